What follows belongs to an exercise in optimizing a design on an open flow for small area and a short achievable clock period; a production flow would make more cautious choices. At most, simulation tests tie the RTL to the original design; equivalence was not proved. Runs are listed by start time; runs that overlapped did not see each other's results, and the first one shown may already differ from the original design. Not every run is shown, and edits may drop behaviour that the tests do not exercise. No functional check of the RTL was part of runs 1, 3 to 5, 12, 15, 17 and 19. Power is estimated from default activity; no workload was simulated.

$ cat config.mk
export PLATFORM = sky130hd
export DESIGN_NAME = mips
export DESIGN_NICKNAME = mips
export VERILOG_FILES = /design/flow/design.v
export SDC_FILE = /design/flow/constraint.sdc
export NUM_CORES = 4
export LEC_CHECK = 0
export CAP_MARGIN = 20
export CORE_MARGIN = 2
export CORE_UTILIZATION = 40
export SETUP_SLACK_MARGIN = 0.2
export SLEW_MARGIN = 20
$ cat constraint.sdc
create_clock -name core_clock -period 10.0 [get_ports {clk}]
set_input_delay 2.0000 -clock core_clock [delete_from_list [all_inputs] [get_ports {clk}]]
set_output_delay 2.0000 -clock core_clock [all_outputs]
set_load 0.01 [all_outputs]
$ cat design.v
`timescale 1ns / 1ps
module adder(
				input wire [31:0] a, b,
				output wire [31:0] y
);
	assign y = a + b;
endmodule
`timescale 1ns / 1ps
module alu(
	input wire [31:0]scrA,	
	input wire [31:0]scrB,	
	input wire [3:0]operation,		
	output reg [31:0]ALUResult,
	output wire zero		
);
	always @(scrA,scrB,operation)begin
			case (operation)
				4'b0000: 	ALUResult <= scrA & scrB;  
				4'b0001: 	ALUResult <= scrA | scrB;  
				3'b0010:	ALUResult <= scrA + scrB;  
				4'b0110:	ALUResult <= scrA - scrB;	 
				4'b0111:	ALUResult <= (scrA < scrB) ? 1:0;  
				4'b1000:	ALUResult <= {scrB[15:0], 16'b0};  
				default: ALUResult <= 32'd0;
			endcase
	end
assign zero = (ALUResult == 0)? 1:0;
endmodule
`timescale 1ns / 1ps
module alu_dec(input wire [5:0] function_number,
					input wire [1:0] alu_operation,
					input wire [5:0] dec_operation,
					output reg [3:0] alu_control  );
always@(*) begin
	case(alu_operation)
	2'b00: alu_control <= 4'b0010;  
	2'b01: alu_control <= 4'b0110;  
	2'b11: 
		case (dec_operation) 
			6'b001111: alu_control <= 4'b1000;  
			6'b001101: alu_control <= 4'b0001;  
			default: alu_control <= 4'b0000;
		endcase	
		default: case(function_number)  
		6'b100100: alu_control <= 4'b0000;  
		6'b100101: alu_control <= 4'b0001;  
		6'b100000: alu_control <= 4'b0010;  
		6'b100010: alu_control <= 4'b0110;  
		6'b101010: alu_control <= 4'b0111;  
		default:   alu_control <= 4'b0000;  
		endcase
	endcase
end
endmodule
`timescale 1ns / 1ps
module controller(
							input wire [5:0] operation, functions_number,
							input wire zero,
							output wire noExt,jal,
							output wire memwrite,
							output wire pcsrc, alusrc,
							output wire regwrite,memtoreg,
							output wire [1:0]regdst,jump,
							output wire [3:0] alu_control);
wire [1:0] alu_operation;
wire branch;
main_dec md (
    .operation(operation), 
    .memtoreg(memtoreg), 
    .mem_write(memwrite), 
    .branch(branch), 
    .alu_src(alusrc), 
    .reg_dst(regdst), 
    .reg_write(regwrite), 
    .jump(jump), 
	 .noExt(noExt),
	 .jal(jal),
    .alu_operation(alu_operation),
	 .function_number(functions_number)
    );
alu_dec ad (
    .function_number(functions_number), 
    .alu_operation(alu_operation), 
	 .dec_operation(operation),
    .alu_control(alu_control)
    );
assign pcsrc = branch & zero;
endmodule
`timescale 1ns / 1ps
module datapath(
						input wire clk, reset,
						input wire mem_to_reg,
						input wire pc_src,
						input wire alu_src,
						input wire [1:0]jump,reg_dst,
						input wire reg_write,noExt,jal,
						input wire [3:0] alu_control,
						output wire zero,
						input wire [31:0] readData,
						input wire [31:0] instruction,						
						output wire [31:0] pc,
						output wire [31:0] writeData,
						output wire [31:0]ALU
		);
wire [4:0] write_reg;
wire [31:0] pc_next, pc_nextbr, pc_plus4, pc_branch;
wire [31:0] signimm, signimmsh,resultofmux,salida2Registro,datosInmediatos;
wire [31:0] srca, srcb;
wire [31:0]srcb2;
wire [31:0] result;
assign writeData = salida2Registro;
alu alu (
    .scrA(srca), 
    .scrB(srcb), 
    .operation(alu_control), 
    .ALUResult(ALU),  
    .zero(zero)  
    );
flopr #(32) pcreg (
    .clk(clk), 
    .reset(reset), 
    .d(pc_next), 
    .q(pc)
    );
adder pcadd1 (
    .a(pc), 
    .b(32'b100), 
    .y(pc_plus4) 
    );
sl2 immsh (
    .a(signimm), 
    .y(signimmsh) 
    );
adder pcadd2 (
    .a(pc_plus4), 
    .b(signimmsh), 
    .y(pc_branch) 
    );
mux2 #(32) pcbrmux (
    .d0(pc_plus4), 
    .d1(pc_branch), 
    .s(pc_src), 
    .y(pc_nextbr)  
    );
mux4 #(32) pcmux (
    .d0({pc_nextbr[31:2], 2'b00}),  
    .d2({pc_plus4[31:28],instruction[25:0], 2'b00}),  
	 .d1(srca+32'd4),  
	 .d3(32'd0), 
    .s(jump), 
    .y(pc_next)  
    );
regfile rf (
    .clk(clk), 
    .we3(reg_write), 
    .ra1(instruction[25:21]), 
    .ra2(instruction[20:16]), 
    .wa3(write_reg), 
    .wd3(result), 
    .rd1(srca), 
    .rd2(salida2Registro)
    );
mux2 #(32) jalmux(
	 .d0(resultofmux), 
    .d1(pc), 
    .s(jal), 
    .y(result)  
);	 
mux4 #(5) wrmux (
    .d0(instruction[20:16]), 
    .d1(instruction[15:11]), 
	 .d2(5'd31),
	 .d3(5'd0),
    .s(reg_dst), 
    .y(write_reg) 
    );
mux2 #(32) resmux (
    .d0(ALU), 
    .d1(readData),
    .s(mem_to_reg), 
    .y(resultofmux) 
    );
signext sei (
    .a(instruction[15:0]), 
    .y(signimm)  
    );
mux2 #(32) semux (
    .d0(signimm), 
    .d1({16'b0,instruction[15:0]}), 
    .s(noExt), 
    .y(datosInmediatos)  
    );
mux2 #(32) srcbmux (
    .d0(salida2Registro), 
    .d1(datosInmediatos), 
    .s(alu_src), 
    .y(srcb) 
    );
endmodule
`timescale 1ns / 1ps
module flopr #(parameter WIDTH = 8)
	(input wire clk, reset,
	input wire [WIDTH-1:0] d,
	output reg [WIDTH-1:0] q);
	always @(posedge clk, posedge reset)
		if (reset) q <= 32'd0; 
		else q <= d;
endmodule
`timescale 1ns / 1ps
module main_dec(input wire [5:0] operation,					
					output wire  mem_write,noExt,jal,
					output wire branch, alu_src,memtoreg,reg_write,
					output wire [1:0] reg_dst,jump,
					output wire [1:0] alu_operation,
					input wire [5:0] function_number
					);
	reg [12:0] controls; 
	assign {reg_write, reg_dst, alu_src, branch, mem_write,memtoreg, jump, alu_operation,noExt,jal} = controls;
	always@(*) begin
		case(operation)
			6'b000000:
			case(function_number)
				6'b001000: controls <= 13'b0_00_0_0_0_0_01_00_0_0;  
				default: controls <= 13'b1_01_0_0_0_0_00_10_0_0;  
			endcase
			6'b100011: controls <= 13'b1_00_1_0_0_1_00_00_0_0;  
			6'b101011: controls <= 13'b0_00_1_0_1_0_00_00_0_0;  
			6'b000100: controls <= 13'b0_00_0_1_0_0_00_01_0_0;  
			6'b001000: controls <= 13'b1_00_1_0_0_0_00_00_0_0;  
			6'b001101: controls <= 13'b1_00_1_0_0_0_00_11_1_0;  
			6'b001111: controls <= 13'b1_00_1_0_0_0_00_11_0_0;  
			6'b000010: controls <= 13'b0_00_0_0_0_0_10_00_0_0;  
			6'b000011: controls <= 13'b1_10_0_0_0_0_10_00_0_1;  
			default: controls <= 13'b0;  
		endcase
	end
endmodule
`timescale 1ns / 1ps
module mips(
		input wire clk, reset,	
		output wire [31:0] pc,		
		input wire [31:0] instruction,
		output wire	mem_write,
		output wire [31:0]writeData,		
		input wire [31:0]readData,
		output wire [31:0]Result
);
wire noExt, alu_src, reg_write, pc_src, zero,jal,mem_to_reg;
wire [3:0] alu_control;
wire [1:0]reg_dst,jump;
controller c(
    .operation(instruction[31:26]),  
    .functions_number(instruction[5:0]),  
    .zero(zero),
	 .noExt(noExt),	  
	 .jal(jal),
    .memtoreg(mem_to_reg), 
    .memwrite(mem_write), 
    .pcsrc(pc_src), 
    .alusrc(alu_src), 
    .regdst(reg_dst), 
    .regwrite(reg_write), 
    .jump(jump),
    .alu_control(alu_control)
    );
datapath dp (
    .clk(clk), 
    .reset(reset), 
    .mem_to_reg(mem_to_reg), 
    .pc_src(pc_src), 
    .alu_src(alu_src), 
    .reg_dst(reg_dst), 
    .reg_write(reg_write), 
    .jump(jump),
    .noExt(noExt),
    .jal(jal),	 
    .alu_control(alu_control), 
    .zero(zero),  
    .readData(readData), 
    .instruction(instruction), 
    .pc(pc),   
    .writeData(writeData), 
	.ALU(Result)  
    );
endmodule
`timescale 1ns / 1ps
module mux2 #(parameter WIDTH = 8)
				(input wire [WIDTH-1:0] d0, d1,
				input wire s,
				output wire [WIDTH-1:0] y);
				assign y = s ? d1 : d0;
endmodule
`timescale 1ns / 1ps
module mux4 #(parameter WIDTH = 8)
				(input wire [WIDTH-1:0] d0, d1,d2,d3,
				input wire [1:0] s,
				output reg [WIDTH-1:0] y);
				always@(*)
				begin
					case(s)
						2'b00:y<=d0;
						2'b01:y<=d1;
						2'b10:y<=d2;
						2'b11:y<=d3;
						default: y<=d0;
					endcase
				end
endmodule
`timescale 1ns / 1ps
module regfile(input wire clk,
					input wire we3,
					input wire [4:0] ra1, ra2, wa3,
					input wire [31:0] wd3,
					output wire [31:0] rd1, rd2);
reg [31:0] rf[31:0];
always @(posedge clk)
if (we3) rf[wa3] <= wd3;
assign rd1 = (ra1 != 0) ? rf[ra1] : 0;
assign rd2 = (ra2 != 0) ? rf[ra2] : 0;
endmodule
`timescale 1ns / 1ps
module signext(
					input wire [15:0] a,
					output wire [31:0] y);
assign y = {{16{a[15]}}, a};
endmodule
`timescale 1ns / 1ps
module sl2(input wire [31:0] a,
				output wire [31:0] y
);
assign y = {a[29:0], 2'b00};
endmodule
$ cat run.sh
#!/bin/bash
# synth_recipe.tcl (not shown) runs the flow's synth.tcl, then flattens the netlist and writes it again
# the make line also repeats each setting of config.mk as NAME=value (left out here)
make -C /OpenROAD-flow-scripts/flow DESIGN_CONFIG=/design/flow/config.mk WORK_HOME=/design/flow/orfs CLKGATE_MAP_FILE= SYNTH_SCRIPT=/design/flow/synth_recipe.tcl finish
==> metrics.cfg, run 1 <==
[setup_path]
cp_slowest_cell=mux4_2
arrival_ps=7710
critical_path.cell_chain=buf_8 -> buf_12 -> mux4_2 -> mux4_2 -> mux2i_1 -> nor2_1 -> nand2_1 -> nand2_1 -> ha_1 -> buf_4 -> inv_1 -> nand2_1 -> a2111oi_0 -> nor2_1 -> a211oi_1 -> buf_4 -> a41oi_1 -> or3_1 -> mux2_2 -> a22oi_1 -> inv_1 -> clkdlybuf4s50_1
rrSetupSlack_ps=3050
required_ps=8000
worstSetupStartpoint=instruction[17]
crit_top_cell=nand2_1
reg2reg_to=dp.pcreg.q[31]$_DFF_PP0_
critical_path.endpoint=Result[29]
cp_max_fo=60
cpPeakStageDelay_ps=490
critPathKind=primary input to output pin
cp-start-kind=primary input
cp-end-kind=output pin
worstReg2RegStart=dp.rf.rf[3][0]$_DFFE_PP_
reg2reg_depth=20

[min_path]
whs_path_depth=3
hold_path.class=flop to flop

[timing]
maxSlewViolCount=0
timing.final.crit_share=0.971
finalSetupTns_ps=0
finalWorstPathRequiredPeriod_ps=9710
rsz0062_at_grt=true
maxSlewHeadroom=0.158
setup_viol=0
worst_slew_pin_slew_ps=1250
max_freq_ghz=0.103
finalHoldViolCount=0
skew_ps=36.7

[detailed_routing]
dr_wl_met2_um=99800
vias=40200
wl_um=213000
dr.max_layer_used=met5
wl_met3_um=21400
drt-pass1-iter-count=6
post_drt_wl_per_cell_um=34.3
drc=0
routed_via_density=6.48
met1_length_um=80500
drtIter0Drc=4917
postRouteAntennaNets=0

[finish]
drive_gt1_frac=0.269
fillers=12400
syn2layout_area_growth_pct=16.6
layout_common_cells=1024 x edfxtp_1, 510 x mux4_2, 293 x buf_4
regArea_um2=31600
final_common_cell=edfxtp_1
finalNetCount=4417
multi_input_area_um2=25500

[die]
num_rows=139
die_area_um2=148000
dieHeight_um=385
pin_count=163
start_util=0.404
die_x_um=385
fp.coreArea_um2=144000

[global_route]
grt-ovfl-total=0
grt_pass1_vias=39600
grt_start_max_net_pins=61
grt_pass1_wl_um=297000
antenna_found_initial=6
grt_usage=0.284

[clock_tree]
cts-buffers-inserted=107
clockBufferDepth=3
cts_tree=yes
root_buffer=clkbuf_16
clk_latency_ps=750
cts_sinks=1056
h-tree-depth=3
cts_hold_buf=0
path_clk_slew_ps=60

[synth]
ys_warn_count=7
synth-edff-count=1024
synthSimpleGateAreaFrac=0.0621
synth_top_family_by_area=multiplexers
synthMuxAreaShare=0.241
ys_ff_latch=1056
synth-xor-area-share=0.0124
yosysUniqueCellTypes=93
syn-mean-instance-area_um2=14.9
ys_seq_area_frac=0.543
synthArstFlopShare=0.0303
yosysTopAreaCell=edfxtp_1
ys_top_cells_by_area=edfxtp_1 53%, mux4_2 20%, mux2i_1 3.7%
synth_top_area_frac=0.529
synth_ff_type=edfxtp_1
netlist_instances=3891
synth_area_um2=58100
synth_compound_area_frac=0.0847
synthAdderAreaFrac=0.0284

[power]
power.leakage_nw=23.4
vdd_drop_max_uv=133
fin_total_pwr_mw=12.8
p_per_area_nw_per_um2=189

[placed_design]
place.gp.congestion=0.995
placement.io_buffers=162
hpwlAfterDp_um=139000

[flow_run]
drv_cap=0

[status]
status=complete, no violations

-- registers in the layout, indices dropped and copies added, names as in the netlist --
signal	count
dp.pcreg.q	32
dp.rf.rf	1024
-- logic make-up (layout without fill, tap and decap cells) --
group                    Yosys count  count (layout)
buffers and inverters            388             800
adder cells (fa/ha/maj)          130             130
flip-flops                      1056            1056
AND/OR/NAND/NOR                  743             743
other                              0               2
AO/OA/AOI/OAI                    732             732
multiplexers                     760             760
XOR/XNOR                          82              82
-- stage by stage --
step | worst slack [ps] | std cells | hold WS, ps | util | cell area [um^2]
2_1_floorplan | 206 | 3891 | 694 | - | 58200
3_3_place_gp | -130 | 6009 | 709 | 0.447 | 64300
3_5_place_dp | 143 | 6010 | 725 | 0.447 | 64300
4_1_cts | 225 | 6201 | 734 | 0.470 | 67500
5_1_grt | 136 | 6207 | 771 | 0.471 | 67800
6_report | 286 | 6208 | 726 | 0.471 | 67800
-- per-layer routing --
| layer | up-vias | GRT usage |
|---|---|---|
| met1 | 20900 | 0.372 |
| met4 | 8 | 0.128 |
| met5 | - | 0 |
| met3 | 474 | 0.0545 |
| met2 | 2271 | 0.458 |
| li1 | 16500 | - |
-- synth_stat cells (all sizes together), types with 19 or more instances --
library cell  number
and3              27
nand4             26
nand2b            32
ha               127
o211ai            25
a211o             24
nor2b             32
o21ai            150
a21oi            165
nand2            160
a21o              44
nor3              50
xor2              23
mux2i            217
mux4             510
dfrtp             32
a211oi            42
xnor2             59
nand3             81
inv              111
o221ai            26
a22oi             42
o22ai             53
nor2             239
mux2              33
clkbuf           171
and2              19
edfxtp          1024
buf              104
-- how the worst min path moves through the flow --
stage,start,end
after floorplan,dp.pcreg.q[21]$_DFF_PP0_,dp.pcreg.q[21]$_DFF_PP0_
after global placement,dp.pcreg.q[21]$_DFF_PP0_,dp.pcreg.q[21]$_DFF_PP0_
after detailed placement,dp.pcreg.q[21]$_DFF_PP0_,dp.pcreg.q[21]$_DFF_PP0_
after CTS,dp.pcreg.q[21]$_DFF_PP0_,dp.pcreg.q[21]$_DFF_PP0_
after global routing,dp.pcreg.q[21]$_DFF_PP0_,dp.pcreg.q[21]$_DFF_PP0_
final,dp.pcreg.q[21]$_DFF_PP0_,dp.pcreg.q[21]$_DFF_PP0_
-- critical path, delay by kind of cell --
kind                     cells  cell delay, ps
multiplexers                 4            1470
AND/OR/NAND/NOR              6            1010
AO/OA/AOI/OAI                4            1170
adder cells (fa/ha/maj)      1             310
buffers and inverters        7            1650
-- power breakdown --
part	leakage (nW)	switching (mW)	internal, mW
Sequential	9.57	0.0698	5.45
Combinational	12.3	2.17	1.30
Clock	1.59	1.75	2.08
Total	23.4	4.00	8.84
-- cell type report --
cell class | count | area share
antenna | 2 | 0.0000739
clock buffer | 129 | 0.0410
clock inverter | 62 | 0.00694
inverter | 113 | 0.00628
multi-input combinational | 2447 | 0.376
sequential | 1056 | 0.466
tap | 1903 | 0.0351
timing repair buffer | 496 | 0.0692
-- what timing repair did --
| item | 4_1_cts | 5_1_grt |
|---|---|---|
| cloned | 0 | 3 |
| buffers inserted | 0 | 2 |
| pin swaps | 0 | 1 |
| endpoints found under the hold margin | 0 | 0 |
| gates resized for setup | 1 | 36 |
| setup endpoints to repair | 2 | 16 |
==> run 2: changes to the inputs <==
==> design.v (replaced) <==
module mips(
    input  wire        clk, reset,
    output wire [31:0] pc,
    input  wire [31:0] instruction,
    output wire        mem_write,
    output wire [31:0] writeData,
    input  wire [31:0] readData,
    output wire [31:0] Result
);
wire [5:0]  op  = instruction[31:26];
wire [5:0]  fn  = instruction[5:0];
wire [4:0]  ra1 = instruction[25:21];
wire [4:0]  ra2 = instruction[20:16];
wire [4:0]  rd  = instruction[15:11];
wire [15:0] imm = instruction[15:0];
wire is_r    = ~op[5] & ~op[3] & ~op[2] & ~op[1];    
wire is_beq  = ~op[5] & ~op[3] &  op[2];             
wire is_j    = ~op[5] & ~op[3] & ~op[2] &  op[1];    
wire is_jal  = is_j & op[0];                         
wire is_lw   =  op[5] & ~op[3];                      
wire is_sw   =  op[5] &  op[3];                      
wire is_iop  = ~op[5] &  op[3];                      
wire is_addi = is_iop & ~op[2];                      
wire is_ori  = is_iop &  op[2] & ~op[1];             
wire is_lui  = is_iop &  op[1];                      
wire is_alur = is_r & fn[5];                         
wire is_jr   = is_r & ~fn[5];                        
reg  [31:0] rf [1:31];
wire [31:0] sel1, sel2;
wire [31:0] rs_v, rt_v;
wire [32*31-1:0] rf_flat;
genvar g;
generate
    for (g = 1; g < 32; g = g + 1) begin : flat
        assign rf_flat[32*(g-1) +: 32] = rf[g];
    end
endgenerate
dec5 d1 (.a(ra1), .y(sel1));
dec5 d2 (.a(ra2), .y(sel2));
rdmux m1 (.sel(sel1[31:1]), .d(rf_flat), .y(rs_v));
rdmux m2 (.sel(sel2[31:1]), .d(rf_flat), .y(rt_v));
integer i;
wire        sub  = (is_r & fn[1]) | is_beq;          
wire [31:0] immb = is_r ? 32'd4 : is_ori ? {16'd0, imm} : {{16{imm[15]}}, imm};
wire [31:0] b    = (is_alur | is_beq) ? rt_v : immb;
wire [31:0] sum;
wire        cout, pall;
ks_add32 add (.a(rs_v), .b(b ^ {32{sub}}), .cin(sub), .s(sum), .cout(cout), .pall(pall));
wire        ltu  = ~cout;
wire s_sum = (is_alur & ~fn[2] & ~fn[3]) | is_addi;
wire s_and = is_alur & fn[2] & ~fn[0];
wire s_or  = (is_alur & fn[2] & fn[0]) | is_ori;
wire s_slt = is_alur & fn[3];
wire [31:0] wd = (sum & {32{s_sum}})
               | ((rs_v & b) & {32{s_and}})
               | ((rs_v | b) & {32{s_or}})
               | {31'd0, ltu & s_slt}
               | ({imm, 16'd0} & {32{is_lui}})
               | (readData & {32{is_lw}})
               | (pc & {32{is_jal}});
wire       we = is_alur | is_iop | is_lw | is_jal;
wire [4:0] wa = is_jal ? 5'd31 : is_r ? rd : ra2;
always @(posedge clk)
    for (i = 1; i < 32; i = i + 1)
        if (we && wa == i) rf[i] <= wd;
reg  [31:0] pc_q;
wire [29:0] pc4   = pc_q[31:2] + 30'd1;
wire [29:0] pcbr  = pc4 + {{14{imm[15]}}, imm};
wire        taken = is_beq & pall;
wire [31:0] pc_next = is_j  ? {pc4[29:26], instruction[25:0], 2'b00}
                    : is_jr ? sum
                    : taken ? {pcbr, 2'b00}
                    :         {pc4, 2'b00};
always @(posedge clk, posedge reset)
    if (reset) pc_q <= 32'd0;
    else       pc_q <= pc_next;
assign pc        = pc_q;
assign mem_write = is_sw;
assign writeData = rt_v;
assign Result    = sum;
endmodule
module dec5(input wire [4:0] a, output wire [31:0] y);
genvar g;
generate
    for (g = 0; g < 32; g = g + 1) begin : d
        assign y[g] = (a == g);
    end
endgenerate
endmodule
module rdmux(input wire [30:0] sel, input wire [32*31-1:0] d, output reg [31:0] y);
integer k;
always @(*) begin
    y = 32'd0;
    for (k = 0; k < 31; k = k + 1)
        y = y | (d[32*k +: 32] & {32{sel[k]}});
end
endmodule
module ks_add32(input wire [31:0] a, b, input wire cin,
                output wire [31:0] s, output wire cout, output wire pall);
wire [31:0] p0 = a ^ b;
wire [31:0] g0 = (a & b) | {31'd0, p0[0] & cin};
wire [31:0] g1, p1, g2, p2, g3, p3, g4, p4, g5, p5;
assign g1 = g0 | (p0 & {g0[30:0], 1'b0});
assign p1 = p0 & {p0[30:0], 1'b1};
assign g2 = g1 | (p1 & {g1[29:0], 2'b0});
assign p2 = p1 & {p1[29:0], 2'b11};
assign g3 = g2 | (p2 & {g2[27:0], 4'b0});
assign p3 = p2 & {p2[27:0], 4'hf};
assign g4 = g3 | (p3 & {g3[23:0], 8'b0});
assign p4 = p3 & {p3[23:0], 8'hff};
assign g5 = g4 | (p4 & {g4[15:0], 16'b0});
assign p5 = p4 & {p4[15:0], 16'hffff};
assign s    = p0 ^ {g5[30:0], cin};
assign cout = g5[31];
assign pall = p5[31];
endmodule
--- a/config.mk
+++ b/config.mk
@@ -9,4 +9,5 @@
 export CORE_MARGIN = 2
 export CORE_UTILIZATION = 40
-export SETUP_SLACK_MARGIN = 0.2
+export SETUP_SLACK_MARGIN = 1.5
 export SLEW_MARGIN = 20
+export SYNTH_HIERARCHICAL = 1
==> run 2 against run 1 <==
Utilization rose by 2.0 points. Power fell by 9.6%. Maximum frequency rose by 13%. Via count fell by 1.6%. Critical path depth did not move. Non-clock buffer count rose by 10. Cell count fell by 8.3%. Highest routed layer unchanged.
==> metrics.cfg, run 2 <==
[status]
status=complete, no violations

[setup_path]
required_ps=8000  ; about the same
arrival_ps=6610  ; -1100 ps
critPathKind=primary input to output pin
cp-end-kind=output pin
cp_max_fo=5  ; -92%
cp-start-kind=primary input

[global_route]
grt_pass1_vias=37700  ; -4.9%
grtUsageMet3=0.0987  ; +0.0442
busiest_layer=met2
grt_pass1_wl_um=278000  ; -6.2%
antenna_found_initial=10  ; +4
gr-usage-met2=0.471  ; +0.0125
grt_start_max_net_pins=65  ; +6.6%
grt_usage=0.311  ; +0.0269
grt-ovfl-total=0  ; unchanged
grt_use_met1=0.393  ; +0.0212

[placed_design]
place_ws_ps=-127  ; -270 ps
hpwlAfterDp_um=126000  ; -9.6%
place.gp.congestion=0.969  ; -2.6%
placed_area_um2=54000  ; -16%
placement.io_buffers=161  ; -0.62%

[finish]
regArea_um2=30600  ; -3.0%
finalNetCount=4136  ; -6.4%
multi_input_area_um2=18600  ; -27%
reg.largest.list=rf: 992 flops, pc_q: 32 flops
final_common_cell=edfxtp_1
fillers=10500  ; -15%
drive_gt1_frac=0.220  ; -0.0492
antenna_cells=0  ; -2
syn2layout_area_growth_pct=21.6
layout_common_cells=992 x edfxtp_1, 763 x a22oi_1, 276 x buf_4
largest_reg_flops=992  ; -3.1%
largest-register=rf
finalInstanceArea_um2=59100  ; -13%

[detailed_routing]
postRouteAntennaNets=0  ; unchanged
wl_um=200000  ; -6.1%
drtIter0Drc=6422  ; +31%
post_drt_wl_per_cell_um=35.1  ; +2.4%
drc=0  ; unchanged
vias=39600  ; -1.6%
routed_via_density=6.95  ; +7.3%
drt-pass1-iter-count=9  ; +3

[flow_run]
drv_cap=0  ; unchanged

[timing]
skew_ps=53.1  ; +16.3 ps
holdWs_ps=762  ; +36.5 ps
finalWorstPathRequiredPeriod_ps=8610  ; -1100 ps
maxSlewViolCount=0  ; unchanged
maxSlewHeadroom=0.250  ; +0.0922
worst_slew_pin_slew_ps=1120  ; -129 ps
timing.final.crit_share=0.861  ; -0.110
rsz0062_at_grt=true
layout_setup_ws_ps=1390  ; +1100 ps
finalHoldViolCount=0  ; unchanged
setup_viol=0  ; unchanged
max_freq_ghz=0.116  ; +13%

[die]
die_area_um2=124000  ; -16%
fp.coreArea_um2=120000  ; -16%
dieHeight_um=353  ; -8.4%
pin_count=163  ; unchanged
die_x_um=353  ; -8.4%
start_util=0.404  ; about the same
num_rows=127  ; -8.6%

[synth]
ys_warn_count=9  ; +2
synth_area_um2=48600  ; -16%
syn-mean-instance-area_um2=13.4  ; -10%
netlist_instances=3636  ; -6.6%

[power]
power.leakage_nw=19.3  ; -17%
p_per_area_nw_per_um2=196  ; +3.7%
vdd_drop_max_uv=158  ; +19%

[clock_tree]
clk_latency_ps=730  ; -20 ps
cts-buffers-inserted=106  ; -0.93%
root_buffer=clkbuf_16
cts_sinks=1024  ; -3.0%
cts_tree=yes
path_clk_slew_ps=60  ; about the same
cts_hold_buf=0  ; unchanged
clockBufferDepth=3  ; unchanged
h-tree-depth=3  ; unchanged

[min_path]
hold_path.class=flop to flop

-- run 2: per-layer routing --
| metal | vias to the layer above | routed length [um] |
|---|---|---|
| met5 | - | 35 |
| met4 | 6 | 13300 |
| met3 | 627 | 26100 |
| met2 | 2912 | 87100 |
| met1 | 19900 | 73400 |
| li1 | 16100 | - |
-- run 2: path summary, 6_finish.rpt --
| kind | start | end | slack [ps] | depth (start not counted) |
|---|---|---|---|---|
| min in group asynchronous | reset | pc_q[23]$_DFF_PP0_ | 1710 | 3 |
| setup / recovery | instruction[19] | Result[31] | 1390 | 22 |
| setup reg to reg | rf[2][0]$_DFFE_PP_ | rf[9][20]$_DFFE_PP_ | 4440 | 23 |
| hold reg to reg | pc_q[31]$_DFF_PP0_ | pc_q[31]$_DFF_PP0_ | 760 | 3 |
| max in group asynchronous | reset | pc_q[12]$_DFF_PP0_ | 7930 | 3 |
| hold / removal | pc_q[31]$_DFF_PP0_ | pc_q[31]$_DFF_PP0_ | 760 | 3 |
-- run 2: cell type report --
cell class,instances,area share
clock buffer,127,0.0462
clock inverter,66,0.00906
inverter,16,0.00102
multi-input combinational,2344,0.314
sequential,1024,0.517
tap,1612,0.0341
timing repair buffer,506,0.0780
-- run 2: repair_timing --
action	CTS	global route
resized for setup	278	118
hold endpoints to repair	0	0
buffers inserted	58	29
endpoints found under the setup margin	30	24
cloned	2	1
pin swaps	62	86
-- run 2: metrics by stage --
stage	cells	setup TNS [ps]	utilization	power (mW)
floorplan	3636	0	-	6.42
CTS	5664	0	0.486	11.4
global placement	5411	-293	0.449	7.61
global route	5695	0	0.491	11.9
finish	5695	0	0.491	11.6
detailed placement	5411	-330	0.449	7.62
-- run 2: critical path, cell delays in order --
cell,delay [ps]
buf_8,90
buf_6,120
nand3b_1,190
buf_6,170
nor2_4,60
buf_4,190
buf_4,190
a22oi_1,170
nand4_1,260
or4_4,600
a22oi_2,250
xnor2_1,110
ha_1,380
a21oi_2,340
o211ai_1,220
buf_4,180
a31oi_1,150
o21ai_0,120
a31o_4,240
a31o_1,220
a21oi_2,170
buf_2,160
-- run 2: report_power, final --
| part | switching, mW | total, mW | internal, mW |
|---|---|---|---|
| sequential | 0.120 | 5.08 | 4.96 |
| combinational | 1.64 | 2.73 | 1.09 |
| clock | 1.70 | 3.79 | 2.10 |
| total | 3.45 | 11.6 | 8.15 |
==> run 3: changes to the inputs <==
--- a/design.v
+++ b/design.v
@@ -1,2 +1,65 @@
+module ks_addr(input wire [31:0] a, b, output wire [31:0] s);
+wire [31:0] x;
+wire [31:0] g0, t0, g1, t1, g2, t2, g3, t3, g4, t4, g5;
+genvar i;
+generate
+    for (i = 0; i < 32; i = i + 1) begin : l0
+        c_xor2  ux (.a(a[i]), .b(b[i]), .y(x[i]));
+        c_nand2 ug (.a(a[i]), .b(b[i]), .y(g0[i]));
+        c_nor2  ut (.a(a[i]), .b(b[i]), .y(t0[i]));
+    end
+    for (i = 0; i < 32; i = i + 1) begin : l1
+        if (i < 1) begin : p
+            c_inv ug (.a(g0[i]), .y(g1[i]));
+        end else begin : c
+            c_o21ai ug (.a1(t0[i]), .a2(g0[i-1]), .b1(g0[i]), .y(g1[i]));
+            if (i >= 2) begin : tt
+                c_nor2 ut (.a(t0[i]), .b(t0[i-1]), .y(t1[i]));
+            end
+        end
+    end
+    for (i = 0; i < 32; i = i + 1) begin : l2
+        if (i < 2) begin : p
+            c_inv ug (.a(g1[i]), .y(g2[i]));
+        end else begin : c
+            c_a21oi ug (.a1(t1[i]), .a2(g1[i-2]), .b1(g1[i]), .y(g2[i]));
+            if (i >= 4) begin : tt
+                c_nand2 ut (.a(t1[i]), .b(t1[i-2]), .y(t2[i]));
+            end
+        end
+    end
+    for (i = 0; i < 32; i = i + 1) begin : l3
+        if (i < 4) begin : p
+            c_inv ug (.a(g2[i]), .y(g3[i]));
+        end else begin : c
+            c_o21ai ug (.a1(t2[i]), .a2(g2[i-4]), .b1(g2[i]), .y(g3[i]));
+            if (i >= 8) begin : tt
+                c_nor2 ut (.a(t2[i]), .b(t2[i-4]), .y(t3[i]));
+            end
+        end
+    end
+    for (i = 0; i < 32; i = i + 1) begin : l4
+        if (i < 8) begin : p
+            c_inv ug (.a(g3[i]), .y(g4[i]));
+        end else begin : c
+            c_a21oi ug (.a1(t3[i]), .a2(g3[i-8]), .b1(g3[i]), .y(g4[i]));
+            if (i >= 16) begin : tt
+                c_nand2 ut (.a(t3[i]), .b(t3[i-8]), .y(t4[i]));
+            end
+        end
+    end
+    for (i = 0; i < 32; i = i + 1) begin : l5
+        if (i < 16) begin : p
+            c_inv ug (.a(g4[i]), .y(g5[i]));
+        end else begin : c
+            c_o21ai ug (.a1(t4[i]), .a2(g4[i-16]), .b1(g4[i]), .y(g5[i]));
+        end
+    end
+    assign s[0] = x[0];
+    for (i = 1; i < 32; i = i + 1) begin : sm
+        c_xor2 us (.a(x[i]), .b(g5[i-1]), .y(s[i]));
+    end
+endgenerate
+endmodule
 module mips(
     input  wire        clk, reset,
@@ -27,5 +90,4 @@
 wire is_jr   = is_r & ~fn[5];                        
 reg  [31:0] rf [1:31];
-wire [31:0] sel1, sel2;
 wire [31:0] rs_v, rt_v;
 wire [32*31-1:0] rf_flat;
@@ -36,23 +98,25 @@
     end
 endgenerate
-dec5 d1 (.a(ra1), .y(sel1));
-dec5 d2 (.a(ra2), .y(sel2));
-rdmux m1 (.sel(sel1[31:1]), .d(rf_flat), .y(rs_v));
-rdmux m2 (.sel(sel2[31:1]), .d(rf_flat), .y(rt_v));
+rport p1 (.ra(ra1), .d(rf_flat), .y(rs_v));
+rport p2 (.ra(ra2), .d(rf_flat), .y(rt_v));
 integer i;
-wire        sub  = (is_r & fn[1]) | is_beq;          
-wire [31:0] immb = is_r ? 32'd4 : is_ori ? {16'd0, imm} : {{16{imm[15]}}, imm};
-wire [31:0] b    = (is_alur | is_beq) ? rt_v : immb;
+wire [31:0] immx = is_r ? 32'd4 : {{16{imm[15]}}, imm};
+wire [31:0] addr;
+ks_addr aadd (.a(rs_v), .b(immx), .s(addr));
+wire        sub  = fn[1] | is_beq;                   
+wire [31:0] bx   = rt_v ^ {32{sub}};
 wire [31:0] sum;
 wire        cout, pall;
-ks_add32 add (.a(rs_v), .b(b ^ {32{sub}}), .cin(sub), .s(sum), .cout(cout), .pall(pall));
+ks_add32 add (.a(rs_v), .b(bx), .cin(sub), .s(sum), .cout(cout), .pall(pall));
 wire        ltu  = ~cout;
-wire s_sum = (is_alur & ~fn[2] & ~fn[3]) | is_addi;
-wire s_and = is_alur & fn[2] & ~fn[0];
-wire s_or  = (is_alur & fn[2] & fn[0]) | is_ori;
-wire s_slt = is_alur & fn[3];
-wire [31:0] wd = (sum & {32{s_sum}})
-               | ((rs_v & b) & {32{s_and}})
-               | ((rs_v | b) & {32{s_or}})
+wire [31:0] lb  = is_ori ? {16'd0, imm} : rt_v;
+wire s_sum  = is_alur & ~fn[2] & ~fn[3];            
+wire s_and  = is_alur & fn[2] & ~fn[0];
+wire s_or   = (is_alur & fn[2] & fn[0]) | is_ori;
+wire s_slt  = is_alur & fn[3];
+wire [31:0] wd = (addr & {32{is_addi}})
+               | (sum & {32{s_sum}})
+               | ((rs_v & rt_v) & {32{s_and}})
+               | ((rs_v | lb) & {32{s_or}})
                | {31'd0, ltu & s_slt}
                | ({imm, 16'd0} & {32{is_lui}})
@@ -69,5 +133,5 @@
 wire        taken = is_beq & pall;
 wire [31:0] pc_next = is_j  ? {pc4[29:26], instruction[25:0], 2'b00}
-                    : is_jr ? sum
+                    : is_jr ? addr
                     : taken ? {pcbr, 2'b00}
                     :         {pc4, 2'b00};
@@ -78,21 +142,5 @@
 assign mem_write = is_sw;
 assign writeData = rt_v;
-assign Result    = sum;
-endmodule
-module dec5(input wire [4:0] a, output wire [31:0] y);
-genvar g;
-generate
-    for (g = 0; g < 32; g = g + 1) begin : d
-        assign y[g] = (a == g);
-    end
-endgenerate
-endmodule
-module rdmux(input wire [30:0] sel, input wire [32*31-1:0] d, output reg [31:0] y);
-integer k;
-always @(*) begin
-    y = 32'd0;
-    for (k = 0; k < 31; k = k + 1)
-        y = y | (d[32*k +: 32] & {32{sel[k]}});
-end
+assign Result    = addr;
 endmodule
 module ks_add32(input wire [31:0] a, b, input wire cin,
@@ -115,2 +163,51 @@
 assign pall = p5[31];
 endmodule
+module c_inv   (input wire a, output wire y); assign y = ~a; endmodule
+module c_nand2 (input wire a, b, output wire y); assign y = ~(a & b); endmodule
+module c_nand3 (input wire a, b, c, output wire y); assign y = ~(a & b & c); endmodule
+module c_nand4 (input wire a, b, c, d, output wire y); assign y = ~(a & b & c & d); endmodule
+module c_nor2  (input wire a, b, output wire y); assign y = ~(a | b); endmodule
+module c_xor2  (input wire a, b, output wire y); assign y = a ^ b; endmodule
+module c_a22oi (input wire a1, a2, b1, b2, output wire y); assign y = ~((a1 & a2) | (b1 & b2)); endmodule
+module c_a21oi (input wire a1, a2, b1, output wire y); assign y = ~((a1 & a2) | b1); endmodule
+module c_o21ai (input wire a1, a2, b1, output wire y); assign y = ~((a1 | a2) & b1); endmodule
+module rport(input wire [4:0] ra, input wire [32*31-1:0] d, output wire [31:0] y);
+wire [4:0] ran;
+wire [3:0] lo_n;
+wire [7:0] hi_n;
+wire [31:0] sel;
+genvar i, k;
+generate
+    for (i = 0; i < 5; i = i + 1) begin : iv
+        c_inv u (.a(ra[i]), .y(ran[i]));
+    end
+    for (i = 0; i < 4; i = i + 1) begin : lo
+        c_nand2 u (.a(i[0] ? ra[0] : ran[0]), .b(i[1] ? ra[1] : ran[1]), .y(lo_n[i]));
+    end
+    for (i = 0; i < 8; i = i + 1) begin : hi
+        c_nand3 u (.a(i[0] ? ra[2] : ran[2]), .b(i[1] ? ra[3] : ran[3]),
+                   .c(i[2] ? ra[4] : ran[4]), .y(hi_n[i]));
+    end
+    assign sel[0] = 1'b0;
+    for (i = 1; i < 32; i = i + 1) begin : sl
+        c_nor2 u (.a(lo_n[i % 4]), .b(hi_n[i / 4]), .y(sel[i]));
+    end
+    for (k = 0; k < 32; k = k + 1) begin : bt
+        wire [3:0]  q;    
+        wire [1:0]  r;    
+        for (i = 0; i < 3; i = i + 1) begin : g8
+            aor8 u (.d({d[32*(8*i+7)+k], d[32*(8*i+6)+k], d[32*(8*i+5)+k], d[32*(8*i+4)+k],
+                        d[32*(8*i+3)+k], d[32*(8*i+2)+k], d[32*(8*i+1)+k], d[32*(8*i)+k]}),
+                    .s(sel[8*i+8:8*i+1]), .y(q[i]));
+        end
+        aor8 u3 (.d({1'b0, d[32*30+k], d[32*29+k], d[32*28+k], d[32*27+k], d[32*26+k], d[32*25+k], d[32*24+k]}),
+                 .s({1'b0, sel[31:25]}), .y(q[3]));
+        c_nor2  u16a (.a(q[0]), .b(q[1]), .y(r[0]));
+        c_nor2  u16b (.a(q[2]), .b(q[3]), .y(r[1]));
+        c_nand2 uo   (.a(r[0]), .b(r[1]), .y(y[k]));
+    end
+endgenerate
+endmodule
+module aor8(input wire [7:0] d, s, output wire y);
+assign y = |(d & s);
+endmodule
--- a/config.mk
+++ b/config.mk
@@ -12,2 +12,3 @@
 export SLEW_MARGIN = 20
 export SYNTH_HIERARCHICAL = 1
+export SYNTH_MINIMUM_KEEP_SIZE = 0
==> run 3 against run 2 <==
Clock power grew 9.0%. Maximum frequency up 0.70%. Cell count rose by 13%. Die area up 3.6%. Sequential power about the same. Still clean on timing, DRC and antenna. Setup slack improved by 60 ps. Synthesized cell count up 13%. Final area rose by 4.0%. Sequential share of layout area decreased by 2.0 points. Largest cell class unchanged. Global-route usage grew 1.2 points. Synthesized area increased by 3.7%.
==> metrics.cfg, run 3 <==
[detailed_routing]
wl_um=215000  ; +7.4%
post_drt_wl_per_cell_um=33.3  ; -5.2%
vias=43100  ; +9.0%
drt-pass1-iter-count=10  ; +1
drtIter0Drc=6560  ; +2.1%
postRouteAntennaNets=0  ; unchanged
routed_via_density=6.69  ; -3.8%
drc=0  ; unchanged

[setup_path]
cpLargestDelayFamily=buffers and inverters
worstReg2RegStart=rf[6][0]$_DFFE_PP_
critPathKind=primary input to output pin
critPathBufInv=5  ; -2
rrSetupSlack_ps=4250  ; -190 ps
cpPeakStageDelay_ps=640  ; +40 ps
crit_top_cell=o21ai_1
cp_slowest_cell=clkdlybuf4s50_1
cp_max_fo=32  ; +27
arrival_ps=6550  ; -60 ps
worstSetupStartpoint=instruction[25]
cp-end-kind=output pin
critical_path.cell_chain=clkdlybuf4s50_1 -> inv_2 -> nand3_2 -> nor2_4 -> buf_12 -> a22oi_1 -> nand4_1 -> nor2_1 -> nand2_1 -> buf_4 -> nand2_1 -> o21ai_1 -> a21oi_2 -> o21ai_1 -> a21oi_2 -> o21ai_1 -> xor2_2 -> clkdlybuf4s50_1
cp-start-kind=primary input
required_ps=8000  ; about the same

[status]
status=complete, no violations

[timing]
setup_viol=0  ; unchanged
timing.final.crit_share=0.855  ; -0.00600
maxSlewHeadroom=0.245  ; -0.00562
rsz0062_at_grt=true
finalWorstPathRequiredPeriod_ps=8550  ; -60.0 ps
maxSlewViolCount=0  ; unchanged
max_freq_ghz=0.117  ; +0.70%
finalSetupTns_ps=0  ; unchanged
worst_slew_pin_slew_ps=1130  ; +8.43 ps
finalHoldViolCount=0  ; unchanged
skew_ps=73.5  ; +20.5 ps

[synth]
synth_area_um2=50400  ; +3.7%
ys_top_cells_by_area=edfxtp_1 59%, a22oi_1 15%, nand4_1 3.5%
synthArstFlopShare=0.0313
ys_ff_latch=1024
post-synth-top-count-cell=a22oi_1
synthTopCellsByCount=1026 x a22oi_1, 992 x edfxtp_1, 381 x nor2_1
ys_seq_area_frac=0.607
synth-edff-count=992
yosysUniqueCellTypes=88
ys_warn_count=8  ; -1
netlist_instances=4116  ; +13%
synth_ff_type=edfxtp_1
yosysTopAreaCell=edfxtp_1
syn-mean-instance-area_um2=12.2  ; -8.4%
synth_top_area_frac=0.591

[clock_tree]
cts_sinks=1024  ; unchanged
path_clk_slew_ps=50  ; about the same
cts_tree=yes
clockBufferDepth=3  ; unchanged
cts_hold_buf=0  ; unchanged
cts-buffers-inserted=103  ; -2.8%
clk_latency_ps=750  ; +20 ps
root_buffer=clkbuf_16
h-tree-depth=3  ; unchanged

[placed_design]
hpwlAfterDp_um=140000  ; +12%
placement.io_buffers=161  ; unchanged
place.gp.congestion=1.05  ; +8.2%

[min_path]
min_from=pc_q[31]$_DFF_PP0_
hold_path.class=flop to flop

[global_route]
grt-ovfl-total=0  ; unchanged
antenna_found_initial=9  ; -1
grt_pass1_wl_um=298000  ; +7.1%
grt_pass1_vias=40400  ; +7.1%
grt_usage=0.322  ; +0.0115
grt_start_max_net_pins=33  ; -49%

[finish]
largest-register=rf
reg.largest.list=rf: 992 flops, pc_q: 32 flops
drive_gt1_frac=0.149  ; -0.0708
finalNetCount=4850  ; +17%
fillers=11000  ; +5.1%
syn2layout_area_growth_pct=21.9
largest_reg_flops=992  ; unchanged
layout_common_cells=1026 x a22oi_1, 992 x edfxtp_1, 347 x nand2_1
fin_util=0.490  ; -0.00141
final_common_cell=a22oi_1

[die]
start_util=0.402  ; -0.00224
fp.coreArea_um2=125000  ; +4.3%
num_rows=130  ; +2.4%
die_area_um2=129000  ; +3.6%
pin_count=163  ; unchanged
dieHeight_um=359  ; +1.8%
die_x_um=359  ; +1.8%

[power]
vdd_drop_max_uv=161  ; +1.9%
power.leakage_nw=20.3  ; +5.1%
p_per_area_nw_per_um2=201  ; +2.5%

[flow_run]
drv_cap=0  ; unchanged

run 3: cell types whose count changed in the layout (fill, tap and decap cells not counted), moves of 59 or more:
cell,previous run,this run
a221oi_2,60,0
a222oi_1,95,32
a22o_1,64,1
a22oi_1,763,1026
conb_1,0,128
nand2_1,145,347
nand3_1,150,69
nand4_1,144,279
nor2_1,44,261
o21ai_1,14,73
run 3: cells by family after synthesis:
family,after synthesis,share of synthesized area
compound gates,1502,0.219
xor+xnor,169,0.0297
fa+ha+maj,72,0.0183
buf+inv,129,0.0115
flops,1024,0.607
mux,4,0.000794
other cells,2,0.000149
simple gates,1214,0.114
run 3: layout make-up:
| type | count | area, um^2 | share of cell area |
|---|---|---|---|
| well taps | 1650 | 2060 | 0.0336 |
| multi-input cells | 3089 | 20900 | 0.339 |
| clock buffers | 123 | 2670 | 0.0435 |
| repair buffers | 433 | 4120 | 0.0671 |
| inverters | 61 | 229 | 0.00373 |
| clock inverters | 67 | 905 | 0.0147 |
| flip-flops and latches | 1024 | 30600 | 0.498 |
| diodes | 5 | 12.5 | 0.000204 |
run 3: worst reg2reg max path, delay by kind of cell, from the launching register on:
kind / cells / cell delay [ps]
AOI/OAI and AO/OA: 7 / 1940
and+or+nand+nor: 6 / 1450
xor gates and xnor gates: 2 / 400
DFF: 1 / 390
buffers and inverters: 1 / 260
adders and majority gates: 2 / 910
run 3: timing repair:
item                                    CTS  global route
pin swaps                                12            12
resized for setup                        66            51
endpoints found under the setup margin   29           106
endpoints found under the hold margin     0             0
buffers inserted                         33             1
run 3: final timing paths:
check,end,depth (start not counted)
max in group asynchronous,pc_q[0]$_DFF_PP0_,3
min in group asynchronous,pc_q[10]$_DFF_PP0_,3
setup / recovery,Result[31],18
hold reg to reg,pc_q[31]$_DFF_PP0_,3
hold / removal,pc_q[31]$_DFF_PP0_,3
setup reg to reg,rf[4][26]$_DFFE_PP_,18
run 3: through the flow:
stage	hold WS (ps)	total power, mW	std cells	setup slack [ps]	instance area (um^2)
6_report	782	12.4	6452	1450	61500
5_1_grt	861	12.7	6447	1480	61400
4_1_cts	786	12.3	6443	1460	61200
3_5_place_dp	778	8.14	6220	626	57000
3_3_place_gp	756	8.12	6220	646	57000
2_1_floorplan	701	6.72	4242	1890	50900
run 3: layer usage:
metal | routed length, um | part of all wire | vias to the layer above | track usage
met2 | 92700 | 0.43 | 2938 | 0.482
met1 | 80000 | 0.37 | 21700 | 0.417
met3 | 25900 | 0.12 | 485 | 0.0840
met4 | 16000 | 0.075 | 8 | 0.201
li1 | - | - | 18100 | -
met5 | 50 | 0.00023 | - | 0
run 3: per-module statistics from Yosys (local to each module, per instance), excerpt:
module,flops+latches,cell area (um^2)
rport,0,3.75
ks_addr,0,7.51
aor8,0,36.3
c_a21oi,0,8.76
c_nand3,0,5.00
c_o21ai,0,5.00
c_inv,0,3.75
c_nor2,0,3.75
c_nand2,0,3.75
c_xor2,0,8.76
run 3: power breakdown:
part	total [mW]	internal [mW]	switching (mW)	leakage, nW
Sequential	5.10	4.94	0.160	9.48
Combinational	3.13	1.08	2.06	9.12
Clock	4.13	2.41	1.72	1.73
Total	12.4	8.43	3.94	20.3
==> run 4: changes to the inputs <==
==> flow/run.sh (new file) <==
#!/bin/bash
# The standard layout (standard synthesis unchanged), with three changes:
# the resizer may swap cells of any footprint, non-critical gates are
# downsized after global routing, and ports get small buffers that the
# resizer upsizes where timing needs it. make's full output goes to make.log;
# every step's own log stays under orfs/logs.
set -euo pipefail
bash standard.sh MATCH_CELL_FOOTPRINT=0 RECOVER_POWER=100 \
    "BUFFER_PORTS_ARGS=-buffer_cell sky130_fd_sc_hd__buf_1" finish > make.log 2>&1
==> standard.sh (new file) <==
#!/bin/bash
# synth_recipe.tcl (not shown) runs the flow's synth.tcl, then flattens the netlist and writes it again
# the make line also repeats each setting of config.mk as NAME=value (left out here)
make -C /OpenROAD-flow-scripts/flow DESIGN_CONFIG=/design/flow/config.mk WORK_HOME=/design/flow/orfs CLKGATE_MAP_FILE= SYNTH_SCRIPT=/design/flow/synth_recipe.tcl "${@:-finish}"
--- a/config.mk
+++ b/config.mk
@@ -9,5 +9,5 @@
 export CORE_MARGIN = 2
 export CORE_UTILIZATION = 40
-export SETUP_SLACK_MARGIN = 1.5
+export SETUP_SLACK_MARGIN = 2.5
 export SLEW_MARGIN = 20
 export SYNTH_HIERARCHICAL = 1
removed: run.sh
==> run 4 against run 3 <==
The layout now fails its checks (max-capacitance violations, max-slew violations). Power down 4.5%. Clock power down 8.5%. Final area down 1.9%. Flip-flop and latch count unchanged. Via count up 0.79%. Global-route usage down 0.30 points. Non-clock buffer count down 1. Sequential share of layout area up 0.98 points. Die area unchanged. Critical path type is now primary input to flop. Largest cell class unchanged. Highest routed layer unchanged.
==> metrics.cfg, run 4 <==
[status]
status=finished with violations
so.violations=max-capacitance violations, max-slew violations

[finish]
layout_common_cells=1026 x a22oi_1, 992 x edfxtp_1, 336 x nand2_1
final_common_cell=a22oi_1
reg.largest.list=rf: 992 flops, pc_q: 32 flops
syn2layout_area_growth_pct=19.6
finalNetCount=4851  ; +0.021%
largest_reg_flops=992  ; unchanged
largest-register=rf
drive_gt1_frac=0.143  ; -0.00616

[setup_path]
rrSetupSlack_ps=4210  ; -40 ps
worstReg2RegStart=rf[6][0]$_DFFE_PP_
arrival_ps=9190  ; +2640 ps
required_ps=10340  ; +2340 ps
crit_top_cell=nand2_1
cp-end-kind=flop
critical_path.cell_chain=buf_1 -> clkbuf_1 -> inv_1 -> nand2_1 -> clkbuf_1 -> nor2_4 -> buf_4 -> a22oi_1 -> nand4_1 -> nor2_1 -> nand2_1 -> xnor2_1 -> ha_1 -> and3_4 -> and2_0 -> a32oi_2 -> nand2_1 -> a31o_1 -> a311oi_1 -> a21oi_1 -> nand2_1 -> nand3_1 -> a221o_1 -> buf_4
critPathKind=primary input to flop
cp_max_fo=31  ; -3.1%
cpPeakStageDelay_ps=870  ; +230 ps
reg2reg_depth=15  ; -3
cp-start-kind=primary input
reg2reg_to=rf[4][6]$_DFFE_PP_
cp_slowest_cell=clkbuf_1

[die]
pin_count=163  ; unchanged
die_area_um2=129000  ; unchanged
num_rows=130  ; unchanged
start_util=0.402  ; unchanged
dieHeight_um=359  ; unchanged
fp.coreArea_um2=125000  ; unchanged
die_x_um=359  ; unchanged

[timing]
finalHoldViolCount=0  ; unchanged
holdWs_ps=856  ; +73.5 ps
timing.final.crit_share=0.885  ; +0.0297
maxSlewHeadroom=-0.913  ; -1.16
skew_ps=47.5  ; -26.0 ps
rsz0062_at_grt=true
maxSlewViolCount=1283  ; +1283
worst_slew_pin_slew_ps=2870  ; +1740 ps
max_freq_ghz=0.113  ; -3.4%
finalSetupTns_ps=0  ; unchanged
finalWorstPathRequiredPeriod_ps=8850  ; +297 ps
setup_viol=0  ; unchanged

[synth]
synth_ff_type=edfxtp_1
ys_ff_latch=1024  ; unchanged
synth-edff-count=992  ; unchanged
synth_top_area_frac=0.591  ; unchanged
post-synth-top-count-cell=a22oi_1
synthTopCellsByCount=1026 x a22oi_1, 992 x edfxtp_1, 381 x nor2_1
netlist_instances=4116  ; unchanged
yosysTopAreaCell=edfxtp_1
ys_top_cells_by_area=edfxtp_1 59%, a22oi_1 15%, nand4_1 3.5%
synthArstFlopShare=0.0313  ; unchanged
ys_seq_area_frac=0.607  ; unchanged
syn-mean-instance-area_um2=12.2  ; unchanged
synth_area_um2=50400  ; unchanged
yosysUniqueCellTypes=88  ; unchanged
ys_warn_count=8  ; unchanged

[placed_design]
place.gp.congestion=1.08  ; +3.1%
placement.io_buffers=161  ; unchanged
hpwlAfterDp_um=138000  ; -1.5%

[power]
power.leakage_nw=19.7  ; -3.3%
p_per_area_nw_per_um2=196  ; -2.6%
vdd_drop_max_uv=147  ; -8.3%

[clock_tree]
root_buffer=clkbuf_16
cts_tree=yes
cts-buffers-inserted=104  ; +0.97%
clk_latency_ps=700  ; -50 ps
path_clk_slew_ps=60  ; about the same
cts_hold_buf=0  ; unchanged
clockBufferDepth=3  ; unchanged
h-tree-depth=3  ; unchanged
cts_sinks=1024  ; unchanged

[global_route]
grt_pass1_vias=39700  ; -1.6%
antenna_found_initial=4  ; -5
grt-ovfl-total=0  ; unchanged
grt_pass1_wl_um=295000  ; -1.2%
grt_start_max_net_pins=44  ; +33%
grt_usage=0.319  ; -0.00298

[detailed_routing]
routed_via_density=6.74  ; +0.82%
drc=0  ; unchanged
post_drt_wl_per_cell_um=33.2  ; -0.18%
drt-pass1-iter-count=7  ; -3
drtIter0Drc=7161  ; +9.2%
wl_um=214000  ; -0.21%
postRouteAntennaNets=0  ; unchanged
vias=43500  ; +0.79%

[flow_run]
drv_cap=40  ; +40

[min_path]
whs_path_depth=3  ; unchanged
min_to=pc_q[31]$_DFF_PP0_
min_from=pc_q[31]$_DFF_PP0_
hold_path.class=flop to flop

==> run 4: cell counts after synthesis <==
No cell type changed its count.
==> run 4: metrics by stage <==
stage,util,total power [mW],setup WS (ps),instances,cell area (um^2)
after detailed placement,0.443,7.85,1080,6168,55500
after CTS,0.481,11.7,2480,6431,60300
after global routing,0.480,12.1,1220,6445,60300
final,0.481,11.8,1150,6450,60300
after global placement,0.443,7.84,1120,6168,55500
after floorplan,-,6.72,2630,4242,50900
==> run 4: timing repair <==
action                                  CTS  global route
gates resized for setup                 185            76
cloned                                    1             0
buffers inserted                         75            13
endpoints found under the setup margin  614           589
hold endpoints to repair                  0             0
pin swaps                                51            38
==> run 4: area by class of cell <==
class / count / area, um^2
Multi-Input combinational cell: 3090 / 21100
Fill cell: 11200 / 65100
Tap cell: 1650 / 2060
Antenna cell: 6 / 15.0
Sequential cell: 1024 / 30600
Clock buffer: 140 / 2800
Clock inverter: 47 / 428
Timing Repair Buffer: 432 / 3080
Inverter: 61 / 234
==> run 4: worst max-delay path by stage <==
| stage | start | to | slack, ps | cells past startpoint |
|---|---|---|---|---|
| after floorplan | instruction[20] | rf[10][0]$_DFFE_PP_ | 2630 | 19 |
| after global placement | instruction[22] | Result[29] | 1120 | 17 |
| after detailed placement | instruction[22] | Result[29] | 1080 | 17 |
| after CTS | instruction[23] | Result[17] | 2480 | 17 |
| after global routing | instruction[17] | pc_q[26]$_DFF_PP0_ | 1220 | 23 |
| final | instruction[17] | rf[4][31]$_DFFE_PP_ | 1150 | 24 |
==> run 4: cells by family after synthesis <==
| group | Yosys count | share of synthesized area |
|---|---|---|
| other cells | 2 | 0.000149 |
| compound gates | 1502 | 0.219 |
| buf+inv | 129 | 0.0115 |
| flops | 1024 | 0.607 |
| fa+ha+maj | 72 | 0.0183 |
| xor+xnor | 169 | 0.0297 |
| simple gates | 1214 | 0.114 |
| mux | 4 | 0.000794 |
==> run 4: where the power goes <==
group	internal [mW]	switching, mW
Combinational	0.888	2.04
Sequential	4.95	0.148
Clock	2.14	1.64
Total	7.98	3.83
==> run 4: per-layer routing <==
metal | GRT usage | share of wire
met5 | 0 | 0.000051
met4 | 0.193 | 0.077
met3 | 0.0766 | 0.13
met2 | 0.477 | 0.43
met1 | 0.421 | 0.36
==> run 4: critical path: cells and delay by family <==
family          cells  cell delay [ps]
simple gates       10             2600
buf+inv             6             2280
compound gates      6             1570
fa+ha+maj           1              400
xor+xnor            1              230
==> run 4: Yosys stat by module (local to each module, per instance), excerpt <==
module	times used	area, um^2
c_inv	41	3.75
ks_add32	1	1870
c_xor2	63	8.76
mips	1	36100
c_nor2	272	3.75
c_nand3	16	5.00
==> run 5: changes to the inputs <==
--- a/design.v
+++ b/design.v
@@ -201,6 +201,6 @@
                     .s(sel[8*i+8:8*i+1]), .y(q[i]));
         end
-        aor8 u3 (.d({1'b0, d[32*30+k], d[32*29+k], d[32*28+k], d[32*27+k], d[32*26+k], d[32*25+k], d[32*24+k]}),
-                 .s({1'b0, sel[31:25]}), .y(q[3]));
+        aor7 u3 (.d({d[32*30+k], d[32*29+k], d[32*28+k], d[32*27+k], d[32*26+k], d[32*25+k], d[32*24+k]}),
+                 .s(sel[31:25]), .y(q[3]));
         c_nor2  u16a (.a(q[0]), .b(q[1]), .y(r[0]));
         c_nor2  u16b (.a(q[2]), .b(q[3]), .y(r[1]));
@@ -212,2 +212,5 @@
 assign y = |(d & s);
 endmodule
+module aor7(input wire [6:0] d, s, output wire y);
+assign y = |(d & s);
+endmodule
--- a/config.mk
+++ b/config.mk
@@ -9,4 +9,6 @@
 export CORE_MARGIN = 2
 export CORE_UTILIZATION = 40
+export CTS_CLUSTER_DIAMETER = 80
+export CTS_CLUSTER_SIZE = 24
 export SETUP_SLACK_MARGIN = 2.5
 export SLEW_MARGIN = 20
==> run 5 against run 4 <==
Still fails the layout checks on max-capacitance violations, max-slew violations. Non-clock buffer count is 79 higher. Count of clock-buffer cells in the layout down 81. Clock power shrank 36%. Final area decreased by 2.3%. Critical endpoint is now rf[13][8]$_DFFE_PP_. Synthesized area fell by 0.81%. Highest routed layer unchanged. Utilization decreased by 0.49 points. Largest cell class unchanged. Synthesized cell count is 1.6% lower. Register-to-register slack got worse by 90 ps. Sequential power barely moved. Global-route usage rose by 1.2 points. Maximum frequency rose by 1.1%.
==> metrics.cfg, run 5 <==
[status]
status=finished with violations
so.violations=max-capacitance violations, max-slew violations

[finish]
multi_input_area_um2=20700  ; -1.6%
syn2layout_area_growth_pct=17.8
drive_gt1_frac=0.167  ; +0.0242
reg.largest.list=rf: 992 flops, pc_q: 32 flops
finalInstanceArea_um2=58900  ; -2.3%
largest-register=rf
largest_reg_flops=992  ; unchanged
final_common_cell=edfxtp_1
fillers=11300  ; +0.78%
layout_common_cells=992 x edfxtp_1, 889 x a22oi_1, 328 x nand2_1
regArea_um2=30600  ; unchanged
finalNetCount=4707  ; -3.0%

[die]
start_util=0.404  ; +0.00193
pin_count=163  ; unchanged
num_rows=129  ; -0.77%
dieHeight_um=358  ; -0.40%
fp.coreArea_um2=124000  ; -1.3%
die_area_um2=128000  ; -0.80%
die_x_um=358  ; -0.40%

[synth]
synthArstFlopShare=0.0313  ; unchanged
synth-xor-area-share=0.0299  ; +0.000242
yosysTopAreaCell=edfxtp_1
synth_area_um2=50000  ; -0.81%
ys_seq_area_frac=0.612  ; +0.00495
syn-mean-instance-area_um2=12.3  ; +0.81%
synthSimpleGateAreaFrac=0.113  ; -0.000673
synth_compound_area_frac=0.214  ; -0.00462
netlist_instances=4050  ; -1.6%
synth_ff_type=edfxtp_1
synth-edff-count=992  ; unchanged
ys_ff_latch=1024  ; unchanged
synthAdderAreaFrac=0.0185  ; +0.000149
yosysUniqueCellTypes=87  ; -1.1%
ys_top_cells_by_area=edfxtp_1 60%, a22oi_1 13%, nor2_1 2.9%
synthMuxAreaShare=0.000801  ; +0.00000648
ys_warn_count=8  ; unchanged
synth_top_family_by_area=compound AO/OA/AOI/OAI gates
post-synth-top-count-cell=edfxtp_1
synthTopCellsByCount=992 x edfxtp_1, 898 x a22oi_1, 381 x nor2_1
synth_top_area_frac=0.596  ; +0.00482

[timing]
finalHoldViolCount=0  ; unchanged
max_freq_ghz=0.114  ; +1.1%
timing.final.crit_share=0.875  ; -0.0100
worst_slew_pin_slew_ps=2860  ; -13.6 ps
maxSlewHeadroom=-0.904  ; +0.00909
finalSetupTns_ps=0  ; unchanged
maxSlewViolCount=1337  ; +4.2%
rsz0062_at_grt=true
skew_ps=45.0  ; -2.49 ps
finalWorstPathRequiredPeriod_ps=8750  ; -100 ps
setup_viol=0  ; unchanged

[global_route]
grt_pass1_wl_um=298000  ; +1.1%
antenna_found_initial=4  ; unchanged
grt_usage=0.331  ; +0.0118
grt-ovfl-total=0  ; unchanged
grt_pass1_vias=39000  ; -1.7%
grt_start_max_net_pins=34  ; -23%

[setup_path]
arrival_ps=8990  ; -200 ps
critPathKind=primary input to flop
reg2reg_to=pc_q[20]$_DFF_PP0_
rrSetupSlack_ps=4120  ; -90 ps
critical_path.cell_chain=buf_1 -> buf_4 -> inv_1 -> nand3_1 -> nor2_1 -> a22oi_1 -> nand4_1 -> nor2_1 -> nand2_1 -> xnor2_1 -> fa_1 -> fa_1 -> a211oi_1 -> o21ai_0 -> a31o_2 -> a21o_1 -> xor2_1 -> nand2_1 -> nand3_1 -> a221o_1
cp_max_fo=31  ; unchanged
critical_path.endpoint=rf[13][8]$_DFFE_PP_
cpPeakStageDelay_ps=1370  ; +500 ps
worstSetupStartpoint=instruction[19]
required_ps=10240  ; -100 ps
reg2reg_depth=16  ; +1
cp_slowest_cell=a221o_1
worstReg2RegStart=rf[9][16]$_DFFE_PP_
cp-end-kind=flop
cp-start-kind=primary input

[clock_tree]
clockBufferDepth=3  ; unchanged
cts-buffers-inserted=52  ; -50%
h-tree-depth=2  ; -1
clk_latency_ps=720  ; +20 ps
path_clk_slew_ps=90  ; +30 ps
cts_tree=yes
cts_hold_buf=0  ; unchanged
root_buffer=clkbuf_16
cts_sinks=1024  ; unchanged

[placed_design]
hpwlAfterDp_um=140000  ; +1.3%
placed_area_um2=54600  ; -1.6%
place.gp.congestion=1.07  ; -0.87%
placement.io_buffers=161  ; unchanged

[power]
power_frac_clock=0.229  ; -0.091
sequentialPowerShare=0.480  ; +0.048
p_comb_frac=0.291  ; +0.043
fin_total_pwr_mw=10.6  ; -10%
vdd_drop_max_uv=146  ; -1.3%
p_sw_frac=0.353  ; +0.0285
p_int_mw=6.88  ; -14%
power.leakage_nw=19.0  ; -3.2%
p_per_area_nw_per_um2=180  ; -7.9%
switchingPower_mw=3.75  ; -2.1%

[detailed_routing]
drtIter0Drc=7614  ; +6.3%
wl_um=223000  ; +4.0%
drt-pass1-iter-count=17  ; +10
drc=0  ; unchanged
routed_via_density=6.96  ; +3.3%
post_drt_wl_per_cell_um=35.8  ; +7.7%
vias=43400  ; -0.26%
postRouteAntennaNets=0  ; unchanged

[flow_run]
drv_cap=41  ; +2.5%

[min_path]
hold_path.class=flop to flop

run 5: changes by cell type in the layout (fill, tap and decap cells not counted), sizes merged, moves of 29 or more:
cell,delta
nand4,-64
buf,+65
clkinv,-29
conb,-128
nand3,+64
a222oi,+64
clkbuf,-67
a22oi,-128
run 5: worst min-delay path by stage:
stage	from	endpoint	slack (ps)	depth (start not counted)
floorplan	pc_q[11]$_DFF_PP0_	pc_q[11]$_DFF_PP0_	700	3
global placement	pc_q[31]$_DFF_PP0_	pc_q[31]$_DFF_PP0_	800	3
detailed placement	pc_q[31]$_DFF_PP0_	pc_q[31]$_DFF_PP0_	820	3
CTS	pc_q[31]$_DFF_PP0_	pc_q[31]$_DFF_PP0_	830	3
global route	pc_q[31]$_DFF_PP0_	pc_q[31]$_DFF_PP0_	900	3
finish	pc_q[2]$_DFF_PP0_	pc_q[2]$_DFF_PP0_	870	3
run 5: critical path: cells and delay by family:
| family | cells | cell delay, ps |
|---|---|---|
| xor gates and xnor gates | 2 | 340 |
| adders and majority gates | 2 | 900 |
| AOI/OAI and AO/OA | 6 | 2540 |
| and+or+nand+nor | 7 | 2640 |
| buffers and inverters | 3 | 480 |
run 5: per-module statistics from Yosys (local to each module, per instance), excerpt:
module | area, um^2 | flops+latches | copies in the design
c_xor2 | 8.76 | 0 | 63
c_a21oi | 8.76 | 0 | 52
ks_addr | 7.51 | 0 | 1
c_nand3 | 5.00 | 0 | 16
c_o21ai | 5.00 | 0 | 72
c_inv | 3.75 | 0 | 41
run 5: routing by layer:
layer,global-route usage,up-vias,share of wire
met5,0,-,0.000081
met4,0.207,2,0.082
met3,0.0870,651,0.13
met2,0.494,3287,0.43
met1,0.430,21700,0.36
li1,-,17700,-
run 5: power groups by stage:
stage / combinational, mW / clock (mW) / sequential (mW)
after detailed placement: 2.74 / 0 / 5.18
final: 3.09 / 2.43 / 5.10
after floorplan: 1.57 / 0 / 5.13
after global routing: 3.20 / 2.57 / 5.10
after CTS: 2.89 / 2.43 / 5.08
after global placement: 2.73 / 0 / 5.18
run 5: layout make-up:
class | count | area share
tap | 1637 | 0.0348
timing repair buffer | 511 | 0.0634
clock inverter | 11 | 0.00285
sequential | 1024 | 0.520
antenna | 6 | 0.000255
multi-input combinational | 2919 | 0.352
clock buffer | 59 | 0.0231
inverter | 61 | 0.00416
run 5: what timing repair did:
| action | CTS | global route |
|---|---|---|
| gates resized for setup | 218 | 182 |
| cloned | 15 | 11 |
| buffers inserted | 70 | 85 |
| setup endpoints to repair | 623 | 493 |
| pin swaps | 75 | 94 |
run 5: metrics by stage:
step	util	instances	hold WS [ps]	worst slack (ps)
after detailed placement	0.441	5971	819	1060
after CTS	0.467	6126	828	2500
final	0.476	6228	871	1250
after floorplan	-	4050	701	2630
after global placement	0.441	5971	804	1090
after global routing	0.476	6222	904	1240
run 5: kinds of logic after synthesis:
group	after synthesis
and+or+nand+nor	1214
adders and majority gates	72
DFF	1024
xor gates and xnor gates	169
muxes	4
buffers and inverters	129
AOI/OAI and AO/OA	1438
==> run 6: changes to the inputs <==
--- a/design.v
+++ b/design.v
@@ -1,3 +1,4 @@
-module ks_addr(input wire [31:0] a, b, output wire [31:0] s);
+module ks32 #(parameter HAS_CIN = 0)
+            (input wire [31:0] a, b, input wire cin, output wire [31:0] s, output wire co);
 wire [31:0] x;
 wire [31:0] g0, t0, g1, t1, g2, t2, g3, t3, g4, t4, g5;
@@ -6,5 +7,9 @@
     for (i = 0; i < 32; i = i + 1) begin : l0
         c_xor2  ux (.a(a[i]), .b(b[i]), .y(x[i]));
-        c_nand2 ug (.a(a[i]), .b(b[i]), .y(g0[i]));
+        if (i == 0 && HAS_CIN) begin : gc
+            c_majn ug (.a(a[i]), .b(b[i]), .c(cin), .y(g0[i]));
+        end else begin : gg
+            c_nand2 ug (.a(a[i]), .b(b[i]), .y(g0[i]));
+        end
         c_nor2  ut (.a(a[i]), .b(b[i]), .y(t0[i]));
     end
@@ -56,9 +61,17 @@
         end
     end
-    assign s[0] = x[0];
+    if (HAS_CIN) begin : s0c
+        c_xor2 us (.a(x[0]), .b(cin), .y(s[0]));
+    end else begin : s0
+        assign s[0] = x[0];
+    end
+    assign co = g5[31];
     for (i = 1; i < 32; i = i + 1) begin : sm
         c_xor2 us (.a(x[i]), .b(g5[i-1]), .y(s[i]));
     end
 endgenerate
+endmodule
+module eq32(input wire [31:0] a, b, output wire y);
+assign y = (a == b);
 endmodule
 module mips(
@@ -103,10 +116,12 @@
 wire [31:0] immx = is_r ? 32'd4 : {{16{imm[15]}}, imm};
 wire [31:0] addr;
-ks_addr aadd (.a(rs_v), .b(immx), .s(addr));
-wire        sub  = fn[1] | is_beq;                   
+wire        aco;
+ks32 #(.HAS_CIN(0)) aadd (.a(rs_v), .b(immx), .cin(1'b0), .s(addr), .co(aco));
+wire        sub  = fn[1];                            
 wire [31:0] bx   = rt_v ^ {32{sub}};
 wire [31:0] sum;
 wire        cout, pall;
-ks_add32 add (.a(rs_v), .b(bx), .cin(sub), .s(sum), .cout(cout), .pall(pall));
+ks32 #(.HAS_CIN(1)) add (.a(rs_v), .b(bx), .cin(sub), .s(sum), .co(cout));
+eq32 cmp (.a(rs_v), .b(rt_v), .y(pall));
 wire        ltu  = ~cout;
 wire [31:0] lb  = is_ori ? {16'd0, imm} : rt_v;
@@ -144,23 +159,4 @@
 assign Result    = addr;
 endmodule
-module ks_add32(input wire [31:0] a, b, input wire cin,
-                output wire [31:0] s, output wire cout, output wire pall);
-wire [31:0] p0 = a ^ b;
-wire [31:0] g0 = (a & b) | {31'd0, p0[0] & cin};
-wire [31:0] g1, p1, g2, p2, g3, p3, g4, p4, g5, p5;
-assign g1 = g0 | (p0 & {g0[30:0], 1'b0});
-assign p1 = p0 & {p0[30:0], 1'b1};
-assign g2 = g1 | (p1 & {g1[29:0], 2'b0});
-assign p2 = p1 & {p1[29:0], 2'b11};
-assign g3 = g2 | (p2 & {g2[27:0], 4'b0});
-assign p3 = p2 & {p2[27:0], 4'hf};
-assign g4 = g3 | (p3 & {g3[23:0], 8'b0});
-assign p4 = p3 & {p3[23:0], 8'hff};
-assign g5 = g4 | (p4 & {g4[15:0], 16'b0});
-assign p5 = p4 & {p4[15:0], 16'hffff};
-assign s    = p0 ^ {g5[30:0], cin};
-assign cout = g5[31];
-assign pall = p5[31];
-endmodule
 module c_inv   (input wire a, output wire y); assign y = ~a; endmodule
 module c_nand2 (input wire a, b, output wire y); assign y = ~(a & b); endmodule
@@ -172,4 +168,5 @@
 module c_a21oi (input wire a1, a2, b1, output wire y); assign y = ~((a1 & a2) | b1); endmodule
 module c_o21ai (input wire a1, a2, b1, output wire y); assign y = ~((a1 | a2) & b1); endmodule
+module c_majn  (input wire a, b, c, output wire y); assign y = ~((a & b) | (c & (a | b))); endmodule
 module rport(input wire [4:0] ra, input wire [32*31-1:0] d, output wire [31:0] y);
 wire [4:0] ran;
==> flow/run.sh (replaced) <==
#!/bin/bash
# The standard layout (standard synthesis unchanged), with two changes:
# the resizer may swap cells of any footprint, and ports get small buffers
# that the resizer upsizes where timing needs it. make's full output goes to make.log;
# every step's own log stays under orfs/logs.
set -euo pipefail
bash standard.sh MATCH_CELL_FOOTPRINT=0 \
    "BUFFER_PORTS_ARGS=-buffer_cell sky130_fd_sc_hd__buf_1" finish > make.log 2>&1
--- a/config.mk
+++ b/config.mk
@@ -9,7 +9,5 @@
 export CORE_MARGIN = 2
 export CORE_UTILIZATION = 40
-export CTS_CLUSTER_DIAMETER = 80
-export CTS_CLUSTER_SIZE = 24
-export SETUP_SLACK_MARGIN = 2.5
+export SETUP_SLACK_MARGIN = 3.5
 export SLEW_MARGIN = 20
 export SYNTH_HIERARCHICAL = 1
==> run 6 against run 5 <==
Now clean on timing, DRC and antenna. Clock power is 67% higher. Highest routed layer unchanged. Wire length is 3.1% higher. Largest cell class unchanged. Die area is 0.82% higher. Critical path type is now primary input to output pin. Setup slack better by 1600 ps. Critical endpoint is now Result[21]. Via count is 3.9% higher. Final area is 9.6% higher. Count of clock-buffer cells in the layout is 66 higher.
==> metrics.cfg, run 6 <==
[setup_path]
reg2reg_to=rf[12][29]$_DFFE_PP_
cpPeakStageDelay_ps=380  ; -990 ps
arrival_ps=5180  ; -3810 ps
cp-end-kind=output pin
critPathKind=primary input to output pin
required_ps=8000  ; -2240 ps
cp_max_fo=10  ; -68%
worstReg2RegStart=rf[25][4]$_DFFE_PP_
critical_path.cell_chain=buf_12 -> inv_8 -> nand3_4 -> buf_12 -> nor2_4 -> buf_12 -> buf_6 -> a22oi_1 -> nand4_1 -> nor2_4 -> nand2_4 -> nor2_4 -> o21ai_2 -> a21oi_2 -> o21ai_2 -> a21oi_2 -> o21ai_2 -> xor2_2 -> buf_2
rrSetupSlack_ps=5190  ; +1070 ps
cp-start-kind=primary input
cp_slowest_cell=nor2_4
reg2reg_depth=19  ; +3

[placed_design]
placement.io_buffers=161  ; unchanged
place.gp.congestion=1.02  ; -4.4%
hpwlAfterDp_um=143000  ; +2.5%

[die]
dieHeight_um=359  ; +0.41%
num_rows=130  ; +0.78%
die_area_um2=129000  ; +0.82%
die_x_um=359  ; +0.41%
start_util=0.402  ; -0.00186
pin_count=163  ; unchanged
fp.coreArea_um2=125000  ; +1.3%

[min_path]
whs_path_depth=3  ; unchanged
min_from=pc_q[11]$_DFF_PP0_
min_to=pc_q[11]$_DFF_PP0_
hold_path.class=flop to flop

[timing]
setup_viol=0  ; unchanged
timing.final.crit_share=0.718  ; -0.157
max_freq_ghz=0.139  ; +22%
maxSlewViolCount=0  ; -100%
finalSetupTns_ps=0  ; unchanged
finalWorstPathRequiredPeriod_ps=7180  ; -1570 ps
maxSlewHeadroom=0.285  ; +1.19
rsz0062_at_grt=true
worst_slew_pin_slew_ps=1070  ; -1780 ps
finalHoldViolCount=0  ; unchanged
skew_ps=39.4  ; -5.62 ps

[finish]
regArea_um2=30600  ; unchanged
syn2layout_area_growth_pct=28.0
finalNetCount=4966  ; +5.5%
reg.largest.list=rf: 992 flops, pc_q: 32 flops
fillers=10800  ; -4.4%
final_common_cell=edfxtp_1
antenna_cells=0  ; -6
multi_input_area_um2=22600  ; +9.1%
layout_common_cells=992 x edfxtp_1, 878 x a22oi_1, 379 x buf_4
largest-register=rf
largest_reg_flops=992  ; unchanged
drive_gt1_frac=0.273  ; +0.106
fin_util=0.515  ; +0.0390

[global_route]
grt_pass1_vias=42400  ; +8.6%
grt_usage=0.339  ; +0.00841
grt-ovfl-total=0  ; unchanged
antenna_found_initial=6  ; +2
grt_pass1_wl_um=313000  ; +4.9%
grt_start_max_net_pins=50  ; +47%

[synth]
ys_warn_count=8  ; unchanged
syn-mean-instance-area_um2=12.1  ; -1.8%
synth_area_um2=50400  ; +0.83%
netlist_instances=4160  ; +2.7%

[power]
fin_total_pwr_mw=12.5  ; +18%
vdd_drop_max_uv=148  ; +1.4%
p_per_area_nw_per_um2=194  ; +7.5%
power.leakage_nw=21.5  ; +13%

[detailed_routing]
wl_um=230000  ; +3.1%
drc=0  ; unchanged
postRouteAntennaNets=0  ; unchanged
routed_via_density=6.83  ; -2.0%
post_drt_wl_per_cell_um=34.8  ; -2.7%
vias=45100  ; +3.9%
drtIter0Drc=7513  ; -1.3%
drt-pass1-iter-count=12  ; -5

[clock_tree]
h-tree-depth=3  ; +1
clk_latency_ps=750  ; +30 ps
root_buffer=clkbuf_16
path_clk_slew_ps=60  ; -30 ps
cts_sinks=1024  ; unchanged
cts-buffers-inserted=105  ; +100%
clockBufferDepth=3  ; unchanged
cts_tree=yes

[status]
status=complete, no violations

[flow_run]
drv_cap=0  ; -100%

run 6: worst max-delay path by stage:
stage / slack, ps / cells after the start / startpoint / to
finish: 2820 / 19 / instruction[23] / Result[21]
global route: 2790 / 19 / instruction[23] / Result[29]
CTS: 3000 / 18 / instruction[23] / Result[31]
detailed placement: 1020 / 17 / instruction[23] / Result[30]
global placement: 1060 / 17 / instruction[23] / Result[30]
floorplan: 3530 / 14 / instruction[23] / Result[22]
run 6: timing repair:
item	in CTS	in global routing
endpoints found under the setup margin	1022	464
pin swaps	173	79
buffers inserted	195	59
endpoints found under the hold margin	0	0
resized for setup	662	143
cloned	12	5
hold buffers	0	0
run 6: layout make-up:
type / instances / area share
clock buffer: 125 / 0.0419
clock inverter: 70 / 0.0123
inverter: 82 / 0.00556
multi-input combinational: 3006 / 0.350
sequential: 1024 / 0.474
tap: 1650 / 0.0320
timing repair buffer: 643 / 0.0839
run 6: power by group:
group	leakage, nW	internal [mW]	switching, mW
sequential	9.47	4.93	0.116
combinational	10.4	1.10	2.32
clock	1.71	2.30	1.74
total	21.5	8.33	4.19
run 6: per-stage QoR:
| step | hold WS, ps | worst slack, ps | area [um^2] | std cells |
|---|---|---|---|---|
| 2_1_floorplan | 682 | 3530 | 50700 | 4160 |
| 3_3_place_gp | 743 | 1060 | 55300 | 6133 |
| 3_5_place_dp | 753 | 1020 | 55400 | 6134 |
| 4_1_cts | 764 | 3000 | 63300 | 6536 |
| 5_1_grt | 801 | 2790 | 64500 | 6600 |
| 6_report | 781 | 2820 | 64500 | 6600 |
run 6: routing by layer:
layer / track usage / share of wire / up-vias
met5: 0.00703 / 0.00070 / -
met4: 0.233 / 0.080 / 12
met3: 0.0926 / 0.13 / 746
met2: 0.510 / 0.43 / 3578
met1: 0.427 / 0.36 / 22300
li1: - / - / 18400
run 6: worst max-delay path, delay by kind of cell:
family                    cells  cell delay, ps
and+or+nand+nor               6            1150
AOI/OAI and AO/OA             6             850
buffers and inverters         6             820
xor gates and xnor gates      1             320
==> run 7: changes to the inputs <==
--- a/config.mk
+++ b/config.mk
@@ -9,4 +9,6 @@
 export CORE_MARGIN = 2
 export CORE_UTILIZATION = 40
+export CTS_CLUSTER_DIAMETER = 80
+export CTS_CLUSTER_SIZE = 24
 export SETUP_SLACK_MARGIN = 3.5
 export SLEW_MARGIN = 20
==> run 7 against run 6 <==
Clock skew grew 30 ps. Synthesized area is the same. Non-clock buffer count shrank 1. Largest power group unchanged. Largest cell class unchanged. Sequential power is essentially flat. Still clean on timing, DRC and antenna. Global-route usage shrank 0.15 points.
==> metrics.cfg, run 7 <==
[finish]
drive_gt1_frac=0.256  ; -0.0173
fillers=10900  ; +1.4%
layout_common_cells=992 x edfxtp_1, 880 x a22oi_1, 383 x buf_4
fin_util=0.498  ; -0.0170
reg.largest.list=rf: 992 flops, pc_q: 32 flops
finalInstanceArea_um2=62400  ; -3.3%
syn2layout_area_growth_pct=23.8
regArea_um2=30600  ; unchanged
finalNetCount=4912  ; -1.1%
final_common_cell=edfxtp_1
largest-register=rf
largest_reg_flops=992  ; unchanged
multi_input_area_um2=22500  ; -0.43%

[setup_path]
cp_max_fo=19  ; +9
required_ps=8000  ; about the same
cp-end-kind=output pin
reg2reg_depth=18  ; -1
reg2reg_to=rf[2][29]$_DFFE_PP_
cp-start-kind=primary input
rrSetupSlack_ps=5300  ; +110 ps
critPathKind=primary input to output pin
arrival_ps=5200  ; +20 ps
worstReg2RegStart=rf[25][4]$_DFFE_PP_

[min_path]
hold_path.class=flop to flop
min_to=pc_q[11]$_DFF_PP0_
min_from=pc_q[11]$_DFF_PP0_
whs_path_depth=3  ; unchanged

[placed_design]
placement.io_buffers=161  ; unchanged
place.gp.congestion=1.02  ; unchanged
placed_area_um2=55400  ; unchanged
place_ws_ps=1020  ; unchanged
hpwlAfterDp_um=143000  ; unchanged

[synth]
synth_area_um2=50400  ; unchanged
ys_warn_count=8  ; unchanged
syn-mean-instance-area_um2=12.1  ; unchanged
netlist_instances=4160  ; unchanged

[clock_tree]
cts_sinks=1024  ; unchanged
cts_hold_buf=0  ; unchanged
path_clk_slew_ps=80  ; +20 ps
h-tree-depth=2  ; -1
clockBufferDepth=3  ; unchanged
cts_tree=yes
cts-buffers-inserted=52  ; -50%
clk_latency_ps=730  ; -20 ps
root_buffer=clkbuf_16

[die]
fp.coreArea_um2=125000  ; unchanged
die_area_um2=129000  ; unchanged
num_rows=130  ; unchanged
pin_count=163  ; unchanged
start_util=0.402  ; unchanged
dieHeight_um=359  ; unchanged
die_x_um=359  ; unchanged

[global_route]
antenna_found_initial=5  ; -1
grt_start_max_net_pins=50  ; unchanged
grt_pass1_vias=41900  ; -1.3%
grt-ovfl-total=0  ; unchanged
grt_pass1_wl_um=311000  ; -0.47%
grt_usage=0.338  ; -0.00153

[timing]
holdWs_ps=775  ; -5.82 ps
max_freq_ghz=0.139  ; -0.38%
setup_viol=0  ; unchanged
maxSlewHeadroom=0.277  ; -0.00780
layout_setup_ws_ps=2800  ; -27.3 ps
maxSlewViolCount=0  ; unchanged
timing.final.crit_share=0.720  ; +0.00273
skew_ps=69.2  ; +29.8 ps
rsz0062_at_grt=true
worst_slew_pin_slew_ps=1080  ; +11.7 ps
finalSetupTns_ps=0  ; unchanged
finalWorstPathRequiredPeriod_ps=7200  ; +27.3 ps
finalHoldViolCount=0  ; unchanged

[flow_run]
drv_cap=0  ; unchanged

[detailed_routing]
wl_um=228000  ; -0.78%
drt-pass1-iter-count=9  ; -3
vias=44400  ; -1.4%
drtIter0Drc=7436  ; -1.0%
post_drt_wl_per_cell_um=35.2  ; +1.2%
routed_via_density=6.86  ; +0.56%
drc=0  ; unchanged
postRouteAntennaNets=0  ; unchanged

[status]
status=complete, no violations

[power]
p_per_area_nw_per_um2=174  ; -10%
vdd_drop_max_uv=142  ; -3.5%
power.leakage_nw=20.5  ; -4.8%

[run 7: layer usage]
| metal | wire, um | up-vias | GRT usage | share of wire |
|---|---|---|---|---|
| li1 | - | 18300 | - | - |
| met1 | 82900 | 22100 | 0.429 | 0.36 |
| met2 | 97800 | 3380 | 0.506 | 0.43 |
| met3 | 28800 | 708 | 0.0902 | 0.13 |
| met4 | 18500 | 6 | 0.228 | 0.081 |
| met5 | 40 | - | 0 | 0.00018 |
[run 7: final cells by class]
type,instances,share of cell area
Multi-Input combinational cell,3006,0.361
Inverter,82,0.00579
Sequential cell,1024,0.490
Antenna cell,2,0.0000802
Tap cell,1650,0.0331
Clock inverter,13,0.00287
Clock buffer,53,0.0209
Timing Repair Buffer,642,0.0863
[run 7: critical path: stages]
cell and delay (ps):
buf_12 130, inv_6 100, nand3_4 140, buf_12 160
nor2_4 180, buf_12 210, a22oi_1 100, nand4_1 190
nor2_4 120, nand2_4 220, nor2_4 80, nor2_2 200
nand2_1 130, nor2_1 280, nand2_1 110, o21ai_2 230
xor2_2 330, buf_2 200
[run 7: report_power, final]
group          total, mW  switching (mW)  leakage (nW)  internal [mW]
combinational       3.42            2.32          10.3           1.11
sequential          5.03           0.115          9.47           4.92
clock               2.40            1.43         0.725          0.970
[run 7: worst max path at each step]
stage                 end  slack [ps]            start
2_1_floorplan  Result[22]        3530  instruction[23]
3_3_place_gp   Result[30]        1060  instruction[23]
3_5_place_dp   Result[30]        1020  instruction[23]
4_1_cts        Result[27]        2990  instruction[22]
5_1_grt        Result[27]        2790  instruction[22]
6_report       Result[21]        2800  instruction[24]
[run 7: per-stage QoR]
step / std cells / total power, mW
6_report: 6472 / 10.9
3_5_place_dp: 6134 / 7.90
4_1_cts: 6418 / 10.6
3_3_place_gp: 6133 / 7.89
2_1_floorplan: 4160 / 6.72
5_1_grt: 6471 / 11.2
[run 7: timing repair]
item / CTS / global route
gates cloned: 13 / 4
pin swaps: 203 / 49
buffers inserted: 205 / 48
gates resized for setup: 692 / 102
endpoints found under the setup margin: 1023 / 423
hold endpoints to repair: 0 / 0
==> run 8: changes to the inputs <==
--- a/design.v
+++ b/design.v
@@ -103,5 +103,5 @@
 wire is_jr   = is_r & ~fn[5];                        
 reg  [31:0] rf [1:31];
-wire [31:0] rs_v, rt_v;
+wire [31:0] rs_v, rt_v, rs_a, rt_a;
 wire [32*31-1:0] rf_flat;
 genvar g;
@@ -111,11 +111,11 @@
     end
 endgenerate
-rport p1 (.ra(ra1), .d(rf_flat), .y(rs_v));
-rport p2 (.ra(ra2), .d(rf_flat), .y(rt_v));
+rport p1 (.ra(ra1), .d(rf_flat), .y(rs_v), .ya(rs_a));
+rport p2 (.ra(ra2), .d(rf_flat), .y(rt_v), .ya(rt_a));
 integer i;
 wire [31:0] immx = is_r ? 32'd4 : {{16{imm[15]}}, imm};
 wire [31:0] addr;
 wire        aco;
-ks32 #(.HAS_CIN(0)) aadd (.a(rs_v), .b(immx), .cin(1'b0), .s(addr), .co(aco));
+ks32 #(.HAS_CIN(0)) aadd (.a(rs_a), .b(immx), .cin(1'b0), .s(addr), .co(aco));
 wire        sub  = fn[1];                            
 wire [31:0] bx   = rt_v ^ {32{sub}};
@@ -156,5 +156,5 @@
 assign pc        = pc_q;
 assign mem_write = is_sw;
-assign writeData = rt_v;
+assign writeData = rt_a;
 assign Result    = addr;
 endmodule
@@ -169,9 +169,9 @@
 module c_o21ai (input wire a1, a2, b1, output wire y); assign y = ~((a1 | a2) & b1); endmodule
 module c_majn  (input wire a, b, c, output wire y); assign y = ~((a & b) | (c & (a | b))); endmodule
-module rport(input wire [4:0] ra, input wire [32*31-1:0] d, output wire [31:0] y);
+module rport(input wire [4:0] ra, input wire [32*31-1:0] d, output wire [31:0] y, ya);
 wire [4:0] ran;
 wire [3:0] lo_n;
 wire [7:0] hi_n;
-wire [31:0] sel;
+wire [31:1] sel, selh;
 genvar i, k;
 generate
@@ -186,7 +186,7 @@
                    .c(i[2] ? ra[4] : ran[4]), .y(hi_n[i]));
     end
-    assign sel[0] = 1'b0;
     for (i = 1; i < 32; i = i + 1) begin : sl
-        c_nor2 u (.a(lo_n[i % 4]), .b(hi_n[i / 4]), .y(sel[i]));
+        c_nor2 ul (.a(lo_n[i % 4]), .b(hi_n[i / 4]), .y(sel[i]));
+        c_nor2 uh (.a(lo_n[i % 4]), .b(hi_n[i / 4]), .y(selh[i]));
     end
     for (k = 0; k < 32; k = k + 1) begin : bt
@@ -196,11 +196,12 @@
             aor8 u (.d({d[32*(8*i+7)+k], d[32*(8*i+6)+k], d[32*(8*i+5)+k], d[32*(8*i+4)+k],
                         d[32*(8*i+3)+k], d[32*(8*i+2)+k], d[32*(8*i+1)+k], d[32*(8*i)+k]}),
-                    .s(sel[8*i+8:8*i+1]), .y(q[i]));
+                    .s(k < 16 ? sel[8*i+8:8*i+1] : selh[8*i+8:8*i+1]), .y(q[i]));
         end
         aor7 u3 (.d({d[32*30+k], d[32*29+k], d[32*28+k], d[32*27+k], d[32*26+k], d[32*25+k], d[32*24+k]}),
-                 .s(sel[31:25]), .y(q[3]));
+                 .s(k < 16 ? sel[31:25] : selh[31:25]), .y(q[3]));
         c_nor2  u16a (.a(q[0]), .b(q[1]), .y(r[0]));
         c_nor2  u16b (.a(q[2]), .b(q[3]), .y(r[1]));
         c_nand2 uo   (.a(r[0]), .b(r[1]), .y(y[k]));
+        c_nand2 uoa  (.a(r[0]), .b(r[1]), .y(ya[k]));
     end
 endgenerate
--- a/config.mk
+++ b/config.mk
@@ -8,5 +8,5 @@
 export CAP_MARGIN = 20
 export CORE_MARGIN = 2
-export CORE_UTILIZATION = 40
+export CORE_UTILIZATION = 48
 export CTS_CLUSTER_DIAMETER = 80
 export CTS_CLUSTER_SIZE = 24
==> run 8 against run 7 <==
Combinational power shrank 6%. Global-route usage grew 2.8 points. Largest power group unchanged. Largest cell class unchanged. Synthesized area grew 0.94%. Setup slack lost 54 ps. Sequential power is essentially flat. Flip-flop and latch count is the same. Maximum frequency shrank 0.74%. Power shrank 1.4%. Critical endpoint is now Result[17]. Clock power grew 3%. Clock skew shrank 24 ps.
==> metrics.cfg, run 8 <==
[clock_tree]
path_clk_slew_ps=90  ; about the same
cts-buffers-inserted=54  ; +3.8%
root_buffer=clkbuf_16
cts_tree=yes
clk_latency_ps=720  ; about the same
cts_sinks=1024  ; unchanged
h-tree-depth=2  ; unchanged
clockBufferDepth=3  ; unchanged

[setup_path]
cp-start-kind=primary input
cpPeakStageDelay_ps=270  ; -60 ps
cpLargestDelayFamily=simple AND/OR/NAND/NOR gates
crit_top_cell=nor2_4
critPathKind=primary input to output pin
path_depth=18  ; unchanged
arrival_ps=5260  ; +60 ps
cp_slowest_cell=nor2_1
critPathBufInv=5  ; unchanged
reg2reg_depth=14  ; -4
cp-end-kind=output pin
cp_max_fo=8  ; -11
critical_path.cell_chain=buf_12 -> clkinvlp_4 -> nand3_4 -> buf_6 -> nor2_4 -> buf_12 -> a22oi_2 -> nand4_1 -> nor2_4 -> nand2_4 -> nor2_4 -> nor2_2 -> nand2_1 -> nor2_1 -> nand2_1 -> o21ai_2 -> xor2_2 -> buf_2
required_ps=8000  ; about the same

[timing]
max_freq_ghz=0.138  ; -0.74%
holdWs_ps=726  ; -48.5 ps
maxSlewHeadroom=0.269  ; -0.00754
layout_setup_ws_ps=2740  ; -54.0 ps
timing.final.crit_share=0.726  ; +0.00540
rsz0062_at_grt=true
finalHoldViolCount=0  ; unchanged
finalSetupTns_ps=0  ; unchanged
finalWorstPathRequiredPeriod_ps=7260  ; +54.0 ps
maxSlewViolCount=0  ; unchanged
setup_viol=0  ; unchanged
skew_ps=45.1  ; -24.1 ps
worst_slew_pin_slew_ps=1100  ; +11.5 ps

[placed_design]
placed_area_um2=54900  ; -0.85%
place.gp.congestion=1.03  ; +0.51%
place_ws_ps=1430  ; +409 ps
hpwlAfterDp_um=130000  ; -9.3%
placement.io_buffers=161  ; unchanged

[global_route]
grt_use_met1=0.489  ; +0.0601
grt-ovfl-total=0  ; unchanged
grtUsageMet3=0.0659  ; -0.0243
grt_usage=0.366  ; +0.0279
gr-usage-met2=0.553  ; +0.0464
grt_pass1_vias=39500  ; -5.6%
antenna_found_initial=2  ; -3
grt_pass1_wl_um=283000  ; -9.1%
busiest_layer=met2
grt_start_max_net_pins=42  ; -16%

[min_path]
whs_path_depth=3  ; unchanged
hold_path.class=flop to flop

[detailed_routing]
drtIter0Drc=6392  ; -14%
postRouteAntennaNets=0  ; unchanged
drc=0  ; unchanged
drt-pass1-iter-count=9  ; unchanged
routed_via_density=7.00  ; +2.0%
post_drt_wl_per_cell_um=33.3  ; -5.4%
wl_um=207000  ; -9.3%
vias=43500  ; -2.2%

[die]
pin_count=163  ; unchanged
die_x_um=330  ; -8.2%
die_area_um2=109000  ; -16%
num_rows=119  ; -8.5%
fp.coreArea_um2=105000  ; -16%
dieHeight_um=330  ; -8.2%
start_util=0.483  ; +0.0814

[finish]
fillers=8680  ; -20%
finalInstanceArea_um2=61000  ; -2.2%
finalNetCount=4890  ; -0.45%
layout_common_cells=992 x edfxtp_1, 855 x a22oi_1, 361 x nand2_1
fin_util=0.580  ; +0.0823
syn2layout_area_growth_pct=20.0
largest_reg_flops=992  ; unchanged
reg.largest.list=rf: 992 flops, pc_q: 32 flops
drive_gt1_frac=0.229  ; -0.0269
final_common_cell=edfxtp_1
largest-register=rf

[power]
vdd_drop_max_uv=156  ; +9.8%
p_per_area_nw_per_um2=175  ; +0.83%
power.leakage_nw=20.2  ; -1.8%

[synth]
synth_area_um2=50900  ; +0.94%
ys_warn_count=8  ; unchanged
syn-mean-instance-area_um2=11.9  ; -2.0%
netlist_instances=4286  ; +3.0%

[status]
status=complete, no violations

[flow_run]
drv_cap=0  ; unchanged

==> run 8: final timing paths <==
path | startpoint | endpoint | slack, ps
worst max-delay path | instruction[23] | Result[17] | 2740
worst min-delay path | pc_q[22]$_DFF_PP0_ | pc_q[22]$_DFF_PP0_ | 730
worst max register to register | pc_q[8]$_DFF_PP0_ | pc_q[31]$_DFF_PP0_ | 5550
worst min register to register | pc_q[22]$_DFF_PP0_ | pc_q[22]$_DFF_PP0_ | 730
max in group asynchronous | reset | pc_q[31]$_DFF_PP0_ | 8220
min in group asynchronous | reset | pc_q[29]$_DFF_PP0_ | 1400
==> run 8: power by group <==
group	total [mW]	internal, mW	switching, mW
Clock	2.47	1.03	1.43
Combinational	3.22	1.05	2.17
Sequential	5.02	4.92	0.0982
Total	10.7	7.00	3.70
==> run 8: worst min-delay path, cell delays in order, from the launching register on <==
cell     delay [ps]
dfrtp_1         420
xnor2_1         120
nand2_1          60
a31oi_1          80
==> run 8: what timing repair did <==
item	4_1_cts	5_1_grt
setup endpoints to repair	931	564
gates cloned	14	5
gates resized for setup	660	232
hold buffers	0	0
pin swaps	189	133
buffers inserted	69	38
==> run 8: metrics by stage <==
step           instances  power, mW
6_report            6203       10.7
3_3_place_gp        5993       7.70
2_1_floorplan       4286       6.74
3_5_place_dp        5993       7.71
5_1_grt             6200       11.0
4_1_cts             6155       10.4
==> run 8: cell type report <==
class	count	area (um^2)	share of cell area
diodes	3	7.51	0.000123
clock buffers	63	1400	0.0229
clock inverters	16	214	0.00350
inverters	82	330	0.00541
multi-input cells	3127	23000	0.377
flip-flops and latches	1024	30600	0.501
well taps	1391	1740	0.0285
repair buffers	497	3730	0.0611
==> run 8: per-layer routing <==
metal  wire [um]  up-vias
li1            -    18300
met1       76600    21600
met2       92300     2959
met3       22500      550
met4       15400        0
met5           0        -
==> run 9: changes to the inputs <==
--- a/config.mk
+++ b/config.mk
@@ -8,5 +8,5 @@
 export CAP_MARGIN = 20
 export CORE_MARGIN = 2
-export CORE_UTILIZATION = 48
+export CORE_UTILIZATION = 40
 export CTS_CLUSTER_DIAMETER = 80
 export CTS_CLUSTER_SIZE = 24
==> run 9 against run 8 <==
Still clean. Synthesized area is the same. Global-route usage decreased by 4.9 points. Combinational power grew 1%. Via count up 1.3%. Wire length increased by 3.6%. Maximum frequency up 1.2%. Critical path type unchanged. Largest power group unchanged.
==> metrics.cfg, run 9 <==
[placed_design]
hpwlAfterDp_um=142000  ; +9.3%
place_ws_ps=995  ; -437 ps
placement.io_buffers=161  ; unchanged
place.gp.congestion=0.974  ; -5.5%
numPlacedInstances=6268  ; +4.6%

[detailed_routing]
met1_length_um=82300  ; +7.4%
dr_wl_met2_um=94100  ; +2.0%
drt-pass1-iter-count=11  ; +2
routed_via_density=6.77  ; -3.3%
wl_um=214000  ; +3.6%
post_drt_wl_per_cell_um=33.0  ; -1.1%
vias=44000  ; +1.3%
drtIter0Drc=7631  ; +19%
postRouteAntennaNets=0  ; unchanged
drc=0  ; unchanged
wl_met3_um=25400  ; +13%
dr.max_layer_used=met5

[timing]
maxSlewHeadroom=0.258  ; -0.0107
layout_setup_ws_ps=2830  ; +88.3 ps
finalHoldViolCount=0  ; unchanged
rsz0062_at_grt=true
timing.final.crit_share=0.717  ; -0.00883
setup_viol=0  ; unchanged
maxSlewViolCount=0  ; unchanged
holdWs_ps=808  ; +81.8 ps
max_freq_ghz=0.140  ; +1.2%
skew_ps=96.1  ; +51.0 ps
finalSetupTns_ps=0  ; unchanged
finalWorstPathRequiredPeriod_ps=7170  ; -88.3 ps
worst_slew_pin_slew_ps=1110  ; +16.1 ps

[setup_path]
arrival_ps=5170  ; -90 ps
required_ps=8000  ; about the same
cp-end-kind=output pin
critPathKind=primary input to output pin
cp-start-kind=primary input
cp_max_fo=11  ; +3

[finish]
finalNetCount=4931  ; +0.84%
instances_no_fill=6500  ; +4.8%
layout_common_cells=992 x edfxtp_1, 859 x a22oi_1, 366 x nand2_1
drive_gt1_frac=0.233  ; +0.00460
reg.largest.list=rf: 992 flops, pc_q: 32 flops
largest-register=rf
final_common_cell=edfxtp_1
largest_reg_flops=992  ; unchanged
syn2layout_area_growth_pct=21.0

[synth]
netlist_instances=4286  ; unchanged
ys_warn_count=8  ; unchanged
syn-mean-instance-area_um2=11.9  ; unchanged
synth_area_um2=50900  ; unchanged

[die]
die_area_um2=130000  ; +20%
dieHeight_um=361  ; +9.4%
num_rows=130  ; +9.2%
start_util=0.404  ; -0.0792
die_x_um=361  ; +9.4%
pin_count=163  ; unchanged
fp.coreArea_um2=126000  ; +20%

[clock_tree]
cts_sinks=1024  ; unchanged
root_buffer=clkbuf_16
cts_tree=yes
path_clk_slew_ps=70  ; -20 ps
clockBufferDepth=3  ; unchanged
clk_latency_ps=770  ; +50 ps
cts-buffers-inserted=55  ; +1.9%
h-tree-depth=2  ; unchanged

[status]
status=complete, no violations

[global_route]
grt-ovfl-total=0  ; unchanged
grt_usage=0.317  ; -0.0489
grt_start_max_net_pins=42  ; unchanged
grt_pass1_wl_um=298000  ; +5.4%
grt_pass1_vias=40800  ; +3.3%
antenna_found_initial=12  ; +10

[flow_run]
drv_cap=0  ; unchanged

[power]
p_per_area_nw_per_um2=176  ; +0.42%
fin_total_pwr_mw=10.8  ; +1.3%
vdd_drop_max_uv=174  ; +11%
power.leakage_nw=20.3  ; +0.89%

[min_path]
hold_path.class=flop to flop

-- run 9: routing by layer --
layer  global-route usage  vias up
li1                     -    18400
met1                0.429    22100
met2                0.477     3023
met3               0.0712      471
met4                0.161       10
met5                    0        -
-- run 9: area by class of cell --
class                   instances  area (um^2)
diodes                          3         7.51
clock buffers                  58         1390
clock inverters                19          303
fillers                     11300        64300
inverters                      82          319
multi-input cells            3123        22700
flip-flops and latches       1024        30600
well taps                    1650         2060
repair buffers                541         4170
-- run 9: worst paths after layout --
check / start / slack [ps] / to / cells past startpoint
max: instruction[25] / 2830 / Result[30] / 19
min: pc_q[11]$_DFF_PP0_ / 810 / pc_q[11]$_DFF_PP0_ / 3
max reg2reg: rf[25][31]$_DFFE_PP_ / 5270 / pc_q[28]$_DFF_PP0_ / 13
min reg2reg: pc_q[11]$_DFF_PP0_ / 810 / pc_q[11]$_DFF_PP0_ / 3
max in group asynchronous: reset / 8240 / pc_q[11]$_DFF_PP0_ / 3
min in group asynchronous: reset / 1380 / pc_q[27]$_DFF_PP0_ / 3
-- run 9: critical path: stages --
cell	delay, ps
buf_12	110
clkinvlp_4	200
nand3_4	160
buf_12	150
buf_6	100
nor2_4	40
buf_8	150
a22oi_2	130
nand4_1	300
nor2_2	280
nand2_4	120
nor2_4	230
nor2_4	70
a21oi_4	180
o21ai_2	110
a21oi_2	220
o21ai_2	130
xor2_2	270
buf_2	190
-- run 9: per-stage QoR --
| step | utilization | area [um^2] |
|---|---|---|
| after floorplan | - | 50900 |
| after global placement | 0.440 | 55300 |
| after detailed placement | 0.440 | 55400 |
| after CTS | 0.480 | 60400 |
| after global routing | 0.489 | 61600 |
| final | 0.489 | 61600 |
-- run 9: power by group --
part | total [mW] | internal, mW | switching (mW) | leakage [nW]
Sequential | 5.03 | 4.92 | 0.115 | 9.47
Combinational | 3.26 | 1.06 | 2.20 | 10.0
Clock | 2.55 | 1.07 | 1.48 | 0.814
Total | 10.8 | 7.04 | 3.80 | 20.3
-- run 9: timing repair --
action | in CTS | in global routing
hold endpoints to repair | 0 | 0
hold buffers | 0 | 0
buffers inserted | 94 | 42
pin swaps | 153 | 96
gates cloned | 10 | 5
resized for setup | 655 | 192
endpoints found under the setup margin | 1055 | 504
==> run 10: changes to the inputs <==
--- a/config.mk
+++ b/config.mk
@@ -11,5 +11,5 @@
 export CTS_CLUSTER_DIAMETER = 80
 export CTS_CLUSTER_SIZE = 24
-export SETUP_SLACK_MARGIN = 3.5
+export SETUP_SLACK_MARGIN = 4.2
 export SLEW_MARGIN = 20
 export SYNTH_HIERARCHICAL = 1
==> run 10 against run 9 <==
Non-clock buffer count grew 238. Clock skew decreased by 45 ps. Synthesized area is the same. Cell count rose by 3.6%. First-iteration DRC count up 6.7%. Critical path type unchanged. Wire length increased by 4.9%. Critical endpoint is now Result[28].
==> metrics.cfg, run 10 <==
[detailed_routing]
routed_via_density=6.77  ; -0.11%
postRouteAntennaNets=0  ; unchanged
vias=45600  ; +3.5%
dr.max_layer_used=met5
wl_met3_um=29100  ; +15%
wl_um=225000  ; +4.9%
drtIter0Drc=8146  ; +6.7%
dr_wl_met2_um=97800  ; +3.9%
post_drt_wl_per_cell_um=33.4  ; +1.2%
drc=0  ; unchanged
drt-pass1-iter-count=9  ; -2
met1_length_um=83000  ; +0.85%

[timing]
maxSlewViolCount=0  ; unchanged
timing.final.crit_share=0.729  ; +0.0120
finalSetupTns_ps=0  ; unchanged
setup_viol=0  ; unchanged
worst_slew_pin_slew_ps=1250  ; +139 ps
skew_ps=51.0  ; -45.1 ps
finalWorstPathRequiredPeriod_ps=7290  ; +120 ps
finalHoldViolCount=0  ; unchanged
rsz0062_at_grt=true
max_freq_ghz=0.137  ; -1.6%
layout_setup_ws_ps=2710  ; -120 ps
maxSlewHeadroom=0.166  ; -0.0926

[clock_tree]
cts_tree=yes
root_buffer=clkbuf_16
cts_hold_buf=0  ; unchanged
h-tree-depth=2  ; unchanged
clk_latency_ps=730  ; -40 ps
path_clk_slew_ps=80  ; about the same
cts_sinks=1024  ; unchanged
cts-buffers-inserted=53  ; -3.6%
clockBufferDepth=3  ; unchanged

[setup_path]
critPathBufInv=6  ; unchanged
cp_max_fo=8  ; -3
critical_path.cell_chain=buf_12 -> clkinvlp_4 -> nand3_4 -> buf_12 -> nor2_4 -> buf_8 -> a22oi_1 -> nand4_1 -> nor2_4 -> buf_12 -> nand2_4 -> nor2_4 -> nor2_2 -> nand2_1 -> nor2_1 -> a21oi_4 -> o21ai_2 -> xor2_2 -> buf_2
cp-start-kind=primary input
arrival_ps=5290  ; +120 ps
worstReg2RegStart=rf[17][9]$_DFFE_PP_
cpLargestDelayFamily=simple AND/OR/NAND/NOR gates
cp_slowest_cell=o21ai_2
critPathKind=primary input to output pin
worstSetupStartpoint=instruction[23]
cpPeakStageDelay_ps=290  ; about the same
cp-end-kind=output pin
required_ps=8000  ; about the same

[placed_design]
hpwlAfterDp_um=141000  ; -0.90%
placement.io_buffers=161  ; unchanged
placed_area_um2=55400  ; about the same
place.gp.congestion=1.00  ; +2.9%
place_ws_ps=1200  ; +200 ps

[finish]
final_common_cell=edfxtp_1
largest-register=rf
drive_gt1_frac=0.340  ; +0.106
syn2layout_area_growth_pct=30.7
regArea_um2=30600  ; unchanged
reg.largest.list=rf: 992 flops, pc_q: 32 flops
layout_common_cells=992 x edfxtp_1, 753 x a22oi_1, 380 x buf_4
finalNetCount=5173  ; +4.9%
multi_input_area_um2=24500  ; +7.6%
finalInstanceArea_um2=66500  ; +8.0%
fillers=10600  ; -5.6%
largest_reg_flops=992  ; unchanged
fin_util=0.528  ; +0.0391

[global_route]
grt_usage=0.327  ; +0.00974
grt_pass1_wl_um=306000  ; +2.7%
grt_start_max_net_pins=42  ; unchanged
antenna_found_initial=8  ; -4
grt-ovfl-total=0  ; unchanged
grt_pass1_vias=41900  ; +2.6%

[synth]
netlist_instances=4286  ; unchanged
ys_warn_count=8  ; unchanged
synth_area_um2=50900  ; unchanged
syn-mean-instance-area_um2=11.9  ; unchanged

[die]
num_rows=130  ; unchanged
fp.coreArea_um2=126000  ; unchanged
die_x_um=361  ; unchanged
start_util=0.404  ; unchanged
dieHeight_um=361  ; unchanged
pin_count=163  ; unchanged
die_area_um2=130000  ; unchanged

[status]
status=complete, no violations

[flow_run]
drv_cap=0  ; unchanged

[min_path]
min_from=pc_q[22]$_DFF_PP0_
hold_path.class=flop to flop

[power]
p_per_area_nw_per_um2=169  ; -4.2%
vdd_drop_max_uv=147  ; -15%
power.leakage_nw=22.3  ; +9.5%

## run 10: worst reg2reg max path: cells and delay by family, from the launching register on
family	cells	cell delay (ps)
compound gates	6	1820
simple gates	5	1150
buf+inv	4	640
flops	1	420
xor+xnor	1	170
## run 10: path summary, 6_finish.rpt
path | endpoint | slack (ps) | cells after the start
max | Result[28] | 2710 | 19
min | pc_q[22]$_DFF_PP0_ | 800 | 3
max reg2reg | rf[1][12]$_DFFE_PP_ | 5490 | 16
min reg2reg | pc_q[22]$_DFF_PP0_ | 800 | 3
max in group asynchronous | pc_q[3]$_DFF_PP0_ | 8270 | 3
min in group asynchronous | pc_q[31]$_DFF_PP0_ | 1360 | 3
## run 10: metal layers
| metal | track usage | up-vias |
|---|---|---|
| li1 | - | 18900 |
| met1 | 0.438 | 22600 |
| met2 | 0.491 | 3527 |
| met3 | 0.0781 | 553 |
| met4 | 0.171 | 8 |
| met5 | 0 | - |
## run 10: power by group
| group | internal (mW) | total [mW] | switching, mW |
|---|---|---|---|
| combinational | 1.33 | 3.71 | 2.38 |
| sequential | 4.92 | 5.03 | 0.113 |
| clock | 1.02 | 2.47 | 1.46 |
## run 10: timing repair
action                      CTS  global route
gates cloned                 40            17
pin swaps                   335           242
setup endpoints to repair  1086           943
resized for setup          1132           470
buffers inserted            242            96
## run 10: layout make-up
type / count / share of cell area
inverter: 82 / 0.00540
clock buffer: 55 / 0.0201
antenna: 4 / 0.000151
tap: 1650 / 0.0310
multi-input combinational: 3129 / 0.368
sequential: 1024 / 0.460
timing repair buffer: 779 / 0.112
clock inverter: 12 / 0.00329
## run 10: stage by stage
step / power, mW / cells / hold slack (ps)
2_1_floorplan: 6.74 / 4286 / 682
3_3_place_gp: 7.81 / 6264 / 777
5_1_grt: 11.5 / 6734 / 846
6_report: 11.2 / 6735 / 800
3_5_place_dp: 7.81 / 6268 / 756
4_1_cts: 10.7 / 6617 / 772
==> run 11: changes to the inputs <==
--- a/config.mk
+++ b/config.mk
@@ -11,5 +11,6 @@
 export CTS_CLUSTER_DIAMETER = 80
 export CTS_CLUSTER_SIZE = 24
-export SETUP_SLACK_MARGIN = 4.2
+export GPL_TIMING_DRIVEN = 0
+export SETUP_SLACK_MARGIN = 3.5
 export SLEW_MARGIN = 20
 export SYNTH_HIERARCHICAL = 1
==> run 11 against run 10 <==
Synthesized cell count unchanged. Combinational power shrank 8.1%. First-iteration DRC count is 3.0% lower. Via count decreased by 0.59%. Cell count fell by 1.7%. Worst hold slack worse by 5.1 ps. Critical path type unchanged. Largest power group unchanged.
==> metrics.cfg, run 11 <==
[detailed_routing]
drt-pass1-iter-count=8  ; -1
postRouteAntennaNets=0  ; unchanged
post_drt_wl_per_cell_um=34.0  ; +1.8%
routed_via_density=6.84  ; +1.1%
drc=0  ; unchanged
drtIter0Drc=7899  ; -3.0%
vias=45300  ; -0.59%
wl_um=225000  ; about the same

[finish]
fin_util=0.512  ; -0.0167
drive_gt1_frac=0.259  ; -0.0811
regArea_um2=30600  ; unchanged
finalNetCount=5048  ; -2.4%
multi_input_area_um2=23500  ; -3.8%
instances_no_fill=6622  ; -1.7%
layout_common_cells=992 x edfxtp_1, 860 x a22oi_1, 357 x nand2_1
largest-register=rf
largest_reg_flops=992  ; unchanged
reg.largest.list=rf: 992 flops, pc_q: 32 flops
fillers=10800  ; +1.4%
syn2layout_area_growth_pct=26.6
finalInstanceArea_um2=64400  ; -3.2%
final_common_cell=edfxtp_1

[timing]
finalHoldViolCount=0  ; unchanged
rsz0062_at_grt=true
finalWorstPathRequiredPeriod_ps=7320  ; +34.9 ps
layout_setup_ws_ps=2680  ; -34.9 ps
max_freq_ghz=0.137  ; -0.48%
holdWs_ps=795  ; -5.09 ps
finalSetupTns_ps=0  ; unchanged
worst_slew_pin_slew_ps=1280  ; +27.8 ps
maxSlewHeadroom=0.147  ; -0.0185
skew_ps=56.7  ; +5.73 ps
timing.final.crit_share=0.732  ; +0.00349
maxSlewViolCount=0  ; unchanged
setup_viol=0  ; unchanged

[power]
power.leakage_nw=21.1  ; -5.1%
vdd_drop_max_uv=156  ; +6.4%
p_per_area_nw_per_um2=170  ; +0.90%
fin_total_pwr_mw=11.0  ; -2.3%

[min_path]
whs_path_depth=3  ; unchanged
hold_path.class=flop to flop
min_from=pc_q[22]$_DFF_PP0_
min_to=pc_q[22]$_DFF_PP0_

[die]
dieHeight_um=361  ; unchanged
pin_count=163  ; unchanged
start_util=0.404  ; unchanged
num_rows=130  ; unchanged
die_x_um=361  ; unchanged
fp.coreArea_um2=126000  ; unchanged
die_area_um2=130000  ; unchanged

[clock_tree]
path_clk_slew_ps=80  ; about the same
root_buffer=clkbuf_16
h-tree-depth=2  ; unchanged
cts_tree=yes
cts-buffers-inserted=53  ; unchanged
clockBufferDepth=3  ; unchanged
cts_sinks=1024  ; unchanged
clk_latency_ps=730  ; about the same

[placed_design]
place.gp.congestion=1.03  ; +3.1%
numPlacedInstances=6252  ; -0.26%
place_ws_ps=708  ; -487 ps
placement.io_buffers=161  ; unchanged
hpwlAfterDp_um=154000  ; +9.1%
placed_area_um2=56500  ; +2.0%

[setup_path]
required_ps=8000  ; about the same
critPathKind=primary input to output pin
cp-start-kind=primary input
rrSetupSlack_ps=5320  ; -170 ps
reg2reg_depth=14  ; -2
reg2reg_to=rf[17][29]$_DFFE_PP_
arrival_ps=5320  ; +30 ps
worstReg2RegStart=rf[25][7]$_DFFE_PP_
cp-end-kind=output pin
cp_max_fo=10  ; +2
worstSetupStartpoint=instruction[1]

[global_route]
antenna_found_initial=14  ; +6
grt_usage=0.328  ; +0.00142
grt_pass1_vias=41700  ; -0.60%
grt_start_max_net_pins=32  ; -24%
grt_pass1_wl_um=307000  ; +0.16%
grt-ovfl-total=0  ; unchanged

[synth]
netlist_instances=4286  ; unchanged
synth_area_um2=50900  ; unchanged
ys_warn_count=8  ; unchanged
syn-mean-instance-area_um2=11.9  ; unchanged

[flow_run]
drv_cap=0  ; unchanged

[status]
status=complete, no violations

[run 11: worst max path at each step]
stage                          endpoint  slack [ps]
floorplan                    Result[21]        3550
global placement    rf[18][2]$_DFFE_PP_         -40
detailed placement           Result[29]         710
CTS                          Result[29]        2890
global route                 Result[28]        2660
finish                       Result[31]        2680
[run 11: cell type report]
cell class | instances | share of cell area
Tap cell | 1650 | 0.0321
Clock buffer | 62 | 0.0219
Antenna cell | 7 | 0.000272
Multi-Input combinational cell | 3139 | 0.366
Clock inverter | 14 | 0.00332
Inverter | 82 | 0.00517
Sequential cell | 1024 | 0.475
Timing Repair Buffer | 585 | 0.0929
Buffer | 59 | 0.00387
[run 11: critical path, cell delays in order]
cell	delay, ps
clkbuf_2	310
clkbuf_4	420
clkbuf_2	410
nor2b_1	590
nand2_2	210
o21ai_4	270
a21oi_4	70
o21ai_2	240
a21oi_4	110
o21ai_4	250
xor2_4	270
buf_6	140
[run 11: per-layer routing]
layer	vias up	GRT usage	routed length, um
met1	22300	0.435	83400
met4	10	0.182	15100
met3	672	0.0802	28900
met5	-	0	61
met2	3611	0.493	97500
li1	18700	-	-
[run 11: report_power, final]
group	internal [mW]	switching [mW]	leakage [nW]
registers	4.92	0.123	9.47
clock network	1.08	1.42	0.791
logic	1.10	2.31	10.9
[run 11: timing repair]
action | 4_1_cts | 5_1_grt
hold buffers | 0 | 0
buffers inserted | 192 | 72
gates cloned | 12 | 8
gates resized for setup | 687 | 165
pin swaps | 173 | 104
setup endpoints to repair | 1070 | 656
==> run 12: changes to the inputs <==
--- a/design.v
+++ b/design.v
@@ -74,4 +74,67 @@
 module eq32(input wire [31:0] a, b, output wire y);
 assign y = (a == b);
+endmodule
+module ks32h(input wire [31:0] al0, al1, a, b, bl, output wire [31:0] s);
+wire [31:0] x;
+wire [31:0] g0, t0, g1, t1, g2, t2, g3, t3, g4, t4, g5;
+genvar i;
+generate
+    for (i = 0; i < 32; i = i + 1) begin : l0
+        c_xor2  ux (.a(a[i]), .b(b[i]), .y(x[i]));
+        c_a21oi ug (.a1(al0[i]), .a2(al1[i]), .b1(bl[i]), .y(g0[i]));
+        c_nand3 ut (.a(al0[i]), .b(al1[i]), .c(bl[i]), .y(t0[i]));
+    end
+    for (i = 0; i < 32; i = i + 1) begin : l1
+        if (i < 1) begin : p
+            c_inv ug (.a(g0[i]), .y(g1[i]));
+        end else begin : c
+            c_a21oi ug (.a1(t0[i]), .a2(g0[i-1]), .b1(g0[i]), .y(g1[i]));
+            if (i >= 2) begin : tt
+                c_nand2 ut (.a(t0[i]), .b(t0[i-1]), .y(t1[i]));
+            end
+        end
+    end
+    for (i = 0; i < 32; i = i + 1) begin : l2
+        if (i < 2) begin : p
+            c_inv ug (.a(g1[i]), .y(g2[i]));
+        end else begin : c
+            c_o21ai ug (.a1(t1[i]), .a2(g1[i-2]), .b1(g1[i]), .y(g2[i]));
+            if (i >= 4) begin : tt
+                c_nor2 ut (.a(t1[i]), .b(t1[i-2]), .y(t2[i]));
+            end
+        end
+    end
+    for (i = 0; i < 32; i = i + 1) begin : l3
+        if (i < 4) begin : p
+            c_inv ug (.a(g2[i]), .y(g3[i]));
+        end else begin : c
+            c_a21oi ug (.a1(t2[i]), .a2(g2[i-4]), .b1(g2[i]), .y(g3[i]));
+            if (i >= 8) begin : tt
+                c_nand2 ut (.a(t2[i]), .b(t2[i-4]), .y(t3[i]));
+            end
+        end
+    end
+    for (i = 0; i < 32; i = i + 1) begin : l4
+        if (i < 8) begin : p
+            c_inv ug (.a(g3[i]), .y(g4[i]));
+        end else begin : c
+            c_o21ai ug (.a1(t3[i]), .a2(g3[i-8]), .b1(g3[i]), .y(g4[i]));
+            if (i >= 16) begin : tt
+                c_nor2 ut (.a(t3[i]), .b(t3[i-8]), .y(t4[i]));
+            end
+        end
+    end
+    for (i = 0; i < 32; i = i + 1) begin : l5
+        if (i < 16) begin : p
+            c_inv ug (.a(g4[i]), .y(g5[i]));
+        end else begin : c
+            c_a21oi ug (.a1(t4[i]), .a2(g4[i-16]), .b1(g4[i]), .y(g5[i]));
+        end
+    end
+    assign s[0] = x[0];
+    for (i = 1; i < 32; i = i + 1) begin : sm
+        c_xnor2 us (.a(x[i]), .b(g5[i-1]), .y(s[i]));
+    end
+endgenerate
 endmodule
 module mips(
@@ -103,5 +166,5 @@
 wire is_jr   = is_r & ~fn[5];                        
 reg  [31:0] rf [1:31];
-wire [31:0] rs_v, rt_v, rs_a, rt_a;
+wire [31:0] rs_v, rt_v, rs_a, rt_a, rs_l0, rs_l1;
 wire [32*31-1:0] rf_flat;
 genvar g;
@@ -111,11 +174,10 @@
     end
 endgenerate
-rport p1 (.ra(ra1), .d(rf_flat), .y(rs_v), .ya(rs_a));
-rport p2 (.ra(ra2), .d(rf_flat), .y(rt_v), .ya(rt_a));
+rport p1 (.ra(ra1), .d(rf_flat), .y(rs_v), .ya(rs_a), .yl0(rs_l0), .yl1(rs_l1));
+rport p2 (.ra(ra2), .d(rf_flat), .y(rt_v), .ya(rt_a), .yl0(), .yl1());
 integer i;
 wire [31:0] immx = is_r ? 32'd4 : {{16{imm[15]}}, imm};
 wire [31:0] addr;
-wire        aco;
-ks32 #(.HAS_CIN(0)) aadd (.a(rs_a), .b(immx), .cin(1'b0), .s(addr), .co(aco));
+ks32h aadd (.al0(rs_l0), .al1(rs_l1), .a(rs_a), .b(immx), .bl(~immx), .s(addr));
 wire        sub  = fn[1];                            
 wire [31:0] bx   = rt_v ^ {32{sub}};
@@ -169,5 +231,6 @@
 module c_o21ai (input wire a1, a2, b1, output wire y); assign y = ~((a1 | a2) & b1); endmodule
 module c_majn  (input wire a, b, c, output wire y); assign y = ~((a & b) | (c & (a | b))); endmodule
-module rport(input wire [4:0] ra, input wire [32*31-1:0] d, output wire [31:0] y, ya);
+module c_xnor2 (input wire a, b, output wire y); assign y = ~(a ^ b); endmodule
+module rport(input wire [4:0] ra, input wire [32*31-1:0] d, output wire [31:0] y, ya, yl0, yl1);
 wire [4:0] ran;
 wire [3:0] lo_n;
@@ -204,4 +267,6 @@
         c_nand2 uo   (.a(r[0]), .b(r[1]), .y(y[k]));
         c_nand2 uoa  (.a(r[0]), .b(r[1]), .y(ya[k]));
+        assign yl0[k] = r[0];
+        assign yl1[k] = r[1];
     end
 endgenerate
--- a/config.mk
+++ b/config.mk
@@ -11,5 +11,4 @@
 export CTS_CLUSTER_DIAMETER = 80
 export CTS_CLUSTER_SIZE = 24
-export GPL_TIMING_DRIVEN = 0
 export SETUP_SLACK_MARGIN = 3.5
 export SLEW_MARGIN = 20
==> run 12 against run 11 <==
Still clean on timing, DRC and antenna. Cell count is 1.5% lower. Sequential power hardly changed. Via count is 2.3% lower. Non-clock buffer count is 117 lower. Sequential share of layout area is 2.1 points higher. Die area is 0.54% higher. Critical path depth is 9 higher. Wire length is 4.5% lower. Maximum frequency is 0.29% lower.
==> metrics.cfg, run 12 <==
[status]
status=complete, no violations

[timing]
skew_ps=49.8  ; -6.94 ps
maxSlewHeadroom=0.275  ; +0.127
finalSetupTns_ps=0  ; unchanged
holdWs_ps=732  ; -62.7 ps
max_freq_ghz=0.136  ; -0.29%
setup_viol=0  ; unchanged
worst_slew_pin_slew_ps=1090  ; -192 ps
rsz0062_at_grt=true
finalHoldViolCount=0  ; unchanged
layout_setup_ws_ps=2660  ; -21.6 ps
maxSlewViolCount=0  ; unchanged
timing.final.crit_share=0.734  ; +0.00216
finalWorstPathRequiredPeriod_ps=7340  ; +21.6 ps

[setup_path]
reg2reg_depth=14  ; unchanged
cp_max_fo=16  ; +6
reg2reg_to=pc_q[30]$_DFF_PP0_
cp-start-kind=primary input
critPathKind=primary input to output pin
required_ps=8000  ; about the same
cp-end-kind=output pin
rrSetupSlack_ps=5570  ; +250 ps
cpPeakStageDelay_ps=330  ; -260 ps
cpLargestDelayFamily=buffers and inverters
arrival_ps=5340  ; +20 ps
critical_path.cell_chain=buf_8 -> buf_12 -> clkinvlp_4 -> buf_12 -> buf_12 -> nand2_8 -> nor2_1 -> buf_6 -> a22oi_1 -> nand4_1 -> nor2_4 -> buf_6 -> a21oi_4 -> a21oi_4 -> o21ai_2 -> a21oi_2 -> o21ai_1 -> a21oi_2 -> xnor2_1 -> buf_4 -> buf_6
path_depth=21  ; +9
critPathBufInv=9  ; +5
worstReg2RegStart=pc_q[8]$_DFF_PP0_
cp_slowest_cell=nor2_4

[synth]
synth_area_um2=51200  ; +0.55%
syn-mean-instance-area_um2=11.9  ; +0.32%
synth_top_area_frac=0.582
ys_warn_count=8  ; unchanged
synthArstFlopShare=0.0313
synthTopCellsByCount=992 x edfxtp_1, 896 x a22oi_1, 458 x nor2_1
synth_ff_type=edfxtp_1
ys_top_cells_by_area=edfxtp_1 58%, a22oi_1 13%, nor2_1 3.4%
yosysUniqueCellTypes=77
ys_seq_area_frac=0.598
ys_ff_latch=1024
post-synth-top-count-cell=edfxtp_1
yosysTopAreaCell=edfxtp_1
synth-edff-count=992
netlist_instances=4296  ; +0.23%

[die]
die_x_um=362  ; +0.27%
start_util=0.402  ; -0.00192
num_rows=131  ; +0.77%
die_area_um2=131000  ; +0.54%
fp.coreArea_um2=127000  ; +1.0%
dieHeight_um=362  ; +0.27%
pin_count=163  ; unchanged

[clock_tree]
root_buffer=clkbuf_16
cts-buffers-inserted=52  ; -1.9%
h-tree-depth=2  ; unchanged
clockBufferDepth=3  ; unchanged
cts_tree=yes
cts_sinks=1024  ; unchanged
clk_latency_ps=690  ; -40 ps
path_clk_slew_ps=100  ; +20 ps

[placed_design]
placement.io_buffers=161  ; unchanged
place.gp.congestion=1.04  ; +1.1%
hpwlAfterDp_um=137000  ; -11%
place_ws_ps=1450  ; +744 ps
placed_area_um2=55600  ; -1.5%

[detailed_routing]
vias=44300  ; -2.3%
postRouteAntennaNets=0  ; unchanged
post_drt_wl_per_cell_um=32.9  ; -3.1%
drt-pass1-iter-count=10  ; +2
drtIter0Drc=7905  ; +0.076%
drc=0  ; unchanged
wl_um=215000  ; -4.5%
routed_via_density=6.79  ; -0.76%

[power]
p_per_area_nw_per_um2=175  ; +2.8%
vdd_drop_max_uv=145  ; -7.3%
power.leakage_nw=20.4  ; -3.3%

[min_path]
hold_path.class=flop to flop
whs_path_depth=3  ; unchanged
min_to=pc_q[31]$_DFF_PP0_
min_from=pc_q[31]$_DFF_PP0_

[global_route]
grt_start_max_net_pins=42  ; +31%
grt_pass1_wl_um=290000  ; -5.2%
grt-ovfl-total=0  ; unchanged
grt_usage=0.309  ; -0.0190
grt_pass1_vias=40300  ; -3.2%
antenna_found_initial=6  ; -8

[finish]
reg.largest.list=rf: 992 flops, pc_q: 32 flops
syn2layout_area_growth_pct=20.5
largest-register=rf
fin_util=0.485  ; -0.0270
regArea_um2=30600  ; unchanged
drive_gt1_frac=0.225  ; -0.0341
finalInstanceArea_um2=61600  ; -4.3%
largest_reg_flops=992  ; unchanged
multi_input_area_um2=23000  ; -2.2%
layout_common_cells=992 x edfxtp_1, 853 x a22oi_1, 376 x nand2_1
fillers=11400  ; +5.4%
finalNetCount=4936  ; -2.2%
final_common_cell=edfxtp_1

[flow_run]
drv_cap=0  ; unchanged

## run 12: layout make-up
| type | count | area share |
|---|---|---|
| antenna | 6 | 0.000244 |
| clock buffer | 67 | 0.0220 |
| clock inverter | 9 | 0.00250 |
| inverter | 99 | 0.00682 |
| multi-input combinational | 3128 | 0.374 |
| sequential | 1024 | 0.496 |
| tap | 1662 | 0.0337 |
| timing repair buffer | 527 | 0.0649 |
## run 12: layer usage
layer,up-vias,global-route usage,share of wire
met5,-,0,0.00011
met4,4,0.136,0.054
met3,548,0.0625,0.12
met2,3313,0.478,0.44
met1,21900,0.421,0.38
li1,18500,-,-
## run 12: timing repair
item,in CTS,in global routing
pin swaps,136,107
endpoints found under the setup margin,993,676
resized for setup,462,307
cloned,8,11
hold endpoints to repair,0,0
hold buffers,0,0
buffers inserted,77,58
## run 12: worst reg2reg max path, cell delays in order (launching register included)
cell	delay, ps
dfrtp_1	520
and4_1	330
nand4_2	260
nand2b_1	370
nor3_1	230
xor2_1	390
ha_1	360
and2_1	230
a221o_1	340
a31oi_1	210
nand4_1	160
a31oi_2	280
o21bai_2	90
a2111oi_1	440
a211oi_1	110
## run 12: Yosys stat by module (local to each module, per instance), excerpt
module   flip-flops and latches  copies in the design
mips                       1024                     1
aor8                          0                   192
aor7                          0                    64
c_majn                        0                     1
c_a21oi                       0                   157
c_xor2                        0                    96
c_xnor2                       0                    31
ks32h                         0                     1
c_o21ai                       0                   127
c_nand3                       0                    46
c_nand2                       0                   263
c_inv                         0                    72
c_nor2                        0                   379
## run 12: worst max path at each step
stage / start / endpoint / slack, ps
after CTS: instruction[21] / Result[21] / 2780
final: instruction[21] / Result[21] / 2660
after global placement: instruction[23] / Result[15] / 1520
after detailed placement: instruction[23] / Result[27] / 1450
after floorplan: instruction[21] / Result[29] / 3650
after global routing: instruction[23] / Result[30] / 2620
## run 12: stage by stage
stage | power, mW | cells
after CTS | 10.5 | 6447
after detailed placement | 7.85 | 6286
after global placement | 7.83 | 6286
after global routing | 11.1 | 6516
after floorplan | 6.78 | 4296
final | 10.8 | 6522
## run 12: cells by family after synthesis
| group | share of synthesized area |
|---|---|
| AO/OA/AOI/OAI | 0.221 |
| XOR/XNOR | 0.0407 |
| adder cells (fa/ha/maj) | 0.00944 |
| buffers and inverters | 0.0112 |
| flip-flops | 0.598 |
| multiplexers | 0.00352 |
| AND/OR/NAND/NOR | 0.116 |
## run 12: report_power, final
part	internal, mW	switching [mW]
sequential	4.92	0.102
clock	0.986	1.41
combinational	1.12	2.25
==> run 13: changes to the inputs <==
==> design.v: back to that of run 8 <==
--- a/config.mk
+++ b/config.mk
@@ -9,6 +9,6 @@
 export CORE_MARGIN = 2
 export CORE_UTILIZATION = 40
-export CTS_CLUSTER_DIAMETER = 80
-export CTS_CLUSTER_SIZE = 24
+export CTS_CLUSTER_DIAMETER = 70
+export CTS_CLUSTER_SIZE = 32
 export SETUP_SLACK_MARGIN = 3.5
 export SLEW_MARGIN = 20
==> run 13 against run 12 <==
Largest cell class unchanged. Critical path depth decreased by 4. Synthesized area decreased by 0.55%. Combinational power down 3%. Still clean on timing, DRC and antenna. Sequential share of layout area is 0.70 points lower. Utilization increased by 1.2 points. First-iteration DRC count shrank 4.4%. Via count is 0.22% lower. Wire length barely moved. Power up 6.9%. Die area down 0.54%.
==> metrics.cfg, run 13 <==
[status]
status=complete, no violations

[timing]
max_freq_ghz=0.139  ; +2.0%
rsz0062_at_grt=true
maxSlewViolCount=0  ; unchanged
maxSlewHeadroom=0.166  ; -0.109
finalWorstPathRequiredPeriod_ps=7200  ; -142 ps
finalHoldViolCount=0  ; unchanged
holdWs_ps=783  ; +50.9 ps
timing.final.crit_share=0.720  ; -0.0142
setup_viol=0  ; unchanged
skew_ps=104  ; +54.0 ps
layout_setup_ws_ps=2800  ; +142 ps
worst_slew_pin_slew_ps=1250  ; +164 ps
finalSetupTns_ps=0  ; unchanged

[finish]
finalInstanceArea_um2=62500  ; +1.4%
final_common_cell=edfxtp_1
fillers=11200  ; -1.7%
fin_util=0.497  ; +0.0120
instances_no_fill=6547  ; +0.38%
finalNetCount=4945  ; +0.18%
reg.largest.list=rf: 992 flops, pc_q: 32 flops
syn2layout_area_growth_pct=22.8
largest-register=rf
drive_gt1_frac=0.242  ; +0.0177
largest_reg_flops=992  ; unchanged
layout_common_cells=992 x edfxtp_1, 853 x a22oi_1, 369 x nand2_1

[power]
power.leakage_nw=20.7  ; +1.4%
p_per_area_nw_per_um2=184  ; +5.4%
fin_total_pwr_mw=11.5  ; +6.9%
vdd_drop_max_uv=122  ; -16%

[setup_path]
critPathKind=primary input to output pin
required_ps=8000  ; about the same
cp_max_fo=16  ; unchanged
cp-end-kind=output pin
critical_path.cell_chain=buf_12 -> buf_12 -> nand3_4 -> nor2_1 -> buf_6 -> a22oi_1 -> nand4_1 -> nor2_4 -> nand2_4 -> nor2_4 -> o21ai_4 -> a21oi_2 -> o21ai_2 -> a21oi_2 -> o21ai_2 -> xor2_2 -> buf_2
arrival_ps=5200  ; -140 ps
cpPeakStageDelay_ps=350  ; +20 ps
cp-start-kind=primary input
cp_slowest_cell=nor2_4

[clock_tree]
cts_sinks=1024  ; unchanged
clockBufferDepth=3  ; unchanged
cts_tree=yes
path_clk_slew_ps=50  ; -50 ps
clk_latency_ps=750  ; +60 ps
h-tree-depth=3  ; +1
cts-buffers-inserted=68  ; +31%
root_buffer=clkbuf_16

[die]
fp.coreArea_um2=126000  ; -1.0%
num_rows=130  ; -0.76%
pin_count=163  ; unchanged
die_x_um=361  ; -0.27%
die_area_um2=130000  ; -0.54%
start_util=0.404  ; +0.00192
dieHeight_um=361  ; -0.27%

[placed_design]
placed_area_um2=55400  ; -0.43%
place_ws_ps=995  ; -457 ps
placement.io_buffers=161  ; unchanged
hpwlAfterDp_um=142000  ; +3.7%
numPlacedInstances=6268  ; -0.29%
place.gp.congestion=0.974  ; -6.8%

[global_route]
grt-ovfl-total=0  ; unchanged
grt_start_max_net_pins=42  ; unchanged
antenna_found_initial=12  ; +6
grt_usage=0.318  ; +0.00952
grt_pass1_vias=40800  ; +1.3%
grt_pass1_wl_um=299000  ; +3.1%

[synth]
syn-mean-instance-area_um2=11.9  ; -0.32%
synth_area_um2=50900  ; -0.55%
ys_warn_count=8  ; unchanged
netlist_instances=4286  ; -0.23%

[detailed_routing]
wl_um=215000  ; about the same
vias=44200  ; -0.22%
drc=0  ; unchanged
post_drt_wl_per_cell_um=32.8  ; -0.30%
drtIter0Drc=7555  ; -4.4%
routed_via_density=6.75  ; -0.60%
postRouteAntennaNets=0  ; unchanged
drt-pass1-iter-count=10  ; unchanged

[min_path]
hold_path.class=flop to flop

[flow_run]
drv_cap=0  ; unchanged

## run 13: layer usage
metal | GRT usage | up-vias | part of all wire
li1 | - | 18500 | -
met1 | 0.435 | 22100 | 0.38
met2 | 0.481 | 3106 | 0.44
met3 | 0.0674 | 495 | 0.12
met4 | 0.159 | 12 | 0.058
met5 | 0 | - | 0.00032
## run 13: worst paths after layout
kind | start | end | slack, ps | depth (start not counted)
min in group asynchronous | reset | pc_q[27]$_DFF_PP0_ | 1390 | 3
setup reg to reg | rf[22][3]$_DFFE_PP_ | rf[25][14]$_DFFE_PP_ | 5320 | 17
max in group asynchronous | reset | pc_q[5]$_DFF_PP0_ | 8190 | 3
hold reg to reg | pc_q[11]$_DFF_PP0_ | pc_q[11]$_DFF_PP0_ | 780 | 3
hold / removal | pc_q[11]$_DFF_PP0_ | pc_q[11]$_DFF_PP0_ | 780 | 3
setup / recovery | instruction[25] | Result[30] | 2800 | 17
## run 13: worst max-delay path: cells and delay by family
kind / cells / cell delay, ps
buf+inv: 4 / 630
compound gates: 6 / 930
xor+xnor: 1 / 260
simple gates: 6 / 1320
## run 13: repair_timing
| item | CTS | global route |
|---|---|---|
| cloned | 12 | 4 |
| resized for setup | 695 | 181 |
| setup endpoints to repair | 1055 | 566 |
| hold buffers | 0 | 0 |
| setup buffers | 100 | 36 |
| pin swaps | 170 | 86 |
## run 13: layout make-up
class / instances / area [um^2] / area share
sequential: 1024 / 30600 / 0.489
antenna: 2 / 5.00 / 0.0000801
tap: 1650 / 2060 / 0.0330
inverter: 82 / 324 / 0.00518
clock inverter: 53 / 826 / 0.0132
multi-input combinational: 3123 / 22800 / 0.364
clock buffer: 71 / 1710 / 0.0274
timing repair buffer: 542 / 4220 / 0.0675
## run 13: report_power, final
group          total, mW  switching [mW]  internal (mW)
sequential          5.03           0.114           4.92
clock               3.23            1.79           1.44
combinational       3.26            2.21           1.06
total               11.5            4.11           7.41
==> run 14: changes to the inputs <==
--- a/config.mk
+++ b/config.mk
@@ -9,8 +9,9 @@
 export CORE_MARGIN = 2
 export CORE_UTILIZATION = 40
-export CTS_CLUSTER_DIAMETER = 70
-export CTS_CLUSTER_SIZE = 32
+export CTS_CLUSTER_DIAMETER = 80
+export CTS_CLUSTER_SIZE = 24
 export SETUP_SLACK_MARGIN = 3.5
 export SLEW_MARGIN = 20
 export SYNTH_HIERARCHICAL = 1
 export SYNTH_MINIMUM_KEEP_SIZE = 0
+export TNS_END_PERCENT = 30
==> run 14 against run 13 <==
Critical path depth up 1. Clock power is 21% lower. Power fell by 6.0%. Count of clock-buffer cells in the layout shrank 13.
==> metrics.cfg, run 14 <==
[finish]
finalInstanceArea_um2=61600  ; -1.5%
largest_reg_flops=992  ; unchanged
syn2layout_area_growth_pct=21.0
fillers=11300  ; +0.89%
fin_util=0.489  ; -0.00759
final_common_cell=edfxtp_1
drive_gt1_frac=0.232  ; -0.00998
largest-register=rf
reg.largest.list=rf: 992 flops, pc_q: 32 flops
layout_common_cells=992 x edfxtp_1, 859 x a22oi_1, 367 x nand2_1
finalNetCount=4931  ; -0.28%
instances_no_fill=6500  ; -0.72%

[die]
fp.coreArea_um2=126000  ; unchanged
die_area_um2=130000  ; unchanged
die_x_um=361  ; unchanged
dieHeight_um=361  ; unchanged
pin_count=163  ; unchanged
start_util=0.404  ; unchanged
num_rows=130  ; unchanged

[clock_tree]
h-tree-depth=2  ; -1
clockBufferDepth=3  ; unchanged
cts_hold_buf=0  ; unchanged
root_buffer=clkbuf_16
cts_sinks=1024  ; unchanged
clk_latency_ps=770  ; +20 ps
path_clk_slew_ps=70  ; +20 ps
cts-buffers-inserted=55  ; -19%
cts_tree=yes

[power]
fin_total_pwr_mw=10.8  ; -6.0%
p_per_area_nw_per_um2=176  ; -4.6%
power.leakage_nw=20.3  ; -1.9%
vdd_drop_max_uv=172  ; +41%

[timing]
skew_ps=91.8  ; -12.0 ps
finalHoldViolCount=0  ; unchanged
finalWorstPathRequiredPeriod_ps=7160  ; -45.4 ps
finalSetupTns_ps=0  ; unchanged
max_freq_ghz=0.140  ; +0.63%
layout_setup_ws_ps=2840  ; +45.4 ps
holdWs_ps=801  ; +17.9 ps
timing.final.crit_share=0.716  ; -0.00454
setup_viol=0  ; unchanged
rsz0062_at_grt=true
maxSlewViolCount=0  ; unchanged
maxSlewHeadroom=0.241  ; +0.0751
worst_slew_pin_slew_ps=1140  ; -113 ps

[placed_design]
placed_area_um2=55400  ; unchanged
placement.io_buffers=161  ; unchanged
hpwlAfterDp_um=142000  ; unchanged
place_ws_ps=995  ; unchanged
place.gp.congestion=0.974  ; unchanged
numPlacedInstances=6268  ; unchanged

[synth]
ys_warn_count=8  ; unchanged
synth_area_um2=50900  ; unchanged
netlist_instances=4286  ; unchanged
syn-mean-instance-area_um2=11.9  ; unchanged

[status]
status=complete, no violations

[setup_path]
cpLargestDelayFamily=simple AND/OR/NAND/NOR gates
critical_path.endpoint=Result[30]
reg2reg_to=pc_q[28]$_DFF_PP0_
cpPeakStageDelay_ps=320  ; -30 ps
worstSetupStartpoint=instruction[25]
worstReg2RegStart=rf[25][31]$_DFFE_PP_
critPathBufInv=5  ; +1
rrSetupSlack_ps=5280  ; -40 ps
critical_path.cell_chain=buf_12 -> clkinvlp_4 -> nand3_4 -> buf_12 -> nor2_4 -> buf_6 -> a22oi_1 -> nand4_1 -> nor2_2 -> nand2_4 -> nor2_4 -> nor2_4 -> a21oi_4 -> o21ai_2 -> a21oi_2 -> o21ai_2 -> xor2_2 -> buf_2
arrival_ps=5160  ; -40 ps
cp-start-kind=primary input
path_depth=18  ; +1
crit_top_cell=nor2_4
cp_slowest_cell=nand4_1
reg2reg_depth=13  ; -4
required_ps=8000  ; about the same
cp_max_fo=8  ; -8
cp-end-kind=output pin
critPathKind=primary input to output pin

[detailed_routing]
vias=44100  ; -0.10%
wl_um=214000  ; -0.29%
drc=0  ; unchanged
postRouteAntennaNets=0  ; unchanged
post_drt_wl_per_cell_um=33.0  ; +0.43%
routed_via_density=6.79  ; +0.62%
drtIter0Drc=7595  ; +0.53%
drt-pass1-iter-count=14  ; +4

[global_route]
grt_usage=0.317  ; -0.00169
grt_start_max_net_pins=42  ; unchanged
antenna_found_initial=12  ; unchanged
grt_pass1_vias=40800  ; -0.024%
grt-ovfl-total=0  ; unchanged
grt_pass1_wl_um=298000  ; -0.47%

[min_path]
whs_path_depth=3  ; unchanged
hold_path.class=flop to flop

[flow_run]
drv_cap=0  ; unchanged

run 14: cell count changes in the layout (fill, tap and decap cells not counted), sizes merged:
cell      change
buf           -4
inv          -21
clkbuf       -10
clkinv       -12
diode         +1
clkinvlp      -1
run 14: cell type report:
class | count | area, um^2 | share of cell area
clock inverter | 19 | 303 | 0.00492
sequential | 1024 | 30600 | 0.497
timing repair buffer | 541 | 4170 | 0.0677
tap | 1650 | 2060 | 0.0335
clock buffer | 58 | 1390 | 0.0225
antenna | 3 | 7.51 | 0.000122
multi-input combinational | 3123 | 22700 | 0.369
inverter | 82 | 319 | 0.00518
run 14: worst reg2reg max path: cells and delay by family (launching register included):
family / cells / cell delay, ps
and+or+nand+nor: 9 / 2770
AOI/OAI and AO/OA: 2 / 710
DFF: 1 / 410
buffers and inverters: 1 / 330
xor gates and xnor gates: 1 / 320
run 14: metal layers:
| metal | track usage | share of wire | vias up |
|---|---|---|---|
| met5 | 0 | 0.00023 | - |
| met4 | 0.161 | 0.060 | 8 |
| met3 | 0.0712 | 0.12 | 493 |
| met2 | 0.477 | 0.44 | 3168 |
| met1 | 0.429 | 0.38 | 22100 |
| li1 | - | - | 18400 |
run 14: timing repair:
item | CTS | global route
setup endpoints to repair | 1055 | 504
gates cloned | 10 | 5
pin swaps | 153 | 93
setup buffers | 94 | 42
resized for setup | 655 | 184
run 14: worst min-delay path by stage:
stage / from / endpoint / slack, ps
6_report: pc_q[11]$_DFF_PP0_ / pc_q[11]$_DFF_PP0_ / 800
2_1_floorplan: pc_q[11]$_DFF_PP0_ / pc_q[11]$_DFF_PP0_ / 680
4_1_cts: pc_q[11]$_DFF_PP0_ / pc_q[11]$_DFF_PP0_ / 790
3_3_place_gp: pc_q[11]$_DFF_PP0_ / pc_q[11]$_DFF_PP0_ / 740
5_1_grt: pc_q[11]$_DFF_PP0_ / pc_q[11]$_DFF_PP0_ / 830
3_5_place_dp: pc_q[11]$_DFF_PP0_ / pc_q[11]$_DFF_PP0_ / 780
run 14: where the power goes:
group | internal (mW) | leakage (nW) | switching (mW)
clock | 1.07 | 0.814 | 1.48
sequential | 4.92 | 9.47 | 0.115
combinational | 1.05 | 10.0 | 2.20
==> run 15: changes to the inputs <==
--- a/design.v
+++ b/design.v
@@ -74,4 +74,78 @@
 module eq32(input wire [31:0] a, b, output wire y);
 assign y = (a == b);
+endmodule
+module hc32(input wire [31:0] a, b, input wire cin, output wire [31:0] s, output wire co);
+wire [31:0] x, gn, tn, g, t;
+wire [31:0] g1, t1, g2, t2, g3, t3, g4, t4, g5, ge;
+genvar i;
+generate
+    for (i = 0; i < 32; i = i + 1) begin : l0
+        c_xor2 ux (.a(a[i]), .b(b[i]), .y(x[i]));
+        if (i == 0) begin : gc
+            c_majn ug (.a(a[i]), .b(b[i]), .c(cin), .y(gn[i]));
+        end else begin : gg
+            c_nand2 ug (.a(a[i]), .b(b[i]), .y(gn[i]));
+            c_nor2  ut (.a(a[i]), .b(b[i]), .y(tn[i]));
+        end
+    end
+    for (i = 1; i < 32; i = i + 2) begin : l1
+        c_o21ai ug (.a1(tn[i]), .a2(gn[i-1]), .b1(gn[i]), .y(g1[i]));
+        if (i >= 3) begin : tt
+            c_nor2 ut (.a(tn[i]), .b(tn[i-1]), .y(t1[i]));
+        end
+    end
+    for (i = 1; i < 32; i = i + 2) begin : l2
+        if (i < 3) begin : p
+            c_inv ug (.a(g1[i]), .y(g2[i]));
+        end else begin : c
+            c_a21oi ug (.a1(t1[i]), .a2(g1[i-2]), .b1(g1[i]), .y(g2[i]));
+            if (i >= 5) begin : tt
+                c_nand2 ut (.a(t1[i]), .b(t1[i-2]), .y(t2[i]));
+            end
+        end
+    end
+    for (i = 1; i < 32; i = i + 2) begin : l3
+        if (i < 5) begin : p
+            c_inv ug (.a(g2[i]), .y(g3[i]));
+        end else begin : c
+            c_o21ai ug (.a1(t2[i]), .a2(g2[i-4]), .b1(g2[i]), .y(g3[i]));
+            if (i >= 9) begin : tt
+                c_nor2 ut (.a(t2[i]), .b(t2[i-4]), .y(t3[i]));
+            end
+        end
+    end
+    for (i = 1; i < 32; i = i + 2) begin : l4
+        if (i < 9) begin : p
+            c_inv ug (.a(g3[i]), .y(g4[i]));
+        end else begin : c
+            c_a21oi ug (.a1(t3[i]), .a2(g3[i-8]), .b1(g3[i]), .y(g4[i]));
+            if (i >= 17) begin : tt
+                c_nand2 ut (.a(t3[i]), .b(t3[i-8]), .y(t4[i]));
+            end
+        end
+    end
+    for (i = 1; i < 32; i = i + 2) begin : l5
+        if (i < 17) begin : p
+            c_inv ug (.a(g4[i]), .y(g5[i]));
+        end else begin : c
+            c_o21ai ug (.a1(t4[i]), .a2(g4[i-16]), .b1(g4[i]), .y(g5[i]));
+        end
+    end
+    assign ge[0] = gn[0];
+    for (i = 2; i < 32; i = i + 2) begin : le
+        c_inv ig (.a(gn[i]), .y(g[i]));
+        c_inv it (.a(tn[i]), .y(t[i]));
+        c_a21oi ug (.a1(t[i]), .a2(g5[i-1]), .b1(g[i]), .y(ge[i]));
+    end
+    c_xor2 us0 (.a(x[0]), .b(cin), .y(s[0]));
+    for (i = 1; i < 32; i = i + 1) begin : sm
+        if (i % 2 == 1) begin : so
+            c_xnor2 us (.a(x[i]), .b(ge[i-1]), .y(s[i]));
+        end else begin : se
+            c_xor2 us (.a(x[i]), .b(g5[i-1]), .y(s[i]));
+        end
+    end
+endgenerate
+assign co = g5[31];
 endmodule
 module mips(
@@ -122,5 +196,5 @@
 wire [31:0] sum;
 wire        cout, pall;
-ks32 #(.HAS_CIN(1)) add (.a(rs_v), .b(bx), .cin(sub), .s(sum), .co(cout));
+hc32 add (.a(rs_v), .b(bx), .cin(sub), .s(sum), .co(cout));
 eq32 cmp (.a(rs_v), .b(rt_v), .y(pall));
 wire        ltu  = ~cout;
@@ -169,4 +243,5 @@
 module c_o21ai (input wire a1, a2, b1, output wire y); assign y = ~((a1 | a2) & b1); endmodule
 module c_majn  (input wire a, b, c, output wire y); assign y = ~((a & b) | (c & (a | b))); endmodule
+module c_xnor2 (input wire a, b, output wire y); assign y = ~(a ^ b); endmodule
 module rport(input wire [4:0] ra, input wire [32*31-1:0] d, output wire [31:0] y, ya);
 wire [4:0] ran;
--- a/config.mk
+++ b/config.mk
@@ -15,3 +15,2 @@
 export SYNTH_HIERARCHICAL = 1
 export SYNTH_MINIMUM_KEEP_SIZE = 0
-export TNS_END_PERCENT = 30
==> run 15 against run 14 <==
Setup slack lost 120 ps. Maximum frequency shrank 1.6%. Synthesized area shrank 0.83%. Global-route usage shrank 1.2 points. Clock power shrank 7%. Worst hold slack lost 70 ps. Critical path type unchanged. Largest cell class unchanged. Highest routed layer unchanged.
==> metrics.cfg, run 15 <==
[placed_design]
placement.io_buffers=161  ; unchanged
numPlacedInstances=6161  ; -1.7%
place_ws_ps=1420  ; +424 ps
hpwlAfterDp_um=133000  ; -6.4%
placed_area_um2=54800  ; -1.0%
place.gp.congestion=0.962  ; -1.2%

[flow_run]
drv_cap=0  ; unchanged

[die]
dieHeight_um=359  ; -0.41%
die_x_um=359  ; -0.41%
fp.coreArea_um2=125000  ; -0.39%
num_rows=130  ; unchanged
die_area_um2=129000  ; -0.82%
start_util=0.402  ; -0.00179
pin_count=163  ; unchanged

[timing]
finalWorstPathRequiredPeriod_ps=7270  ; +116 ps
maxSlewHeadroom=0.258  ; +0.0168
skew_ps=39.2  ; -52.6 ps
worst_slew_pin_slew_ps=1110  ; -28.7 ps
finalHoldViolCount=0  ; unchanged
setup_viol=0  ; unchanged
finalSetupTns_ps=0  ; unchanged
max_freq_ghz=0.138  ; -1.6%
timing.final.crit_share=0.727  ; +0.0116
layout_setup_ws_ps=2730  ; -116 ps
maxSlewViolCount=0  ; unchanged
rsz0062_at_grt=true

[finish]
final_common_cell=edfxtp_1
reg.largest.list=rf: 992 flops, pc_q: 32 flops
instances_no_fill=6388  ; -1.7%
drive_gt1_frac=0.228  ; -0.00443
finalNetCount=4816  ; -2.3%
finalInstanceArea_um2=61000  ; -0.91%
layout_common_cells=992 x edfxtp_1, 879 x a22oi_1, 333 x nand2_1
syn2layout_area_growth_pct=20.9  ; about the same
largest_reg_flops=992  ; unchanged
largest-register=rf

[power]
power.leakage_nw=20.1  ; -1.3%
vdd_drop_max_uv=131  ; -24%
fin_total_pwr_mw=10.5  ; -3.2%
p_per_area_nw_per_um2=172  ; -2.3%

[global_route]
grt_pass1_vias=39900  ; -2.4%
antenna_found_initial=2  ; -10
grt_pass1_wl_um=285000  ; -4.2%
grt-ovfl-total=0  ; unchanged
grt_start_max_net_pins=42  ; unchanged
grt_usage=0.305  ; -0.0118

[detailed_routing]
drc=0  ; unchanged
post_drt_wl_per_cell_um=32.7  ; -0.65%
wl_um=209000  ; -2.4%
routed_via_density=6.75  ; -0.54%
postRouteAntennaNets=0  ; unchanged
drt-pass1-iter-count=7  ; -7
vias=43100  ; -2.3%
drtIter0Drc=7130  ; -6.1%

[clock_tree]
h-tree-depth=2  ; unchanged
cts_tree=yes
cts-buffers-inserted=51  ; -7.3%
clk_latency_ps=680  ; -90 ps
cts_sinks=1024  ; unchanged
path_clk_slew_ps=80  ; about the same
root_buffer=clkbuf_16
clockBufferDepth=3  ; unchanged

[synth]
synth_area_um2=50500  ; -0.83%
netlist_instances=4202  ; -2.0%
syn-mean-instance-area_um2=12.0  ; +1.2%
ys_warn_count=8  ; unchanged

[status]
status=complete, no violations

[setup_path]
cp_max_fo=8  ; unchanged
arrival_ps=5270  ; +110 ps
critPathKind=primary input to output pin
critPathBufInv=7  ; +2
required_ps=8000  ; about the same
cp-start-kind=primary input
cp_slowest_cell=nor2_4
critical_path.cell_chain=buf_16 -> clkinvlp_4 -> nand2_8 -> buf_4 -> buf_12 -> nor2_2 -> buf_6 -> a22oi_2 -> nand4_1 -> nor2_4 -> nand2_4 -> nor2_4 -> nor2_2 -> a21oi_2 -> inv_2 -> a21oi_4 -> o21ai_4 -> xor2_2 -> buf_2
cpLargestDelayFamily=simple AND/OR/NAND/NOR gates
cp-end-kind=output pin
cpPeakStageDelay_ps=300  ; -20 ps

[min_path]
hold_path.class=flop to flop

## run 15: final timing paths
check,startpoint,to,slack (ps),depth (start not counted)
worst max-delay path,instruction[22],Result[28],2730,19
worst min-delay path,pc_q[11]$_DFF_PP0_,pc_q[11]$_DFF_PP0_,730,3
worst max register to register,rf[25][2]$_DFFE_PP_,rf[4][5]$_DFFE_PP_,5310,15
worst min register to register,pc_q[11]$_DFF_PP0_,pc_q[11]$_DFF_PP0_,730,3
max in group asynchronous,reset,pc_q[30]$_DFF_PP0_,8240,3
min in group asynchronous,reset,pc_q[4]$_DFF_PP0_,1380,3
## run 15: report_power, final
part	switching [mW]	leakage, nW	internal (mW)	total, mW
clock network	1.39	0.711	0.977	2.36
registers	0.103	9.47	4.92	5.02
logic	2.07	9.89	1.03	3.10
total	3.56	20.1	6.92	10.5
## run 15: final cells by class
type,instances,area [um^2]
sequential,1024,30600
inverter,96,390
multi-input combinational,3028,22400
clock buffer,67,1360
fill,11000,64400
tap,1650,2060
clock inverter,9,115
antenna,3,7.51
timing repair buffer,511,4040
## run 15: per-layer routing
metal,up-vias,track usage,part of all wire
met5,-,0,0.00013
met4,2,0.150,0.060
met3,543,0.0633,0.12
met2,3112,0.475,0.44
met1,21500,0.405,0.38
li1,18000,-,-
## run 15: worst reg2reg max path: stages (launching register included)
cell and delay, ps:
edfxtp_1 420, a222oi_1 410, nand3_1 200, nor2_4 200, nand2_4 110, nor2_4 220, o21ai_4 110, a21oi_4 180
o21ai_4 90, inv_2 90, inv_2 60, xor2_4 200, buf_4 190, a222oi_1 620, nand4_1 770, buf_4 490
## run 15: stage by stage
stage,hold WS [ps],util
2_1_floorplan,682,-
3_3_place_gp,693,0.437
3_5_place_dp,697,0.437
4_1_cts,714,0.473
5_1_grt,764,0.486
6_report,731,0.486
## run 15: repair_timing
action                                  in CTS  in global routing
setup buffers                               78                 55
cloned                                       6                  9
endpoints found under the setup margin    1086                673
resized for setup                          594                255
pin swaps                                  143                138
hold buffers                                 0                  0
==> run 16: changes to the inputs <==
==> design.v: back to that of run 8 <==
--- a/config.mk
+++ b/config.mk
@@ -11,5 +11,5 @@
 export CTS_CLUSTER_DIAMETER = 80
 export CTS_CLUSTER_SIZE = 24
-export SETUP_SLACK_MARGIN = 3.5
+export SETUP_SLACK_MARGIN = 2.6
 export SLEW_MARGIN = 20
 export SYNTH_HIERARCHICAL = 1
==> run 16 against run 15 <==
Via count decreased by 0.13%. Cell count is essentially flat. Register-to-register slack got worse by 130 ps. First-iteration DRC count up 8.0%. Combinational power down 4%. Maximum frequency down 2.6%. Sequential power about the same. Utilization is 2.1 points lower. Clock power up 6%. Synthesized area rose by 0.84%. Critical path type unchanged. Highest routed layer unchanged.
==> metrics.cfg, run 16 <==
[finish]
syn2layout_area_growth_pct=15.1
largest-register=rf
largest_reg_flops=992  ; unchanged
finalNetCount=4824  ; +0.17%
finalInstanceArea_um2=58600  ; -4.0%
layout_common_cells=992 x edfxtp_1, 894 x a22oi_1, 394 x nand2_1
reg.largest.list=rf: 992 flops, pc_q: 32 flops
fillers=11500  ; +4.4%
final_common_cell=edfxtp_1
drive_gt1_frac=0.161  ; -0.0670

[setup_path]
critPathKind=primary input to output pin
required_ps=8000  ; about the same
cp-start-kind=primary input
arrival_ps=5470  ; +200 ps
cp_max_fo=16  ; +8
cp-end-kind=output pin

[power]
vdd_drop_max_uv=121  ; -7.5%
power_frac_clock=0.237  ; +0.012
power.leakage_nw=19.3  ; -4.0%
switchingPower_mw=3.68  ; +3.2%
p_sw_frac=0.350  ; +0.0104
p_comb_frac=0.284  ; -0.012
p_per_area_nw_per_um2=179  ; +4.3%
sequentialPowerShare=0.479  ; about the same
p_int_mw=6.82  ; -1.5%

[synth]
ys_warn_count=8  ; unchanged
syn-mean-instance-area_um2=11.9  ; -1.1%
netlist_instances=4286  ; +2.0%
synth_area_um2=50900  ; +0.84%

[timing]
finalSetupTns_ps=0  ; unchanged
maxSlewHeadroom=0.179  ; -0.0788
finalWorstPathRequiredPeriod_ps=7470  ; +196 ps
timing.final.crit_share=0.747  ; +0.0196
worst_slew_pin_slew_ps=1230  ; +122 ps
setup_viol=0  ; unchanged
rsz0062_at_grt=true
finalHoldViolCount=0  ; unchanged
maxSlewViolCount=0  ; unchanged
skew_ps=79.8  ; +40.7 ps
max_freq_ghz=0.134  ; -2.6%

[global_route]
grt_pass1_wl_um=289000  ; +1.3%
grt-ovfl-total=0  ; unchanged
antenna_found_initial=11  ; +9
grt_start_max_net_pins=42  ; unchanged
grt_pass1_vias=39300  ; -1.5%
grt_usage=0.308  ; +0.00302

[clock_tree]
path_clk_slew_ps=80  ; about the same
root_buffer=clkbuf_16
cts_tree=yes
h-tree-depth=2  ; unchanged
cts_sinks=1024  ; unchanged
clockBufferDepth=3  ; unchanged
cts-buffers-inserted=54  ; +5.9%
clk_latency_ps=750  ; +70 ps
cts_hold_buf=0  ; unchanged

[die]
dieHeight_um=361  ; +0.41%
start_util=0.404  ; +0.00179
fp.coreArea_um2=126000  ; +0.39%
pin_count=163  ; unchanged
die_area_um2=130000  ; +0.83%
die_x_um=361  ; +0.41%
num_rows=130  ; unchanged

[status]
status=complete, no violations

[min_path]
hold_path.class=flop to flop

[detailed_routing]
routed_via_density=6.74  ; -0.22%
drc=0  ; unchanged
post_drt_wl_per_cell_um=32.6  ; -0.48%
vias=43100  ; -0.13%
postRouteAntennaNets=0  ; unchanged
drt-pass1-iter-count=10  ; +3
wl_um=208000  ; -0.39%
drtIter0Drc=7702  ; +8.0%

[flow_run]
drv_cap=0  ; unchanged

[placed_design]
placed_area_um2=55500  ; +1.2%
hpwlAfterDp_um=142000  ; +7.0%
place.gp.congestion=0.998  ; +3.7%
placement.io_buffers=161  ; unchanged

## run 16: layout make-up
type	instances	area [um^2]	area share
Multi-Input combinational cell	3122	21200	0.362
Clock inverter	20	254	0.00434
Clock buffer	59	1370	0.0234
Inverter	82	314	0.00536
Tap cell	1650	2060	0.0353
Antenna cell	1	2.50	0.0000427
Sequential cell	1024	30600	0.522
Timing Repair Buffer	436	2780	0.0474
## run 16: layer usage
metal | part of all wire | vias to the layer above | track usage
met5 | 0.00028 | - | 0
met4 | 0.050 | 8 | 0.129
met3 | 0.12 | 389 | 0.0658
met2 | 0.43 | 2988 | 0.461
met1 | 0.40 | 21500 | 0.433
li1 | - | 18200 | -
## run 16: path summary, 6_finish.rpt
check	cells after the start	endpoint	from	slack (ps)
hold / removal	3	pc_q[11]$_DFF_PP0_	pc_q[11]$_DFF_PP0_	790
max in group asynchronous	3	pc_q[1]$_DFF_PP0_	reset	8230
setup reg to reg	15	rf[15][26]$_DFFE_PP_	rf[25][9]$_DFFE_PP_	5180
setup / recovery	18	Result[29]	instruction[21]	2530
hold reg to reg	3	pc_q[11]$_DFF_PP0_	pc_q[11]$_DFF_PP0_	790
min in group asynchronous	3	pc_q[27]$_DFF_PP0_	reset	1390
## run 16: critical path: stages
cell and delay [ps]:
clkbuf_4 200, nand2_4 290, buf_4 290, nor2_1 80, buf_4 230, a22oi_1 180, nand4_1 270, nor2_2 240
nand2_2 160, nor2_2 180, nor2_2 90, a21oi_2 190, o21ai_1 140, a21oi_2 210, o21ai_2 140, xor2_1 200
buf_4 190, clkbuf_2 150
## run 16: power by group through the flow
stage	sequential (mW)	clock (mW)	combinational [mW]
5_1_grt	5.04	2.65	3.15
3_3_place_gp	5.12	0	2.70
2_1_floorplan	5.11	0	1.63
4_1_cts	5.02	2.50	2.84
3_5_place_dp	5.12	0	2.71
6_report	5.03	2.49	2.98
## run 16: timing repair
| item | in CTS | in global routing |
|---|---|---|
| resized for setup | 237 | 84 |
| setup buffers | 18 | 14 |
| setup endpoints to repair | 35 | 529 |
| pin swaps | 59 | 54 |
| cloned | 0 | 1 |
## run 16: stage by stage
| step | hold WS, ps | utilization | power [mW] | worst slack [ps] | std cells |
|---|---|---|---|---|---|
| final | 787 | 0.465 | 10.5 | 2530 | 6394 |
| after global routing | 834 | 0.465 | 10.8 | 2520 | 6394 |
| after CTS | 780 | 0.462 | 10.4 | 2610 | 6377 |
| after detailed placement | 767 | 0.440 | 7.83 | 1150 | 6280 |
| after global placement | 754 | 0.440 | 7.82 | 1180 | 6278 |
| after floorplan | 682 | - | 6.74 | 3260 | 4286 |
==> run 17: changes to the inputs <==
==> design.v: back to that of run 15 <==
--- a/config.mk
+++ b/config.mk
@@ -11,5 +11,5 @@
 export CTS_CLUSTER_DIAMETER = 80
 export CTS_CLUSTER_SIZE = 24
-export SETUP_SLACK_MARGIN = 2.6
+export SETUP_SLACK_MARGIN = 3.0
 export SLEW_MARGIN = 20
 export SYNTH_HIERARCHICAL = 1
==> run 17 against run 16 <==
Still clean on timing, DRC and antenna. Register-to-register slack gained 70 ps. Combinational power is essentially flat. Wire length shrank 3.3%. Cell count shrank 1.0%. Critical path depth grew 2. Maximum frequency grew 1.5%. Utilization grew 0.91 points. Worst hold slack lost 31 ps. Critical path type unchanged. Critical endpoint is now Result[20]. Largest power group unchanged. Highest routed layer unchanged.
==> metrics.cfg, run 17 <==
[detailed_routing]
vias=42500  ; -1.3%
routed_via_density=6.72  ; -0.26%
drc=0  ; unchanged
postRouteAntennaNets=0  ; unchanged
post_drt_wl_per_cell_um=31.8  ; -2.3%
wl_um=202000  ; -3.3%
drtIter0Drc=6920  ; -10%
drt-pass1-iter-count=9  ; -1

[clock_tree]
path_clk_slew_ps=90  ; about the same
cts-buffers-inserted=52  ; -3.7%
cts_sinks=1024  ; unchanged
cts_tree=yes
root_buffer=clkbuf_16
clockBufferDepth=3  ; unchanged
cts_hold_buf=0  ; unchanged
clk_latency_ps=680  ; -70 ps
h-tree-depth=2  ; unchanged

[finish]
instances_no_fill=6328  ; -1.0%
multi_input_area_um2=21700  ; +2.6%
fin_util=0.474  ; +0.00908
reg.largest.list=rf: 992 flops, pc_q: 32 flops
regArea_um2=30600  ; unchanged
layout_common_cells=992 x edfxtp_1, 873 x a22oi_1, 344 x nand2_1
syn2layout_area_growth_pct=17.8
drive_gt1_frac=0.201  ; +0.0404
largest_reg_flops=992  ; unchanged
final_common_cell=edfxtp_1
fillers=11200  ; -2.6%
finalNetCount=4756  ; -1.4%
largest-register=rf

[timing]
holdWs_ps=756  ; -31.2 ps
maxSlewHeadroom=0.290  ; +0.110
finalHoldViolCount=0  ; unchanged
finalSetupTns_ps=0  ; unchanged
maxSlewViolCount=0  ; unchanged
worst_slew_pin_slew_ps=1060  ; -168 ps
setup_viol=0  ; unchanged
skew_ps=32.1  ; -47.8 ps
finalWorstPathRequiredPeriod_ps=7360  ; -108 ps
max_freq_ghz=0.136  ; +1.5%
timing.final.crit_share=0.736  ; -0.0108
rsz0062_at_grt=true

[setup_path]
cp_max_fo=8  ; -8
crit_top_cell=nor2_4
arrival_ps=5360  ; -110 ps
cp-start-kind=primary input
path_depth=20  ; +2
cp_slowest_cell=xor2_2
cpLargestDelayFamily=simple AND/OR/NAND/NOR gates
reg2reg_to=rf[14][27]$_DFFE_PP_
cp-end-kind=output pin
worstReg2RegStart=rf[25][8]$_DFFE_PP_
critical_path.cell_chain=buf_1 -> buf_6 -> clkinvlp_4 -> buf_12 -> nand3_4 -> buf_12 -> nor2_4 -> buf_6 -> a22oi_1 -> nand4_1 -> nor2_4 -> nand2_4 -> nor2_4 -> nor2_2 -> a21oi_2 -> o21ai_2 -> a21oi_2 -> o21ai_2 -> xor2_2 -> buf_2
rrSetupSlack_ps=5250  ; +70 ps
cpPeakStageDelay_ps=330  ; +40 ps
required_ps=8000  ; about the same
critPathKind=primary input to output pin
critPathBufInv=7  ; +2
reg2reg_depth=15  ; unchanged

[power]
p_per_area_nw_per_um2=175  ; -2.5%
fin_total_pwr_mw=10.4  ; -0.98%
vdd_drop_max_uv=139  ; +15%
power.leakage_nw=19.5  ; +1.4%

[placed_design]
placement.io_buffers=161  ; unchanged
place.gp.congestion=0.988  ; -1.0%
hpwlAfterDp_um=133000  ; -6.9%
numPlacedInstances=6159  ; -1.9%

[die]
pin_count=163  ; unchanged
fp.coreArea_um2=125000  ; -0.39%
die_area_um2=129000  ; -0.82%
num_rows=130  ; unchanged
die_x_um=359  ; -0.41%
start_util=0.402  ; -0.00179
dieHeight_um=359  ; -0.41%

[synth]
syn-mean-instance-area_um2=12.0  ; +1.2%
synth_area_um2=50500  ; -0.83%
netlist_instances=4202  ; -2.0%
ys_warn_count=8  ; unchanged

[global_route]
grt_usage=0.298  ; -0.00966
grt_pass1_vias=39800  ; +1.3%
antenna_found_initial=3  ; -8
grt_start_max_net_pins=50  ; +19%
grt-ovfl-total=0  ; unchanged
grt_pass1_wl_um=281000  ; -3.0%

[min_path]
whs_path_depth=3  ; unchanged
hold_path.class=flop to flop
min_to=pc_q[22]$_DFF_PP0_
min_from=pc_q[22]$_DFF_PP0_

[status]
status=complete, no violations

[flow_run]
drv_cap=0  ; unchanged

run 17: cell count changes in the layout (fill, tap and decap cells not counted), moves of 21 or more:
cell / change
nor2_4: +41
a22oi_1: -21
o21ai_2: +32
nand2_1: -50
buf_6: +31
nor2_1: -61
a22oi_2: +21
buf_1: -29
o21ai_1: -76
xor2_1: -22
run 17: how the worst max path moves through the flow:
stage / startpoint / endpoint / slack (ps)
2_1_floorplan: instruction[31] / Result[22] / 3260
5_1_grt: instruction[23] / Result[20] / 2590
6_report: instruction[23] / Result[20] / 2640
3_3_place_gp: instruction[25] / Result[20] / 1450
4_1_cts: instruction[23] / Result[20] / 2740
3_5_place_dp: instruction[25] / Result[24] / 1430
run 17: power breakdown:
group	total, mW	internal, mW	switching (mW)	leakage (nW)
registers	5.02	4.92	0.103	9.47
logic	2.97	0.971	2.00	9.32
clock network	2.40	1.00	1.40	0.740
total	10.4	6.89	3.50	19.5
run 17: what timing repair did:
action                                  4_1_cts  5_1_grt
endpoints found under the setup margin      544      707
gates cloned                                  6        0
endpoints found under the hold margin         0        0
pin swaps                                   141       52
resized for setup                           562      106
setup buffers                                66       17
run 17: final cells by class:
class	instances	share of cell area
timing repair buffer	455	0.0534
inverter	96	0.00623
clock inverter	11	0.00250
antenna	2	0.0000842
clock buffer	67	0.0232
tap	1650	0.0347
multi-input combinational	3023	0.366
sequential	1024	0.514
run 17: worst reg2reg max path, delay by kind of cell, from the launching register on:
family,cells,cell delay [ps]
AND/OR/NAND/NOR,7,1770
AO/OA/AOI/OAI,6,1720
XOR/XNOR,2,500
flip-flops,1,390
run 17: metal layers:
layer	GRT usage	vias up	wire (um)
li1	-	17900	-
met1	0.400	21200	77500
met2	0.465	2892	89900
met3	0.0631	473	23100
met4	0.136	2	11000
met5	0	-	13
run 17: stage by stage:
step	instance area, um^2	worst slack (ps)
after floorplan	50500	3260
after global placement	54700	1450
final	59500	2640
after global routing	59500	2590
after detailed placement	54800	1430
after CTS	58900	2740
==> run 18: changes to the inputs <==
==> design.v: back to that of run 8 <==
==> run 18 against run 17 <==
Register-to-register slack got worse by 40 ps. Sequential power about the same. Final area increased by 1.3%. Critical path depth fell by 2. Die area grew 0.83%. Count of clock-buffer cells in the layout shrank 8. Power rose by 3.0%. Setup slack improved by 170 ps. Clock power increased by 4%. Flip-flop and latch count unchanged. Wire length up 5.1%. Sequential share of layout area shrank 0.67 points. Largest cell class unchanged.
==> metrics.cfg, run 18 <==
[status]
status=complete, no violations

[finish]
syn2layout_area_growth_pct=18.4
drive_gt1_frac=0.203  ; +0.00150
fillers=11300  ; +1.4%
reg.largest.list=rf: 992 flops, pc_q: 32 flops
largest-register=rf
largest_reg_flops=992  ; unchanged
finalNetCount=4890  ; +2.8%
layout_common_cells=992 x edfxtp_1, 874 x a22oi_1, 382 x nand2_1
final_common_cell=edfxtp_1

[timing]
finalWorstPathRequiredPeriod_ps=7190  ; -169 ps
timing.final.crit_share=0.719  ; -0.0169
finalSetupTns_ps=0  ; unchanged
rsz0062_at_grt=true
setup_viol=0  ; unchanged
maxSlewHeadroom=0.165  ; -0.125
max_freq_ghz=0.139  ; +2.3%
skew_ps=74.4  ; +42.3 ps
finalHoldViolCount=0  ; unchanged
maxSlewViolCount=0  ; unchanged
worst_slew_pin_slew_ps=1250  ; +190 ps

[min_path]
min_to=pc_q[11]$_DFF_PP0_
min_from=pc_q[11]$_DFF_PP0_
hold_path.class=flop to flop
whs_path_depth=3  ; unchanged

[die]
pin_count=163  ; unchanged
die_x_um=361  ; +0.41%
dieHeight_um=361  ; +0.41%
num_rows=130  ; unchanged
start_util=0.404  ; +0.00179
die_area_um2=130000  ; +0.83%
fp.coreArea_um2=126000  ; +0.39%

[global_route]
grt_pass1_wl_um=292000  ; +4.0%
grt_pass1_vias=39700  ; -0.36%
grt_start_max_net_pins=42  ; -16%
antenna_found_initial=11  ; +8
busiest_layer=met2
grtUsageMet3=0.0669  ; +0.00377
gr-usage-met2=0.467  ; +0.00211
grt-ovfl-total=0  ; unchanged
grt_use_met1=0.435  ; +0.0353
grt_usage=0.311  ; +0.0124

[detailed_routing]
post_drt_wl_per_cell_um=32.8  ; +2.9%
drc=0  ; unchanged
drt-pass1-iter-count=11  ; +2
routed_via_density=6.77  ; +0.68%
vias=43700  ; +2.8%
wl_um=212000  ; +5.1%
postRouteAntennaNets=0  ; unchanged
drtIter0Drc=7947  ; +15%

[power]
p_sw_frac=0.352  ; +0.0148
p_int_mw=6.94  ; +0.71%
p_per_area_nw_per_um2=178  ; +1.7%
switchingPower_mw=3.77  ; +7.5%
fin_total_pwr_mw=10.7  ; +3.0%
power.leakage_nw=19.9  ; +1.9%
vdd_drop_max_uv=122  ; -12%
power_frac_clock=0.233  ; +0.002
p_comb_frac=0.297  ; +0.011
sequentialPowerShare=0.470  ; -0.013

[clock_tree]
root_buffer=clkbuf_16
clk_latency_ps=750  ; +70 ps
clockBufferDepth=3  ; unchanged
h-tree-depth=2  ; unchanged
cts_hold_buf=0  ; unchanged
cts_tree=yes
cts_sinks=1024  ; unchanged
cts-buffers-inserted=54  ; +3.8%
path_clk_slew_ps=80  ; about the same

[synth]
syn-mean-instance-area_um2=11.9  ; -1.1%
netlist_instances=4286  ; +2.0%
synth_area_um2=50900  ; +0.84%
ys_warn_count=8  ; unchanged

[setup_path]
reg2reg_to=rf[31][24]$_DFFE_PP_
cp-end-kind=output pin
worstSetupStartpoint=instruction[23]
reg2reg_depth=15  ; unchanged
rrSetupSlack_ps=5210  ; -40 ps
critPathKind=primary input to output pin
critical_path.cell_chain=buf_12 -> clkinvlp_4 -> buf_4 -> nand3_4 -> nor2_4 -> buf_8 -> a22oi_1 -> nand4_1 -> nor2_4 -> nand2_4 -> nor2_4 -> o21ai_2 -> a21oi_2 -> o21ai_2 -> a21oi_2 -> o21ai_2 -> xor2_2 -> buf_2
cp-start-kind=primary input
arrival_ps=5190  ; -170 ps
cpPeakStageDelay_ps=300  ; -30 ps
required_ps=8000  ; about the same
cp_slowest_cell=nand4_1
worstReg2RegStart=rf[25][6]$_DFFE_PP_
cp_max_fo=8  ; unchanged

[flow_run]
drv_cap=0  ; unchanged

[placed_design]
placement.io_buffers=161  ; unchanged
place.gp.congestion=0.998  ; +1.0%
hpwlAfterDp_um=142000  ; +7.5%

## run 18: cell count changes in the layout (fill, tap and decap cells not counted), moves of 15 or more
cell     before  now
xnor2_1      48   32
nor2_1      272  289
xor2_1      156  174
buf_4       247  282
nand2_1     344  382
o21ai_1      64  108
a21oi_2      89  104
## run 18: worst max path at each step
| stage | end | slack [ps] |
|---|---|---|
| after floorplan | Result[22] | 3260 |
| after global placement | Result[28] | 1180 |
| after detailed placement | Result[28] | 1150 |
| after CTS | Result[29] | 2900 |
| after global routing | Result[30] | 2750 |
| final | Result[30] | 2810 |
## run 18: layout make-up
type | count | area (um^2) | area share
sequential | 1024 | 30600 | 0.508
multi-input combinational | 3122 | 22000 | 0.366
timing repair buffer | 502 | 3610 | 0.0598
tap | 1650 | 2060 | 0.0343
clock buffer | 59 | 1370 | 0.0227
inverter | 82 | 317 | 0.00525
clock inverter | 20 | 254 | 0.00421
antenna | 5 | 12.5 | 0.000208
## run 18: repair_timing
action / CTS / global route
endpoints found under the setup margin: 977 / 475
setup buffers: 43 / 44
pin swaps: 129 / 69
cloned: 6 / 5
gates resized for setup: 424 / 202
## run 18: per-stage QoR
stage / hold WS, ps / utilization / instances / setup slack (ps) / instance area [um^2]
global placement: 754 / 0.440 / 6278 / 1180 / 55400
detailed placement: 767 / 0.440 / 6280 / 1150 / 55500
CTS: 780 / 0.469 / 6408 / 2900 / 59000
global route: 834 / 0.479 / 6460 / 2750 / 60300
finish: 770 / 0.479 / 6464 / 2810 / 60300
floorplan: 682 / - / 4286 / 3260 / 50900
## run 18: power groups by stage
| stage | Combinational [mW] | Clock, mW | Sequential (mW) |
|---|---|---|---|
| floorplan | 1.63 | 0 | 5.11 |
| global placement | 2.70 | 0 | 5.12 |
| detailed placement | 2.71 | 0 | 5.12 |
| CTS | 2.94 | 2.50 | 5.02 |
| global route | 3.34 | 2.65 | 5.04 |
| finish | 3.18 | 2.50 | 5.03 |
## run 18: metal layers
layer	vias to the layer above	wire length, um
li1	18300	-
met1	21800	83000
met5	-	142
met3	381	26300
met4	6	9790
met2	3178	92500
## run 18: critical path, delay by kind of cell
family	cells	cell delay (ps)
and+or+nand+nor	6	1150
AOI/OAI and AO/OA	6	950
buffers and inverters	5	800
xor gates and xnor gates	1	260
==> run 19: changes to the inputs <==
==> design.v: back to that of run 15 <==
--- a/config.mk
+++ b/config.mk
@@ -11,5 +11,5 @@
 export CTS_CLUSTER_DIAMETER = 80
 export CTS_CLUSTER_SIZE = 24
-export SETUP_SLACK_MARGIN = 3.0
+export SETUP_SLACK_MARGIN = 2.8
 export SLEW_MARGIN = 20
 export SYNTH_HIERARCHICAL = 1
==> run 19 against run 18 <==
Cell count decreased by 2.5%. Critical path type unchanged. Worst hold slack got worse by 27 ps. Critical endpoint is now Result[22]. Clock power decreased by 4%. Count of clock-buffer cells in the layout increased by 8. Via count decreased by 3.1%. Flip-flop and latch count unchanged. Utilization decreased by 1.0 points. Combinational power decreased by 8.8%. Non-clock buffer count decreased by 70. Synthesized area decreased by 0.83%.
==> metrics.cfg, run 19 <==
[global_route]
grt_usage=0.296  ; -0.0148
grt_pass1_vias=39300  ; -0.87%
grt_start_max_net_pins=50  ; +19%
antenna_found_initial=5  ; -6
grt-ovfl-total=0  ; unchanged
grt_pass1_wl_um=278000  ; -4.7%

[setup_path]
reg2reg_to=rf[2][26]$_DFFE_PP_
cp-start-kind=primary input
rrSetupSlack_ps=5010  ; -200 ps
cp_max_fo=16  ; +8
arrival_ps=5430  ; +240 ps
worstSetupStartpoint=instruction[23]
cp-end-kind=output pin
critPathKind=primary input to output pin
required_ps=8000  ; about the same
worstReg2RegStart=rf[25][10]$_DFFE_PP_
reg2reg_depth=15  ; unchanged

[die]
fp.coreArea_um2=125000  ; -0.39%
die_x_um=359  ; -0.41%
pin_count=163  ; unchanged
dieHeight_um=359  ; -0.41%
start_util=0.402  ; -0.00179
num_rows=130  ; unchanged
die_area_um2=129000  ; -0.82%

[placed_design]
place.gp.congestion=0.988  ; -1.0%
placement.io_buffers=161  ; unchanged
hpwlAfterDp_um=133000  ; -6.9%

[timing]
maxSlewViolCount=0  ; unchanged
worst_slew_pin_slew_ps=1160  ; -90.2 ps
setup_viol=0  ; unchanged
max_freq_ghz=0.135  ; -3.2%
timing.final.crit_share=0.743  ; +0.0239
finalSetupTns_ps=0  ; unchanged
rsz0062_at_grt=true
maxSlewHeadroom=0.218  ; +0.0530
finalWorstPathRequiredPeriod_ps=7430  ; +239 ps
finalHoldViolCount=0  ; unchanged
skew_ps=44.3  ; -30.1 ps

[finish]
finalNetCount=4733  ; -3.2%
drive_gt1_frac=0.182  ; -0.0207
layout_common_cells=992 x edfxtp_1, 891 x a22oi_1, 359 x nand2_1
final_common_cell=edfxtp_1
reg.largest.list=rf: 992 flops, pc_q: 32 flops
largest_reg_flops=992  ; unchanged
fillers=11300  ; -0.59%
fin_util=0.469  ; -0.0102
syn2layout_area_growth_pct=16.4
largest-register=rf

[min_path]
min_to=pc_q[22]$_DFF_PP0_
hold_path.class=flop to flop
whs_path_depth=3  ; unchanged
min_from=pc_q[22]$_DFF_PP0_

[synth]
synth_area_um2=50500  ; -0.83%
netlist_instances=4202  ; -2.0%
ys_warn_count=8  ; unchanged
syn-mean-instance-area_um2=12.0  ; +1.2%

[detailed_routing]
routed_via_density=6.73  ; -0.63%
postRouteAntennaNets=0  ; unchanged
drt-pass1-iter-count=10  ; -1
post_drt_wl_per_cell_um=31.8  ; -3.0%
wl_um=200000  ; -5.4%
vias=42400  ; -3.1%
drtIter0Drc=7175  ; -9.7%
drc=0  ; unchanged

[clock_tree]
cts_sinks=1024  ; unchanged
clockBufferDepth=3  ; unchanged
clk_latency_ps=690  ; -60 ps
cts-buffers-inserted=52  ; -3.7%
h-tree-depth=2  ; unchanged
root_buffer=clkbuf_16
path_clk_slew_ps=90  ; about the same
cts_tree=yes

[power]
fin_total_pwr_mw=10.3  ; -3.7%
power.leakage_nw=19.3  ; -3.0%
p_per_area_nw_per_um2=176  ; -1.2%
vdd_drop_max_uv=139  ; +14%

[status]
status=complete, no violations

[flow_run]
drv_cap=0  ; unchanged

-- run 19: area by class of cell --
type / instances / area [um^2] / area share
flip-flops and latches: 1024 / 30600 / 0.521
multi-input cells: 3023 / 21300 / 0.363
repair buffers: 432 / 2890 / 0.0492
well taps: 1650 / 2060 / 0.0351
clock buffers: 67 / 1380 / 0.0235
inverters: 96 / 370 / 0.00630
clock inverters: 11 / 149 / 0.00253
diodes: 1 / 2.50 / 0.0000426
-- run 19: repair_timing --
| action | CTS | global route |
|---|---|---|
| resized for setup | 377 | 153 |
| gates cloned | 3 | 0 |
| pin swaps | 92 | 40 |
| endpoints found under the setup margin | 408 | 446 |
| hold buffers | 0 | 0 |
| buffers inserted | 44 | 19 |
-- run 19: report_power, final --
group / total [mW] / internal [mW] / switching, mW
logic: 2.90 / 0.926 / 1.97
clock network: 2.40 / 1.00 / 1.39
registers: 5.02 / 4.92 / 0.103
-- run 19: through the flow --
| stage | std cells | cell area (um^2) | hold WS, ps | worst slack (ps) |
|---|---|---|---|---|
| 3_5_place_dp | 6159 | 54800 | 708 | 1430 |
| 6_report | 6304 | 58800 | 744 | 2570 |
| 2_1_floorplan | 4202 | 50500 | 682 | 3260 |
| 3_3_place_gp | 6158 | 54700 | 697 | 1450 |
| 4_1_cts | 6284 | 58100 | 725 | 2650 |
| 5_1_grt | 6303 | 58800 | 807 | 2510 |
-- run 19: per-layer routing --
layer  vias up  global-route usage  wire length [um]
li1      17900                   -                 -
met1     21200               0.401             77400
met2      2885               0.463             90200
met3       429              0.0589             22500
met4         2               0.127             10200
met5         -                   0                13
-- run 19: worst max-delay path by stage --
stage                             to  slack [ps]
after floorplan           Result[22]        3260
after global placement    Result[20]        1450
after detailed placement  Result[24]        1430
after CTS                 Result[24]        2650
after global routing      Result[21]        2510
final                     Result[22]        2570
-- run 19: critical path, stage by stage --
cell and delay [ps]:
buf_1 90, buf_6 160, clkinvlp_4 150, buf_6 150
nand3_4 190, nor2_1 120, buf_6 190, a222oi_1 460
nand3_1 280, nor2_4 230, nand2_4 100, nor2_4 140
o21ai_2 90, a21oi_2 210, o21ai_2 120, a21oi_2 130
o21ai_2 110, xor2_2 290, buf_2 200
==> run 20: changes to the inputs <==
==> design.v: back to that of run 8 <==
--- a/config.mk
+++ b/config.mk
@@ -8,8 +8,8 @@
 export CAP_MARGIN = 20
 export CORE_MARGIN = 2
-export CORE_UTILIZATION = 40
+export CORE_UTILIZATION = 44
 export CTS_CLUSTER_DIAMETER = 80
 export CTS_CLUSTER_SIZE = 24
-export SETUP_SLACK_MARGIN = 2.8
+export SETUP_SLACK_MARGIN = 3.0
 export SLEW_MARGIN = 20
 export SYNTH_HIERARCHICAL = 1
==> run 20 against run 19 <==
Maximum frequency up 3.1%. First-iteration DRC count down 8.9%. Register-to-register slack better by 190 ps. Global-route usage up 4.0 points. Critical endpoint is now Result[28]. Largest cell class unchanged.
==> metrics.cfg, run 20 <==
[status]
status=complete, no violations

[min_path]
hold_path.class=flop to flop

[setup_path]
cp_slowest_cell=a222oi_1
critical_path.cell_chain=buf_12 -> clkinvlp_4 -> nand2_8 -> buf_6 -> buf_12 -> nor2_4 -> buf_8 -> a222oi_1 -> nand3_2 -> nor2_4 -> nand2_4 -> nor2_4 -> nor2_2 -> a21oi_2 -> o21ai_2 -> a21oi_2 -> o21ai_2 -> xor2_2 -> buf_2
cpPeakStageDelay_ps=420  ; -40 ps
required_ps=8000  ; about the same
crit_top_cell=nor2_4
critPathKind=primary input to output pin
cp-end-kind=output pin
cp-start-kind=primary input
cp_max_fo=8  ; -8
arrival_ps=5210  ; -220 ps

[placed_design]
placement.io_buffers=161  ; unchanged
hpwlAfterDp_um=135000  ; +2.2%
place_ws_ps=1480  ; +49.3 ps
place.gp.congestion=1.04  ; +5.5%

[die]
num_rows=124  ; -4.6%
die_area_um2=118000  ; -8.2%
dieHeight_um=344  ; -4.2%
die_x_um=344  ; -4.2%
pin_count=163  ; unchanged
start_util=0.444  ; +0.0420
fp.coreArea_um2=115000  ; -8.7%

[clock_tree]
root_buffer=clkbuf_16
clk_latency_ps=700  ; about the same
cts_tree=yes
cts-buffers-inserted=53  ; +1.9%
clockBufferDepth=3  ; unchanged
h-tree-depth=2  ; unchanged
path_clk_slew_ps=80  ; about the same
cts_sinks=1024  ; unchanged

[timing]
layout_setup_ws_ps=2790  ; +221 ps
skew_ps=38.0  ; -6.34 ps
rsz0062_at_grt=true
worst_slew_pin_slew_ps=1210  ; +43.3 ps
finalHoldViolCount=0  ; unchanged
timing.final.crit_share=0.721  ; -0.0221
finalSetupTns_ps=0  ; unchanged
maxSlewViolCount=0  ; unchanged
maxSlewHeadroom=0.196  ; -0.0217
setup_viol=0  ; unchanged
max_freq_ghz=0.139  ; +3.1%
finalWorstPathRequiredPeriod_ps=7210  ; -221 ps

[global_route]
grt_pass1_wl_um=284000  ; +2.2%
grt_start_max_net_pins=50  ; unchanged
grt_usage=0.336  ; +0.0397
antenna_found_initial=1  ; -4
grt_pass1_vias=39900  ; +1.4%
grt-ovfl-total=0  ; unchanged

[detailed_routing]
post_drt_wl_per_cell_um=32.7  ; +2.8%
drt-pass1-iter-count=11  ; +1
routed_via_density=6.87  ; +2.1%
drtIter0Drc=6535  ; -8.9%
wl_um=206000  ; +2.6%
vias=43200  ; +1.9%
drc=0  ; unchanged
postRouteAntennaNets=0  ; unchanged

[finish]
final_common_cell=edfxtp_1
drive_gt1_frac=0.202  ; +0.0201
largest-register=rf
reg.largest.list=rf: 992 flops, pc_q: 32 flops
finalNetCount=4860  ; +2.7%
largest_reg_flops=992  ; unchanged
syn2layout_area_growth_pct=17.7
layout_common_cells=992 x edfxtp_1, 873 x a22oi_1, 373 x nand2_1

[synth]
synth_area_um2=50900  ; +0.84%
netlist_instances=4286  ; +2.0%
ys_warn_count=8  ; unchanged
syn-mean-instance-area_um2=11.9  ; -1.1%

[power]
vdd_drop_max_uv=145  ; +4.1%
power.leakage_nw=19.8  ; +2.8%
p_per_area_nw_per_um2=176  ; +0.52%

[flow_run]
drv_cap=0  ; unchanged

-- run 20: routing by layer --
metal | up-vias | GRT usage | part of all wire
met1 | 21600 | 0.450 | 0.38
li1 | 18300 | - | -
met3 | 467 | 0.0607 | 0.11
met2 | 2839 | 0.520 | 0.45
met4 | 0 | 0.180 | 0.065
met5 | - | 0 | 0
-- run 20: through the flow --
stage	area, um^2	cells	utilization	power (mW)	hold slack [ps]
CTS	58900	6257	0.515	10.4	723
global placement	55100	6119	0.481	7.72	700
detailed placement	55100	6119	0.481	7.73	707
floorplan	50900	4286	-	6.74	682
finish	59900	6292	0.523	10.6	743
global route	59900	6290	0.523	10.9	766
-- run 20: worst paths after layout --
| check | startpoint | to | slack [ps] | depth (start not counted) |
|---|---|---|---|---|
| setup / recovery | instruction[21] | Result[28] | 2790 | 19 |
| hold / removal | pc_q[11]$_DFF_PP0_ | pc_q[11]$_DFF_PP0_ | 740 | 3 |
| setup reg to reg | rf[25][4]$_DFFE_PP_ | rf[27][10]$_DFFE_PP_ | 5200 | 15 |
| hold reg to reg | pc_q[11]$_DFF_PP0_ | pc_q[11]$_DFF_PP0_ | 740 | 3 |
| max in group asynchronous | reset | pc_q[11]$_DFF_PP0_ | 8180 | 3 |
| min in group asynchronous | reset | pc_q[29]$_DFF_PP0_ | 1380 | 3 |
-- run 20: report_power, final --
part	leakage (nW)	switching, mW	internal [mW]
logic	9.57	2.09	0.965
clock network	0.791	1.42	1.08
registers	9.47	0.0970	4.92
-- run 20: final cells by class --
cell class	count	area, um^2
Antenna cell	2	5.00
Clock buffer	64	1410
Clock inverter	13	211
Fill cell	9982	54600
Inverter	82	322
Multi-Input combinational cell	3121	22100
Sequential cell	1024	30600
Tap cell	1512	1890
Timing Repair Buffer	474	3420
-- run 20: worst max-delay path, delay by kind of cell --
family	cells	cell delay (ps)
and+or+nand+nor	7	1070
AOI/OAI and AO/OA	5	950
buffers and inverters	6	900
xor gates and xnor gates	1	270
-- run 20: timing repair --
action	CTS	global route
setup buffers	58	29
resized for setup	463	202
gates cloned	3	4
endpoints found under the setup margin	651	324
pin swaps	126	77
hold buffers	0	0

[static timing again, ports no longer ideal]
In the flow no input, the clock included, has a driving cell. The finished layouts below were timed again as built, in two steps. Step 1 sets driving cells, clkbuf_16 on the clock port and buf_2 on the other inputs (assumed; they add their load-dependent delay and slew). Step 2, shift: input delay + t, output delay - t, t = (earliest + latest rising clock arrival at the registers) / 2. This alone moves slack from input paths to output paths. Three values: ideal ports, drivers, drivers and shift; two values: the first two.
| run | t, ns | setup slack, ns | worst setup path after step 2 |
|---|---|---|---|
| run 1 | 0.805 | 0.286 / 0.215 / 0.215 | input to output |
| run 2 | 0.786 | 1.389 / 1.336 / 1.336 | input to output |
| run 3 | 0.783 | 1.449 / 1.419 / 0.837 | input to register |
| run 4 | 0.748 | 1.152 / 1.199 / 0.451 | input to register |
| run 5 | 0.775 | 1.252 / 1.219 / 0.532 | input to register |
| run 6 | 0.811 | 2.825 / 2.750 / 2.681 | input to register |
| run 7 | 0.770 | 2.798 / 2.739 / 2.739 | input to output |
| run 8 | 0.770 | 2.744 / 2.695 / 2.695 | input to output |
| run 9 | 0.798 | 2.832 / 2.763 / 2.763 | input to output |
| run 10 | 0.790 | 2.712 / 2.656 / 2.656 | input to output |
| run 11 | 0.774 | 2.677 / 2.583 / 2.524 | input to register |
| run 12 | 0.738 | 2.655 / 2.569 / 2.569 | input to output |
| run 13 | 0.767 | 2.798 / 2.746 / 2.746 | input to output |
| run 14 | 0.798 | 2.843 / 2.775 / 2.775 | input to output |
| run 15 | 0.739 | 2.727 / 2.633 / 2.633 | input to output |
| run 16 | 0.785 | 2.531 / 2.509 / 1.990 | input to register |
| run 17 | 0.744 | 2.639 / 2.612 / 2.377 | input to register |
| run 18 | 0.785 | 2.808 / 2.723 / 2.226 | input to register |
| run 19 | 0.738 | 2.569 / 2.543 / 2.161 | input to register |
| run 20 | 0.763 | 2.790 / 2.723 / 2.319 | input to register |
The setup slack of run 5, which loses most, moves by -0.033 ns with the drivers and by -0.720 ns with both steps.
